This design comes from an exercise in tuning for small area, a short achievable clock period and few clock cycles per item on the open sky130 flow, not from production work.
RTL that was checked went through simulation tests only; none was proved equivalent to the original.
Runs are listed by start time; runs that overlapped did not see each other's results, and the first one shown may already differ from the original design.
The series may have gaps, and a smaller design here may also do less where the tests do not look.
Function not checked in runs 2 to 4, 9, 10 and 20: the RTL went through the layout flow alone.
Power and IR drop assume default switching activity.

File: flow/run.sh
#!/bin/bash
# synth_recipe.tcl (not shown) runs the flow's synth.tcl, then flattens the netlist and writes it again
# the make line also repeats each setting of config.mk as NAME=value (left out here)
make -C /OpenROAD-flow-scripts/flow DESIGN_CONFIG=/design/flow/config.mk WORK_HOME=/design/flow/orfs CLKGATE_MAP_FILE= SYNTH_SCRIPT=/design/flow/synth_recipe.tcl finish
File: flow/config.mk
export PLATFORM = sky130hd
export DESIGN_NAME = top
export DESIGN_NICKNAME = top
export VERILOG_FILES = /design/flow/design.v
export SDC_FILE = /design/flow/constraint.sdc
export NUM_CORES = 4
export LEC_CHECK = 0
export CAP_MARGIN = 20
export CORE_MARGIN = 2
export CORE_UTILIZATION = 40
export SLEW_MARGIN = 20
File: flow/constraint.sdc
create_clock -name core_clock -period 8.0 [get_ports {clock}]
set_input_delay 1.6000 -clock core_clock [delete_from_list [all_inputs] [get_ports {clock}]]
set_output_delay 1.6000 -clock core_clock [all_outputs]
set_load 0.01 [all_outputs]
File: flow/design.v
module top(
    input start, op, reset, clock,
    input [31:0] data_a, data_b,
    output busy, ready,
    output [31:0] data_o
);
reg [1:0] EA;
reg [2:0] count;
reg [23:0] mantissa_a, mantissa_b;
reg [47:0] mantissa_soma;
reg [8:0] expoente_a, expoente_b;
reg sinal_o;
reg [8:0] expoente_o;
reg [22:0] mantissa_o;
wire [23:0] mantissa_b_inv;
wire[8:0] expoente_calculo;
wire complemento;
reg erro;
reg [6:0] virgula;
reg soma;
wire loop;
wire loop1;
wire loop2;
reg [4:0] loopcount;
reg A;
always @(posedge clock or posedge reset)
begin
    if(reset == 1'b1)
    begin
        EA <= 2'd0;
    end
    else
    begin
        case(EA)
            2'd0 : begin
                if(start == 1'b1)
                begin
                    EA <= 2'd1;
                end
            end
            2'd1 : begin
                if(count == 3'd7)
                begin
                    EA <= 2'd2;
                end
            end
            2'd2 : begin
                if(ready == 1'b1)
                begin
                    EA <= 2'd0;
                end
            end
        endcase   
    end
end
always @(posedge clock)
begin
    if((EA == 'd0 || EA == 2'd2 || start == 1'b1) && EA != 2'd1)
    begin
        count <= 3'd0;
    end
    else
    begin
        if(loop == 1'b1)
        begin
            count <= count;
        end
        else
        begin
        count <= count + 1'd1;
        end
    end
end
always @(posedge clock)
begin
    if(loop == 1'b0)
    begin
        if(EA == 2'd1)
        begin
            loopcount <= loopcount;
        end
        else
        begin
        loopcount <= 5'd0;
        end
    end
    else
    begin
        loopcount <= loopcount + 1'd1;
    end
end
always @(posedge clock or posedge reset)
begin
    if(reset == 1'b1)
    begin
        mantissa_a <= 23'd0;
        mantissa_b <= 23'd0;
        mantissa_o <= 23'd0;
        expoente_a <= 8'd0;
        expoente_b <= 8'd0;
        expoente_o <= 8'd0;
        A <= 1'b0;
        soma <= 1'b0;
    end
    else
    begin
        case(count)
        3'd0 : begin  
            expoente_a <= data_a[30:23];
            expoente_b <= data_b[30:23];
            virgula <= 7'd22;
            erro <= 1'b0;
            mantissa_soma <= 48'd0;
            mantissa_a <= {1'b1, data_a[22:0]};
            mantissa_b <= {1'b1, data_b[22:0]};
            soma <= 1'b0;
            erro <= 1'b0;
        end
        3'd1 : begin  
            if(expoente_calculo > 9'd23)
            begin
                if(expoente_a > expoente_b)
                begin
                    mantissa_soma <= {1'b0, mantissa_a, 23'd0};
                    expoente_o <= expoente_b;
                    A <= 1'b1;
                end
                else
                begin
                    mantissa_soma <= {1'b0, mantissa_b, 23'd0};
                    expoente_o <= expoente_a;
                end
            end
            else if(expoente_calculo <= 9'd23 && expoente_calculo != 9'd0)
            begin
                if(expoente_a > expoente_b)
                begin
                    mantissa_soma <= mantissa_a << expoente_calculo;
                    expoente_o <= expoente_b;
                    A <= 1'b1;
                end
                else
                begin
                    mantissa_soma <= mantissa_b << expoente_calculo;
                    expoente_o <= expoente_a;
                end
            end
            else
            begin
                expoente_o <= expoente_a;
                mantissa_soma <= mantissa_a;
                A <= 1'b1;
            end
        end
        3'd2 : begin  
            if(data_a[31] == 1'b1)
            begin
                if(A == 1'b1)
                begin
                    mantissa_soma <= ~mantissa_soma + 1'b1;
                end
                else
                begin
                    mantissa_a <= ~mantissa_a + 1'b1;
                end
            end
            if(data_b[31] == 1'b1)
            begin
                if(A == 1'b0)
                begin
                    mantissa_soma <= ~mantissa_soma + 1'b1;
                end
                else
                begin
                    mantissa_b <= ~mantissa_b + 1'b1;
                end
            end
        end
        3'd3 : begin  
        if(expoente_a > expoente_b && expoente_calculo < 8'd23)
        begin
            erro <= mantissa_b[expoente_calculo];
        end
        else if (expoente_calculo < 8'd23)
        begin
            erro <= mantissa_a[expoente_calculo];
        end
                if(op == 1'b0)
                begin
                    if(data_b == 1'b1)
                    begin
                        mantissa_soma[47:24] <= mantissa_soma[47:24] + 24'hFFFFFF;
                        mantissa_soma[23:0] <= mantissa_soma[23:0] + mantissa_b;
                    end
                    else
                    begin
                    mantissa_soma <= mantissa_soma + mantissa_b;
                    end
                end
                else
                begin
                if(data_b == 1'b1)
                    begin
                        mantissa_soma[47:24] <= mantissa_soma[47:24] - 24'hFFFFFF;
                        mantissa_soma[23:0] <= mantissa_soma[23:0] - mantissa_b;
                    end
                    else
                    begin
                    mantissa_soma <= mantissa_soma - mantissa_b;
                    end 
                end
        end
        3'd4 : begin  
        if(mantissa_soma[47] == 1'b1)
        begin
            sinal_o <= 1'b1;
            mantissa_soma <= ~mantissa_soma + 1'b1;
        end
        else
        begin
            sinal_o <= 1'b0;
        end
        end
        3'd5 : begin  
        if(|mantissa_soma[46:24] == 1'b1)
            begin
                soma <= 1'b1;
                mantissa_soma <= mantissa_soma >> 1'b1;
            end
        else
        begin
            if(|mantissa_soma[22:0] == 1'b1)
            begin
                mantissa_soma <= mantissa_soma << 1'b1;
            end
        end
        end
        3'd6 : begin  
        if(soma == 1'b1)
        begin
            expoente_o <= expoente_o + loopcount;
        end
        else
        begin
            expoente_o <= expoente_o - loopcount;
        end
        end
        3'd7 : begin  
        mantissa_o <= mantissa_soma[22:0];
        end
        endcase
    end
end
assign expoente_calculo = (expoente_a > expoente_b) ? expoente_a - expoente_b : (expoente_b > expoente_a) ? expoente_b - expoente_a : 8'd0;
assign data_o[31] = (EA == 2'd2) ? sinal_o : 1'b0;
assign data_o[30:23] = (EA == 2'd2) ? expoente_o[7:0] : 8'd0;
assign data_o[22:0] = (EA == 2'd2 && complemento == 1'b1) ? mantissa_o - erro : (EA == 2'd2 && complemento == 1'b0) ? mantissa_o + erro : 8'd0;
assign busy = (EA == 2'd1) ? 1'b1 : 1'b0;
assign ready = (EA == 2'd2) ? 1'b1 : 1'b0;
assign complemento = ((op == 1'b1 && data_a[31] == data_b[31]) || (op == 1'b0 && data_a[31] != data_b[31])) ? 1'b1 : 1'b0;
assign mantissa_b_inv = ~mantissa_b + 1'b1;
assign loop1 = (count == 3'd5 && (|mantissa_soma[46:24] == 1'b1)) ? 1'b1 : 1'b0;
assign loop2 = (count == 3'd5 && (|mantissa_soma[22:0] == 1'b1) && loop1 == 1'b0 && mantissa_soma[23] != 1'b1) ? 1'b1 : 1'b0;
assign loop = (loop1 || loop2 == 1'b1) ? 1'b1 : 1'b0;
endmodule
==> results of run 1 <==
## sequential cells by signal, summed over array words and instances, names as in the netlist, 2 cells and up
| register | count |
|---|---|
| mantissa_a | 24 |
| expoente_b | 8 |
| mantissa_b | 24 |
| mantissa_o | 23 |
| EA | 2 |
| loopcount | 5 |
| expoente_a | 8 |
| count | 3 |
| expoente_o | 8 |
| mantissa_soma | 48 |
## logic make-up (layout without fill, tap and decap cells)
logic type	count (synthesis)	after routing	share of synthesized area [%]
AO/OA/AOI/OAI	978	978	31.8
XOR/XNOR	80	80	3.45
adder cells (fa/ha/maj)	98	98	6.22
buffers and inverters	339	305	6.44
flip-flops	157	157	20.6
multiplexers	142	142	9.47
other	0	6	0
AND/OR/NAND/NOR	950	950	22.1
## final cells by class
cell class | instances | area share, %
Multi-Input combinational cell | 2248 | 66.4
Sequential cell | 157 | 18.7
Timing Repair Buffer | 168 | 6.78
Tap cell | 672 | 3.75
Clock buffer | 20 | 1.95
Inverter | 105 | 1.77
Clock inverter | 12 | 0.613
Antenna cell | 6 | 0.0669
## Yosys cell counts, types with 44 or more instances
| cell type | instances | area (µm²) |
|---|---|---|
| nand2_1 | 306 | 1150 |
| a21oi_1 | 227 | 1140 |
| o21ai_0 | 221 | 1110 |
| nor2_1 | 214 | 803 |
| clkbuf_1 | 204 | 766 |
| nor3_1 | 110 | 551 |
| inv_1 | 102 | 383 |
| dfrtp_1 | 99 | 2480 |
| ha_1 | 93 | 1160 |
| nand3_1 | 80 | 400 |
| mux2i_1 | 73 | 731 |
| a211oi_1 | 57 | 428 |
| edfxtp_1 | 55 | 1650 |
| a31oi_1 | 54 | 338 |
| xnor2_1 | 50 | 438 |
| a221oi_1 | 44 | 385 |
## worst max-delay path: stages, from the launching register on
cell	delay (ns)
dfrtp_1	0.48
or4_4	0.59
or3_4	0.35
or3_4	0.35
or3_4	0.35
or3_1	0.33
or3_4	0.36
nor4_2	0.26
nand2_1	0.13
or4_1	0.43
mux2_2	0.27
o21ai_1	0.11
and2_1	0.13
clkdlybuf4s50_1	0.53
## per-layer routing
metal / vias to the layer above / share of wire, %
li1: 10300 / -
met1: 11500 / 42
met2: 1479 / 44
met3: 245 / 10
met4: 2 / 4.1
met5: - / 0.018
## metrics by stage
step,hold slack (ns),util [%],setup WS (ns)
2_1_floorplan,0.481,-,2.44
3_3_place_gp,0.526,43.6,1.47
3_5_place_dp,0.520,43.6,1.48
4_1_cts,0.535,44.7,1.20
5_1_grt,0.583,44.7,1.01
6_report,0.529,44.7,1.23
## worst min path at each step
stage	from	endpoint	slack [ns]
6_report	expoente_o[0]$_DFFE_PP0P_	expoente_o[0]$_DFFE_PP0P_	0.53
5_1_grt	expoente_o[0]$_DFFE_PP0P_	expoente_o[0]$_DFFE_PP0P_	0.58
4_1_cts	expoente_o[0]$_DFFE_PP0P_	expoente_o[0]$_DFFE_PP0P_	0.54
3_5_place_dp	expoente_o[0]$_DFFE_PP0P_	expoente_o[0]$_DFFE_PP0P_	0.52
3_3_place_gp	expoente_o[0]$_DFFE_PP0P_	expoente_o[0]$_DFFE_PP0P_	0.53
2_1_floorplan	expoente_o[0]$_DFFE_PP0P_	expoente_o[0]$_DFFE_PP0P_	0.48
## cell usage in the layout (no fill, tap or decap), types with 42 or more instances in the layout
cell | netlist | routed
inv_1 | 102 | 101
a21oi_1 | 227 | 225
buf_4 | 1 | 66
dfrtp_1 | 99 | 99
nand3_1 | 80 | 80
and2_1 | 43 | 43
clkdlybuf4s50_1 | 0 | 100
a221oi_1 | 44 | 44
mux2i_1 | 73 | 73
nor2_1 | 214 | 210
a211oi_1 | 57 | 57
nor3_1 | 110 | 110
a31oi_1 | 54 | 54
edfxtp_1 | 55 | 55
xnor2_1 | 50 | 50
ha_1 | 93 | 92
nand2_1 | 306 | 305
o21ai_0 | 221 | 219
o211ai_1 | 42 | 42
==> results list, run 1 <==
- The flow ran to the end and the layout has no timing, DRC or antenna violations.
* Terminus of the critical flop-to-flop path: erro$_DFFE_PP_
- Maximum number of pins on one net before global-route repair: 78
- The number of placed instances, taps included, is between 3000 and 4000.
* TritonCTS Sinks: ~160
* Effective utilization at floorplan: 40.5%
- The number of global-route vias before repair came to roughly 22000.
* Busiest grt layer: met2
- Data on the critical path arrives at its endpoint at 5.17 ns.
- The worst register-to-register path begins at expoente_a[4]$_DFFE_PP0P_.
- Worst setup path endpoint: data_o[22]
- For this run the aggregate overflow at the end of global routing stands at 0.
* Combined area of all synthesized cells: slightly above 0.02 mm²
* H-tree levels: 4
- Area of the multi-input gates: ~0.015 mm²
* Area growth from synthesis to final layout: 10.4%
* Total via count in the routed design: 23500
- Clock-pin slew on the worst setup and hold paths: around 0.070 ns
* Critical Path Sink Type: primary output
- Count of cells along the worst register-to-register path: 16
- The worst register-to-register path has a setup slack of ~1.9 ns.
* Wire length of the first global-routing pass: between 100000 and 150000 µm
- Input/output buffers: 101
- Antenna-violating nets left: 0
- Clock latency on the worst-skew pair: roughly 0.5 ns
- On the final layout, the worst clock skew is between 0.02 and 0.025 ns.
- Final std cell area, no fill: 0.0225 mm²
- Width of the chip: around 230 µm
* M1 GR Usage: ~52%
* Launching element of the worst setup path: mantissa_o[2]$_DFFE_PP0P_
* Category of the critical setup timing path: reg -> out
* Number of flops mapped to enable cells by yosys: 55
* CTS Hold Bufs: 0
- Transition time at the pin with the least slew margin: between 1 and 1.5 ns
- In this run the count of I/O pins placed on the die edge is ~100.
- STA puts the critical path data required time at around 6.4 ns.
- Number of buffers inserted to repair setup after CTS: 0
* First-pass iteration count of the detailed router: 7
- Critical-path maximum fanout: 11
- Yosys reg bits: roughly 160
- Clock Tree Root: clkbuf_16
- TritonCTS clock tree: yes
* Post-layout minimum cycle time: 6.77 ns
- Resized cells post-CTS: 0
* Net count of the mapped netlist: around 2900
* Share of layout cells above drive strength 1: 7.71%
* DRC viols: 0
- Routing usage on met3: 8.19%
- Aggregate global-route resource usage: a little under two fifths
- Unrepaired setup endpoints after global routing: false
- Clock tree synthesis inserted a total of 17 buffers.
- Ys async rst share: a little over three fifths
* Worst hold path type: reg -> reg
* Slew HR: between 20 and 30%
* DRC marker count from the first detailed-route iteration: roughly 3600
- Number of failing hold endpoints at the final stage: 0
- After legalization and detailed placement, the total HPWL measured a little under 80000 µm.
- Yosys Warn Count: 1
- Number of fill cells in the layout: 5071
- Setup violations remaining at the end of the flow were counted as 0.
- The routed design has about 100000 µm of wire.
- Area of the die: 0.0526 mm²
* Detail-routed via count per cell: 6.95
* Per-instance average area after synthesis: 7.41 µm²
* Maximum buffer depth of the clock tree: 2
- After detailed routing, the average wire length per cell comes to 30.0 µm.
- In the synthesized netlist the dominant register cell turns out to be dfrtp_1.
- Final GP Congestion: ~1.1
* Cell depth of the worst hold path: 2
* Net count of the finished layout: roughly 2900
- In the global route stage, met2 resource usage came out at between 50% and 60%.
- Initial antenna violation count: 7
- Placement Rows: 82
- The netlist uses 86 different library cells.
* Setup TNS: 0 ns
- Sequential area share after synthesis: between 20% and 30%
* Number of max-slew violations in the final report: 0
* Fmax: about 150 MHz
- The die is about 230 µm tall.
- Across the run, the number of max-cap violations was 0.
- Core Region: 0.0502 mm²
* Final non-filler cell total: 3388
- Final Cycle Share: approximately 85%
- Counting every instance in the synthesized netlist gives around 2700.
- Placed cell areas: between 0.02 and 0.025 mm²
- Startpoint type of the worst setup path: flip-flop
- The sequential cells in the finished layout cover a total of 0.00419 mm².
Testbench counts, summed over its fixed seeds: cycles 56,687, items 3,200.
Power of run 1 is not shown: default switching activity piles up to over one toggle a cycle in this logic, so the estimate is an artifact.
==> run 2, diff against run 1 <==
==> flow/design.v (replaced) <==
module top(
    input start, op, reset, clock,
    input [31:0] data_a, data_b,
    output busy, ready,
    output [31:0] data_o
);
reg        act;    
reg        F;      
reg [29:0] X;      
reg        Un;     
reg [2:0]  cnt;    
wire        sa = data_a[31];
wire        sb = data_b[31];
wire [7:0]  ea = data_a[30:23];
wire [7:0]  eb = data_b[30:23];
wire [23:0] ma = {1'b1, data_a[22:0]};
wire [23:0] mb = {1'b1, data_b[22:0]};
wire [8:0] dab = {1'b0, ea} - {1'b0, eb};
wire [8:0] dba = {1'b0, eb} - {1'b0, ea};
wire       ge  = ~dab[8];
wire       gt  = ge & (dab[7:0] != 8'd0);
wire [7:0] d   = ge ? dab[7:0] : dba[7:0];
wire [4:0] k   = (d > 8'd23) ? 5'd23 : d[4:0];
wire Fn   = F | ge;
wire negS = (sa & Fn) | (sb & ~Fn);    
wire nega = sa & ~Fn;                  
wire negb = sb & Fn;                   
wire sgnZ = negS ^ op;                 
wire [23:0] nmb = -mb;
wire [23:0] M   = ge ? ma : mb;
wire        special = (data_b == 32'h00000001);
wire [4:0]  ks  = (ea > 8'd23) ? 5'd23 : ea[4:0];
wire [4:0]  is  = 5'd23 - ks;
wire        t23 = ma[is];                                    
wire        tnz = |(ma[22:0] & ((23'd1 << is) - 23'd1));     
wire        s23 = t23 ^ (sa & tnz);                          
wire        cy  = op ? (s23 & tnz)
                     : (s23 | (sa & (ea == 8'd0) & (data_a[22:0] == 23'h000001)));
wire [2:0]  Dsp = op ? (cy ? 3'd1 : 3'd2) : (cy ? 3'd6 : 3'd7);
wire [2:0]  Dz  = special ? (sa ? -Dsp : Dsp) : 3'd0;
wire [23:0] Zlo = (sgnZ ^ negb) ? nmb : mb;
wire [2:0]  Zhi = {3{sgnZ}} + Dz;
wire [29:0] Zsh = $signed({Zhi, Zlo, 3'b000}) >>> k;
wire [26:0] U = {3'b000, M} + Zsh[29:3];
wire done;
always @(posedge clock or posedge reset)
begin
    if (reset) begin
        act <= 1'b0;
        F   <= 1'b0;
    end else begin
        act <= start | (act & ~done);
        if (start)
            F <= Fn;
    end
end
wire [23:0] x    = gt ? mb : ma;
wire        negx = gt ? negb : nega;
wire        xd   = x[d[4:0]];
wire        xnz  = |(x & ((24'd1 << d[4:0]) - 24'd1));
wire        r    = (d < 8'd23) & (xd ^ (negx & xnz));
wire        c    = op ^ sa ^ sb;
wire [7:0]  emin = gt ? eb : ea;
wire        wrap = (k == 5'd23) & ~X[29] & X[27];
wire [2:0]  wj   = X[5:3] + {2'b00, data_b[22:0] != 23'd0};
wire [28:0] V    = X[29] ? -X[28:0] : X[28:0];
wire        Vnz  = |X;
wire [1:0]  lz   = V[28] ? 2'd0 : V[27] ? 2'd1 : V[26] ? 2'd2 : 2'd3;
assign      done = ~Vnz | (V[28:25] != 4'd0);
always @(posedge clock)
begin
    X   <= act ? {1'b0, V[24:0], 4'b0000} : {U, Zsh[2:0]};
    Un  <= act ? Un : U[26];
    cnt <= act ? cnt + 3'd1 : 3'd0;
end
wire [28:0] Vn   = V << lz;
wire [21:0] f22  = wrap ? -{19'd0, wj} : Vn[26:5];
wire [7:0]  eo   = wrap ? ((wj == 3'd0) ? emin : emin + 8'd23)
                 : Vnz  ? emin + {3'b000, k} + 8'd2 - {3'b000, cnt, lz}
                 : emin;
wire        sign = wrap ? (~negS | (wj == 3'd0))
                 : negS ? (~Un & Vnz) : Un;
wire [21:0] f22m = f22 - 22'd1;
wire [22:0] fo   = (c & r) ? {f22m, 1'b1} : {f22, r};
assign data_o = {sign, eo, fo};
assign ready  = act & done;
assign busy   = act & ~done;
endmodule
--- a/flow/config.mk
+++ b/flow/config.mk
@@ -9,3 +9,4 @@
 export CORE_MARGIN = 2
-export CORE_UTILIZATION = 40
+export CORE_UTILIZATION = 55
+export GPL_TIMING_DRIVEN = 0
 export SLEW_MARGIN = 20
==> run 2 against run 1 <==
The layout now fails its checks (setup timing). Cell count shrank 38%. Synthesized cell count is 41% lower. Count of clock-buffer cells in the layout down 14. Largest cell class unchanged.
==> results list, run 2 <==
* Wire length of the first global-routing pass: between 70000 and 80000 µm
- Of the synthesized area, sequential elements account for 6.95%.
- Placed Instances: 1975
- The number of antenna violations at the first check in global routing was 2.
* Number of fill cells in the layout: approximately 1400
* Post-layout minimum cycle time: 9.28 ns
* Library cell with the largest summed area after synthesis: ha_1
- In this run the core area contains 50 standard-cell rows.
- Num ports: ~100
- In this run, the number of DRC markers left after iteration 0 of detailed routing was between 2000 and 2500.
- Per-instance average area after synthesis: between 6 and 7 µm²
- The largest registers in the layout are X (30), cnt (3).
* Internal power of the cells: 1990 µW
- Setup TNS: -26.81 ns
- The design draws about 4600 µW.
- Top delay family on crit path: compound AO/OA/AOI/OAI gates
* Final non-filler cell total: 2100
- PD cells: between 300 and 400 mW/mm²
- Setup repair after global routing could not meet its margin everywhere.
* Effective utilization at floorplan: 56.4%
* Ys async rst share: 5.56%
- The critical path is of the in -> reg type.
* Area share of the largest cell type after synthesis: 7.98%
- Number of instances in the synthesized netlist: approximately 1600
* Width of the chip: 143 µm
- In this run, the clock network consumes ~4.7% of the power.
- Worst path max stage delay: about 0.44 ns
- Net count of the finished layout: 1984
- H-tree levels: 2
* Yosys reg bits: 36
- Clock skew on the completed layout was measured at between 0.005 and 0.006 ns.
- At the pin with the least slew margin, the transition time is 1.00 ns.
* Area of the multi-input gates: 0.0107 mm²
- Fmax: ~110 MHz
* Clock-pin slew on the worst setup and hold paths: around 0.06 ns
* Switching power share of the total: roughly 56%
* Wirelength, routed: approximately 51000 µm
* Number of failing hold endpoints at the final stage: 0
* Top_reg_cell synth: dfxtp_1
- Yosys Warn Count: 1
- Combined area of all synthesized cells: approximately 0.011 mm²
- Summed over all cells, the static leakage comes to 0.00586 µW.
- Critical path's slowest cell: or3_4
- Max-cap violations: 0
- Most numerous cell in the Yosys netlist: nand2_1
* HPWL Detailed: 34600 µm
- The number of slew-limit violations in the final report is 0.
- The final critical path takes up 116% of the cycle.
- After detailed routing, the average wire length per cell comes to between 20 and 25 µm.
- The layout checks failed on setup timing.
- Commonest non-fill, non-tap cell in the layout: nand2_1
- DRC viols: 0
- Final GP Congestion: between 1 and 1.5
- Critical-path maximum fanout: 4
- The worst hold path belongs to the class reg -> reg.
- The share of total power dissipated in combinational logic is ~90%.
- For this design, the CTS-stage hold fixing added 0 buffers.
* Setup WS post-layout: -1.28 ns
* Startpoint type of the worst setup path: input port
- In the synthesized netlist, the cells that appear most often are nand2_1, nor2_1, o21ai_0.
* Maximum buffer depth of the clock tree: 2
* Share of layout cells above drive strength 1: 25.3%
- Worst EP arrival: between 9 and 10 ns
- Antenna-violating nets left: 0
* Slew HR: 32.7%
- Data required time of the critical path: between 8 and 9 ns
- First-pass iteration count of the detailed router: 12
* Core Region: around 0.019 mm²
- Counting distinct cell types in the post-synthesis netlist gives 89.
- Top area cells in the synthesized netlist: ha_1, nand2_1, mux2i_1
- The worst-case IR drop observed on VDD is roughly 0.00016 V.
- Buf+Inv Stages, Crit Path: 9
- Sw Pwr: 2580 µW
- CTS saw 36 sinks.
- Global routing finished with a remaining overflow of 0.
- Input/output buffers: 92
* Net count of the mapped netlist: 1768
- In this run, CTS created clock tree buffers numbering 5.
- Relative to the synthesized area, the layout overhead comes to 37.9%.
* Final std cell area, no fill: about 0.015 mm²
- Counting flops with a built-in enable in the synthesized netlist gives 1.
* Register with the most flip-flops: X
- Final setup violation count: 50
- Maximum number of pins on one net before global-route repair: 13
- In the layout the commonest cells are nand2_1, nor2_1, o21ai_0.
- Area of the die: about 0.02 mm²
* Clock latency on the worst-skew pair: 0.30 ns
- ANT cells: 0
- Die Span Y: between 100 and 150 µm
- Detail-routed via count per cell: a little over 7
* Core Util, Final: 77.8%
- STA classifies the critical path endpoint as a flip-flop.
- TritonCTS built the clock tree.
- Storage cell area: between 700 and 800 µm²
* Total via count in the routed design: approximately 15000
* Largest register FFs: 30
* Clock Tree Root: clkbuf_16
- The number of global-route vias before repair came to ~14000.
- Aggregate global-route resource usage: roughly 47%
- Sequential share of power: under 10%
* Placed cell areas: 0.0123 mm²
- Status: complete, but fails checks
-- run 2: cell count changes after synthesis, moves of 33 or more --
| cell | previous run | this run |
|---|---|---|
| nor2_1 | 214 | 168 |
| nand3_1 | 80 | 27 |
| xor2_1 | 30 | 63 |
| clkbuf_1 | 204 | 83 |
| edfxtp_1 | 55 | 1 |
| mux4_2 | 37 | 3 |
| nor3_1 | 110 | 49 |
| nand2_1 | 306 | 206 |
| dfrtp_1 | 99 | 2 |
| and2_1 | 43 | 7 |
| a21oi_1 | 227 | 128 |
| o21ai_0 | 221 | 140 |
-- run 2: cells by family (layout without fill, tap and decap cells) --
| group | Yosys count | after routing | synth area share [%] |
|---|---|---|---|
| simple gates | 601 | 601 | 26.3 |
| compound gates | 509 | 509 | 30.5 |
| buf+inv | 181 | 398 | 6.69 |
| xor+xnor | 126 | 126 | 10.6 |
| mux | 92 | 92 | 9.20 |
| fa+ha+maj | 78 | 78 | 9.76 |
| flops | 36 | 36 | 6.95 |
-- run 2: path summary, 6_finish.rpt --
kind                                         from                 to  slack (ns)  depth (start not counted)
worst min register to register  cnt[0]$_SDFF_PN0_  cnt[0]$_SDFF_PN0_        0.47                          1
worst max-delay path                   data_a[28]      X[28]$_DFF_P_       -1.28                         47
worst max register to register      F$_DFFE_PP0P_      X[28]$_DFF_P_        1.23                         31
worst min-delay path            cnt[0]$_SDFF_PN0_  cnt[0]$_SDFF_PN0_        0.47                          1
min in group asynchronous                   reset      F$_DFFE_PP0P_        1.56                          2
max in group asynchronous                   reset      act$_DFF_PP0_        6.32                          2
-- run 2: per-stage QoR --
step / hold WS [ns] / setup WS [ns]
floorplan: 0.417 / -0.587
global placement: 0.430 / -2.62
detailed placement: 0.446 / -2.86
CTS: 0.455 / -0.961
global route: 0.500 / -1.42
finish: 0.475 / -1.28
-- run 2: repair_timing --
action	4_1_cts	5_1_grt
gates cloned	1	1
setup buffers	106	35
endpoints found under the setup margin	57	55
pin swaps	101	78
resized for setup	363	99
-- run 2: power by group through the flow --
stage	clock [µW]	sequential, µW	combinational (µW)
6_report	214	352	4000
3_5_place_dp	0	349	3150
4_1_cts	204	346	3560
3_3_place_gp	0	345	3110
5_1_grt	214	360	4170
2_1_floorplan	0	328	2130
-- run 2: final cells by class --
type / instances / area share, %
clock inverters: 2 / 0.0936
well taps: 260 / 2.21
plain buffers: 99 / 4.41
multi-input cells: 1406 / 72.4
inverters: 77 / 2.24
clock buffers: 6 / 0.944
repair buffers: 214 / 12.6
flip-flops and latches: 36 / 5.04
-- run 2: worst register-to-register path, delay by kind of cell, from the launching register on --
family          cells  cell delay [ns]
compound gates     12             3.02
xor+xnor            4             0.95
fa+ha+maj           3             0.80
buf+inv             6             0.65
simple gates        5             0.50
flops               1             0.43
mux                 1             0.29
-- run 2: layer usage --
metal	up-vias	global-route usage (%)	part of all wire (%)
li1	6353	-	-
met3	378	10.5	13
met2	1341	75.5	43
met4	4	22.1	7.6
met1	6755	59.3	36
met5	-	0	0.063
==> run 3, diff against run 2 <==
--- a/flow/config.mk
+++ b/flow/config.mk
@@ -9,4 +9,3 @@
 export CORE_MARGIN = 2
-export CORE_UTILIZATION = 55
-export GPL_TIMING_DRIVEN = 0
+export CORE_UTILIZATION = 40
 export SLEW_MARGIN = 20
==> run 3 against run 2 <==
Combinational power rose by 4%. Critical path depth fell by 4. Still fails the layout checks on setup timing. Die area rose by 36%. Critical path type unchanged. Largest cell class unchanged.
==> results list, run 3 <==
- The flow ran to the end, but the layout failed its checks.
* SO Viols: setup timing
- Counting distinct cell types in the post-synthesis netlist gives roughly 90.
- For this configuration, the core starts out at a cell density of 40.8%.
- Top_reg_cell synth: dfxtp_1
* Critical Path Sink Type: flip-flop
* Initial antenna violation count: 1
- The largest single stage delay on the critical path is between 0.3 and 0.4 ns.
- For this design the ratio of total power to cell area is between 200 and 300 mW/mm².
- The cell family contributing the most delay on the critical path is simple AND/OR/NAND/NOR gates.
- Critical-path maximum fanout: 6
- Dividing the detail-routed via count by the number of cells gives 5.90.
- Area share of the largest cell type after synthesis: roughly 8.0%
- After Yosys synthesis, full adders, half adders and majority gates account for approximately 10% of the synthesized area.
- Post-layout minimum cycle time: 8.60 ns
* Share of layout cells above drive strength 1: 36.0%
- Synth top cells by count: nand2_1, nor2_1, o21ai_0
* Register with the most flip-flops: X
* Number of max-slew violations in the final report: 0
* DRC marker count from the first detailed-route iteration: ~1400
* Number of failing hold endpoints at the final stage: 0
- H-tree levels: 2
- Global routing finished with a remaining overflow of 0.
- The largest registers in the layout are X (30), cnt (3).
- The die is approximately 170 µm tall.
- Data required time of the critical path: 8.18 ns
- Buf+Inv Stages, Crit Path: 5
- The floorplan step defined a die boundary enclosing ~0.028 mm².
* Dominant combinational cell family by area after synthesis: compound AO/OA/AOI/OAI gates
- Clock latency on the worst-skew pair: 0.29 ns
- Top area cells in the synthesized netlist: ha_1, nand2_1, mux2i_1
- First-pass iteration count of the detailed router: 27
* Final Cycle Share: 107%
* Yosys Warn Count: 1
* Number of instances in the synthesized netlist: ~1600
- Placement Rows: slightly below 60
* Clock Tree Root: clkbuf_16
- The number of global-route vias before repair was around 13000.
- Parity-gate share of the synthesized area counting xor and xnor cells: between 10% and 20%
- CTS Hold Bufs: 0
* Final setup violation count: 13
- Sequential elements use 6.95% of the synthesized area.
- Net count of the mapped netlist: approximately 1800
- Max-cap violations: 0
- The worst setup path is launched from an input port.
- Once placement finished, the instance area stood at roughly 0.015 mm².
- HPWL Detailed: between 30000 and 40000 µm
- Unrepaired setup endpoints after global routing: true
- Transition time at the pin with the least slew margin: roughly 1.1 ns
* Slew HR: roughly 25%
- Summing the areas of all and, or, nand and nor instances in the mapped netlist gives between 20% and 30% of the synthesized area.
- Library cell with the largest summed area after synthesis: ha_1
* Total via count in the routed design: ~14000
* Leakage: 0.00725 µW
- After detailed routing, the average wire length per cell comes to a little over 20 µm.
- Buffers inserted during clock tree synthesis total 5.
* Final std cell area, no fill: about 0.017 mm²
* Ys async rst share: about 5.6%
- The min-delay analysis places its worst path in the category reg -> reg.
- Worst EP arrival: just under 9 ns
- Static timing analysis puts the maximum clock frequency at ~120 MHz.
- Compound-cell area share of the yosys netlist: a little under a third
- IR analysis of the VDD net gives a maximum drop of between 0.00015 and 0.0002 V.
* Share of cell area taken by muxes after synthesis: under 10%
* Yosys reg bits: 36
- Clock-pin slew on the worst setup and hold paths: roughly 0.050 ns
- Maximum number of pins on one net before global-route repair: between 40 and 50
* Wirelength, routed: a little under 50000 µm
- From synthesis to final layout, the design area changed by 56.5%.
- The register with the most flip-flops in the layout has 30 of them.
- Leaving out filler cells and counting taps, the final layout contains ~2400.
- Combined area of all synthesized cells: between 0.01 and 0.015 mm²
- At the end of the flow, the number of nets in the layout was about 2200.
- The worst setup path is of the in -> reg kind.
- Critical path's slowest cell: a2111oi_4
- Dividing the synthesized area by the synthesized cell count gives 6.57 µm².
- TritonCTS Sinks: 36
* DRC viols: 0
- nand2_1 is the most common cell in the netlist.
- The first global-routing pass estimated 74100 µm of wire.
* Final GP Congestion: between 1 and 1.5
- Global routing used about 33% of the available tracks across all layers.
- Input/output buffers: 101
- Commonest cells after routing, fill and taps aside: buf_4, nand2_1, nor2_1
* Maximum buffer depth of the clock tree: 2
- The layout has approximately 2400 filler cells.
* Core Region: 0.0261 mm²
- TritonCTS built the clock tree.
- Counting flops with a built-in enable in the synthesized netlist gives 1.
* Setup WS post-layout: -0.600 ns
* Num ports: 102
- In this design, the critical path's most frequently occurring cell is o21ai_1.
- Worst clock skew on the final layout: a little over 0.006 ns
* Placed Instances: between 2000 and 2500
- Commonest non-fill, non-tap cell in the layout: buf_4
* Antenna-violating nets left: 0
* Width of the chip: around 170 µm
run 3: cell counts after synthesis:
No cell type changed its count.
run 3: power by group:
group / switching (µW) / internal (µW) / leakage [µW]
sequential: 124 / 262 / 0.000308
combinational: 2260 / 1910 / 0.00687
clock: 78.5 / 124 / 0.0000773
run 3: layer usage:
| metal | GRT usage [%] | part of all wire [%] | vias up |
|---|---|---|---|
| met4 | 8.02 | 2.7 | 0 |
| met5 | 0 | 0 | - |
| met2 | 55.5 | 46 | 600 |
| met1 | 45.4 | 44 | 6753 |
| li1 | - | - | 6837 |
| met3 | 2.86 | 6.5 | 98 |
run 3: final timing paths:
path                       slack [ns]                 to  cells after the start              start
setup reg to reg                 2.36   X[29]$_SDFF_PP0_                     26      F$_DFFE_PP0P_
setup / recovery                -0.60   X[29]$_SDFF_PP0_                     43         data_a[29]
hold reg to reg                  0.46  cnt[0]$_SDFF_PN0_                      1  cnt[0]$_SDFF_PN0_
max in group asynchronous        6.37      act$_DFF_PP0_                      2              reset
min in group asynchronous        1.52      F$_DFFE_PP0P_                      2              reset
hold / removal                   0.46  cnt[0]$_SDFF_PN0_                      1  cnt[0]$_SDFF_PN0_
run 3: logic make-up (layout without fill, tap and decap cells):
group                      after synthesis  in the layout
AOI/OAI and AO/OA                      509            509
xor gates and xnor gates               126            126
adders and majority gates               78             78
buffers and inverters                  181            645
DFF                                     36             36
muxes                                   92             92
other                                    0              1
and+or+nand+nor                        601            601
run 3: timing repair:
| item | CTS | global route |
|---|---|---|
| gates cloned | 0 | 1 |
| endpoints found under the setup margin | 54 | 51 |
| buffers inserted | 25 | 27 |
| pin swaps | 67 | 120 |
| gates resized for setup | 161 | 232 |
run 3: final cells by class:
class                   count  area (µm²)  area share [%]
inverters                  77         303            1.81
flip-flops and latches     36         741            4.44
diodes                      1        2.50          0.0150
multi-input cells        1406       10600            63.3
well taps                 335         419            2.51
clock buffers               6         139           0.832
repair buffers            560        4510            27.0
clock inverters             2        13.8          0.0825
run 3: stage by stage:
step / TNS, ns / hold WS (ns) / setup WS (ns) / total power [µW] / utilization, %
global placement: -48.28 / 0.433 / -1.35 / 4140 / 57.8
floorplan: -2.81 / 0.417 / -0.587 / 2460 / -
global route: -12.79 / 0.474 / -1.05 / 5100 / 63.9
detailed placement: -51.00 / 0.451 / -1.46 / 4180 / 57.8
CTS: -4.74 / 0.464 / -0.593 / 4430 / 60.4
finish: -3.88 / 0.463 / -0.600 / 4760 / 63.9
==> run 4, diff against run 3 <==
--- a/flow/design.v
+++ b/flow/design.v
@@ -10,3 +10,5 @@
 reg        Un;     
-reg [2:0]  cnt;    
+reg [7:0]  Eb;     
+reg        R;      
+reg        K23;    
 wire        sa = data_a[31];
@@ -22,3 +24,5 @@
 wire [7:0] d   = ge ? dab[7:0] : dba[7:0];
-wire [4:0] k   = (d > 8'd23) ? 5'd23 : d[4:0];
+wire [4:0] kab = (dab[7:0] > 8'd23) ? 5'd23 : dab[4:0];
+wire [4:0] kba = (dba[7:0] > 8'd23) ? 5'd23 : dba[4:0];
+wire [4:0] k   = ge ? kab : kba;
 wire Fn   = F | ge;
@@ -32,5 +36,9 @@
 wire [4:0]  ks  = (ea > 8'd23) ? 5'd23 : ea[4:0];
-wire [4:0]  is  = 5'd23 - ks;
-wire        t23 = ma[is];                                    
-wire        tnz = |(ma[22:0] & ((23'd1 << is) - 23'd1));     
+wire [23:0] mar;                                             
+genvar gi;
+generate for (gi = 0; gi < 24; gi = gi + 1) begin : rev
+    assign mar[gi] = ma[23 - gi];
+end endgenerate
+wire        t23 = mar[ks];                                   
+wire        tnz = |(mar[23:1] & ~((23'd1 << ks) - 23'd1));   
 wire        s23 = t23 ^ (sa & tnz);                          
@@ -38,8 +46,8 @@
                      : (s23 | (sa & (ea == 8'd0) & (data_a[22:0] == 23'h000001)));
-wire [2:0]  Dsp = op ? (cy ? 3'd1 : 3'd2) : (cy ? 3'd6 : 3'd7);
-wire [2:0]  Dz  = special ? (sa ? -Dsp : Dsp) : 3'd0;
 wire [23:0] Zlo = (sgnZ ^ negb) ? nmb : mb;
-wire [2:0]  Zhi = {3{sgnZ}} + Dz;
-wire [29:0] Zsh = $signed({Zhi, Zlo, 3'b000}) >>> k;
-wire [26:0] U = {3'b000, M} + Zsh[29:3];
+wire [2:0]  Zh0 = ~special ? {3{sgnZ}} : sa ? (op ? 3'd6 : 3'd0) : (op ? 3'd1 : 3'd7);
+wire [2:0]  Zh1 = ~special ? {3{sgnZ}} : sa ? (op ? 3'd7 : 3'd1) : (op ? 3'd0 : 3'd6);
+wire [2:0]  Zhi = cy ? Zh1 : Zh0;
+wire [29:0] Zx  = $signed({Zhi, Zlo, 3'b000}) >>> k;
+wire [26:0] U = {3'b000, M} + Zx[29:3];
 wire done;
@@ -63,3 +71,3 @@
 wire [7:0]  emin = gt ? eb : ea;
-wire        wrap = (k == 5'd23) & ~X[29] & X[27];
+wire        wrap = K23 & ~X[29] & X[27];
 wire [2:0]  wj   = X[5:3] + {2'b00, data_b[22:0] != 23'd0};
@@ -71,5 +79,7 @@
 begin
-    X   <= act ? {1'b0, V[24:0], 4'b0000} : {U, Zsh[2:0]};
+    X   <= act ? {1'b0, V[24:0], 4'b0000} : {U, Zx[2:0]};
     Un  <= act ? Un : U[26];
-    cnt <= act ? cnt + 3'd1 : 3'd0;
+    Eb  <= act ? Eb - 8'd4 : emin + {3'b000, k} + 8'd2;
+    R   <= act ? R : r;
+    K23 <= act ? K23 : (k == 5'd23);
 end
@@ -77,5 +87,4 @@
 wire [21:0] f22  = wrap ? -{19'd0, wj} : Vn[26:5];
-wire [7:0]  eo   = wrap ? ((wj == 3'd0) ? emin : emin + 8'd23)
-                 : Vnz  ? emin + {3'b000, k} + 8'd2 - {3'b000, cnt, lz}
-                 : emin;
+wire [1:0]  lze  = wrap ? 2'd2 : lz;                  
+wire [7:0]  eo   = (~Vnz | (wrap & (wj == 3'd0))) ? emin : Eb - {6'd0, lze};
 wire        sign = wrap ? (~negS | (wj == 3'd0))
@@ -83,3 +92,3 @@
 wire [21:0] f22m = f22 - 22'd1;
-wire [22:0] fo   = (c & r) ? {f22m, 1'b1} : {f22, r};
+wire [22:0] fo   = (c & R) ? {f22m, 1'b1} : {f22, R};
 assign data_o = {sign, eo, fo};
--- a/flow/config.mk
+++ b/flow/config.mk
@@ -10,2 +10,3 @@
 export CORE_UTILIZATION = 40
+export GPL_TIMING_DRIVEN = 0
 export SLEW_MARGIN = 20
==> run 4 against run 3 <==
Fmax grew 5.9%. Largest power group unchanged. Core utilization down 11 points. Area after synthesis is 10% higher. Sequential share of layout area is 1.6 points higher. Wire length grew 8.5%. The layout still fails its checks (setup timing).
==> results list, run 4 <==
- The flow ran to the end, but the layout failed its checks.
* SO Viols: setup timing
- The number of global-route vias before repair is 13400.
* Library cell with the largest summed area after synthesis: mux2i_1
* Total global routing overflow: 0
* Ys async rst share: between 4 and 5%
- For this run, the number of Yosys warnings is 1.
* Commonest cells after routing, fill and taps aside: nand2_1, nor2_1, a21oi_1
- Leaving out fill and tap cells, the most frequent cell in the layout is nand2_1.
* Wirelength, routed: ~53000 µm
- The number of slew-limit violations in the final report came to 0.
* Routed wire length per instance: 23.3 µm
- Entering global routing, the biggest net connects 20 pins.
* Internal power of the cells: between 1500 and 2000 µW
- The HPWL after detailed placement is 41000 µm.
- For this design the total switching power over the nets is 2100 µW.
- The worst hold path belongs to the class reg -> reg.
- Clock-pin slew on the worst setup and hold paths: around 0.06 ns
- Critical-path maximum fanout: 10
- Final setup violation count: 3
* Aggregate global-route resource usage: 32.4%
- Worst slack, placed: -2.58 ns
* Combined area of all synthesized cells: 0.0118 mm²
* Antenna-violating nets left: 0
- STA classifies the critical path endpoint as a flip-flop.
* Worst clock skew on the final layout: roughly 0.0095 ns
- Category of the critical setup timing path: in -> reg
- Yosys reg bits: between 40 and 50
- Fmax: 123 MHz
* Setup WS post-layout: -0.123 ns
- Summed over all cells, the static leakage comes to around 0.0059 µW.
- Share of layout cells above drive strength 1: about a fifth
- Top area cells in the synthesized netlist: mux2i_1, nand2_1, ha_1
- The first detailed-routing pass took 8 iterations.
- Net count of the finished layout: just over 2000
- X holds more flip-flops than any other register.
* Startpoint type of the worst setup path: input port
* Core Region: 0.0288 mm²
- Across the VDD grid, the largest voltage drop is between 0.0001 and 0.00015 V.
- After detailed placement, the design holds a cell count of between 2000 and 2500.
- The tree is rooted in a clkbuf_16.
- At the later pin of the worst-skew pair, clock insertion delay measures approximately 0.29 ns.
- In the routed layout, each cell is associated on average with a via count of 6.43.
- The clock network accounts for under 10% of the total power.
- Final GP Congestion: approximately 1
- Maximum buffer depth of the clock tree: 2
- Fraction of power consumed by combinational cells: between 80% and 90%
* Width of the chip: between 150 and 200 µm
* Transition time at the pin with the least slew margin: 1.11 ns
- During placement, the flow inserted port buffers numbering 90.
- On the critical path, the stage with the largest delay is an instance of clkbuf_1.
- For this block, the via count after detailed routing is roughly 15000.
* Worst EP arrival: 8.29 ns
- Among all cell types in the netlist, the one instantiated most often is nand2_1.
- H-tree levels: 2
- Synthesis produced a netlist with a net count of around 1800.
* DRC viols: 0
* Worst path max stage delay: 0.47 ns
* Number of instances in the synthesized netlist: approximately 1700
- Top_reg_cell synth: dfxtp_1
* Placement Rows: 62
- Sequential share of power: about a tenth
- Counting the fill cells in the layout gives 2868.
* Final non-filler cell total: around 2300
* Data required time of the critical path: 8.17 ns
- Per-instance average area after synthesis: approximately 6.9 µm²
- Number of failing hold endpoints at the final stage: 0
- Power comes to a little under 4000 µW.
- PD cells: 262 mW/mm²
- Number of flops mapped to enable cells by yosys: 5
- The first global-routing pass estimated just under 80000 µm of wire.
- DRC marker count from the first detailed-route iteration: about 1400
- The number of antenna violations at the first check in global routing is 1.
- The register with the most flip-flops in the layout has 30 of them.
- In this run, CTS created clock tree buffers numbering 5.
- TritonCTS built the clock tree.
- The routed design could run at a clock period as short as 8.12 ns.
- The die covers about 0.03 mm².
- Counting every sink on the clock net gives 43.
* Num ports: 102
* Unrepaired setup endpoints after global routing: true
- Slew HR: roughly a quarter
- Top flop regs: X (30), Eb (8)
- The commonest cells after synthesis are nand2_1, nor2_1, a21oi_1.
- Final Cycle Share: 102%
- Measured along the y axis, the die boundary spans between 150 and 200 µm.
- The initial utilization of the core area, before any placement, comes to 40.8%.
- Switching power share of the total: approximately 53%
* Sequential area share after synthesis: under 10%
* Area share of the largest cell type after synthesis: 8.01%
- Together, buffers and inverters on the worst path number 6.
- Top delay family on crit path: compound AO/OA/AOI/OAI gates
- From synthesis to final layout, the design area changed by 29.3%.
- The number of different library cells used by synthesis comes to 115.
- Max-cap violations: 0
==> run 4: changes by cell type after synthesis, moves of 11 or more <==
cell and change:
a21o_1 +11, nand3_1 +17, xor2_1 -13, nor2_1 -34, mux2i_1 +23, inv_1 -11, o21ai_0 -45, nor3_1 +11
a21oi_1 -11
==> run 4: logic make-up (layout without fill, tap and decap cells) <==
kind of cell               Yosys count  in the layout  share of synthesized area, %
DFF                                 43             43                          7.84
and+or+nand+nor                    661            661                          28.4
AOI/OAI and AO/OA                  499            499                          29.7
muxes                              126            126                          11.6
other                                0              1                             0
buffers and inverters              197            379                          6.78
adders and majority gates           66             66                          7.35
xor gates and xnor gates           109            109                          8.25
==> run 4: per-layer routing <==
layer  track usage, %  routed length [µm]  part of all wire (%)
met1             43.8               22100                    42
met2             53.5               24000                    45
met3             3.87                4790                   9.1
met4             10.7                2060                   3.9
met5                0                   0                     0
==> run 4: power by group through the flow <==
stage	clock [µW]	combinational, µW	sequential (µW)
floorplan	0	1990	392
global placement	0	2910	413
detailed placement	0	2930	416
CTS	218	3100	412
global route	228	3600	426
finish	218	3340	412
==> run 4: final cells by class <==
type	count	area, µm²	share of cell area, %
tap	384	480	3.16
inverter	67	270	1.78
antenna	1	2.50	0.0165
clock inverter	1	7.51	0.0494
clock buffer	7	153	1.00
timing repair buffer	179	1600	10.6
buffer	125	724	4.77
sequential	43	921	6.06
multi-input combinational	1461	11000	72.6
==> run 4: tightest hold or removal path: stages (launching register included) <==
cell and delay, ns:
dfxtp_1 0.32, nand2_1 0.05, o21ai_0 0.07
==> run 4: path summary, 6_finish.rpt <==
| kind | slack [ns] | end | cells after the start | start |
|---|---|---|---|---|
| min in group asynchronous | 1.49 | F$_DFFE_PP0P_ | 2 | reset |
| worst min register to register | 0.50 | X[4]$_DFF_P_ | 2 | X[0]$_SDFF_PP0_ |
| max in group asynchronous | 6.37 | act$_DFF_PP0_ | 2 | reset |
| worst min-delay path | 0.50 | X[4]$_DFF_P_ | 2 | X[0]$_SDFF_PP0_ |
| worst max register to register | 2.56 | X[27]$_DFF_P_ | 24 | F$_DFFE_PP0P_ |
| worst max-delay path | -0.12 | X[27]$_DFF_P_ | 31 | data_a[23] |
==> run 4: per-stage QoR <==
stage	cell area (µm²)	hold slack, ns	util (%)	setup TNS (ns)
floorplan	11800	0.439	-	0
global placement	13100	0.467	45.6	-96.29
detailed placement	13100	0.479	45.7	-81.93
CTS	14200	0.493	49.4	0
global route	15200	0.545	52.8	-1.38
finish	15200	0.500	52.8	-0.197
==> run 4: what timing repair did <==
| item | 4_1_cts | 5_1_grt |
|---|---|---|
| hold buffers | 0 | 0 |
| resized for setup | 176 | 176 |
| pin swaps | 25 | 57 |
| cloned | 0 | 1 |
| setup endpoints to repair | 63 | 33 |
| setup buffers | 44 | 44 |
==> run 5, diff against run 4 <==
--- a/flow/design.v
+++ b/flow/design.v
@@ -50,3 +50,4 @@
 wire [2:0]  Zhi = cy ? Zh1 : Zh0;
-wire [29:0] Zx  = $signed({Zhi, Zlo, 3'b000}) >>> k;
+wire [59:0] Zxw = {{30{Zhi[2]}}, Zhi, Zlo, 3'b000} >> k;
+wire [29:0] Zx  = Zxw[29:0];
 wire [26:0] U = {3'b000, M} + Zx[29:3];
==> flow/flow/run.sh (new file) <==
#!/bin/bash
# The standard layout (standard.sh, standard synthesis unchanged),
# with the port buffers made from sky130_fd_sc_hd__buf_2 instead of the
# default delay-cell buffer. Every port still gets its own buffer.
set -euo pipefail
export BUFFER_PORTS_ARGS="-buffer_cell sky130_fd_sc_hd__buf_2"
bash standard.sh > standard_make.log 2>&1
==> flow/standard.sh (new file) <==
#!/bin/bash
# synth_recipe.tcl (not shown) runs the flow's synth.tcl, then flattens the netlist and writes it again
# the make line also repeats each setting of config.mk as NAME=value (left out here)
make -C /OpenROAD-flow-scripts/flow DESIGN_CONFIG=/design/flow/config.mk WORK_HOME=/design/flow/orfs CLKGATE_MAP_FILE= SYNTH_SCRIPT=/design/flow/synth_recipe.tcl "${@:-finish}"
--- a/flow/config.mk
+++ b/flow/config.mk
@@ -9,4 +9,5 @@
 export CORE_MARGIN = 2
-export CORE_UTILIZATION = 40
+export CORE_UTILIZATION = 50
 export GPL_TIMING_DRIVEN = 0
+export SETUP_SLACK_MARGIN = 0.2
 export SLEW_MARGIN = 20
removed: flow/run.sh
==> run 5 against run 4 <==
The run now finishes clean. Largest power group unchanged. Clock power is 7% lower. Synthesized cell count shrank 4.8%. Clock skew fell by 0.0027 ns. Critical path type unchanged. Highest routed layer unchanged. Cell count decreased by 9.6%. Count of clock-buffer cells in the layout decreased by 1. Combinational power is 1% lower. Wire length shrank 8.3%.
==> results list, run 5 <==
* Combined area of all synthesized cells: roughly 0.011 mm²
* Basic-gate share of the synthesized area counting and, or, nand and nor cells: approximately 25%
* Worst clock skew on the final layout: 0.00682 ns
- Synth top cells by count: nand2_1, nor2_1, a21oi_1
- Number of instances in the synthesized netlist: between 1500 and 2000
* First-pass iteration count of the detailed router: 5
* Parity-gate share of the synthesized area counting xor and xnor cells: 9.53%
* Commonest non-fill, non-tap cell in the layout: nand2_1
- Area share of the largest cell type after synthesis: about 7.4%
- Clock latency on the worst-skew pair: between 0.2 and 0.3 ns
* Net count of the mapped netlist: ~1800
- Cells fill between 60% and 70% of the core in the end.
- The largest single stage delay on the critical path is around 0.53 ns.
- Unrepaired setup endpoints after global routing: true
- Routed wire length per instance: 23.7 µm
- The register with the most flip-flops in the layout has 30 of them.
- Aggregate global-route resource usage: between 30% and 40%
* Reg-to-reg critical path startpoint: F$_DFFE_PP0P_
- Area growth from synthesis to final layout: 19.9%
- Width of the chip: roughly 150 µm
- Area of the die: between 0.02 and 0.025 mm²
- Post-Synth Adder-Cell Area: around 7.6%
- Top area cells in the synthesized netlist: mux2i_1, ha_1, dfxtp_1
- Library cell with the largest summed area after synthesis: mux2i_1
* Critical Path Sink Type: flip-flop
- TritonCTS Sinks: 43
- Net count of the finished layout: about 1900
- Top_reg_cell synth: dfxtp_1
* Most numerous cell in the Yosys netlist: nand2_1
- Total global routing overflow: 0
- After synthesis, the share of flip-flops with an asynchronous set or reset is under 10%.
- In this run the most critical hold path is launched from X[0]$_SDFF_PP0_.
- The top cell types in the final layout, fill and taps aside, are nand2_1, nor2_1, a21oi_1.
- Sequential area share after synthesis: between 8 and 9%
* Slew HR: 24.4%
- The number of cells on the worst reg-to-reg path is 26.
- The first global-routing pass estimated 72900 µm of wire.
- TritonCTS clock tree: yes
* IR Drop Worst-Case VDD: roughly 0.00018 V
- Placed cell areas: 0.0122 mm²
* Cell variety after synth: 99
* Most used cell along the critical path: buf_6
- Of the post-synthesis cell area, the part taken by muxes is 12.4%.
- Detail-routed via count per cell: 6.74
- The die is 155 µm tall.
- In the finished design, the share of the clock period the worst path needs comes to between 90% and 100%.
- Category of the critical setup timing path: in -> reg
- The congestion estimate from routability-driven global placement came to 1.06.
- By area, the combinational part of the netlist is dominated by compound AO/OA/AOI/OAI gates.
- Startpoint type of the worst setup path: input port
- Initial antenna violation count: 0
- The region available for standard cell placement spans 0.0224 mm².
* H-tree levels: 2
* Final setup violation count: 0
- Clock-pin slew on the worst setup and hold paths: 0.06 ns
* Critical path's slowest cell: or4_4
- In this run the worst path has a maximum fanout of 5.
- Number of flops mapped to enable cells by yosys: 5
- Summed over all cells, the static leakage comes to between 0.005 and 0.006 µW.
- No sink is reached through more buffers than the 2 on the longest clock path.
- Worst Hold Slack: approximately 0.53 ns
- Timing would allow up to 130 MHz.
- For this design the top-level I/O count stands at about 100.
* Number of failing hold endpoints at the final stage: 0
- Compound-cell area share of the yosys netlist: 31.0%
- Maximum number of pins on one net before global-route repair: 15
- Post-layout minimum cycle time: a little under 8 ns
- After detailed routing, the total wire length is around 49000 µm.
- Cell depth of the worst hold path: 2
- Total power consumption of the routed design: between 3000 and 4000 µW
- Data required time of the critical path: 8.04 ns
* Placement Rows: between 50 and 60
- In the final layout, the share of cells above drive strength 1 is roughly 23%.
* Clock Tree Root: clkbuf_16
- Antenna-violating nets left: 0
* Yosys Warn Count: 1
- CTS Hold Bufs: 0
- Number of max-slew violations in the final report: 0
- Effective utilization at floorplan: between 50% and 60%
- The flow ran to the end and the layout has no timing, DRC or antenna violations.
- The number of global-route vias before repair was roughly 13000.
* Worst EP arrival: around 7.7 ns
* Endpoint with the worst hold slack: X[4]$_DFF_P_
- ANT cells: 0
- Inserted Clock Buffers: 5
- For flop-to-flop paths, the worst setup slack is between 2 and 2.5 ns.
- Final std cell area, no fill: 0.0136 mm²
* Yosys reg bits: 43
* Max-cap violations: 0
- Top flop regs: X (30), Eb (8)
- DRC viols: 0
- Transition time at the pin with the least slew margin: roughly 1.1 ns
- For this design the ratio of total power to cell area is slightly below 300 mW/mm².
* Per-instance average area after synthesis: ~7 µm²
- Register with the most flip-flops: X
* Terminus of the critical flop-to-flop path: Un$_DFFE_PN_
- HPWL Detailed: ~38000 µm
- For this block, the initial DRC count from the detailed router was 1349.
* Input/output buffers: just under 90
- Total via count in the routed design: between 10000 and 15000
* Worst hold path type: reg -> reg
-- run 5: power breakdown --
group / switching, µW / internal (µW) / total [µW]
Combinational: 1990 / 1310 / 3300
Clock: 88.0 / 115 / 203
Sequential: 113 / 320 / 433
-- run 5: stage by stage --
| stage | setup TNS (ns) | worst slack [ns] | instances |
|---|---|---|---|
| 6_report | 0 | 0.299 | 2050 |
| 5_1_grt | 0 | 0.114 | 2050 |
| 4_1_cts | 0 | 0.0529 | 2015 |
| 3_5_place_dp | -29.55 | -1.65 | 1993 |
| 3_3_place_gp | -28.20 | -1.68 | 1993 |
| 2_1_floorplan | 0 | 0.210 | 1620 |
-- run 5: kinds of logic (layout without fill, tap and decap cells) --
family                     count (synthesis)  in the layout
AOI/OAI and AO/OA                        511            511
xor gates and xnor gates                 121            121
adders and majority gates                 66             66
buffers and inverters                    189            334
DFF                                       43             43
muxes                                    129            129
and+or+nand+nor                          561            561
-- run 5: layout make-up --
| cell class | count | area (µm²) |
|---|---|---|
| Multi-Input combinational cell | 1388 | 10400 |
| Fill cell | 2178 | 8820 |
| Sequential cell | 43 | 921 |
| Timing Repair Buffer | 137 | 836 |
| Buffer | 116 | 616 |
| Tap cell | 285 | 357 |
| Inverter | 73 | 297 |
| Clock buffer | 6 | 129 |
| Clock inverter | 2 | 12.5 |
-- run 5: what timing repair did --
item / 4_1_cts / 5_1_grt
pin swaps: 20 / 64
cloned: 0 / 0
buffers inserted: 14 / 35
setup endpoints to repair: 52 / 31
resized for setup: 119 / 162
-- run 5: how the worst max path moves through the flow --
stage                     from  cells after the start             to
global route        data_a[27]                     28  X[27]$_DFF_P_
finish              data_a[27]                     27   Un$_DFFE_PN_
CTS                 data_a[29]                     28  X[28]$_DFF_P_
detailed placement  data_a[23]                     32  X[27]$_DFF_P_
floorplan           data_a[23]                     29  X[28]$_DFF_P_
global placement    data_a[23]                     32  X[27]$_DFF_P_
-- run 5: critical path: cells and delay by family --
| kind | cells | cell delay, ns |
|---|---|---|
| fa+ha+maj | 2 | 0.60 |
| buf+inv | 3 | 0.39 |
| mux | 2 | 0.82 |
| compound gates | 14 | 2.85 |
| simple gates | 6 | 1.48 |
-- run 5: per-layer routing --
layer / global-route usage [%] / routed length, µm / vias to the layer above / share of wire (%)
met4: 17.4 / 2670 / 0 / 5.5
met1: 49.6 / 18800 / 6383 / 39
met3: 4.93 / 4700 / 206 / 9.7
met2: 64.5 / 22300 / 884 / 46
li1: - / - / 6338 / -
met5: 0 / 0 / - / 0
Testbench counts for the RTL of run 5, summed over its fixed seeds: cycles 6,449, items 3,200.
==> run 6, diff against run 5 <==
--- a/flow/design.v
+++ b/flow/design.v
@@ -46,9 +46,11 @@
                      : (s23 | (sa & (ea == 8'd0) & (data_a[22:0] == 23'h000001)));
-wire [23:0] Zlo = (sgnZ ^ negb) ? nmb : mb;
+wire        nm  = act & X[29];
+wire [23:0] Zlo = (sgnZ ^ negb ^ nm) ? nmb : mb;
 wire [2:0]  Zh0 = ~special ? {3{sgnZ}} : sa ? (op ? 3'd6 : 3'd0) : (op ? 3'd1 : 3'd7);
 wire [2:0]  Zh1 = ~special ? {3{sgnZ}} : sa ? (op ? 3'd7 : 3'd1) : (op ? 3'd0 : 3'd6);
-wire [2:0]  Zhi = cy ? Zh1 : Zh0;
+wire [2:0]  Zhi = (cy ? Zh1 : Zh0) ^ {3{nm}};
 wire [59:0] Zxw = {{30{Zhi[2]}}, Zhi, Zlo, 3'b000} >> k;
 wire [29:0] Zx  = Zxw[29:0];
-wire [26:0] U = {3'b000, M} + Zx[29:3];
+wire [27:0] Uc = {{3{nm}}, M ^ {24{nm}}, nm} + {Zx[29:3], nm};    
+wire [26:0] U  = Uc[27:1];
 wire done;
@@ -74,11 +76,11 @@
 wire [2:0]  wj   = X[5:3] + {2'b00, data_b[22:0] != 23'd0};
-wire [28:0] V    = X[29] ? -X[28:0] : X[28:0];
+wire [28:0] V    = X[28:0];
 wire        Vnz  = |X;
 wire [1:0]  lz   = V[28] ? 2'd0 : V[27] ? 2'd1 : V[26] ? 2'd2 : 2'd3;
-assign      done = ~Vnz | (V[28:25] != 4'd0);
+assign      done = ~X[29] & (~Vnz | (V[28:25] != 4'd0));
 always @(posedge clock)
 begin
-    X   <= act ? {1'b0, V[24:0], 4'b0000} : {U, Zx[2:0]};
+    X   <= (act & ~X[29]) ? {1'b0, V[24:0], 4'b0000} : {U, Zx[2:0]};
     Un  <= act ? Un : U[26];
-    Eb  <= act ? Eb - 8'd4 : emin + {3'b000, k} + 8'd2;
+    Eb  <= act ? (X[29] ? Eb : Eb - 8'd4) : emin + {3'b000, k} + 8'd2;
     R   <= act ? R : r;
==> run 6 against run 5 <==
Still clean. Clock skew rose by 0.0027 ns. First-iteration DRC count fell by 1.9%. Critical path depth rose by 9. Design area fell by 9.2%. Via count fell by 11%. Power rose by 36%. Die area fell by 8.8%. Core utilization rose by 0.42 points. Area after synthesis fell by 9.0%. Critical path type unchanged. Highest routed layer is now met5.
==> results list, run 6 <==
- The library cell used most frequently in the layout, excluding fill and tap cells, is nor2_1.
- Per-instance average area after synthesis: between 6 and 7 µm²
- H-tree levels: 2
- For this run, the number of standard cells in the final layout without fillers is around 1900.
- Total via count in the routed design: approximately 12000
- Synthesis produced roughly 1500 cells.
* Area of the die: between 0.02 and 0.025 mm²
* TritonCTS clock tree: yes
- The tightest hold path in the finished design has a slack of 0.500 ns.
- The net count of the finished layout is roughly 1800.
- The number of slew-limit violations in the final report was 0.
- The number of antenna diodes in the final layout is 0.
- The first global-routing pass estimated around 64000 µm of wire.
- TritonCTS Sinks: 43
- Register with the most flip-flops: X
- Inserted Clock Buffers: 5
- Setup violations remaining at the end of the flow were counted as 0.
* Combined area of all synthesized cells: just over 0.01 mm²
- Transition time at the pin with the least slew margin: just under 1 ns
- The run finished with no timing, DRC or antenna violations.
- The clock arrives with 0.00947 ns of skew.
* Detail-routed via count per cell: approximately 6.5
- Number of fill cells in the layout: ~2000
- Largest register FFs: 30
* Final Cycle Share: a little over nine tenths
- Die Span Y: between 100 and 150 µm
- Clock latency on the worst-skew pair: between 0.2 and 0.3 ns
- After synthesis, the share of cell area in mux cells is between 10% and 20%.
- slightly above 100 I/O pins were placed.
- Count of cells along the worst register-to-register path: 28
- Net count of the mapped netlist: between 1500 and 2000
* Clock-pin slew on the worst setup and hold paths: about 0.070 ns
- Most numerous cell in the Yosys netlist: nor2_1
- The total count of hold-check failures in the final report is 0.
- Most used cell along the critical path: a21oi_2
- Of the post-synthesis cell area, the dominant cell type holds under 10%.
* Via count of the first global-routing pass: roughly 11000
- Maximum buffer depth of the clock tree: 2
- Sequential area share after synthesis: under 10%
- After floorplanning, the core was sized to cover ~0.02 mm².
- Timing would allow up to ~130 MHz.
* Wirelength, routed: 42000 µm
- Clock Tree Root: clkbuf_16
- Top flop regs: X (30), Eb (8)
- Of all flip-flops after synthesis, the portion carrying an async set or reset was roughly 4.7%.
- For this design the static power due to leakage is about 0.0051 µW.
* Final GP Congestion: approximately 1.0
- The initialized floorplan defines 52 standard-cell rows.
- Setup repair after global routing could not meet its margin everywhere.
- Final std cell area, no fill: 0.0124 mm²
- Share of layout cells above drive strength 1: 22.0%
* Initial antenna violation count: 1
* IR Drop Worst-Case VDD: 0.000178 V
- STA classifies the critical path startpoint as an input port.
* Post-Synth Adder-Cell Area: under 10%
* DRC viols: 0
- Measured against its own limit, the worst slew margin works out to about a third.
* Input/output buffers: 91
- Yosys mapped a number of flops with a built-in enable equal to 11.
* Dominant combinational cell family by area after synthesis: compound AO/OA/AOI/OAI gates
* Cell variety after synth: 99
* Cell depth of the worst hold path: 2
- Area growth from synthesis to final layout: 19.6%
- First-pass iteration count of the detailed router: 8
- Width of the chip: approximately 150 µm
* Category of the critical setup timing path: in -> reg
- Worst hold path type: reg -> reg
- Once the floorplan was initialized, standard cells occupied approximately half of the core.
- Subtracting the final worst setup slack from the clock period gives 7.71 ns.
- Summing the areas of all compound-gate instances in the mapped netlist gives about 28% of the synthesized area.
* Top_reg_cell synth: dfxtp_1
* Critical Path Sink Type: flip-flop
- STA puts the critical path data arrival time at 7.85 ns.
* PD cells: ~430 mW/mm²
* Critical-path maximum fanout: 5
* Placed cell areas: around 0.011 mm²
- Synth top cells by count: nor2_1, nand2_1, a21oi_1
- The wire-length estimate of the detail-placed layout is between 30000 and 40000 µm.
- Including well taps, the total number of placed cells is 1857.
- The detailed router finished its first iteration with 1323 violations.
- In the final timing run, aggregate negative setup slack is 0 ns.
- Critical path's slowest cell: or4_4
* Routed wire length per instance: 22.0 µm
* Yosys Warn Count: 1
- Parity-gate share of the synthesized area counting xor and xnor cells: 10.3%
* Antenna-violating nets left: 0
* Total global routing overflow: 0
- Basic-gate share of the synthesized area counting and, or, nand and nor cells: roughly a quarter
* Library cell with the largest summed area after synthesis: mux2i_1
* Worst path max stage delay: ~0.54 ns
* Top area cells in the synthesized netlist: mux2i_1, ha_1, a21oi_1
* Max-cap violations: 0
* Core Util, Final: about three fifths
- Maximum number of pins on one net before global-route repair: 16
* Commonest cells after routing, fill and taps aside: nor2_1, nand2_1, a21oi_1
- In this run, synthesis produced a sequential element count of 43.
* Aggregate global-route resource usage: about 37%
- Data required time of the critical path: about 8 ns
[run 6: changes by cell type in the layout (fill, tap and decap cells not counted), sizes merged, moves of 13 or more]
cell and delta:
nor2 +46, nand2 -23, mux2i +14, a211oi -13, o21ai -25, a21oi +22
mux2 -22, clkbuf -20
[run 6: path summary, 6_finish.rpt]
kind / startpoint / slack (ns) / end
worst min-delay path: X[0]$_SDFF_PP0_ / 0.50 / X[4]$_DFF_P_
worst max register to register: act$_DFF_PP0_ / 1.51 / Un$_DFFE_PN_
max in group asynchronous: reset / 6.75 / act$_DFF_PP0_
min in group asynchronous: reset / 1.15 / F$_DFFE_PP0P_
worst max-delay path: data_a[29] / 0.29 / Un$_DFFE_PN_
worst min register to register: X[0]$_SDFF_PP0_ / 0.50 / X[4]$_DFF_P_
[run 6: layout make-up]
class | count | area [µm²] | area share, %
multi-input cells | 1292 | 9320 | 75.4
flip-flops and latches | 43 | 981 | 7.94
repair buffers | 137 | 828 | 6.70
plain buffers | 94 | 479 | 3.88
well taps | 270 | 338 | 2.73
inverters | 67 | 263 | 2.13
clock buffers | 5 | 125 | 1.01
clock inverters | 3 | 25.0 | 0.202
[run 6: critical path: cells and delay by family]
kind | cells | cell delay, ns
xor+xnor | 1 | 0.27
fa+ha+maj | 2 | 0.59
compound gates | 17 | 2.85
mux | 2 | 0.35
simple gates | 10 | 1.63
buf+inv | 4 | 0.53
[run 6: kinds of logic (layout without fill, tap and decap cells)]
family,Yosys count,in the layout
AOI/OAI and AO/OA,441,441
xor gates and xnor gates,119,119
adders and majority gates,66,66
buffers and inverters,161,306
DFF,43,43
muxes,119,119
and+or+nand+nor,547,547
[run 6: through the flow]
stage	power, µW	setup WS, ns
detailed placement	4520	-1.85
floorplan	3420	0.232
global route	5740	-0.0187
CTS	5010	0.206
global placement	4500	-2.17
finish	5350	0.295
[run 6: power by group]
| group | switching, µW | total [µW] | internal [µW] |
|---|---|---|---|
| clock network | 93.7 | 211 | 117 |
| registers | 126 | 493 | 366 |
| logic | 2710 | 4640 | 1940 |
| total | 2930 | 5350 | 2420 |
[run 6: what timing repair did]
item	4_1_cts	5_1_grt
hold buffers	0	0
endpoints found under the setup margin	51	36
resized for setup	84	123
pin swaps	29	56
buffers inserted	22	24
[run 6: routing by layer]
metal / up-vias / global-route usage, % / wire (µm)
met5: - / 0 / 12
met4: 2 / 15.8 / 2100
met3: 134 / 4.44 / 3420
met2: 654 / 60.0 / 19200
met1: 5765 / 48.7 / 17300
li1: 5782 / - / -
Testbench counts for the RTL of run 6, summed over its fixed seeds: cycles 6,476, items 3,200.
==> run 7, diff against run 6 <==
==> flow/flow/run.sh (replaced) <==
#!/bin/bash
# Layout flow: the standard flow (standard.sh), with two changes.
# 1. Synthesis is ORFS's own synthesis script, run with a copy of the ORFS
#    scripts folder whose ABC mapping script (abc_speed.script, from this
#    folder) maps for a delay target, and without the full-adder cell
#    mapping (ADDER_MAP_FILE empty). Registers are mapped as before.
# 2. The port buffers are sky130_fd_sc_hd__buf_2 instead of the default
#    delay-cell buffer. Every port still gets its own buffer.
set -euo pipefail
here=$(pwd)
rm -rf "$here/scripts_abc"
cp -r "$FLOW_HOME/scripts" "$here/scripts_abc"
cp "$here/flow/abc_speed.script" "$here/scripts_abc/abc_speed.script"
export BUFFER_PORTS_ARGS="-buffer_cell sky130_fd_sc_hd__buf_2"
bash standard.sh SCRIPTS_DIR="$here/scripts_abc" ADDER_MAP_FILE= synth > synth_make.log 2>&1
bash standard.sh > standard_make.log 2>&1
==> flow/flow/abc_speed.script (new file) <==
strash
dch -f
map -D 4000
buffer -c
topo
upsize -c -D 4000
dnsize -c -D 4000
==> run 7 against run 6 <==
Fmax increased by 3.9%. Cell count increased by 10%. Die area decreased by 7.6%. Non-clock buffer count decreased by 75. Hold slack improved by 0.0052 ns. Power decreased by 22%. Sequential share of layout area increased by 1.4 points. Clock power about the same. Largest power group unchanged.
==> results list, run 7 <==
- Setup violations remaining at the end of the flow were counted as 0.
- Number of max-slew violations in the final report: 0
* Initial antenna violation count: 0
- Leakage: 0.00494 µW
- The floorplan has 50 rows.
- The congestion estimate from routability-driven global placement came to roughly 1.0.
- Subtracting the final worst setup slack from the clock period gives 7.42 ns.
- Once the floorplan was initialized, standard cells occupied 50.9% of the core.
- In this run the clock root is driven by a clkbuf_16.
* Category of the critical setup timing path: in -> out
- Ranked by flip-flop count, first place goes to X.
* Slew HR: 28.5%
* Width of the chip: around 140 µm
- Share of layout cells above drive strength 1: 11.7%
- Detail-routed via count per cell: 5.98
- On the final layout, the worst hold slack is 0.505 ns.
- In this design, the stage delay of the slowest critical-path cell is approximately 0.67 ns.
* Status: finished clean
* Fmax: 135 MHz
* Top area cells in the synthesized netlist: nand2_1, nor2_1, inv_1
- H-tree levels: 2
- Counting both buffers and inverters, the worst setup path holds a total of 5.
- Summed over all failing endpoints, the final setup total negative slack is 0 ns.
* HPWL Detailed: between 30000 and 40000 µm
* Aggregate global-route resource usage: between 30% and 40%
- First-pass iteration count of the detailed router: 8
* Area of the die: about 0.02 mm²
- Wire length of the first global-routing pass: slightly below 60000 µm
* Num ports: approximately 100
- In the final layout, the registers with the most flip-flops are X (30), Eb (8).
- In this run the post-CTS setup repair buffer count came out at 0.
- Worst hold path type: reg -> reg
* Startpoint type of the worst setup path: input port
- In this run, synthesis inferred 11 flip-flops with an integrated enable.
- nand2_1 takes more of the synthesized area than any other cell.
- Area of the multi-input gates: about 0.0074 mm²
- In the synthesized netlist the dominant register cell turns out to be dfxtp_1.
- Cell variety after synth: 78
- Transition time at the pin with the least slew margin: 1.07 ns
- For this design, the sink count on the clock tree is 43.
- Commonest non-fill, non-tap cell in the layout: nand2_1
- For this run the aggregate overflow at the end of global routing stands at 0.
* DRC marker count from the first detailed-route iteration: between 1000 and 1500
- Final Cycle Share: between 90% and 100%
- The total count of hold-check failures in the final report was 0.
- The worst setup path is captured at a primary output.
- Compared with the post-synthesis result, the final layout area differs by 10.4%.
- For this run, the register share of the synthesized area comes to around a tenth.
* Critical-path maximum fanout: 10
- After filler insertion, the fill cell instance count of the layout stands at 2056.
- Net count of the mapped netlist: 1828
* Core Region: about 0.019 mm²
- Top delay family on crit path: simple AND/OR/NAND/NOR gates
* CP Cell Sequence: buf_2, nor4_2, nand3_1, nor2_2, nand2_1, inv_1, a31oi_1, a21oi_1, nor2_1, clkbuf_1, a221oi_1, inv_1, nor2_1, nand2_1, nor2_1, nand4_1, nor3_2, nand3_1, xor2_1, buf_2
- Most numerous cell in the Yosys netlist: nand2_1
- Leaving out fill and tap cells, the most frequent cells in the layout are nand2_1, nor2_1, inv_1.
- Yosys Warn Count: 1
- Placed Instances: between 2000 and 2500
- TritonCTS built the clock tree.
- The detail route stage leaves a number of antenna-violating nets equal to 0.
- The synthesized design devotes to its leading area cell type about 15% of total area.
- Unrepaired setup endpoints after global routing: false
* Maximum number of pins on one net before global-route repair: 17
- The number of global-route vias before repair was about 12000.
* IR Drop Worst-Case VDD: approximately 0.00013 V
- Clock-pin slew was measured on the worst setup and hold paths at ~0.070 ns.
- Data on the critical path arrives at its endpoint at roughly 5.8 ns.
* Ys async rst share: under 10%
- In this run the cell area of the synthesized design comes to between 0.009 and 0.01 mm².
* Per-instance average area after synthesis: around 5.4 µm²
- Port buffering added a little over 100 buffers.
* PD cells: roughly 390 mW/mm²
* Number of instances in the synthesized netlist: about 1800
- The most numerous cell type found on the critical path is nor2_1.
- Wirelength, routed: about 38000 µm
- After detailed routing, the number of remaining DRC violations is 0.
- The commonest cells after synthesis are nand2_1, nor2_1, inv_1.
- Yosys reg bits: 43
- Summing all flip-flop and latch instances after layout gives 981 µm².
- The register with the most flip-flops in the layout has 30 of them.
- Across the run, the number of max-cap violations was 0.
- Worst clock skew on the final layout: 0.0117 ns
* Total via count in the routed design: around 13000
* ANT cells: 0
* Routed wire length per instance: 18.2 µm
* Clock latency on the worst-skew pair: about 0.30 ns
- Critical path's slowest cell: nor4_2
- For this run, the number of standard cells in the final layout without fillers is roughly 2100.
* CTS Hold Bufs: 0
* Inserted Clock Buffers: 5
* Data required time of the critical path: 6.40 ns
* Net count of the finished layout: roughly 1900
* Die Span Y: 142 µm
* Maximum buffer depth of the clock tree: 2
run 7: cell types whose count changed in the layout (fill, tap and decap cells not counted), sizes merged, moves of 18 or more:
cell	change
nand2	+231
inv	+174
o21ai	+126
nor2	+113
mux2i	-89
ha	-62
xnor2	-59
buf	-48
a21oi	-36
clkbuf	-27
xor2	+25
a31oi	+21
mux2	-18
run 7: timing repair:
action                                  CTS  global route
hold endpoints to repair                  0             0
endpoints found under the setup margin    4            10
resized for setup                         2            12
run 7: worst paths after layout:
check | startpoint | endpoint | slack (ns) | depth (start not counted)
min in group asynchronous | reset | act$_DFF_PP0_ | 1.13 | 2
setup / recovery | data_b[4] | data_o[22] | 0.58 | 20
hold / removal | X[1]$_SDFF_PP0_ | X[5]$_DFF_P_ | 0.51 | 2
hold reg to reg | X[1]$_SDFF_PP0_ | X[5]$_DFF_P_ | 0.51 | 2
max in group asynchronous | reset | F$_DFFE_PP0P_ | 6.76 | 2
setup reg to reg | act$_DFF_PP0_ | X[24]$_DFF_P_ | 2.49 | 27
run 7: logic make-up after synthesis:
group           count (synthesis)  share of synthesized area, %
flops                          43                          10.3
xor+xnor                       85                          7.89
compound gates                487                          31.1
buf+inv                       300                          12.0
mux                             9                         0.946
simple gates                  836                          37.8
run 7: where the power goes:
| part | switching [µW] | internal (µW) | total (µW) | leakage (µW) |
|---|---|---|---|---|
| combinational | 2370 | 1120 | 3490 | 0.00447 |
| sequential | 103 | 349 | 453 | 0.000386 |
| clock | 93.9 | 119 | 212 | 0.0000748 |
run 7: final cells by class:
type / instances / area share (%)
plain buffers: 55 / 2.18
clock buffers: 5 / 1.19
clock inverters: 3 / 0.250
inverters: 245 / 8.74
multi-input cells: 1417 / 70.7
flip-flops and latches: 43 / 9.33
well taps: 234 / 2.78
repair buffers: 101 / 4.81
run 7: worst min-delay path: stages (launching register included):
cell and delay, ns:
dfxtp_1 0.35, nand2_1 0.06, o21ai_0 0.07
run 7: routing by layer:
layer | wire [µm] | part of all wire (%) | GRT usage (%) | vias to the layer above
met3 | 2640 | 6.9 | 3.94 | 128
met1 | 16300 | 43 | 46.9 | 5690
met5 | 0 | 0 | 0 | -
li1 | - | - | - | 6161
met2 | 17400 | 46 | 63.1 | 595
met4 | 1870 | 4.9 | 17.0 | 0
run 7: through the flow:
step / total power [µW] / cell area, µm² / setup WS [ns] / utilization (%)
2_1_floorplan: 2870 / 9530 / 1.46 / -
3_3_place_gp: 3810 / 10300 / 0.148 / 55.2
3_5_place_dp: 3830 / 10300 / 0.102 / 55.2
4_1_cts: 4050 / 10500 / 0.291 / 56.0
5_1_grt: 4530 / 10500 / 0.228 / 56.2
6_report: 4150 / 10500 / 0.583 / 56.2
==> run 8, diff against run 7 <==
--- a/flow/config.mk
+++ b/flow/config.mk
@@ -11,3 +11,3 @@
 export GPL_TIMING_DRIVEN = 0
-export SETUP_SLACK_MARGIN = 0.2
+export SETUP_SLACK_MARGIN = 0.8
 export SLEW_MARGIN = 20
==> run 8 against run 7 <==
Cell count grew 0.62%. Worst setup slack improved by 0.49 ns. Wire length is 0.72% higher. Combinational power rose by 5%. Non-clock buffer count increased by 13. Fmax is 7.0% higher. Sequential power barely moved. Critical path depth unchanged. Global-route usage rose by 0.062 points. Critical path type unchanged. Largest cell class unchanged. Largest power group unchanged.
==> results list, run 8 <==
* Status: finished clean
* Input/output buffers: around 100
* Final non-filler cell total: between 2000 and 2500
- Yosys reg bits: 43
* Top delay family on crit path: simple AND/OR/NAND/NOR gates
- Worst clock skew on the final layout: between 0.01 and 0.015 ns
* Met3 routed WL: 2590 µm
- Clock-pin slew on the worst setup and hold paths: around 0.070 ns
- Yosys Warn Count: 1
* Aggregate global-route resource usage: between 30 and 40%
* Initial antenna violation count: 0
- Width of the chip: 142 µm
- In this run, synthesis inferred 11 flip-flops with an integrated enable.
* Synth top cells by count: nand2_1, nor2_1, inv_1
- Area share of the largest cell type after synthesis: 14.9%
- For this run, the detailed router's first-pass iteration total came to 6.
* Area growth from synthesis to final layout: 15.0%
* Unrepaired setup endpoints after global routing: false
- Once the floorplan was initialized, standard cells occupied 50.9% of the core.
* Placed Instances: between 2000 and 2500
- Dividing the synthesized area by the synthesized cell count gives 5.41 µm².
- VDD sags by at most around 0.00013 V.
- Antenna-violating nets left: 0
* Post-layout minimum cycle time: 6.93 ns
- Counting the fill cells in the layout gives ~2000.
- Detail-routed via count per cell: about 6
- The die covers approximately 0.020 mm².
- For this design the top-level I/O count stands at 102.
- Final GP Congestion: ~1.0
- Setup total negative slack on the finished layout was measured at 0 ns.
- Library cell with the largest summed area after synthesis: nand2_1
* Commonest non-fill, non-tap cell in the layout: nand2_1
- TritonCTS built the clock tree.
- Wire length of the first global-routing pass: roughly 60000 µm
- DRC marker count from the first detailed-route iteration: ~1100
- Wirelength, routed: approximately 38000 µm
- Maximum buffer depth of the clock tree: 2
* Top_reg_cell synth: dfxtp_1
* HPWL Detailed: about 32000 µm
- The number of slew-limit violations in the final report came to 0.
* Largest register FFs: 30
* Final Cycle Share: slightly below 90%
* Maximum number of pins on one net before global-route repair: 17
- After synthesis the cells add up to between 0.009 and 0.01 mm².
- Among all stages on the critical path, the largest delay is contributed by nor4_2.
* Critical-path maximum fanout: 10
- The initialized floorplan defines 50 standard-cell rows.
* Startpoint type of the worst setup path: input port
- Yosys mapped the design onto between 70 and 80 distinct sky130hd cell types.
* Reg-to-reg critical path startpoint: act$_DFF_PP0_
* Clock Tree Root: clkbuf_16
- H-tree levels: 2
- Worst EP arrival: roughly 5.3 ns
* Min-delay src: X[1]$_SDFF_PP0_
- With fillers left out, the area of the finished cells amounts to 0.0110 mm².
- Sequential area share after synthesis: 10.3%
- Number of failing hold endpoints at the final stage: 0
* Inserted Clock Buffers: 5
- Synthesis produced 1760 cells.
- The number of global-route vias before repair came to approximately 12000.
- Across all layers, the routed design uses 12700 vias.
- Top flop regs: X (30), Eb (8)
- Cells fill roughly 59% of the core in the end.
- The largest single stage delay on the critical path is 0.36 ns.
* Leakage: between 0.005 and 0.006 µW
- ANT cells: 0
- Net count of the finished layout: between 1500 and 2000
* Placed cell areas: roughly 0.010 mm²
* Most used cell along the critical path: nor2_1
- Total global routing overflow: 0
- Register with the most flip-flops: X
* Clock latency on the worst-skew pair: about 0.3 ns
- The tool flagged a number of max-cap violations equal to 0.
- CTS Hold Bufs: 0
- Final setup violation count: 0
- Share of layout cells above drive strength 1: about 15%
- After synthesis, the share of flip-flops with an asynchronous set or reset is under 10%.
- The core region is 0.0187 mm².
- DRC viols: 0
* PD cells: between 300 and 400 mW/mm²
* Fmax: between 100 and 150 MHz
* Transition time at the pin with the least slew margin: roughly 1.1 ns
- Category of the critical setup timing path: in -> out
- The worst setup path is captured at a primary output.
* Routed wire length per instance: roughly 18 µm
* Data required time of the critical path: 6.40 ns
- The detailed router put a total of around 16000 µm of wire on met1.
* CP Cell Sequence: buf_2, nor4_2, nand4_1, nor2_4, nand2_1, inv_1, a31oi_1, a21oi_1, nor2_1, clkbuf_1, a221oi_2, inv_1, nor2_1, nand2_1, nor2_1, nand4_1, nor3_4, nand3_1, xor2_1, buf_2
- Measured along the y axis, the die boundary spans 142 µm.
- Net count of the mapped netlist: 1828
- Buf+Inv Stages, Crit Path: 5
* Slew HR: 28.7%
- Launching element of the worst setup path: data_b[8]
* TritonCTS Sinks: 43
* Most numerous cell in the Yosys netlist: nand2_1
- Commonest cells after routing, fill and taps aside: nand2_1, nor2_1, inv_1
- The path class of the tightest hold or removal check is reg -> reg.
- Uppermost layer routed: met4
- Top area cells in the synthesized netlist: nand2_1, nor2_1, inv_1
- Met2 routed wirelength: about 18000 µm
## run 8: cell counts after synthesis
No cell type changed its count.
## run 8: path summary, 6_finish.rpt
path	end	slack, ns	depth (start not counted)
max reg2reg	X[26]$_DFF_P_	2.72	25
min in group asynchronous	act$_DFF_PP0_	1.13	2
min reg2reg	X[5]$_DFF_P_	0.50	2
max	data_o[22]	1.07	20
max in group asynchronous	F$_DFFE_PP0P_	6.76	2
min	X[5]$_DFF_P_	0.50	2
## run 8: layout make-up
class	count	area [µm²]	area share (%)
Multi-Input combinational cell	1417	7770	70.9
Sequential cell	43	981	8.95
Inverter	245	920	8.39
Timing Repair Buffer	114	603	5.50
Tap cell	234	293	2.67
Buffer	55	241	2.20
Clock buffer	5	125	1.14
Clock inverter	3	26.3	0.240
## run 8: layer usage
layer / up-vias / track usage (%)
met5: - / 0
met4: 0 / 16.6
met3: 105 / 3.94
met2: 621 / 63.3
met1: 5743 / 47.1
li1: 6189 / -
## run 8: per-stage QoR
stage | total power (µW) | hold slack, ns | setup slack, ns
after CTS | 4060 | 0.506 | 0.802
after global placement | 3810 | 0.474 | 0.148
after global routing | 4700 | 0.524 | 0.722
after detailed placement | 3830 | 0.484 | 0.102
final | 4310 | 0.497 | 1.07
after floorplan | 2870 | 0.430 | 1.46
## run 8: kinds of logic after synthesis
family          synth area share, %
compound gates                 31.1
buf+inv                        12.0
mux                           0.946
simple gates                   37.8
flops                          10.3
xor+xnor                       7.89
## run 8: worst register-to-register path: stages, from the launching register on
cell	delay [ns]
dfrtp_1	0.37
clkinv_1	0.29
nor2_1	0.73
inv_1	0.12
clkbuf_1	0.30
nand2_1	0.20
nand2_4	0.13
inv_2	0.16
nor2_1	0.07
xor2_1	0.15
nand2_1	0.06
o21ai_0	0.11
o21ai_0	0.27
nor2_1	0.07
a31oi_1	0.24
nand2_1	0.09
o211ai_1	0.15
nor2_1	0.08
a211o_1	0.39
nand2_2	0.19
o21ai_1	0.09
a21oi_1	0.19
nand2_1	0.16
nand3_1	0.14
nand4_1	0.13
a31oi_2	0.29
## run 8: timing repair
item,in CTS,in global routing
gates resized for setup,12,83
setup endpoints to repair,15,39
pin swaps,0,13
buffers inserted,0,13
cloned,0,0
## run 8: power breakdown
part | switching [µW] | internal, µW
Combinational | 2460 | 1190
Clock | 95.5 | 119
Sequential | 104 | 349
==> run 9, diff against run 8 <==
--- a/flow/design.v
+++ b/flow/design.v
@@ -13,2 +13,4 @@
 reg        K23;    
+reg        GT;     
+reg        BNZ;    
 wire        sa = data_a[31];
@@ -23,3 +25,2 @@
 wire       gt  = ge & (dab[7:0] != 8'd0);
-wire [7:0] d   = ge ? dab[7:0] : dba[7:0];
 wire [4:0] kab = (dab[7:0] > 8'd23) ? 5'd23 : dab[4:0];
@@ -69,9 +70,11 @@
 wire        negx = gt ? negb : nega;
-wire        xd   = x[d[4:0]];
-wire        xnz  = |(x & ((24'd1 << d[4:0]) - 24'd1));
-wire        r    = (d < 8'd23) & (xd ^ (negx & xnz));
+wire        xd   = x[k];                                   
+wire        xnz  = |(x & ((24'd1 << k) - 24'd1));
+wire        r    = (k != 5'd23) & (xd ^ (negx & xnz));
 wire        c    = op ^ sa ^ sb;
-wire [7:0]  emin = gt ? eb : ea;
+wire [7:0]  emin = GT ? eb : ea;
+wire        negR = F ? sa : sb;      
 wire        wrap = K23 & ~X[29] & X[27];
-wire [2:0]  wj   = X[5:3] + {2'b00, data_b[22:0] != 23'd0};
+wire [2:0]  wj   = X[5:3] + {2'b00, BNZ};
+wire        Uneg = Un | X[29];
 wire [28:0] V    = X[28:0];
@@ -83,6 +86,8 @@
     X   <= (act & ~X[29]) ? {1'b0, V[24:0], 4'b0000} : {U, Zx[2:0]};
-    Un  <= act ? Un : U[26];
-    Eb  <= act ? (X[29] ? Eb : Eb - 8'd4) : emin + {3'b000, k} + 8'd2;
-    R   <= act ? R : r;
-    K23 <= act ? K23 : (k == 5'd23);
+    Un  <= act & (Un | X[29]);
+    Eb  <= act ? (X[29] ? Eb : Eb - 8'd4) : (gt ? eb : ea) + {3'b000, k} + 8'd2;
+    R   <= r;
+    K23 <= (k == 5'd23);
+    GT  <= gt;
+    BNZ <= (data_b[22:0] != 23'd0);
 end
@@ -92,4 +97,4 @@
 wire [7:0]  eo   = (~Vnz | (wrap & (wj == 3'd0))) ? emin : Eb - {6'd0, lze};
-wire        sign = wrap ? (~negS | (wj == 3'd0))
-                 : negS ? (~Un & Vnz) : Un;
+wire        sign = wrap ? (~negR | (wj == 3'd0))
+                 : negR ? (~Uneg & Vnz) : Uneg;
 wire [21:0] f22m = f22 - 22'd1;
--- a/flow/config.mk
+++ b/flow/config.mk
@@ -11,3 +11,3 @@
 export GPL_TIMING_DRIVEN = 0
-export SETUP_SLACK_MARGIN = 0.8
+export SETUP_SLACK_MARGIN = 0.2
 export SLEW_MARGIN = 20
==> run 9 against run 8 <==
Still clean on timing, DRC and antenna. Synthesized cell count shrank 1.5%. Sequential power shrank 2%. Fmax decreased by 6.6%. First-iteration DRC count is 5.7% higher. Global-route usage is 0.85 points lower. Area after synthesis grew 1.3%. Worst setup slack got worse by 0.49 ns. Critical endpoint unchanged. Largest power group unchanged.
==> results list, run 9 <==
- Status: finished clean
- Summed over all cells, the static leakage comes to between 0.004 and 0.005 µW.
- The worst setup path is launched from an input port.
* Sequential area share after synthesis: about a tenth
* Largest register FFs: 30
* Top delay family on crit path: simple AND/OR/NAND/NOR gates
- H-tree levels: 2
- Final setup violation count: 0
- Fmax: ~130 MHz
- Synthesis produced a netlist whose cell count is around 1700.
* Synth top cells by count: nand2_1, nor2_1, inv_1
* Width of the chip: between 100 and 150 µm
* Aggregate global-route resource usage: between 30% and 40%
- The first global-routing pass estimated approximately 58000 µm of wire.
* Wirelength, routed: 37700 µm
* Clock Tree Root: clkbuf_16
- In the synthesized netlist the async set-or-reset flop fraction comes to around 4.4%.
* Register with the most flip-flops: X
* Yosys Warn Count: 1
- Critical path's slowest cell: or4_1
- Detail-routed via count per cell: between 5 and 6
- Yosys mapped a number of flops with a built-in enable equal to 8.
- The cell area that synthesis handed to floorplanning was around 0.0097 mm².
- Final Cycle Share: between 90% and 100%
- The clock net in this run drives a total of 45 sinks.
* Via count of the first global-routing pass: roughly 11000
- The worst-case IR drop observed on VDD is 0.000232 V.
- Core Region: about 0.019 mm²
- The worst setup path is captured at a primary output.
- Fill cells in the final layout number between 2000 and 2500.
- The sequential cells in the finished layout cover a total of 991 µm².
- Total global routing overflow: 0
* Maximum number of pins on one net before global-route repair: 16
* Area of the die: between 0.02 and 0.025 mm²
- For hold timing, the worst endpoint is X[4]$_DFF_P_.
- Number of max-slew violations in the final report: 0
- Worst hold path type: reg -> reg
- The first routing iteration left approximately 1200 violations.
- Core Util, Final: 56.7%
- In this run the critical register-to-register path is launched from act$_DFF_PP0_.
* Critical-path maximum fanout: 4
* Most numerous cell in the Yosys netlist: nand2_1
- Antenna-violating nets left: 0
- The first detailed-routing pass took 8 iterations.
- Yosys mapped the design onto 75 distinct sky130hd cell types.
- At the later pin of the worst-skew pair, clock insertion delay measures 0.29 ns.
- Top flop regs: X (30), Eb (8)
* Category of the critical setup timing path: in -> out
- CTS Hold Bufs: 0
- The die is between 100 and 150 µm tall.
- Num ports: between 100 and 150
- Clock tree synthesis inserted a total of 5 buffers.
- Row generation in the floorplan step produced 50 rows.
* Sum of routed wire segments on met1: about 17000 µm
- Clock-pin slew on the worst setup and hold paths: ~0.060 ns
* Reg-to-reg slack, setup: roughly 3.1 ns
- Net count of the finished layout: ~1900
- The number of gates resized after CTS was 0.
- Final GP Congestion: 1.01
* Terminus of the critical flop-to-flop path: X[26]$_DFF_P_
- STA puts the critical path data arrival time at 5.82 ns.
- Max-cap violations in this run came to 0.
* Uppermost layer routed: met4
- Setup repair after global routing left no endpoint under its margin.
- Cell depth of the worst hold path: 2
- At the pin with the least slew margin, the transition time is approximately 1.0 ns.
* Worst Hold Slack: between 0.4 and 0.5 ns
* Per-instance average area after synthesis: 5.57 µm²
* Initial antenna violation count: 0
- Slew HR: between 30 and 40%
- PD cells: between 400 and 500 mW/mm²
- Total via count in the routed design: approximately 12000
* Number of buffers inserted to repair setup after CTS: 0
- In the layout the commonest cells are nand2_1, nor2_1, inv_1.
- Wire segments on met2 add up to around 16000 µm in the final route.
- Top area cells in the synthesized netlist: nand2_1, nor2_1, inv_1
- TritonCTS clock tree: yes
* Worst clock skew on the final layout: ~0.0038 ns
- Data required time of the critical path: about 6.4 ns
* Count of cells along the worst register-to-register path: 26
- Post-layout minimum cycle time: approximately 7.4 ns
* Number of failing hold endpoints at the final stage: 0
- After detailed routing, the average wire length per cell comes to 18.0 µm.
- Met3 routed WL: around 3400 µm
- In this run the biggest area consumer among cell types represents between 10% and 20% of the synthesized area.
* Most used cell along the critical path: nand2_1
* Worst path max stage delay: between 0.4 and 0.5 ns
- Buf+Inv Stages, Crit Path: 5
- Setup TNS: 0 ns
- DRC viols: 0
* Library cell with the largest summed area after synthesis: nand2_1
* Top_reg_cell synth: dfxtp_1
- CP Cell Sequence: buf_2, inv_1, nand2_1, nand2_1, inv_1, nand2_1, nand3_1, or3_1, nor2_1, inv_1, nor4_2, nand2_1, or2_2, nor2_1, nand2_1, nor2_1, nand3_1, or2_2, or4_1, nor2_1, nand2_1, xor2_1, buf_2
* Commonest non-fill, non-tap cell in the layout: nand2_1
- Effective utilization at floorplan: 51.3%
- Maximum buffer depth of the clock tree: 2
* Share of layout cells above drive strength 1: 13.7%
* Input/output buffers: 100
* Area growth from synthesis to final layout: 10.5%
- After legalization and detailed placement, the total HPWL measured around 32000 µm.
* Yosys reg bits: 45
- ANT cells: 0
- Net count of the mapped netlist: around 1800
- In this run the most critical hold path is launched from X[0]$_SDFF_PP0_.
* Area of the multi-input gates: 0.00748 mm²
==> run 9: routing by layer <==
layer  vias up  GRT usage [%]
met5         -              0
met4         0           11.2
met3        69           4.09
met2       585           58.5
met1      5598           50.5
li1       6049              -
==> run 9: cell families after synthesis <==
kind of cell / after synthesis / share of synthesized area (%)
compound gates: 473 / 30.4
buf+inv: 302 / 12.3
simple gates: 818 / 38.2
flops: 45 / 10.3
mux: 11 / 1.14
xor+xnor: 84 / 7.70
==> run 9: worst max-delay path by stage <==
| stage | from | end | slack [ns] | cells after the start |
|---|---|---|---|---|
| after floorplan | op | data_o[22] | 1.21 | 21 |
| after global routing | op | data_o[22] | 0.21 | 23 |
| after detailed placement | op | data_o[22] | 0.49 | 23 |
| after CTS | op | data_o[22] | 0.48 | 23 |
| after global placement | op | data_o[22] | 0.58 | 23 |
| final | op | data_o[22] | 0.58 | 23 |
==> run 9: per-stage QoR <==
stage	cells	total power [µW]	instance area, µm²	setup WS [ns]
2_1_floorplan	1733	2960	9650	1.21
3_3_place_gp	2093	3890	10500	0.580
3_5_place_dp	2093	3920	10500	0.494
4_1_cts	2101	4190	10700	0.483
5_1_grt	2101	4660	10700	0.214
6_report	2101	4290	10700	0.576
==> run 9: cell type report <==
| class | count | area share, % |
|---|---|---|
| clock buffer | 6 | 1.41 |
| buffer | 66 | 2.79 |
| sequential | 45 | 9.29 |
| inverter | 236 | 8.30 |
| multi-input combinational | 1386 | 70.1 |
| timing repair buffer | 100 | 4.69 |
| tap | 260 | 3.05 |
| clock inverter | 2 | 0.328 |
==> run 9: where the power goes <==
group | internal (µW) | switching [µW] | total (µW)
clock | 166 | 88.3 | 254
sequential | 355 | 88.0 | 443
combinational | 1170 | 2430 | 3600
==> run 9: worst min-delay path, stage by stage, from the launching register on <==
cell and delay (ns):
dfxtp_1 0.33, nand2_1 0.05, o21ai_0 0.05
==> run 10, diff against run 9 <==
--- a/flow/design.v
+++ b/flow/design.v
@@ -8,3 +8,3 @@
 reg        F;      
-reg [29:0] X;      
+reg [28:0] X;      
 reg        Un;     
@@ -12,2 +12,3 @@
 reg        R;      
+reg        CR;     
 reg        K23;    
@@ -47,3 +48,3 @@
                      : (s23 | (sa & (ea == 8'd0) & (data_a[22:0] == 23'h000001)));
-wire        nm  = act & X[29];
+wire        nm  = act & X[28];
 wire [23:0] Zlo = (sgnZ ^ negb ^ nm) ? nmb : mb;
@@ -52,5 +53,5 @@
 wire [2:0]  Zhi = (cy ? Zh1 : Zh0) ^ {3{nm}};
-wire [59:0] Zxw = {{30{Zhi[2]}}, Zhi, Zlo, 3'b000} >> k;
-wire [29:0] Zx  = Zxw[29:0];
-wire [27:0] Uc = {{3{nm}}, M ^ {24{nm}}, nm} + {Zx[29:3], nm};    
+wire [57:0] Zxw = {{29{Zhi[2]}}, Zhi, Zlo, 2'b00} >> k;
+wire [28:0] Zx  = Zxw[28:0];
+wire [27:0] Uc = {{3{nm}}, M ^ {24{nm}}, nm} + {Zx[28:2], nm};    
 wire [26:0] U  = Uc[27:1];
@@ -73,18 +74,18 @@
 wire        r    = (k != 5'd23) & (xd ^ (negx & xnz));
-wire        c    = op ^ sa ^ sb;
 wire [7:0]  emin = GT ? eb : ea;
 wire        negR = F ? sa : sb;      
-wire        wrap = K23 & ~X[29] & X[27];
-wire [2:0]  wj   = X[5:3] + {2'b00, BNZ};
-wire        Uneg = Un | X[29];
-wire [28:0] V    = X[28:0];
+wire        wrap = K23 & ~X[28] & X[26];
+wire [2:0]  wj   = X[4:2] + {2'b00, BNZ};
+wire        Uneg = Un | X[28];
+wire [27:0] V    = X[27:0];
 wire        Vnz  = |X;
-wire [1:0]  lz   = V[28] ? 2'd0 : V[27] ? 2'd1 : V[26] ? 2'd2 : 2'd3;
-assign      done = ~X[29] & (~Vnz | (V[28:25] != 4'd0));
+wire [1:0]  lz   = V[27] ? 2'd0 : V[26] ? 2'd1 : V[25] ? 2'd2 : 2'd3;
+assign      done = ~X[28] & (~Vnz | (V[27:24] != 4'd0));
 always @(posedge clock)
 begin
-    X   <= (act & ~X[29]) ? {1'b0, V[24:0], 4'b0000} : {U, Zx[2:0]};
-    Un  <= act & (Un | X[29]);
-    Eb  <= act ? (X[29] ? Eb : Eb - 8'd4) : (gt ? eb : ea) + {3'b000, k} + 8'd2;
+    X   <= (act & ~X[28]) ? {1'b0, V[23:0], 4'b0000} : {U, Zx[1:0]};
+    Un  <= act & (Un | X[28]);
+    Eb  <= act ? (X[28] ? Eb : Eb - 8'd4) : (gt ? eb : ea) + {3'b000, k} + 8'd2;
     R   <= r;
+    CR  <= r & (op ^ sa ^ sb);
     K23 <= (k == 5'd23);
@@ -93,4 +94,4 @@
 end
-wire [28:0] Vn   = V << lz;
-wire [21:0] f22  = wrap ? -{19'd0, wj} : Vn[26:5];
+wire [27:0] Vn   = V << lz;
+wire [21:0] f22  = wrap ? -{19'd0, wj} : Vn[25:4];
 wire [1:0]  lze  = wrap ? 2'd2 : lz;                  
@@ -100,3 +101,3 @@
 wire [21:0] f22m = f22 - 22'd1;
-wire [22:0] fo   = (c & R) ? {f22m, 1'b1} : {f22, R};
+wire [22:0] fo   = {CR ? f22m : f22, R};
 assign data_o = {sign, eo, fo};
==> flow/flow/abc_speed.script (replaced) <==
strash
dch -f
map -D 4500
buffer -c
topo
upsize -c -D 4500
dnsize -c -D 4500
--- a/flow/config.mk
+++ b/flow/config.mk
@@ -11,3 +11,3 @@
 export GPL_TIMING_DRIVEN = 0
-export SETUP_SLACK_MARGIN = 0.2
+export SETUP_SLACK_MARGIN = 1.2
 export SLEW_MARGIN = 20
==> run 10 against run 9 <==
Still clean. Design area up 6.3%. Area after synthesis fell by 6.9%. Via count shrank 0.64%. Critical path type is now in -> reg.
==> results list, run 10 <==
- Status: finished clean
* DRC marker count from the first detailed-route iteration: ~1400
- Cell variety after synth: 75
- Per-instance average area after synthesis: 5.45 µm²
- Max-cap violations: 0
- Min-delay src: X[0]$_SDFF_PP0_
- The floorplan has between 40 and 50 rows.
- Number of instances in the synthesized netlist: approximately 1600
- In the layout the commonest cells are nand2_1, nor2_1, inv_1.
* Final setup violation count: 0
- Placed cell areas: between 0.009 and 0.01 mm²
- Yosys instantiated no cell more often than nand2_1.
* IR Drop Worst-Case VDD: ~0.0003 V
* Via count of the first global-routing pass: approximately 11000
* Clock latency on the worst-skew pair: between 0.2 and 0.3 ns
- The number of slew-limit violations in the final report is 0.
- The repair_antennas step left the layout with diodes totalling 0.
- Data on the critical path arrives at its endpoint at slightly above 7 ns.
- Buf+Inv Stages, Crit Path: 3
- The library cell used most frequently in the layout, excluding fill and tap cells, is nand2_1.
- Critical Path Sink Type: flip-flop
- Buffers placed on the I/O ports in this run total 100.
- Ranked by flip-flop count, first place goes to X.
* Number of failing hold endpoints at the final stage: 0
- Placed Instances: 1977
- Initial antenna violation count: 0
* Maximum buffer depth of the clock tree: 2
- Worst Hold Slack: approximately 0.48 ns
* Top_reg_cell synth: dfxtp_1
- After synthesis the netlist holds a flip-flop and latch count of between 40 and 50.
* Share of layout cells above drive strength 1: approximately 24%
- Core Util, Final: between 60 and 70%
- After synthesis, the cell types taking the most area are nand2_1, nor2_1, o21ai_0.
- Unrepaired setup endpoints after global routing: true
- Counting flops with an async set or reset pin after synthesis yields a share of 4.44%.
- Total global routing overflow: 0
- Once detailed placement completed, the half-perimeter wirelength came to ~30000 µm.
- Fill cells in the final layout number between 1500 and 2000.
- Power spread over the standard cell area amounts to 403 mW/mm².
- Clock-pin slew on the worst setup and hold paths: about 0.060 ns
- Critical-path maximum fanout: 5
- The worst register-to-register path begins at act$_DFF_PP0_.
- Startpoint type of the worst setup path: input port
- Width of the chip: 138 µm
- The tree built by TritonCTS fans out to 45 sinks.
* Setup WS post-layout: between 0.9 and 1 ns
- For this run, the number of standard cells in the final layout without fillers is 2043.
- Inserted Clock Buffers: 5
- Prior to clock tree synthesis, the placed netlist has a worst setup slack of -0.0581 ns.
- Largest register FFs: 29
- TritonCTS clock tree: yes
* Slew HR: 23.3%
- Wirelength, routed: about 38000 µm
- Static timing analysis puts the maximum clock frequency at approximately 140 MHz.
* Die Span Y: approximately 140 µm
- Using the TritonRoute via totals, the vias-per-cell ratio works out to around 6.
- After clock tree synthesis, the flow added hold-fix buffers numbering 0.
- Data required time of the critical path: between 8 and 9 ns
- Wire length of the first global-routing pass: roughly 57000 µm
- The net count of the finished layout is approximately 1900.
- Net count of the mapped netlist: between 1500 and 2000
* Launching element of the worst setup path: data_b[28]
* Area of the die: about 0.019 mm²
- Yosys Warn Count: 1
* DRC viols: 0
* Category of the critical setup timing path: in -> reg
- Maximum number of pins on one net before global-route repair: 16
* Effective utilization at floorplan: between 50% and 60%
* Worst path max stage delay: 0.98 ns
* Post-layout minimum cycle time: between 7 and 8 ns
- Combined area of all synthesized cells: 0.00898 mm²
- The tightest min-delay check is of the reg -> reg type.
- The count of nets left with antenna violations once routing finished came out at 0.
- Library cell with the largest summed area after synthesis: nand2_1
- The H-tree was split into 2 levels.
* Area share of the largest cell type after synthesis: 14.2%
- Among all stages on the critical path, the largest delay is contributed by nor4_1.
- The synthesized design contains 8 enable-type register cells.
* Num ports: around 100
- Once layout is done, the placed cells without fillers occupy around 0.011 mm².
- The area growth from synthesis to layout is 26.2%.
- Total via count in the routed design: 12200
* Transition time at the pin with the least slew margin: between 1 and 1.5 ns
- Final GP Congestion: approximately 1.1
* Sequential area share after synthesis: ~11%
- Top delay family on crit path: simple AND/OR/NAND/NOR gates
* Top flop regs: X (29), Eb (8)
- Aggregate global-route resource usage: a little over a third
- Core Region: 0.0178 mm²
- First-pass iteration count of the detailed router: 6
- Between clock sinks in the finished design, the worst skew comes to roughly 0.0057 ns.
- The commonest cells after synthesis are nand2_1, nor2_1, inv_1.
- The worst path uses just under 90% of the clock period.
* Leakage: ~0.005 µW
* Clock Tree Root: clkbuf_16
- In the final routed layout, each cell accounts on average for 18.4 µm.
## run 10: changes by cell type after synthesis, moves of 9 or more
| cell | change |
|---|---|
| o21ai_1 | -18 |
| nand3_1 | -17 |
| nand4_1 | -9 |
| nor2_1 | +37 |
| a21oi_1 | +11 |
| nor4_1 | +13 |
| inv_1 | -15 |
| nand2_1 | -47 |
| o21ai_0 | +31 |
## run 10: layer usage
| metal | up-vias | routed length [µm] | GRT usage [%] |
|---|---|---|---|
| li1 | 5851 | - | - |
| met1 | 5555 | 15500 | 49.5 |
| met2 | 699 | 16700 | 58.7 |
| met3 | 117 | 3660 | 5.02 |
| met4 | 0 | 1670 | 13.8 |
| met5 | - | 0 | 0 |
## run 10: final cells by class
cell class / instances / area (µm²) / share of cell area, %
clock buffer: 6 / 129 / 1.14
tap: 229 / 287 / 2.53
inverter: 219 / 833 / 7.35
buffer: 63 / 278 / 2.45
clock inverter: 2 / 10.0 / 0.0883
sequential: 45 / 991 / 8.74
multi-input combinational: 1322 / 7850 / 69.2
timing repair buffer: 157 / 962 / 8.49
## run 10: per-stage QoR
stage / TNS, ns / total power [µW]
after floorplan: 0 / 2640
after global placement: 0 / 3500
after detailed placement: -0.0841 / 3530
after CTS: 0 / 3930
after global routing: 0 / 4910
final: 0 / 4570
## run 10: where the power goes
part,switching [µW],internal [µW]
clock,80.3,115
sequential,102,355
combinational,2490,1430
## run 10: logic make-up (layout without fill, tap and decap cells)
logic type             count (synthesis)  count (layout)  synth area share, %
AO/OA/AOI/OAI                        454             454                 30.6
XOR/XNOR                              96              96                 9.44
buffers and inverters                282             447                 12.1
flip-flops                            45              45                 11.0
multiplexers                           7               7                0.780
AND/OR/NAND/NOR                      764             765                 36.0
## run 10: path summary, 6_finish.rpt
kind / endpoint / slack (ns) / depth (start not counted)
setup / recovery: X[24]$_DFF_P_ / 0.94 / 25
hold / removal: X[4]$_DFF_P_ / 0.48 / 2
setup reg to reg: X[24]$_DFF_P_ / 2.79 / 27
hold reg to reg: X[4]$_DFF_P_ / 0.48 / 2
max in group asynchronous: F$_DFFE_PP0P_ / 6.69 / 2
min in group asynchronous: act$_DFF_PP0_ / 1.17 / 2
## run 10: tightest hold or removal path: stages (launching register included)
cell and delay [ns]:
dfxtp_1 0.33, nand2_1 0.05, o21ai_0 0.06
## run 10: timing repair
action / CTS / global route
pin swaps: 28 / 83
gates resized for setup: 90 / 188
buffers inserted: 17 / 40
cloned: 1 / 0
endpoints found under the setup margin: 29 / 29
==> run 11, diff against run 10 <==
--- a/flow/design.v
+++ b/flow/design.v
@@ -12,3 +12,2 @@
 reg        R;      
-reg        CR;     
 reg        K23;    
@@ -74,2 +73,3 @@
 wire        r    = (k != 5'd23) & (xd ^ (negx & xnz));
+wire        c    = op ^ sa ^ sb;
 wire [7:0]  emin = GT ? eb : ea;
@@ -89,3 +89,2 @@
     R   <= r;
-    CR  <= r & (op ^ sa ^ sb);
     K23 <= (k == 5'd23);
@@ -101,3 +100,3 @@
 wire [21:0] f22m = f22 - 22'd1;
-wire [22:0] fo   = {CR ? f22m : f22, R};
+wire [22:0] fo   = (c & R) ? {f22m, 1'b1} : {f22, R};
 assign data_o = {sign, eo, fo};
==> flow/flow/abc_speed.script (replaced) <==
strash
dch -f
map -D 4000
buffer -c
topo
upsize -c -D 4000
dnsize -c -D 4000
--- a/flow/config.mk
+++ b/flow/config.mk
@@ -11,3 +11,3 @@
 export GPL_TIMING_DRIVEN = 0
-export SETUP_SLACK_MARGIN = 1.2
+export SETUP_SLACK_MARGIN = 0.8
 export SLEW_MARGIN = 20
==> run 11 against run 10 <==
Clock skew rose by 0.0021 ns. Still clean. Synthesized cell count rose by 3.5%. Worst setup slack improved by 0.26 ns. Core utilization fell by 6.9 points. Clock power rose by 6%. Register-to-register slack improved by 0.02 ns. Area after synthesis rose by 3.4%. Count of clock-buffer cells in the layout fell by 1. Combinational power fell by 18%. Via count fell by 1.6%. Sequential power fell by 3%.
==> results list, run 11 <==
- Core Region: between 0.015 and 0.02 mm²
- TritonCTS built the clock tree.
- The later pin in the worst-skew pair is clocked with a latency of approximately 0.29 ns.
- Clock-pin slew was measured on the worst setup and hold paths at 0.07 ns.
- PD cells: ~380 mW/mm²
* Synth top cells by count: nand2_1, nor2_1, inv_1
- Total via count in the routed design: about 12000
* Most used cell along the critical path: nand2_1
- Worst EP arrival: 6.95 ns
- Critical-path maximum fanout: 6
- Summed over its instances, the top area cell type makes up approximately 15% of the synthesized netlist area.
- Timing would allow up to roughly 150 MHz.
- The worst-case IR drop observed on VDD is 0.000225 V.
- In this run the worst setup path terminates at X[27]$_DFF_P_.
- Largest register FFs: 29
* Data required time of the critical path: 8.16 ns
* Busiest grt layer: met2
- M1 GR Usage: between 50 and 60%
* Count of cells along the worst register-to-register path: 27
* Cell variety after synth: 76
- Number of max-slew violations in the final report: 0
* Net count of the mapped netlist: approximately 1800
- Synthesis produced a netlist whose cell count is about 1700.
* Area growth from synthesis to final layout: 10.7%
- The first detailed-routing pass ran for 8 iterations.
- Area of the die: a little under 0.02 mm²
- TritonCTS Sinks: 44
- Effective utilization at floorplan: around half
- The number of antenna violations at the first check in global routing is 0.
- Stages on the worst setup path: 36
- For the pin with the worst max-slew slack, the measured transition is between 1 and 1.5 ns.
- The total count of hold-check failures in the final report came to 0.
- Aggregate global-route resource usage: a little over a third
- Total power for the finished layout comes to slightly below 4000 µW.
- Maximum number of pins on one net before global-route repair: 16
- Dividing the detail-routed via count by the number of cells gives roughly 6.
* Most numerous cell in the Yosys netlist: nand2_1
* Num ports: a little over 100
- Launching element of the worst setup path: data_a[29]
- Including well taps, the total number of placed cells is between 2000 and 2500.
- For this run, the register share of the synthesized area comes to 10.5%.
- Library cell with the largest summed area after synthesis: nand2_1
* Number of flops mapped to enable cells by yosys: 8
- DRC marker count from the first detailed-route iteration: between 1000 and 1500
- The first global-routing pass estimated 57400 µm of wire.
- Worst slack, placed: 0.867 ns
* Reg-to-reg critical path startpoint: act$_DFF_PP0_
* DRC viols: 0
- Ys async rst share: under 10%
- Counting flops per register, the top entry is X.
- At the end of routability-driven placement, the weighted congestion stood at approximately 1.0.
* Antenna-violating nets left: 0
* Critical path's slowest cell: o21ai_1
- Of the total power, the share spent switching nets is between 60% and 70%.
- Slew HR: between 30 and 40%
* Share of layout cells above drive strength 1: approximately 15%
- Category of the critical setup timing path: in -> reg
- Top area cells in the synthesized netlist: nand2_1, nor2_1, inv_1
- Via count of the first global-routing pass: 10900
- Final non-filler cell total: roughly 2000
* Yosys reg bits: 44
- Per report_power, the combinational group accounts for between 80% and 90% of the total.
- Combined area of all synthesized cells: 0.00929 mm²
- Total global routing overflow: 0
* Clock network fraction of design power: approximately 5.3%
- The worst hold path begins at X[9]$_DFF_P_.
- H-tree levels: 2
- Setup slack on the critical path of the routed design comes to roughly 1.2 ns.
- The worst setup path is launched from an input port.
- In this run the critical register-to-register path is captured at X[25]$_DFF_P_.
- Counting both buffers and inverters, the worst setup path holds a total of 2.
* Die Span Y: 140 µm
- Width of the chip: ~140 µm
* Setup TNS: 0 ns
- Max-cap violations: 0
- Inserted Clock Buffers: 5
- Wires add up to roughly 36000 µm.
- Counting along the longest clock path gives a buffer depth of 2.
* Status: finished clean
- For met2 alone, demand over resource in global routing was 56.6%.
- Yosys Warn Count: 1
* Commonest cells after routing, fill and taps aside: nand2_1, nor2_1, inv_1
- Commonest non-fill, non-tap cell in the layout: nand2_1
- Critical Path Sink Type: flip-flop
- For this run, the leading register cell type out of synthesis is dfxtp_1.
* Sw Pwr: between 2000 and 2500 µW
- Clock Tree Root: clkbuf_16
* Unrepaired setup endpoints after global routing: true
* Input/output buffers: 99
* Reg-to-reg slack, setup: between 2 and 3 ns
- Detailed placement finished with a half-perimeter wire length of approximately 31000 µm.
- Routing usage on met3: 3.11%
- The worst path in the final design needs a cycle of ~6.8 ns, including I/O delays and setup.
* Number of fill cells in the layout: between 2000 and 2500
- The largest single stage delay on the critical path is around 0.31 ns.
- The worst hold path belongs to the class reg -> reg.
- Across the routed clock network, the largest skew measured is ~0.0078 ns.
- Net count of the finished layout: ~1900
- The internal portion of the total power is roughly 1500 µW.
- Routed wire length per instance: about 18 µm
* Placement Rows: 49
* Top flop regs: X (29), Eb (8)
- Per report_power, the sequential group accounts for between 10 and 15% of the total.
- The cell family contributing the most delay on the critical path is simple AND/OR/NAND/NOR gates.
- At the end of the flow the core is filled with cells to ~57%.
- Per-instance average area after synthesis: 5.44 µm²
- After layout, the worst path uses between 80% and 90% of the clock period.
- In this run the static leakage power is 0.00483 µW.
- Buffers added to address setup during post-CTS repair amount to 0.
- Final setup violation count: 0
- The repair_antennas step left the layout with diodes totalling 0.
-- run 11: metrics by stage --
step / hold slack (ns) / area, µm²
final: 0.484 / 10300
after detailed placement: 0.482 / 10100
after floorplan: 0.430 / 9290
after global routing: 0.495 / 10300
after CTS: 0.486 / 10200
after global placement: 0.452 / 10100
-- run 11: area by class of cell --
cell class / count / area, µm² / area share [%]
plain buffers: 64 / 279 / 2.71
clock buffers: 5 / 125 / 1.22
clock inverters: 3 / 22.5 / 0.219
inverters: 238 / 898 / 8.74
multi-input cells: 1360 / 7200 / 70.1
flip-flops and latches: 44 / 971 / 9.44
well taps: 229 / 287 / 2.79
repair buffers: 99 / 495 / 4.82
-- run 11: cells by family after synthesis --
logic type | Yosys count | synth area share (%)
AOI/OAI and AO/OA | 446 | 29.5
xor gates and xnor gates | 89 | 8.47
buffers and inverters | 302 | 12.7
DFF | 44 | 10.5
muxes | 10 | 1.08
and+or+nand+nor | 815 | 37.8
-- run 11: power groups by stage --
stage	clock network (µW)	logic, µW	registers, µW
5_1_grt	214	3580	456
2_1_floorplan	0	2270	410
6_report	207	3220	443
3_5_place_dp	0	3130	446
4_1_cts	207	3140	441
3_3_place_gp	0	3110	443
-- run 11: tightest hold or removal path: cells and delay by family (launching register included) --
kind / cells / cell delay [ns]
simple gates: 1 / 0.07
flops: 1 / 0.33
compound gates: 1 / 0.05
-- run 11: how the worst min path moves through the flow --
stage                    end  slack [ns]  cells past startpoint
2_1_floorplan     Un$_DFF_P_        0.43                      2
3_3_place_gp      Un$_DFF_P_        0.45                      2
3_5_place_dp   X[13]$_DFF_P_        0.48                      2
4_1_cts        X[13]$_DFF_P_        0.49                      2
5_1_grt        X[13]$_DFF_P_        0.50                      2
6_report       X[13]$_DFF_P_        0.48                      2
-- run 11: per-layer routing --
| metal | part of all wire, % | routed length (µm) |
|---|---|---|
| met5 | 0 | 0 |
| met4 | 4.6 | 1670 |
| met3 | 9.5 | 3410 |
| met2 | 42 | 15100 |
| met1 | 44 | 15800 |
-- run 11: timing repair --
action / 4_1_cts / 5_1_grt
endpoints found under the setup margin: 0 / 19
hold buffers: 0 / 0
resized for setup: 0 / 20
Testbench counts for the RTL of run 11, summed over its fixed seeds: cycles 6,476, items 3,200.
==> run 12, diff against run 11 <==
--- a/flow/design.v
+++ b/flow/design.v
@@ -7,2 +7,4 @@
 reg        act;    
+reg        fst;    
+reg        CY;     
 reg        F;      
@@ -12,2 +14,3 @@
 reg        R;      
+reg        CR;     
 reg        K23;    
@@ -47,3 +50,4 @@
                      : (s23 | (sa & (ea == 8'd0) & (data_a[22:0] == 23'h000001)));
-wire        nm  = act & X[28];
+wire        sp1 = fst & special;
+wire        nm  = act & X[28] & ~sp1;
 wire [23:0] Zlo = (sgnZ ^ negb ^ nm) ? nmb : mb;
@@ -51,3 +55,3 @@
 wire [2:0]  Zh1 = ~special ? {3{sgnZ}} : sa ? (op ? 3'd7 : 3'd1) : (op ? 3'd0 : 3'd6);
-wire [2:0]  Zhi = (cy ? Zh1 : Zh0) ^ {3{nm}};
+wire [2:0]  Zhi = (CY ? Zh1 : Zh0) ^ {3{nm}};
 wire [57:0] Zxw = {{29{Zhi[2]}}, Zhi, Zlo, 2'b00} >> k;
@@ -61,2 +65,3 @@
         act <= 1'b0;
+        fst <= 1'b0;
         F   <= 1'b0;
@@ -64,2 +69,3 @@
         act <= start | (act & ~done);
+        fst <= start;
         if (start)
@@ -73,3 +79,2 @@
 wire        r    = (k != 5'd23) & (xd ^ (negx & xnz));
-wire        c    = op ^ sa ^ sb;
 wire [7:0]  emin = GT ? eb : ea;
@@ -82,9 +87,11 @@
 wire [1:0]  lz   = V[27] ? 2'd0 : V[26] ? 2'd1 : V[25] ? 2'd2 : 2'd3;
-assign      done = ~X[28] & (~Vnz | (V[27:24] != 4'd0));
+assign      done = ~sp1 & ~X[28] & (~Vnz | (V[27:24] != 4'd0));
 always @(posedge clock)
 begin
-    X   <= (act & ~X[28]) ? {1'b0, V[23:0], 4'b0000} : {U, Zx[1:0]};
-    Un  <= act & (Un | X[28]);
-    Eb  <= act ? (X[28] ? Eb : Eb - 8'd4) : (gt ? eb : ea) + {3'b000, k} + 8'd2;
+    X   <= (act & ~X[28] & ~sp1) ? {1'b0, V[23:0], 4'b0000} : {U, Zx[1:0]};
+    Un  <= act & (Un | nm);
+    Eb  <= act ? ((X[28] | sp1) ? Eb : Eb - 8'd4) : (gt ? eb : ea) + {3'b000, k} + 8'd2;
     R   <= r;
+    CY  <= cy;
+    CR  <= r & (op ^ sa ^ sb);
     K23 <= (k == 5'd23);
@@ -100,3 +107,3 @@
 wire [21:0] f22m = f22 - 22'd1;
-wire [22:0] fo   = (c & R) ? {f22m, 1'b1} : {f22, R};
+wire [22:0] fo   = {CR ? f22m : f22, R};
 assign data_o = {sign, eo, fo};
==> flow/flow/abc_speed.script (replaced) <==
strash
dch -f
map -D 4500
buffer -c
topo
upsize -c -D 4500
dnsize -c -D 4500
==> run 12 against run 11 <==
Core utilization rose by 1.5 points. Fmax decreased by 0.63%. Non-clock buffer count rose by 8. Highest routed layer is now met5. Sequential share of layout area up 0.82 points. Via count down 6.2%. Largest power group unchanged. Worst setup slack got worse by 0.043 ns. Area after synthesis decreased by 4.7%. Count of clock-buffer cells in the layout unchanged. Clock skew fell by 0.00081 ns. First-iteration DRC count down 32%.
==> results list, run 12 <==
* Worst EP arrival: 7.01 ns
- Sequential area share after synthesis: between 10% and 20%
- STA classifies the critical path startpoint as an input port.
* Wire length of the first global-routing pass: between 50000 and 60000 µm
* Yosys reg bits: 47
- After the last flow step, the layout net total stands at 1800.
- Max-cap violations: 0
* H-tree levels: 2
* Via count of the first global-routing pass: 10200
- Internal power of the cells: about 1700 µW
- Total power consumption of the routed design: slightly above 4000 µW
* IR Drop Worst-Case VDD: roughly 0.00031 V
- Final GP Congestion: 1.04
* Wirelength, routed: 33900 µm
- In the finished design, the share of the clock period the worst path needs comes to 85.5%.
- The pre-antenna-repair detailed-routing pass consisted of 5 iterations.
- In this run switching power makes up roughly 59% of total power.
* Maximum number of pins on one net before global-route repair: 17
- Synth top cells by count: nand2_1, nor2_1, inv_1
- Unrepaired setup endpoints after global routing: true
- 0 antenna diodes ended up in the layout.
- The count of nets left with antenna violations once routing finished came out at 0.
- Placement Rows: 48
- The area growth from synthesis to layout is 14.0%.
- The finished cells cover 0.0101 mm².
- In this run the standard cell core region covers roughly 0.017 mm².
* Net count of the mapped netlist: around 1700
* Effective utilization at floorplan: 51.2%
- Yosys mapped the design onto 65 distinct sky130hd cell types.
* Clock-pin slew on the worst setup and hold paths: approximately 0.070 ns
- In the layout the commonest cells are nand2_1, nor2_1, inv_1.
* Die Span Y: between 100 and 150 µm
* Inserted Clock Buffers: 5
* Width of the chip: 137 µm
* Sw Pwr: between 2000 and 2500 µW
- Detail-routed via count per cell: 5.76
- Before CTS, the worst setup slack after placement is between 0.6 and 0.7 ns.
- Summed over all nets, the half-perimeter wirelength after detailed placement is around 28000 µm.
- Critical Path Sink Type: flip-flop
* Clock Tree Root: clkbuf_16
- Subtracting the final worst setup slack from the clock period gives approximately 6.8 ns.
- Counting tap cells, the placed design contains a total of slightly below 2000 instances.
* Setup TNS: 0 ns
- Setup WS post-layout: between 1 and 1.5 ns
* Leakage: between 0.004 and 0.005 µW
* PD cells: ~400 mW/mm²
* Num ports: 102
* Per-instance average area after synthesis: 5.48 µm²
- Combined area of all synthesized cells: around 0.0089 mm²
* Aggregate global-route resource usage: about a third
- Most used cell along the critical path: inv_1
- The total count of hold-check failures in the final report came to 0.
- Status: finished clean
- Fraction of power consumed by combinational cells: just over 80%
* Data required time of the critical path: about 8.2 ns
* Yosys Warn Count: 1
* DRC viols: 0
- TritonCTS Sinks: 47
- Share of layout cells above drive strength 1: 13.2%
* Ys async rst share: 6.38%
- The final route contains ~11000 vias.
- The clock passes through at most 2 buffers.
- Of all nets on the critical path, the largest fanout is 10.
- Transition time at the pin with the least slew margin: 1.08 ns
- Worst path max stage delay: 0.81 ns
- DRC marker count from the first detailed-route iteration: 901
* Placed cell areas: 0.00964 mm²
- The die covers around 0.019 mm².
- Category of the critical setup timing path: in -> reg
- The min-delay analysis places its worst path in the category reg -> reg.
* Sequential share of power: 11.8%
* Top_reg_cell synth: dfxtp_1
- Number of instances in the synthesized netlist: 1615
* Register with the most flip-flops: X
* Final setup violation count: 0
- Commonest non-fill, non-tap cell in the layout: nand2_1
- Top flop regs: X (29), Eb (8)
* Critical path's slowest cell: nor2_1
* Top area cells in the synthesized netlist: nand2_1, nor2_1, o21ai_0
- Slew HR: 27.7%
- Library cell with the largest summed area after synthesis: nand2_1
* Reg-to-reg slack, setup: a little under 3 ns
* Clock network fraction of design power: under 10%
- TritonCTS clock tree: yes
- Most numerous cell in the Yosys netlist: nand2_1
- Summed over its instances, the top area cell type makes up around 16% of the synthesized netlist area.
- Number of flops mapped to enable cells by yosys: 8
- Total global routing overflow: 0
* Routed wire length per instance: 17.3 µm
- Excluding fillers, the count of instances in the completed layout stands at between 1500 and 2000.
* Clock latency on the worst-skew pair: between 0.2 and 0.3 ns
- The number of slew-limit violations in the final report is 0.
* Input/output buffers: 100
- For this run, the top clock speed supported by timing is between 100 and 150 MHz.
- The number of antenna violations at the first check in global routing came to 1.
* Worst clock skew on the final layout: ~0.0069 ns
* Largest register FFs: 29
## run 12: layer usage
| layer | wire [µm] | vias to the layer above | global-route usage, % |
|---|---|---|---|
| met5 | 13 | - | 0 |
| met4 | 1660 | 2 | 15.9 |
| met3 | 2840 | 95 | 7.15 |
| met2 | 14800 | 467 | 56.5 |
| met1 | 14600 | 5078 | 45.5 |
| li1 | - | 5639 | - |
## run 12: logic make-up after synthesis
kind of cell / synth area share, %
muxes: 1.70
AOI/OAI and AO/OA: 30.4
xor gates and xnor gates: 9.79
and+or+nand+nor: 34.5
DFF: 11.7
buffers and inverters: 11.9
## run 12: final timing paths
path | startpoint | end | depth (start not counted)
max | data_b[23] | X[22]$_DFF_P_ | 33
min | Un$_DFF_P_ | Un$_DFF_P_ | 2
max reg2reg | act$_DFF_PP0_ | X[24]$_DFF_P_ | 27
min reg2reg | Un$_DFF_P_ | Un$_DFF_P_ | 2
max in group asynchronous | reset | fst$_DFF_PP0_ | 2
min in group asynchronous | reset | act$_DFF_PP0_ | 2
## run 12: critical path, delay by kind of cell
kind / cells / cell delay, ns
compound gates: 10 / 2.08
buf+inv: 9 / 1.02
simple gates: 12 / 1.96
xor+xnor: 2 / 0.35
## run 12: repair_timing
action	in CTS	in global routing
setup endpoints to repair	0	21
hold buffers	0	0
buffers inserted	0	10
gates resized for setup	0	57
## run 12: power groups by stage
stage | clock network (µW) | logic (µW) | registers (µW)
3_3_place_gp | 0 | 3110 | 474
2_1_floorplan | 0 | 2280 | 438
4_1_cts | 244 | 3150 | 472
3_5_place_dp | 0 | 3130 | 476
5_1_grt | 253 | 3680 | 487
6_report | 242 | 3320 | 476
## run 12: layout make-up
cell class	instances	area, µm²
clock inverters	3	47.5
multi-input cells	1300	6970
plain buffers	61	280
well taps	225	282
inverters	207	779
fillers	1865	7200
clock buffers	5	125
repair buffers	110	576
flip-flops and latches	47	1040
## run 12: through the flow
stage / hold slack [ns] / utilization (%)
after floorplan: 0.430 / -
after global placement: 0.462 / 55.7
after detailed placement: 0.465 / 55.7
after CTS: 0.475 / 56.7
after global routing: 0.495 / 58.4
final: 0.477 / 58.4
Testbench counts for the RTL of run 12, summed over its fixed seeds: cycles 6,476, items 3,200.
==> run 13, diff against run 12 <==
--- a/flow/design.v
+++ b/flow/design.v
@@ -74,7 +74,8 @@
 end
-wire [23:0] x    = gt ? mb : ma;
-wire        negx = gt ? negb : nega;
-wire        xd   = x[k];                                   
-wire        xnz  = |(x & ((24'd1 << k) - 24'd1));
-wire        r    = (k != 5'd23) & (xd ^ (negx & xnz));
+wire [22:0] below = (23'd1 << k) - 23'd1;
+wire        nza  = |(data_a[22:0] & below);
+wire        nzb  = |(data_b[22:0] & below);
+wire        ra   = ma[k] ^ (nega & nza);
+wire        rb   = Zx[2] ^ ((sgnZ ^ nm) & nzb);
+wire        r    = (k != 5'd23) & (gt ? rb : ra);
 wire [7:0]  emin = GT ? eb : ea;
==> run 13 against run 12 <==
Sequential power is essentially flat. Fmax grew 1.1%. Power grew 1.5%. First-iteration DRC count grew 32%. Combinational power grew 2%. Cell count shrank 2.2%. Critical endpoint is now X[25]$_DFF_P_. Largest power group unchanged. Highest routed layer is now met4.
==> results list, run 13 <==
* Setup TNS: 0 ns
- Register with the most flip-flops: X
- HPWL Detailed: ~28000 µm
* Post-layout minimum cycle time: between 6 and 7 ns
- Via count of the first global-routing pass: about 9800
* Area of the multi-input gates: between 0.007 and 0.008 mm²
- For this block, the routed nets add up to between 30000 and 40000 µm of wire.
- Cell variety after synth: 76
* Net count of the mapped netlist: 1644
* Dominant combinational cell family by area after synthesis: simple AND/OR/NAND/NOR gates
* Final Cycle Share: between 80% and 90%
* Most numerous cell in the Yosys netlist: nand2_1
- Worst path max stage delay: about 0.37 ns
- TritonCTS built the clock tree.
- In this run the core area contains 48 standard-cell rows.
- In this run the horizontal extent of the chip is around 140 µm.
- Critical Path Sink Type: flip-flop
- Status: finished clean
- Counting flops with a built-in enable in the synthesized netlist gives 8.
- Of the total synthesized cell area, the portion taken by full adders, half adders and majority gates is 0%.
- Area of the die: approximately 0.019 mm²
- Clock latency on the worst-skew pair: a little under 0.3 ns
- In this run the worst path has a maximum fanout of 10.
- Die Span Y: between 100 and 150 µm
- Most used cell along the critical path: nand2_1
* Final setup violation count: 0
- Share of cell area taken by muxes after synthesis: 1.59%
- Summing every instance area after synthesis gives ~0.0088 mm².
- Inserted Clock Buffers: 5
- Summed over all cells, the static leakage comes to 0.00462 µW.
* Clock Tree Root: clkbuf_16
- In the synthesized netlist, the number of instances is between 1500 and 2000.
* Compound-cell area share of the yosys netlist: a little under a third
- The congestion estimate from routability-driven global placement came to just over 1.
- Top_reg_cell synth: dfxtp_1
- Unrepaired setup endpoints after global routing: true
- TritonCTS Sinks: 47
- The slowest stage of the critical path is the o31ai_4 cell.
- H-tree levels: 2
* Worst hold path type: reg -> reg
- Entering global routing, the biggest net connects 16 pins.
- For this run, the number of Yosys warnings is 1.
- Clock-pin slew on the worst setup and hold paths: roughly 0.07 ns
* Parity-gate share of the synthesized area counting xor and xnor cells: between 10% and 20%
- Leaving out fill and tap cells, the most frequent cell in the layout is nand2_1.
- DRC viols: 0
- Dividing the detail-routed wire length by the instance count gives about 17 µm.
* Storage cell area: a little over 0.001 mm²
* Detail-routed via count per cell: ~5.8
- The number of antenna violations at the first check in global routing came to 0.
- Port buffering added 100 buffers.
- Max-cap violations: 0
- PD cells: a little over 400 mW/mm²
- Number of max-slew violations in the final report: 0
* Fmax: 148 MHz
- The register with the most flip-flops in the layout has 29 of them.
- For the pin with the worst max-slew slack, the measured transition is 1.05 ns.
* Synth top cells by count: nand2_1, nor2_1, inv_1
- The repair_antennas step left the layout with diodes totalling 0.
- Commonest cells after routing, fill and taps aside: nand2_1, nor2_1, inv_1
* Ys async rst share: 6.38%
* Net count of the finished layout: roughly 1800
* Area growth from synthesis to final layout: 13.5%
- Total via count in the routed design: 11200
- Of the synthesized area, sequential elements account for 11.7%.
- Across the VDD grid, the largest voltage drop is around 0.00037 V.
- Category of the critical setup timing path: in -> reg
- Aggregate global-route resource usage: 34.9%
- For the worst setup path, the data arrival time is between 6 and 7 ns.
- STA puts the critical path data required time at 8.16 ns.
- After synthesis, the largest area contributor takes up 14.8% of total cell area.
- In the post-synthesis netlist, the biggest area contributors are nand2_1, nor2_1, dfxtp_1.
- DRC marker count from the first detailed-route iteration: approximately 1200
- Effective utilization at floorplan: 51.1%
- Num ports: a little over 100
* First-pass iteration count of the detailed router: 6
- Total global routing overflow: 0
- The layout has approximately 1900 filler cells.
- Library cell with the largest summed area after synthesis: nand2_1
* Wire length of the first global-routing pass: 51500 µm
- Worst clock skew on the final layout: between 0.007 and 0.008 ns
- After Yosys synthesis, and, or, nand and nor cells account for approximately a third of the synthesized area.
- Core Region: 0.0173 mm²
- Dividing the synthesized area by the synthesized cell count gives approximately 5.6 µm².
- The count of nets left with antenna violations once routing finished came out at 0.
- Top flop regs: X (29), Eb (8)
- Across all hold checks on the routed design, the worst slack comes to 0.468 ns.
- Headroom to the max-slew limit came out at about 30%.
- The worst setup path is launched from an input port.
* Yosys reg bits: 47
- The total count of hold-check failures in the final report was 0.
* Maximum buffer depth of the clock tree: 2
* Share of layout cells above drive strength 1: a little over an eighth
run 13: changes by cell type in the layout (fill, tap and decap cells not counted), moves of 5 or more:
cell / before / now
nor3_1: 20 / 25
buf_4: 17 / 7
xnor2_1: 42 / 24
a22oi_1: 9 / 16
inv_1: 194 / 171
nand2_1: 373 / 346
xor2_1: 51 / 68
o22ai_1: 23 / 32
o21ai_1: 49 / 60
a21oi_1: 106 / 97
o21ai_0: 143 / 124
inv_2: 10 / 21
run 13: repair_timing:
action                                  4_1_cts  5_1_grt
pin swaps                                     0        4
endpoints found under the setup margin        2       25
setup buffers                                 0        5
gates resized for setup                       1       55
hold buffers                                  0        0
run 13: cell families after synthesis:
group | count (synthesis)
flip-flops | 47
AND/OR/NAND/NOR | 720
multiplexers | 14
XOR/XNOR | 99
AO/OA/AOI/OAI | 444
buffers and inverters | 252
run 13: power by group:
part           internal (µW)  total [µW]  switching, µW
Clock                    147         237           89.8
Combinational           1200        3380           2190
Sequential               369         474            105
Total                   1710        4100           2380
run 13: worst max-delay path, delay by kind of cell:
kind | cells | cell delay (ns)
compound gates | 9 | 1.47
xor+xnor | 2 | 0.34
buf+inv | 7 | 0.58
simple gates | 25 | 2.90
run 13: layer usage:
layer	routed length (µm)	track usage, %	up-vias
li1	-	-	5533
met1	14600	47.3	5038
met2	14800	56.2	540
met3	2990	6.48	51
met4	1060	10.3	0
met5	0	0	-
run 13: layout make-up:
cell class / count / share of cell area, %
Buffer: 55 / 2.55
Clock buffer: 5 / 1.25
Clock inverter: 3 / 0.437
Inverter: 197 / 7.38
Multi-Input combinational cell: 1277 / 69.9
Sequential cell: 47 / 10.3
Tap cell: 225 / 2.81
Timing Repair Buffer: 105 / 5.37
run 13: final timing paths:
path	startpoint	end	slack, ns	cells past startpoint
worst min-delay path	Un$_DFF_P_	Un$_DFF_P_	0.47	2
worst max register to register	act$_DFF_PP0_	X[25]$_DFF_P_	2.60	30
min in group asynchronous	reset	act$_DFF_PP0_	1.19	2
worst max-delay path	data_a[24]	X[25]$_DFF_P_	1.24	43
max in group asynchronous	reset	F$_DFFE_PP0P_	6.66	2
worst min register to register	Un$_DFF_P_	Un$_DFF_P_	0.47	2
run 13: stage by stage:
step                      power, µW  setup WS (ns)  utilization [%]  cell area [µm²]  cells
after floorplan                2780           2.12                -             8830   1576
after global placement         3620          0.264             55.6             9620   1901
after detailed placement       3650          0.397             55.6             9620   1901
after CTS                      3890          0.803             56.6             9790   1909
after global routing           4480          0.753             57.9            10000   1914
final                          4100           1.24             57.9            10000   1914
Testbench counts for the RTL of run 13, summed over its fixed seeds: cycles 6,476, items 3,200.
==> run 14, diff against run 13 <==
--- a/flow/config.mk
+++ b/flow/config.mk
@@ -9,3 +9,4 @@
 export CORE_MARGIN = 2
-export CORE_UTILIZATION = 50
+export CORE_UTILIZATION = 60
+export CTS_BUF_LIST = sky130_fd_sc_hd__clkbuf_8
 export GPL_TIMING_DRIVEN = 0
==> run 14 against run 13 <==
Clock skew decreased by 0.0026 ns. Area after synthesis stayed put. Still clean on timing, DRC and antenna. First-iteration DRC count rose by 17%. Design area down 3.1%. Largest cell class unchanged. Combinational power fell by 4%. Count of clock-buffer cells in the layout unchanged. Worst setup slack got worse by 0.15 ns. Largest power group unchanged.
==> results list, run 14 <==
- Status: finished clean
- Commonest non-fill, non-tap cell in the layout: nand2_1
* Die Span Y: about 130 µm
* Input/output buffers: 100
- Fmax: between 100 and 150 MHz
- TritonCTS built the clock tree.
- Total power consumption of the routed design: roughly 3900 µW
- The worst setup path is launched from an input port.
- Final GP Congestion: approximately 1.1
- The total count of hold-check failures in the final report was 0.
* Number of instances in the synthesized netlist: ~1600
- Effective utilization at floorplan: a little over 60%
- The synthesized netlist contains 76 unique library cells.
- From synthesis to final layout, the design area changed by 9.98%.
- Area of the die: roughly 0.016 mm²
- Met3 routed WL: around 3300 µm
* Placed cell areas: about 0.0096 mm²
- Number of max-slew violations in the final report: 0
- Library cell with the largest summed area after synthesis: nand2_1
- Uppermost layer routed: met4
* TritonCTS Sinks: 47
* Yosys Warn Count: 1
* Data required time of the critical path: between 8 and 9 ns
* Net count of the mapped netlist: 1644
- The worst-case IR drop observed on VDD is 0.000265 V.
- For this block, the via count after detailed routing is roughly 11000.
* Setup TNS: 0 ns
- Sequential area share after synthesis: around an eighth
* Reg-to-reg slack, setup: around 2.6 ns
- Counting I/O delays and the setup requirement, the final critical path takes between 6 and 7 ns.
* Clock latency on the worst-skew pair: around 0.3 ns
* Top area cells in the synthesized netlist: nand2_1, nor2_1, dfxtp_1
- Num ports: approximately 100
- Share of layout cells above drive strength 1: 12.2%
* Top_reg_cell synth: dfxtp_1
* HPWL Detailed: between 20000 and 30000 µm
- Category of the critical setup timing path: in -> reg
* Count of cells along the worst register-to-register path: 24
- Width of the chip: 125 µm
* Maximum number of pins on one net before global-route repair: 16
- The kind of cell with the highest combined delay along the critical path is compound AO/OA/AOI/OAI gates.
* Stages on the worst setup path: 33
- The total overflow left after global routing is 0.
- After detailed routing, the total wire length is approximately 32000 µm.
- Sum of routed wire segments on met1: 13400 µm
* Worst path max stage delay: between 0.4 and 0.5 ns
* ANT cells: 0
- Critical Path Sink Type: flip-flop
- Aggregate global-route resource usage: about two fifths
- The critical path starts at data_a[24].
* Routed wire length per instance: between 15 and 20 µm
* Worst clock skew on the final layout: between 0.004 and 0.005 ns
* Inserted Clock Buffers: 5
- Before antenna repair, the detailed router went through 7 iterations.
- Top flop regs: X (29), Eb (8)
- Antenna-violating nets left: 0
- PD cells: approximately 400 mW/mm²
* Clock-pin slew on the worst setup and hold paths: roughly 0.09 ns
* Unrepaired setup endpoints after global routing: false
* Yosys reg bits: 47
* Reg-to-reg critical path startpoint: act$_DFF_PP0_
* DRC marker count from the first detailed-route iteration: 1385
* Core Region: about 0.014 mm²
* Transition time at the pin with the least slew margin: between 1 and 1.5 ns
- The number of antenna violations at the first check in global routing is 1.
* Slew HR: roughly 28%
* Max-cap violations: 0
- H-tree levels: 2
* Worst hold path type: reg -> reg
* Final setup violation count: 0
- The critical path ends at X[28]$_SDFF_PP0_.
- In this run, post-CTS repair resized a total of 0 instances.
- In the routed layout, each cell is associated on average with a via count of approximately 6.1.
- Of the post-synthesis cell area, the dominant cell type holds roughly 15%.
- Critical path's slowest cell: nor2_1
- The routed design uses 13500 µm of met2 wire.
* Final std cell area, no fill: slightly below 0.01 mm²
* Placement Rows: 44
* Core Util, Final: roughly two thirds
- Per-instance average area after synthesis: 5.61 µm²
* Wire length of the first global-routing pass: ~50000 µm
* CTS Hold Bufs: 0
- Commonest cells after routing, fill and taps aside: nand2_1, nor2_1, inv_1
- Synth top cells by count: nand2_1, nor2_1, inv_1
- The register with the most flip-flops in the layout has 29 of them.
- The final layout contains roughly 1800 nets.
- The endpoint identified for the worst register-to-register timing path is X[28]$_SDFF_PP0_.
- Maximum buffer depth of the clock tree: 2
- Of all nets on the critical path, the largest fanout is 10.
- Number of buffers inserted to repair setup after CTS: 0
- For this design the static power due to leakage is ~0.0045 µW.
- Register with the most flip-flops: X
* Combined area of all synthesized cells: ~0.0088 mm²
* Worst EP arrival: around 7.1 ns
- The cell sitting at the root of the clock tree is a clkbuf_8.
- Counting both buffers and inverters, the worst setup path holds a total of 9.
* Ys async rst share: about 6.4%
- Final Cycle Share: between 80 and 90%
- Yosys mapped a number of flops with a built-in enable equal to 8.
* Most numerous cell in the Yosys netlist: nand2_1
* DRC viols: 0
- Via count of the first global-routing pass: 10300
-- run 14: cell counts after synthesis --
No cell type changed its count.
-- run 14: per-stage QoR --
stage / instances / hold slack, ns / setup slack [ns]
after global routing: 1868 / 0.515 / 0.774
after detailed placement: 1860 / 0.473 / 0.647
after global placement: 1860 / 0.456 / 0.515
after floorplan: 1576 / 0.430 / 2.12
after CTS: 1868 / 0.487 / 0.924
final: 1868 / 0.486 / 1.08
-- run 14: cells by family (layout without fill, tap and decap cells) --
logic type | count (synthesis) | after routing | synth area share, %
simple gates | 720 | 720 | 34.0
compound gates | 444 | 444 | 31.5
xor+xnor | 99 | 99 | 10.1
mux | 14 | 14 | 1.59
flops | 47 | 47 | 11.7
buf+inv | 252 | 360 | 11.2
-- run 14: how the worst min path moves through the flow --
stage / startpoint / end / cells past startpoint
floorplan: X[0]$_SDFF_PP0_ / X[4]$_DFF_P_ / 2
global placement: X[0]$_SDFF_PP0_ / X[4]$_DFF_P_ / 2
detailed placement: X[19]$_DFF_P_ / X[23]$_DFF_P_ / 2
CTS: X[19]$_DFF_P_ / X[23]$_DFF_P_ / 2
global route: X[19]$_DFF_P_ / X[23]$_DFF_P_ / 2
finish: X[19]$_DFF_P_ / X[23]$_DFF_P_ / 2
-- run 14: layout make-up --
cell class	instances	area, µm²
fillers	1449	4760
flip-flops and latches	47	1040
well taps	184	230
clock inverters	3	20.0
repair buffers	100	500
inverters	197	739
multi-input cells	1277	6870
clock buffers	5	68.8
plain buffers	55	251
-- run 14: per-layer routing --
| metal | GRT usage, % | vias to the layer above |
|---|---|---|
| met3 | 5.31 | 118 |
| met2 | 62.8 | 688 |
| li1 | - | 5530 |
| met4 | 19.3 | 0 |
| met1 | 52.3 | 5076 |
| met5 | 0 | - |
-- run 14: tightest hold or removal path, delay by kind of cell (launching register included) --
kind            cells  cell delay, ns
flops               1            0.33
simple gates        1            0.06
compound gates      1            0.05
-- run 14: power breakdown --
part / leakage (µW) / switching [µW] / internal (µW) / total [µW]
Sequential: 0.000418 / 106 / 368 / 475
Combinational: 0.00404 / 2100 / 1130 / 3230
Clock: 0.0000402 / 82.5 / 60.9 / 143
==> run 15, diff against run 14 <==
==> flow/flow/abc_speed.script (replaced) <==
strash
dch -f
map -D 4000
buffer -c
topo
upsize -c -D 4000
dnsize -c -D 4000
--- a/flow/config.mk
+++ b/flow/config.mk
@@ -9,4 +9,3 @@
 export CORE_MARGIN = 2
-export CORE_UTILIZATION = 60
-export CTS_BUF_LIST = sky130_fd_sc_hd__clkbuf_8
+export CORE_UTILIZATION = 50
 export GPL_TIMING_DRIVEN = 0
==> run 15 against run 14 <==
Flip-flop and latch count did not move. Critical endpoint is now X[25]$_DFF_P_. Cell count up 4.4%. Critical path type unchanged. Largest cell class unchanged. Still clean on timing, DRC and antenna. Sequential share of layout area shrank 0.51 points. Synthesized cell count grew 1.8%.
==> results list, run 15 <==
- Number of max-slew violations in the final report: 0
- For this run, asynchronously set or reset flops after synthesis account for 6.38%.
- Setup repair after global routing could not meet its margin everywhere.
- Entering global routing, the biggest net connects 16 pins.
- Top delay family on crit path: compound AO/OA/AOI/OAI gates
- The library cell used most frequently in the layout, excluding fill and tap cells, is nand2_1.
* Critical-path maximum fanout: 10
* Yosys reg bits: 47
- The worst setup path is captured at a flip-flop.
- Adding up every negative setup slack in the final design gives 0 ns.
- In this run the tightest slew margin relative to its limit is roughly 49%.
* Net count of the mapped netlist: about 1700
- Sequential cells were found to cover 11.5% of the synthesized design area.
- Summing every instance area after synthesis gives between 0.008 and 0.009 mm².
- The cell that appears most often on the critical path is nand2_1.
- The routed design uses ~15000 µm of met2 wire.
- In the layout the commonest cells are nand2_1, nor2_1, inv_1.
- Leakage: between 0.004 and 0.005 µW
- Input/output buffers: 100
- In the final layout, the registers with the most flip-flops are X (29), Eb (8).
* Total power consumption of the routed design: approximately 3500 µW
- After the last flow step, the layout net total stands at ~1800.
- For this block, wires on met1 add up to between 15000 and 20000 µm.
- Final setup violation count: 0
- The number of clock buffers added by TritonCTS is 5.
* Most numerous cell in the Yosys netlist: nand2_1
- The die covers 0.0191 mm².
- Number of instances in the synthesized netlist: ~1600
* Final non-filler cell total: between 1500 and 2000
- Uppermost layer routed: met4
- The worst-case IR drop observed on VDD is 0.000285 V.
- The commonest cells after synthesis are nand2_1, nor2_1, inv_1.
- CTS placed an instance of clkbuf_16 at the clock tree root.
- Fmax: around 140 MHz
- Worst EP arrival: about 7.1 ns
* Clock latency on the worst-skew pair: 0.29 ns
- DRC viols: 0
* Maximum buffer depth of the clock tree: 2
- Startpoint type of the worst setup path: input port
* Effective utilization at floorplan: approximately 51%
- Area share of the largest cell type after synthesis: between 10% and 20%
- Via count of the first global-routing pass: 10600
- Antenna-violating nets left: 0
- Placement Rows: between 40 and 50
- The number of cells on the worst reg-to-reg path is 24.
* ANT cells: 0
* Worst path max stage delay: 0.34 ns
- Routed wire length per instance: 18.0 µm
- Counting instances, the worst hold path has a depth of 2.
- Data required time of the critical path: approximately 8.2 ns
- First-pass iteration count of the detailed router: 6
- TritonCTS clock tree: yes
- Relative to the synthesized area, the layout overhead comes to 13.4%.
- During I/O placement, the number of pins put on the boundary was slightly above 100.
* DRC marker count from the first detailed-route iteration: approximately 1100
- Core Region: ~0.018 mm²
- Largest register FFs: 29
- Yosys Warn Count: 1
- In this run the worst hold path is classified as reg -> reg.
* Register with the most flip-flops: X
* Number of flops mapped to enable cells by yosys: 8
* Transition time at the pin with the least slew margin: approximately 0.74 ns
* Share of layout cells above drive strength 1: about 14%
- Top_reg_cell synth: dfxtp_1
- Clock tree synthesis found a total of 47 sinks.
- Routability-driven placement finished with a final weighted congestion of between 1 and 1.5.
- The wire-length estimate of the detail-placed layout is slightly below 30000 µm.
- Cell variety after synth: between 70 and 80
- The number of antenna violations at the first check in global routing was 0.
- Detail-routed via count per cell: 5.97
- The die is around 140 µm tall.
* Stages on the worst setup path: 33
* Wirelength, routed: approximately 35000 µm
- Yosys attributes the largest share of cell area to nand2_1, nor2_1, dfxtp_1.
* Total via count in the routed design: ~12000
- Each instance of the synthesized netlist takes up on average ~5.6 µm².
* Category of the critical setup timing path: in -> reg
* Total global routing overflow: 0
- The number of buffers and inverters on the critical path is 6.
- CTS built an H-tree with a depth of 2.
- Post-layout minimum cycle time: 6.94 ns
- In this run the power density over the cells is between 300 and 400 mW/mm².
- The first global-routing pass estimated roughly 55000 µm of wire.
- Width of the chip: 138 µm
* Critical path's slowest cell: xor2_2
- Max-cap violations in this run came to 0.
* Status: finished clean
- The total count of hold-check failures in the final report came to 0.
* Library cell with the largest summed area after synthesis: nand2_1
- Clock-pin slew on the worst setup and hold paths: about 0.07 ns
- Met3 routed WL: about 3500 µm
- For the final database, setup skew stands at a little over 0.005 ns.
* Placed Instances: 1933
* Final Cycle Share: between 80% and 90%
- Global routing used a little over a third of the available tracks across all layers.
## run 15: changes by cell type after synthesis, sizes merged, moves of 5 or more
cell | before | now
xor2 | 70 | 53
nand4 | 11 | 23
a31oi | 11 | 22
o21ai | 192 | 200
xnor2 | 29 | 36
nor2 | 254 | 260
nor3 | 27 | 21
a21oi | 102 | 97
nand2 | 353 | 348
nand3 | 35 | 30
o211ai | 7 | 12
## run 15: layout make-up
class | count | area, µm²
fill | 1951 | 7580
inverter | 199 | 749
clock inverter | 2 | 37.5
multi-input combinational | 1301 | 7100
clock buffer | 6 | 150
buffer | 57 | 273
tap | 229 | 287
sequential | 47 | 1040
timing repair buffer | 109 | 568
## run 15: worst paths after layout
kind	startpoint	endpoint	slack, ns
worst min register to register	Un$_DFF_P_	Un$_DFF_P_	0.47
worst max-delay path	data_b[30]	X[25]$_DFF_P_	1.06
worst max register to register	act$_DFF_PP0_	X[25]$_DFF_P_	2.85
worst min-delay path	Un$_DFF_P_	Un$_DFF_P_	0.47
min in group asynchronous	reset	act$_DFF_PP0_	1.18
max in group asynchronous	reset	F$_DFFE_PP0P_	6.69
## run 15: report_power, final
group	internal (µW)	switching [µW]	leakage, µW	total (µW)
combinational	966	1820	0.00410	2780
clock	166	94.1	0.0000882	261
sequential	359	97.4	0.000417	456
## run 15: stage by stage
| step | worst slack, ns | util (%) | area (µm²) | hold slack [ns] |
|---|---|---|---|---|
| 2_1_floorplan | 2.19 | - | 8990 | 0.430 |
| 3_3_place_gp | 0.731 | 55.0 | 9780 | 0.444 |
| 3_5_place_dp | 0.768 | 55.0 | 9780 | 0.454 |
| 4_1_cts | 1.04 | 56.1 | 9970 | 0.472 |
| 5_1_grt | 0.732 | 57.4 | 10200 | 0.492 |
| 6_report | 1.06 | 57.4 | 10200 | 0.472 |
## run 15: timing repair
item,4_1_cts,5_1_grt
hold buffers,0,0
setup buffers,0,9
endpoints found under the setup margin,0,21
hold endpoints to repair,0,0
gates resized for setup,0,50
## run 15: per-layer routing
layer | vias to the layer above | GRT usage (%)
met3 | 85 | 7.14
met1 | 5280 | 48.3
met2 | 576 | 55.1
li1 | 5696 | -
met5 | - | 0
met4 | 0 | 12.5
## run 15: cells by family (layout without fill, tap and decap cells)
kind of cell    count (synthesis)  after routing  share of synthesized area, %
compound gates                468            468                          32.7
xor+xnor                       89             89                          8.83
buf+inv                       256            373                          11.3
flops                          47             47                          11.5
mux                            11             11                          1.22
simple gates                  733            733                          34.5
## run 15: worst reg2reg max path, cell delays in order, from the launching register on
cell and delay [ns]:
dfrtp_1 0.45, inv_1 0.16, nor3_1 0.18, buf_2 0.27
inv_2 0.18, xor2_2 0.37, nand2_1 0.17, and2_4 0.19
buf_6 0.14, buf_8 0.15, o21ai_2 0.18, mux2i_1 0.13
o21ai_1 0.21, mux2i_1 0.13, o21ai_1 0.27, a21oi_1 0.13
and2_2 0.24, nor2_2 0.22, nand2_1 0.18, o21ai_1 0.31
a21oi_1 0.12, o21ai_0 0.29, nor2_1 0.09, nand2_1 0.15
a31oi_1 0.10
==> run 16, diff against run 15 <==
==> flow/flow/abc_speed.script (replaced) <==
strash
dch -f
map -D 4500
buffer -c
topo
upsize -c -D 4500
dnsize -c -D 4500
--- a/flow/config.mk
+++ b/flow/config.mk
@@ -11,3 +11,3 @@
 export GPL_TIMING_DRIVEN = 0
-export SETUP_SLACK_MARGIN = 0.8
+export SETUP_SLACK_MARGIN = 1.0
 export SLEW_MARGIN = 20
==> run 16 against run 15 <==
Still clean. Core utilization increased by 1.8 points. Fmax increased by 3.3%. Design area increased by 0.33%. Synthesized cell count decreased by 1.7%. Worst setup slack improved by 0.22 ns. Global-route usage decreased by 0.27 points. Combinational power increased by 26%. Critical path depth decreased by 6. Count of clock-buffer cells in the layout decreased by 1. Critical endpoint is now CR$_DFF_P_.
==> results list, run 16 <==
* Setup WS post-layout: 1.28 ns
* ANT cells: 0
* Input/output buffers: 100
* Transition time at the pin with the least slew margin: about 1.1 ns
* Yosys Warn Count: 1
* Number of instances in the synthesized netlist: 1576
- Terminus of the critical flop-to-flop path: X[24]$_DFF_P_
* Via count of the first global-routing pass: slightly below 10000
- For this block, the routed nets add up to between 30000 and 40000 µm of wire.
- Aggregate global-route resource usage: 35.0%
- The worst setup path is of the in -> reg kind.
* HPWL Detailed: between 20000 and 30000 µm
- The most critical setup path has its endpoint at CR$_DFF_P_.
- The synthesized design devotes to its leading area cell type 14.8% of total area.
* Worst slack, placed: 0.397 ns
- H-tree levels: 2
- Timing would allow up to about 150 MHz.
- Across the run, the number of max-cap violations was 0.
- The net count of the finished layout is 1761.
- After synthesis, the most frequently instantiated cells are nand2_1, nor2_1, inv_1.
- Leakage: approximately 0.0047 µW
- Largest register FFs: 29
* Storage cell area: 0.00104 mm²
* TritonCTS clock tree: yes
- The detailed router finished its first iteration with ~1100 violations.
- The worst path needs ~6.7 ns of the cycle, external delays included.
- Yosys reg bits: 47
- Setup slack on the worst reg-to-reg path comes out at around 2.7 ns.
- Placement Rows: 48
- Once detail routing completed, the nets flagged for antenna violations numbered 0.
- TritonCTS Sinks: 47
- Die Span Y: 137 µm
- Launching element of the worst setup path: data_a[24]
- The floorplan step set the die width to 137 µm.
- Net count of the mapped netlist: around 1600
* Most numerous cell in the Yosys netlist: nand2_1
- Per-instance average area after synthesis: between 5 and 6 µm²
- DRC viols: 0
- After clock tree synthesis, the flow added hold-fix buffers numbering 0.
* Final GP Congestion: 1.03
* Final setup violation count: 0
* Number of failing hold endpoints at the final stage: 0
* Commonest cells after routing, fill and taps aside: nand2_1, nor2_1, inv_1
- Initial antenna violation count: 1
- Entering global routing, the biggest net connects 16 pins.
- In this run the count of I/O pins placed on the die edge is 102.
* PD cells: between 400 and 500 mW/mm²
* Effective utilization at floorplan: 51.1%
- Share of layout cells above drive strength 1: 16.2%
- Yosys attributes the largest share of cell area to nand2_1, nor2_1, dfxtp_1.
- Of all nets on the critical path, the largest fanout is 10.
- Detail-routed via count per cell: about 5.9
- IR Drop Worst-Case VDD: 0.000329 V
- Top_reg_cell synth: dfxtp_1
- Clock Tree Root: clkbuf_16
- For the worst setup path, the data required time is between 8 and 9 ns.
* Maximum buffer depth of the clock tree: 2
- Clock-pin slew was measured on the worst setup and hold paths at approximately 0.060 ns.
- In this run, synthesis inferred 8 flip-flops with an integrated enable.
- Across the routed clock network, the largest skew measured is roughly 0.0082 ns.
* Core Region: ~0.017 mm²
* Top flop regs: X (29), Eb (8)
- Counting cells, the worst reg-to-reg path comes to 30.
- Clock latency on the worst-skew pair, taken at its later pin, is 0.29 ns.
- Library cell with the largest summed area after synthesis: nand2_1
* Area of the die: between 0.015 and 0.02 mm²
* Status: finished clean
* Register with the most flip-flops: X
- The slowest stage of the critical path is the o21ai_0 cell.
* Commonest non-fill, non-tap cell in the layout: nand2_1
* Area growth from synthesis to final layout: 15.9%
* Combined area of all synthesized cells: ~0.0088 mm²
* Worst EP arrival: roughly 6.9 ns
* Ys async rst share: under 10%
- Slew HR: between 20% and 30%
- Dividing the detail-routed wire length by the instance count gives 17.6 µm.
* Number of max-slew violations in the final report: 0
- The tightest min-delay check is of the reg -> reg type.
* Wire length of the first global-routing pass: 51600 µm
* Total via count in the routed design: 11300
- Sequential area share after synthesis: 11.7%
- The multi-input combinational cells in the finished layout cover a total of slightly above 0.007 mm².
* Startpoint type of the worst setup path: input port
* Worst path max stage delay: just under 0.6 ns
- Setup TNS: 0 ns
* Unrepaired setup endpoints after global routing: false
* Reg-to-reg critical path startpoint: act$_DFF_PP0_
* Number of fill cells in the layout: approximately 1800
- Dividing the final minimum period by the clock period gives approximately 84%.
* Worst Hold Slack: 0.468 ns
- First-pass iteration count of the detailed router: 6
* Cell variety after synth: 76
- Total global routing overflow: 0
* Inserted Clock Buffers: 5
- Critical Path Sink Type: flip-flop
[run 16: logic make-up after synthesis]
group	synth area share, %
flops	11.7
buf+inv	11.2
mux	1.59
compound gates	31.5
simple gates	34.0
xor+xnor	10.1
[run 16: stage by stage]
| step | area [µm²] | total power (µW) | util, % | cells |
|---|---|---|---|---|
| 2_1_floorplan | 8830 | 2780 | - | 1576 |
| 3_3_place_gp | 9620 | 3620 | 55.6 | 1901 |
| 3_5_place_dp | 9620 | 3650 | 55.6 | 1901 |
| 4_1_cts | 9800 | 3900 | 56.7 | 1909 |
| 5_1_grt | 10200 | 4580 | 59.2 | 1919 |
| 6_report | 10200 | 4200 | 59.2 | 1919 |
[run 16: layout make-up]
cell class              instances  area share [%]
plain buffers                  55            2.59
multi-input cells            1277            70.0
repair buffers                110            5.62
well taps                     225            2.75
clock inverters                 3           0.428
inverters                     197            7.25
flip-flops and latches         47            10.1
clock buffers                   5            1.22
[run 16: routing by layer]
layer,track usage (%),vias up,wire length [µm]
met5,0,-,10
met4,9.97,2,1030
met3,7.19,65,3130
met2,56.6,536,15000
met1,46.8,5119,14600
li1,-,5548,-
[run 16: worst min-delay path by stage]
stage / startpoint / end / slack, ns / cells past startpoint
after CTS: Un$_DFF_P_ / Un$_DFF_P_ / 0.47 / 2
after detailed placement: Un$_DFF_P_ / Un$_DFF_P_ / 0.46 / 2
final: Un$_DFF_P_ / Un$_DFF_P_ / 0.47 / 2
after global placement: Un$_DFF_P_ / Un$_DFF_P_ / 0.46 / 2
after global routing: Un$_DFF_P_ / Un$_DFF_P_ / 0.49 / 2
after floorplan: X[0]$_SDFF_PP0_ / X[4]$_DFF_P_ / 0.43 / 2
[run 16: what timing repair did]
item / in CTS / in global routing
buffers inserted: 0 / 10
pin swaps: 0 / 11
resized for setup: 4 / 105
gates cloned: 0 / 0
endpoints found under the setup margin: 7 / 30
[run 16: critical path: cells and delay by family]
kind | cells | cell delay [ns]
XOR/XNOR | 2 | 0.37
buffers and inverters | 6 | 0.98
AO/OA/AOI/OAI | 12 | 2.99
AND/OR/NAND/NOR | 7 | 0.94
[run 16: power by group]
part	switching [µW]	internal, µW
logic	2240	1250
clock network	88.6	147
registers	106	369
total	2440	1760
==> run 17, diff against run 16 <==
==> flow/flow/abc_speed.script (replaced) <==
strash
dch -f
map -D 5000
buffer -c
topo
upsize -c -D 5000
dnsize -c -D 5000
--- a/flow/config.mk
+++ b/flow/config.mk
@@ -11,3 +11,3 @@
 export GPL_TIMING_DRIVEN = 0
-export SETUP_SLACK_MARGIN = 1.0
+export SETUP_SLACK_MARGIN = 0.8
 export SLEW_MARGIN = 20
==> run 17 against run 16 <==
Cell count rose by 1.6%. Flip-flop and latch count stayed put. Area after synthesis fell by 2.5%. Synthesized cell count rose by 1.5%. Global-route usage rose by 0.73 points. Critical path type unchanged. Critical endpoint is now X[26]$_DFF_P_.
==> results list, run 17 <==
- Status: finished clean
- Input/output buffers: 100
- STA classifies the critical path endpoint as a flip-flop.
- Routed wire length per instance: between 15 and 20 µm
* Internal power of the cells: roughly 1700 µW
- Of the post-synthesis cell area, the dominant cell type holds 14.9%.
- Clock network fraction of design power: around 5.3%
- The floorplan has 47 rows.
- Number of flops mapped to enable cells by yosys: 8
* DRC viols: 0
- Core Region: 0.0167 mm²
- Detailed placement ended at an HPWL of around 27000 µm.
- Initial antenna violation count: 0
- TritonCTS clock tree: yes
- Between clock sinks in the finished design, the worst skew comes to between 0.006 and 0.007 ns.
- Fraction of power consumed by combinational cells: 83.1%
* Maximum number of pins on one net before global-route repair: 18
- Maximum buffer depth of the clock tree: 2
- The register with the most flip-flops in the final layout is X.
* Worst path max stage delay: between 0.3 and 0.4 ns
* Cell variety after synth: 55
- On the final layout, the worst hold slack is between 0.4 and 0.5 ns.
* Ys async rst share: under 10%
- The die is ~140 µm tall.
- Total power consumption of the routed design: just over 4000 µW
- The most used flip-flop cell after synthesis is dfxtp_1.
- Effective utilization at floorplan: about half
* Total via count in the routed design: 11500
- The detail route stage leaves a number of antenna-violating nets equal to 0.
- CTS placed an instance of clkbuf_16 at the clock tree root.
- Library cell with the largest summed area after synthesis: nand2_1
- Counting I/O delays and the setup requirement, the final critical path takes 6.98 ns.
- Area growth from synthesis to final layout: 18.0%
* Setup TNS: 0 ns
- CTS saw 47 sinks.
- For the worst setup path, the data required time is ~8.2 ns.
* Max-cap violations: 0
- Critical-path maximum fanout: 10
- VDD sags by at most approximately 0.00032 V.
* Inserted Clock Buffers: 5
- The number of slew-limit violations in the final report came to 0.
- The register with the most flip-flops in the layout has 29 of them.
* Wirelength, routed: around 34000 µm
- The congestion estimate from routability-driven global placement came to between 1 and 1.5.
- Yosys Warn Count: 1
- Setup repair after global routing could not meet its margin everywhere.
* Wire length of the first global-routing pass: ~52000 µm
* Yosys reg bits: 47
- PD cells: between 300 and 400 mW/mm²
- Before CTS, the worst setup slack after placement is -0.195 ns.
- Clock-pin slew on the worst setup and hold paths: about 0.07 ns
- The most common cell in the synthesized netlist is nand2_1.
* Final setup violation count: 0
- First-pass iteration count of the detailed router: 6
- Sequential area share after synthesis: 12.0%
* Transition time at the pin with the least slew margin: around 0.9 ns
* Worst EP arrival: 7.14 ns
- Setup WS post-layout: ~1.0 ns
- The worst setup path is launched from an input port.
- The H-tree was split into 2 levels.
- Per-instance average area after synthesis: 5.38 µm²
- Timing would allow up to roughly 140 MHz.
* Top flop regs: X (29), Eb (8)
- Across every metal layer, demand over resource in global routing totals between 30% and 40%.
* Core Util, Final: about three fifths
- The later pin in the worst-skew pair is clocked with a latency of just under 0.3 ns.
- DRC marker count from the first detailed-route iteration: between 1000 and 1500
- The worst pin sits at a relative slew slack of 38.5%.
- The analysis attributes to cell leakage a power of about 0.0047 µW.
* Detail-routed via count per cell: 5.89
- The worst path uses around 87% of the clock period.
- Number of instances in the synthesized netlist: between 1500 and 2000
- Num ports: 102
- Combined area of all synthesized cells: about 0.0086 mm²
- After synthesis, the most frequently instantiated cells are nand2_1, nor2_1, inv_1.
- Sequential share of power: 11.5%
* Via count of the first global-routing pass: a little under 10000
- Area of the die: 0.0183 mm²
- The post-route netlist has about 15% of its cells at a drive strength greater than 1.
* Switching power share of the total: about three fifths
- The tightest min-delay check is of the reg -> reg type.
- Sw Pwr: 2390 µW
* Commonest cells after routing, fill and taps aside: nand2_1, nor2_1, inv_1
* Total global routing overflow: 0
- Width of the chip: 135 µm
* Commonest non-fill, non-tap cell in the layout: nand2_1
* Category of the critical setup timing path: in -> reg
- The slowest stage of the critical path belongs to the cell a221oi_2.
- At the end of the flow, the number of nets in the layout was 1796.
- Net count of the mapped netlist: about 1700
- By area the synthesized netlist is led by nand2_1, nor2_1, o21ai_0.
* Number of failing hold endpoints at the final stage: 0
## run 17: worst max-delay path, delay by kind of cell
family	cells	cell delay (ns)
simple gates	16	1.67
xor+xnor	3	0.73
buf+inv	13	1.31
compound gates	11	1.81
## run 17: cell type report
cell class / instances / area (µm²)
multi-input cells: 1273 / 6910
clock inverters: 3 / 26.3
fillers: 1769 / 6540
inverters: 226 / 868
plain buffers: 54 / 251
diodes: 1 / 2.50
clock buffers: 5 / 125
repair buffers: 121 / 667
flip-flops and latches: 47 / 1040
well taps: 220 / 275
## run 17: path summary, 6_finish.rpt
check	to	start	slack [ns]	depth (start not counted)
worst max-delay path	X[26]$_DFF_P_	data_a[24]	1.02	43
worst min-delay path	X[4]$_DFF_P_	X[0]$_SDFF_PP0_	0.48	2
worst max register to register	X[26]$_DFF_P_	act$_DFF_PP0_	2.97	29
worst min register to register	X[4]$_DFF_P_	X[0]$_SDFF_PP0_	0.48	2
max in group asynchronous	F$_DFFE_PP0P_	reset	6.67	2
min in group asynchronous	fst$_DFF_PP0_	reset	1.18	2
## run 17: metrics by stage
step	area (µm²)	std cells
final	10200	1950
after global routing	10200	1949
after CTS	9670	1929
after detailed placement	9390	1920
after global placement	9390	1920
after floorplan	8610	1600
## run 17: repair_timing
item | 4_1_cts | 5_1_grt
setup endpoints to repair | 29 | 30
buffers inserted | 1 | 19
hold endpoints to repair | 0 | 0
pin swaps | 4 | 23
hold buffers | 0 | 0
cloned | 0 | 1
gates resized for setup | 37 | 141
## run 17: kinds of logic after synthesis
family	after synthesis	share of synthesized area, %
buf+inv	280	12.3
xor+xnor	98	9.97
mux	9	1.05
compound gates	449	31.0
simple gates	717	33.6
flops	47	12.0
## run 17: power groups by stage
stage / clock (µW) / combinational (µW) / sequential, µW
global placement: 0 / 3000 / 468
finish: 215 / 3380 / 469
CTS: 215 / 3090 / 467
global route: 224 / 3710 / 484
floorplan: 0 / 2180 / 437
detailed placement: 0 / 3010 / 471
## run 17: per-layer routing
metal	up-vias	share of wire (%)	track usage, %
li1	5617	-	-
met1	5153	43	49.6
met4	0	4.0	12.3
met2	633	43	57.2
met3	86	9.9	4.30
met5	-	0	0
==> run 18, diff against run 17 <==
==> flow/flow/abc_speed.script (replaced) <==
strash
dch -f
map -D 4500
buffer -c
topo
upsize -c -D 4500
dnsize -c -D 4500
--- a/flow/config.mk
+++ b/flow/config.mk
@@ -11,3 +11,3 @@
 export GPL_TIMING_DRIVEN = 0
-export SETUP_SLACK_MARGIN = 0.8
+export SETUP_SLACK_MARGIN = 0.6
 export SLEW_MARGIN = 20
==> run 18 against run 17 <==
Still clean. Die area rose by 2.5%. Register-to-register slack lost 0.46 ns. Critical path depth is 15 lower. Clock power up about 10%. Area after synthesis up 2.6%. Count of clock-buffer cells in the layout unchanged. Global-route usage decreased by 0.79 points. Non-clock buffer count down 20. Core utilization fell by 4.0 points. Synthesized cell count down 1.5%. Critical endpoint is now CR$_DFF_P_. Largest power group unchanged. Highest routed layer unchanged.
==> results list, run 18 <==
- Measured along the y axis, the die boundary spans approximately 140 µm.
- Wirelength, routed: around 33000 µm
- Of the synthesized area, sequential elements account for a little under an eighth.
* Core Region: 0.0173 mm²
- Core Util, Final: around 57%
- Library cell with the largest summed area after synthesis: nand2_1
* Clock-pin slew on the worst setup and hold paths: about 0.06 ns
* Placed Instances: around 1900
- The synthesized netlist contains 76 unique library cells.
- Worst hold path type: reg -> reg
- The number of slew-limit violations in the final report came to 0.
- Yosys reg bits: 47
- The worst register-to-register path begins at act$_DFF_PP0_.
- Commonest cells after routing, fill and taps aside: nand2_1, nor2_1, inv_1
- Total via count in the routed design: approximately 11000
* Area share of the largest cell type after synthesis: 14.8%
- For this run, the number of standard cells in the final layout without fillers is between 1500 and 2000.
* Share of layout cells above drive strength 1: between 10% and 20%
- TritonCTS Sinks: 47
* Ys async rst share: between 6 and 7%
* Launching element of the worst setup path: data_a[24]
* Per-instance average area after synthesis: 5.61 µm²
* ANT cells: 0
- The first TritonRoute pass finished after 6 iterations.
- DRC viols: 0
- After clock tree synthesis, the setup repair step added 0 buffers.
- Maximum number of pins on one net before global-route repair: 16
- The detailed router finished its first iteration with around 1100 violations.
- Clock latency on the worst-skew pair: approximately 0.29 ns
- Max-cap violations: 0
- Worst slack, placed: approximately 0.40 ns
- For this run, the number of Yosys warnings is 1.
* Commonest non-fill, non-tap cell in the layout: nand2_1
* Maximum buffer depth of the clock tree: 2
* Worst EP arrival: 7.07 ns
- At the worst endpoint, the required time is a little over 8 ns.
- Effective utilization at floorplan: about 50%
- Number of failing hold endpoints at the final stage: 0
* Inserted Clock Buffers: 5
- Category of the critical setup timing path: in -> reg
* Unrepaired setup endpoints after global routing: true
* Count of cells along the worst register-to-register path: 30
- The most common cell in the synthesized netlist is nand2_1.
- Setup TNS: 0 ns
- TritonCTS clock tree: yes
- Setup WS post-layout: around 1.1 ns
* Transition time at the pin with the least slew margin: 1.03 ns
- Register with the most flip-flops: X
- In this run the tightest slew margin relative to its limit is 30.6%.
- Net count of the finished layout: 1751
* Status: finished clean
- Num ports: approximately 100
- Once detail routing completed, the nets flagged for antenna violations numbered 0.
* Final setup violation count: 0
- The largest registers in the layout are X (29), Eb (8).
- The first global-routing pass estimated a little over 50000 µm of wire.
- Fmax: between 100 and 150 MHz
- The register with the most flip-flops in the layout has 29 of them.
* Clock Tree Root: clkbuf_16
- PD cells: slightly above 400 mW/mm²
- Width of the chip: ~140 µm
- Final Cycle Share: a little under nine tenths
- Detail-routed via count per cell: 5.83
- Setup slack on the worst reg-to-reg path comes out at 2.51 ns.
- At the end of routability-driven placement, the weighted congestion stood at approximately 1.0.
- The number of antenna violations at the first check in global routing came to 0.
- Once detailed placement completed, the half-perimeter wirelength came to 27900 µm.
* Number of flops mapped to enable cells by yosys: 8
* Synth top cells by count: nand2_1, nor2_1, inv_1
- Summing all placed instances gives a cell area of a little under 0.01 mm².
- Net count of the mapped netlist: about 1600
- In this run the critical register-to-register path is captured at X[24]$_DFF_P_.
- Startpoint type of the worst setup path: input port
- The worst setup path is captured at a flip-flop.
* Combined area of all synthesized cells: 0.00883 mm²
- In this run the tool buffered the top-level ports with 100 buffer cells.
- In this run the number of H-tree levels came out at 2.
- Area of the die: roughly 0.019 mm²
- Leakage: 0.00454 µW
- Summed over all layers, the global routing overflow is 0.
- After routing the design area is between 0.009 and 0.01 mm².
* Routed wire length per instance: about 17 µm
- Placement Rows: 48
* Worst clock skew on the final layout: slightly below 0.007 ns
- In this run the worst path has a maximum fanout of 10.
* Post-layout minimum cycle time: roughly 6.9 ns
- Number of instances in the synthesized netlist: 1576
- The worst-case IR drop observed on VDD is 0.000416 V.
- Yosys attributes the largest share of cell area to nand2_1, nor2_1, dfxtp_1.
* Top_reg_cell synth: dfxtp_1
- The number of global-route vias before repair was 9808.
- Following the worst setup path forward leads to its endpoint at CR$_DFF_P_.
- Area growth from synthesis to final layout: 11.3%
- CTS Hold Bufs: 0
- Global routing consumed, over all layers together, about a third of the routing resources.
-- run 18: cell types whose count changed in the layout (fill, tap and decap cells not counted), sizes merged, moves of 8 or more --
cell,change
nand2,+9
inv,-33
nor2,-13
clkbuf,-8
buf,-12
-- run 18: through the flow --
stage	power (µW)	hold WS (ns)
floorplan	2780	0.430
global placement	3620	0.457
detailed placement	3650	0.458
CTS	3890	0.469
global route	4350	0.490
finish	3970	0.469
-- run 18: worst min path at each step --
stage                     slack, ns  cells after the start      endpoint       startpoint
after global placement         0.46                      2    Un$_DFF_P_       Un$_DFF_P_
after global routing           0.49                      2    Un$_DFF_P_       Un$_DFF_P_
after detailed placement       0.46                      2    Un$_DFF_P_       Un$_DFF_P_
final                          0.47                      2    Un$_DFF_P_       Un$_DFF_P_
after CTS                      0.47                      2    Un$_DFF_P_       Un$_DFF_P_
after floorplan                0.43                      2  X[4]$_DFF_P_  X[0]$_SDFF_PP0_
-- run 18: final cells by class --
type	instances	area (µm²)
plain buffers	55	251
flip-flops and latches	47	1040
clock buffers	5	125
well taps	225	282
fillers	1874	7470
inverters	197	739
multi-input cells	1277	6850
repair buffers	100	500
clock inverters	3	43.8
-- run 18: critical path, stage by stage --
cell       delay [ns]
buf_2            0.14
inv_2            0.08
nor2_2           0.04
nor2_1           0.21
inv_2            0.05
nor2_1           0.14
nor2_2           0.07
inv_2            0.07
a21oi_1          0.09
o31ai_2          0.27
nand3_1          0.12
nand2_1          0.09
xor2_1           0.19
o2111a_1         0.19
nand2_1          0.12
o22ai_2          0.52
inv_1            0.24
clkbuf_1         0.37
o21ai_0          0.52
o31ai_1          0.21
a31oi_1          0.32
o31ai_1          0.18
o2111ai_1        0.23
a2111oi_0        0.08
a31oi_1          0.23
xnor2_1          0.20
o21ai_0          0.15
nor3_1           0.31
-- run 18: logic make-up (layout without fill, tap and decap cells) --
kind of cell,Yosys count,after routing,synth area share [%]
simple gates,720,720,34.0
compound gates,444,444,31.5
buf+inv,252,360,11.2
xor+xnor,99,99,10.1
flops,47,47,11.7
mux,14,14,1.59
-- run 18: layer usage --
metal | wire (µm) | GRT usage (%)
met1 | 14600 | 47.3
met4 | 1150 | 10.3
met5 | 0 | 0
met3 | 3020 | 6.48
met2 | 14500 | 56.2
-- run 18: repair_timing --
item                                   in CTS  in global routing
endpoints found under the hold margin       0                  0
setup endpoints to repair                   0                 22
resized for setup                           0                 19
-- run 18: report_power, final --
group | internal (µW) | switching (µW) | leakage (µW)
Combinational | 1130 | 2120 | 0.00404
Clock | 147 | 89.5 | 0.0000838
Sequential | 369 | 105 | 0.000418
==> run 19, diff against run 18 <==
--- a/flow/flow/run.sh
+++ b/flow/flow/run.sh
@@ -6,3 +6,3 @@
 #    mapping (ADDER_MAP_FILE empty). Registers are mapped as before.
-# 2. The port buffers are sky130_fd_sc_hd__buf_2 instead of the default
+# 2. The port buffers are sky130_fd_sc_hd__buf_1 instead of the default
 #    delay-cell buffer. Every port still gets its own buffer.
@@ -13,3 +13,3 @@
 cp "$here/flow/abc_speed.script" "$here/scripts_abc/abc_speed.script"
-export BUFFER_PORTS_ARGS="-buffer_cell sky130_fd_sc_hd__buf_2"
+export BUFFER_PORTS_ARGS="-buffer_cell sky130_fd_sc_hd__buf_1"
 bash standard.sh SCRIPTS_DIR="$here/scripts_abc" ADDER_MAP_FILE= synth > synth_make.log 2>&1
--- a/flow/config.mk
+++ b/flow/config.mk
@@ -11,3 +11,3 @@
 export GPL_TIMING_DRIVEN = 0
-export SETUP_SLACK_MARGIN = 0.6
+export SETUP_SLACK_MARGIN = 0.8
 export SLEW_MARGIN = 20
==> run 19 against run 18 <==
Cell count is the same. Non-clock buffer count is the same. First-iteration DRC count shrank 17%. Synthesized cell count is the same.
==> results list, run 19 <==
- Status: finished clean
- Internal power of the cells: approximately 1600 µW
* GR met2 Demand/Resource: 54.7%
* Most numerous cell in the Yosys netlist: nand2_1
- Top delay family on crit path: compound AO/OA/AOI/OAI gates
* Clock network fraction of design power: 5.4%
* Sequential area share after synthesis: roughly an eighth
* Detail-routed via count per cell: 5.83
- The biggest area contributor in the post-synthesis netlist is nand2_1.
- The clock reaches the later pin of the worst-skew pair after 0.29 ns.
* Number of failing hold endpoints at the final stage: 0
* Fraction of power consumed by combinational cells: 82.8%
- about 100 I/O pins were placed.
- Entering global routing, the biggest net connects 17 pins.
- Worst Hold Slack: 0.479 ns
- The worst pin sits at a relative slew slack of around a third.
- Reg-to-reg critical path startpoint: act$_DFF_PP0_
- H-tree levels: 2
- In the finished design, the share of the clock period the worst path needs comes to ~85%.
- Terminus of the critical flop-to-flop path: X[27]$_DFF_P_
- Cells with a size suffix above 1 make up 7.66% of the layout.
- Ranked by instance count, the synthesized netlist is headed by nand2_1, nor2_1, inv_1.
* TritonCTS clock tree: yes
* Unrepaired setup endpoints after global routing: true
- Worst clock skew on the final layout: roughly 0.008 ns
- Number of max-slew violations in the final report: 0
- For this configuration, the core starts out at a cell density of between 50% and 60%.
* Clock Tree Root: clkbuf_16
- For this run, design rule violations remaining after detail routing come to 0.
* Inserted Clock Buffers: 5
- Area share of the largest cell type after synthesis: around 15%
- Worst hold path type: reg -> reg
- In this run the worst path has a maximum fanout of 10.
* Wirelength, routed: between 30000 and 40000 µm
- The congestion estimate from routability-driven global placement came to ~1.1.
- In this run the worst setup path terminates at X[27]$_DFF_P_.
- First-pass iteration count of the detailed router: 6
- IR analysis of the VDD net gives a maximum drop of 0.000360 V.
- Summed over all failing endpoints, the final setup total negative slack is 0 ns.
- Area growth from synthesis to final layout: 11.5%
- The number of global-route vias before repair was 9788.
- The analysis attributes to net switching a power of approximately 2400 µW.
- On the critical path, the stage with the largest delay is an instance of a221o_1.
- The number of antenna violations at the first check in global routing came to 0.
- The worst register-to-register path has a depth of 28.
* Startpoint type of the worst setup path: input port
- The largest registers in the layout are X (29), Eb (8).
- Net count of the mapped netlist: approximately 1600
- The floorplan has 48 rows.
- Commonest non-fill, non-tap cell in the layout: nand2_1
* Width of the chip: 137 µm
- Switching power share of the total: about three fifths
- In this run the most used layer during global routing was met2.
- Ranked by flip-flop count, first place goes to X.
- Total via count in the routed design: between 10000 and 15000
- Input/output buffers: 100
- Number of instances in the synthesized netlist: approximately 1600
* Core Util, Final: between 50% and 60%
- Reg-to-reg slack, setup: roughly 2.7 ns
* Top area cells in the synthesized netlist: nand2_1, nor2_1, dfxtp_1
- Summed over all layers, the global routing overflow is 0.
- Max-cap violations in this run came to 0.
- Routed wire length per instance: roughly 18 µm
- The number of setup buffers added after CTS is 0.
- On the worst path, the slowest cell contributes a delay of roughly 0.36 ns.
- Global routing used about a third of the available tracks across all layers.
- Launching element of the worst setup path: data_a[23]
- After the last flow step, the layout net total stands at roughly 1800.
- The critical path crosses 31 cells after its start point.
* Cell variety after synth: between 70 and 80
- Fill cells in the final layout number a little under 2000.
- Derived from the worst setup path, the maximum achievable clock frequency is 147 MHz.
* Number of flops mapped to enable cells by yosys: 8
- The register with the most flip-flops in the layout has 29 of them.
- Once detail routing completed, the nets flagged for antenna violations numbered 0.
- Per report_power, the sequential group accounts for a little under an eighth of the total.
- For the pin with the worst max-slew slack, the measured transition is between 0.9 and 1 ns.
* CTS Hold Bufs: 0
- Top_reg_cell synth: dfxtp_1
* Final std cell area, no fill: approximately 0.0099 mm²
- Wire length of the first global-routing pass: ~50000 µm
- The repair_antennas step left the layout with diodes totalling 0.
- Category of the critical setup timing path: in -> reg
- From bottom edge to top edge, the die measures roughly 140 µm.
- For this run, the number of Yosys warnings is 1.
- The longest clock path from root to sink contains 2 buffers.
* Leakage: 0.00431 µW
- Critical Path Sink Type: flip-flop
- Counting stages on the worst path, the most repeated cell is nor2_1.
- TritonCTS Sinks: 47
- Combined area of all synthesized cells: about 0.0088 mm²
- The synthesized design contains 47 register bits.
- The routed design could run at a clock period as short as 6.80 ns.
* HPWL Detailed: roughly 28000 µm
- Ys async rst share: under 10%
* Clock-pin slew on the worst setup and hold paths: about 0.07 ns
* Final setup violation count: 0
- Area of the die: 0.0187 mm²
* Per-instance average area after synthesis: 5.61 µm²
- Counting both buffers and inverters, the worst setup path holds a total of 7.
- Global routing consumed, on the met3 layer, between 5 and 6% of the routing resources.
- In the layout the commonest cells are nand2_1, nor2_1, inv_1.
- In this run the power density over the cells is 405 mW/mm².
* DRC marker count from the first detailed-route iteration: approximately 900
- STA puts the critical path data required time at roughly 8.2 ns.
- Worst EP arrival: about 7 ns
* Core Region: 0.0173 mm²
- The placed instances occupy a cell area of 0.00949 mm².
- For met1 alone, demand over resource in global routing was between 40% and 50%.
==> run 19: cell counts after synthesis <==
No cell type changed its count.
==> run 19: logic make-up after synthesis <==
family / Yosys count / share of synthesized area [%]
DFF: 47 / 11.7
AOI/OAI and AO/OA: 444 / 31.5
muxes: 14 / 1.59
xor gates and xnor gates: 99 / 10.1
buffers and inverters: 252 / 11.2
and+or+nand+nor: 720 / 34.0
==> run 19: stage by stage <==
stage | setup WS [ns] | total power, µW | std cells
2_1_floorplan | 2.12 | 2780 | 1576
3_3_place_gp | 0.270 | 3580 | 1901
3_5_place_dp | 0.297 | 3600 | 1901
4_1_cts | 0.854 | 3830 | 1909
5_1_grt | 0.769 | 4380 | 1909
6_report | 1.20 | 3990 | 1909
==> run 19: area by class of cell <==
| cell class | instances | area, µm² | share of cell area, % |
|---|---|---|---|
| sequential | 47 | 1040 | 10.5 |
| inverter | 197 | 742 | 7.53 |
| timing repair buffer | 100 | 382 | 3.87 |
| buffer | 55 | 265 | 2.69 |
| tap | 225 | 282 | 2.86 |
| clock buffer | 5 | 125 | 1.27 |
| multi-input combinational | 1277 | 7000 | 71.0 |
| clock inverter | 3 | 22.5 | 0.229 |
==> run 19: worst min-delay path by stage <==
stage                    start            end  slack (ns)  cells past startpoint
3_3_place_gp        Un$_DFF_P_     Un$_DFF_P_        0.46                      2
5_1_grt          X[21]$_DFF_P_  X[25]$_DFF_P_        0.51                      2
3_5_place_dp        Un$_DFF_P_     Un$_DFF_P_        0.47                      2
6_report            Un$_DFF_P_     Un$_DFF_P_        0.48                      2
4_1_cts             Un$_DFF_P_     Un$_DFF_P_        0.48                      2
2_1_floorplan  X[0]$_SDFF_PP0_   X[4]$_DFF_P_        0.43                      2
==> run 19: power by group through the flow <==
| stage | clock network, µW | registers, µW | logic, µW |
|---|---|---|---|
| global placement | 0 | 474 | 3100 |
| detailed placement | 0 | 475 | 3130 |
| floorplan | 0 | 440 | 2340 |
| finish | 214 | 475 | 3310 |
| CTS | 213 | 471 | 3140 |
| global route | 223 | 488 | 3670 |
==> run 19: tightest hold or removal path, delay by kind of cell (launching register included) <==
kind / cells / cell delay (ns)
DFF: 1 / 0.32
and+or+nand+nor: 2 / 0.12
==> run 19: repair_timing <==
action                                  4_1_cts  5_1_grt
endpoints found under the setup margin        4       25
gates resized for setup                       2       63
pin swaps                                     0        0
==> run 19: layer usage <==
| layer | wire [µm] | part of all wire (%) |
|---|---|---|
| met1 | 15000 | 45 |
| met4 | 1440 | 4.3 |
| met2 | 14500 | 43 |
| met3 | 2640 | 7.9 |
| met5 | 0 | 0 |
==> run 20, diff against run 19 <==
--- a/flow/design.v
+++ b/flow/design.v
@@ -36,3 +36,9 @@
 wire sgnZ = negS ^ op;                 
-wire [23:0] nmb = -mb;
+reg  [23:0] mlo;
+integer b;
+always @* begin
+    mlo[0] = 1'b0;
+    for (b = 1; b < 24; b = b + 1)
+        mlo[b] = mlo[b-1] | mb[b-1];
+end
 wire [23:0] M   = ge ? ma : mb;
@@ -52,3 +58,3 @@
 wire        nm  = act & X[28] & ~sp1;
-wire [23:0] Zlo = (sgnZ ^ negb ^ nm) ? nmb : mb;
+wire [23:0] Zlo = mb ^ ({24{sgnZ ^ negb ^ nm}} & mlo);
 wire [2:0]  Zh0 = ~special ? {3{sgnZ}} : sa ? (op ? 3'd6 : 3'd0) : (op ? 3'd1 : 3'd7);
==> flow/flow/abc_speed.script (replaced) <==
strash
dch
map -D 4500
buffer -c
topo
upsize -c -D 4500
dnsize -c -D 4500
==> run 20 against run 19 <==
The flow now stops in synthesis (1_2_yosys).
==> results list, run 20 <==
* Status: did not finish
- The stage where the run came to a stop is synthesis (1_2_yosys).
- The first error in the log reads "ERROR: ABC script did not complete successfully".
* Yosys Warn Count: 1
==> run 21, diff against run 20 <==
--- a/flow/design.v
+++ b/flow/design.v
@@ -36,9 +36,3 @@
 wire sgnZ = negS ^ op;                 
-reg  [23:0] mlo;
-integer b;
-always @* begin
-    mlo[0] = 1'b0;
-    for (b = 1; b < 24; b = b + 1)
-        mlo[b] = mlo[b-1] | mb[b-1];
-end
+wire [23:0] nmb = -mb;
 wire [23:0] M   = ge ? ma : mb;
@@ -58,3 +52,3 @@
 wire        nm  = act & X[28] & ~sp1;
-wire [23:0] Zlo = mb ^ ({24{sgnZ ^ negb ^ nm}} & mlo);
+wire [23:0] Zlo = (sgnZ ^ negb ^ nm) ? nmb : mb;
 wire [2:0]  Zh0 = ~special ? {3{sgnZ}} : sa ? (op ? 3'd6 : 3'd0) : (op ? 3'd1 : 3'd7);
==> flow/flow/abc_speed.script (replaced) <==
strash
dch -f
map -D 4500
buffer -c
topo
upsize -c -D 4500
dnsize -c -D 4500
--- a/flow/config.mk
+++ b/flow/config.mk
@@ -10,2 +10,4 @@
 export CORE_UTILIZATION = 50
+export CTS_CLUSTER_DIAMETER = 150
+export CTS_CLUSTER_SIZE = 50
 export GPL_TIMING_DRIVEN = 0
==> run 21 against run 20 <==
The run now finishes clean.
==> results list, run 21 <==
* Worst hold path type: reg -> reg
- Cell variety after synth: 76
- Clock latency on the worst-skew pair: roughly 0.29 ns
- Commonest non-fill, non-tap cell in the layout: nand2_1
- Critical-path maximum fanout: 10
* Combined area of all synthesized cells: between 0.008 and 0.009 mm²
- Width of the chip: 137 µm
* Net count of the mapped netlist: between 1500 and 2000
- The finished cells cover 0.00985 mm².
- The highest layer touched by signal routing is met4.
* Total global routing overflow: 0
- Clock-pin slew on the worst setup and hold paths: roughly 0.07 ns
- Yosys Warn Count: 1
- For the final database, setup skew stands at between 0.007 and 0.008 ns.
* TritonCTS Sinks: 47
- Wirelength, routed: 33500 µm
* Total via count in the routed design: about 11000
- Status: finished clean
- Final setup violation count: 0
* Unrepaired setup endpoints after global routing: true
* Effective utilization at floorplan: 51.1%
- ANT cells: 0
- In this run the tightest slew margin relative to its limit is roughly a third.
* Fmax: between 100 and 150 MHz
- STA classifies the critical path endpoint as a flip-flop.
* Net count of the finished layout: around 1800
* Initial antenna violation count: 0
- In the routed layout, each cell is associated on average with a via count of a little under 6.
* Most numerous cell in the Yosys netlist: nand2_1
- The worst register-to-register path begins at act$_DFF_PP0_.
- Category of the critical setup timing path: in -> reg
- Routed wire length per instance: around 18 µm
- The final critical path takes up 85.0% of the cycle.
- In this run, synthesis produced a sequential element count of 47.
- Register with the most flip-flops: X
- In the global route stage, overall resource usage came out at a little over a third.
* Resized cells post-CTS: 2
* Clock Tree Root: clkbuf_16
- Across the VDD grid, the largest voltage drop is between 0.0003 and 0.0004 V.
* Number of buffers inserted to repair setup after CTS: 0
- Counting stages on the worst path, the most repeated cell is nor2_1.
* Endpoint with the worst hold slack: Un$_DFF_P_
- Area of the die: around 0.019 mm²
- H-tree levels: 2
* Maximum buffer depth of the clock tree: 2
- Commonest cells after routing, fill and taps aside: nand2_1, nor2_1, inv_1
- For the pin with the worst max-slew slack, the measured transition is 0.983 ns.
- Number of flops mapped to enable cells by yosys: 8
- Critical path's slowest cell: a221o_1
* Met3 routed WL: between 2000 and 3000 µm
- Wire length of the first global-routing pass: about 52000 µm
* Die Span Y: ~140 µm
- Worst path max stage delay: between 0.3 and 0.4 ns
- The floorplan has between 40 and 50 rows.
- Post-layout minimum cycle time: approximately 7 ns
* Area growth from synthesis to final layout: 11.5%
- In this run the critical register-to-register path is captured at X[27]$_DFF_P_.
- Number of instances in the synthesized netlist: roughly 1600
* Reg-to-reg slack, setup: around 2.7 ns
* Max-cap violations: 0
* Num ports: between 100 and 150
- The worst setup path is launched from an input port.
- Input/output buffers: 100
- Largest register FFs: 29
- The most used flip-flop cell after synthesis is dfxtp_1.
- The number of global-route vias before repair was 9788.
- In the synthesized netlist, the cells that appear most often are nand2_1, nor2_1, inv_1.
- Data arrives at the worst endpoint at 7.01 ns.
- A synthesized cell averages approximately 5.6 µm².
- In this run the cell area measured after placement is approximately 0.0095 mm².
* Ys async rst share: roughly 6.4%
- The post-route netlist has under 10% of its cells at a drive strength greater than 1.
* First-pass iteration count of the detailed router: 6
- Sequential elements use a little under an eighth of the synthesized area.
* Sum of routed wire segments on met1: around 15000 µm
- TritonCTS built the clock tree.
* CTS Hold Bufs: 0
* Library cell with the largest summed area after synthesis: nand2_1
- After floorplanning, the core was sized to cover ~0.017 mm².
* Min-delay src: Un$_DFF_P_
- Data required time of the critical path: a little over 8 ns
- The number of buffers and inverters on the critical path is 7.
* Setup TNS: 0 ns
- Maximum number of pins on one net before global-route repair: 17
- DRC marker count from the first detailed-route iteration: 903
* Top area cells in the synthesized netlist: nand2_1, nor2_1, dfxtp_1
* Top delay family on crit path: compound AO/OA/AOI/OAI gates
- After legalization and detailed placement, the total HPWL measured roughly 28000 µm.
* Area share of the largest cell type after synthesis: 14.8%
- The congestion estimate from routability-driven global placement came to roughly 1.1.
- Counting cells, the worst reg-to-reg path comes to 28.
- Inserted Clock Buffers: 5
- After detailed routing, the number of remaining DRC violations is 0.
- For this design the static power due to leakage is roughly 0.0043 µW.
* Number of failing hold endpoints at the final stage: 0
- Antenna-violating nets left: 0
* PD cells: ~410 mW/mm²
- Number of max-slew violations in the final report: 0
- Top flop regs: X (29), Eb (8)
* Met2 routed wirelength: 14500 µm
* Cell depth of the worst hold path: 2
## run 21: worst max-delay path by stage
| stage | from | to | slack [ns] | cells past startpoint |
|---|---|---|---|---|
| after floorplan | data_a[29] | X[27]$_DFF_P_ | 2.12 | 31 |
| after global placement | data_a[24] | CR$_DFF_P_ | 0.27 | 30 |
| after detailed placement | data_a[24] | CR$_DFF_P_ | 0.30 | 30 |
| after CTS | data_a[24] | CR$_DFF_P_ | 0.85 | 26 |
| after global routing | data_a[24] | X[28]$_SDFF_PP0_ | 0.77 | 37 |
| final | data_a[23] | X[27]$_DFF_P_ | 1.20 | 31 |
## run 21: routing by layer
metal  track usage [%]  vias up
met5                 0        -
met4              14.5        0
met3              5.70       73
met2              54.7      494
met1              47.9     5032
li1                  -     5538
## run 21: tightest hold or removal path: stages (launching register included)
cell,delay [ns]
dfxtp_1,0.32
nand2_1,0.07
nand2_1,0.05
## run 21: final cells by class
type	count	area [µm²]
multi-input combinational	1277	7000
inverter	197	742
sequential	47	1040
clock inverter	3	22.5
timing repair buffer	100	382
tap	225	282
fill	1926	7440
clock buffer	5	125
buffer	55	265
## run 21: report_power, final
part	leakage (µW)	internal, µW	switching, µW	total [µW]
Clock	0.0000708	117	96.8	214
Combinational	0.00382	1120	2190	3310
Sequential	0.000418	369	106	475
## run 21: logic make-up (layout without fill, tap and decap cells)
group	after synthesis	count (layout)	share of synthesized area, %
mux	14	14	1.59
compound gates	444	444	31.5
xor+xnor	99	99	10.1
simple gates	720	720	34.0
buf+inv	252	360	11.2
flops	47	47	11.7
## run 21: through the flow
step	hold WS (ns)	power (µW)	utilization (%)	cells	worst slack [ns]
final	0.479	3990	57.0	1909	1.20
after global routing	0.514	4380	57.0	1909	0.769
after CTS	0.479	3830	55.7	1909	0.854
after detailed placement	0.468	3600	54.9	1901	0.297
after global placement	0.459	3580	54.9	1901	0.270
after floorplan	0.430	2780	-	1576	2.12
Testbench counts for the RTL of run 21, summed over its fixed seeds: cycles 6,476, items 3,200.
==> run 22, diff against run 21 <==
--- a/flow/config.mk
+++ b/flow/config.mk
@@ -9,5 +9,3 @@
 export CORE_MARGIN = 2
-export CORE_UTILIZATION = 50
-export CTS_CLUSTER_DIAMETER = 150
-export CTS_CLUSTER_SIZE = 50
+export CORE_UTILIZATION = 55
 export GPL_TIMING_DRIVEN = 0
==> run 22 against run 21 <==
Sequential power about the same. Critical path type unchanged. Clock skew decreased by 0.0025 ns. Core utilization increased by 5.3 points. Power decreased by 0.43%. Cell count decreased by 0.42%. Register-to-register slack got worse by 0.07 ns. Die area decreased by 8.8%. Wire length decreased by 5.0%. Largest cell class unchanged.
==> results list, run 22 <==
- The synthesized netlist devotes 0% of its cell area to adder and majority cells.
- Along the worst path, the maximum fanout reaches 10.
- Reg-to-reg slack, setup: 2.65 ns
* Net count of the finished layout: about 1800
- Num ports: 102
* Transition time at the pin with the least slew margin: between 1 and 1.5 ns
- Worst hold path type: reg -> reg
- Wire length of the first global-routing pass: slightly below 50000 µm
* Initial antenna violation count: 0
- In this design, the stage delay of the slowest critical-path cell is between 0.6 and 0.7 ns.
* Unrepaired setup endpoints after global routing: true
* Inserted Clock Buffers: 5
- Setup violations remaining at the end of the flow were counted as 0.
- The register with the most flip-flops in the layout has 29 of them.
* Worst Hold Slack: just under 0.5 ns
- Final Cycle Share: around nine tenths
* Width of the chip: ~130 µm
* Total via count in the routed design: 11200
- Summing the areas of all compound-gate instances in the mapped netlist gives between 30% and 40% of the synthesized area.
* Synth top cells by count: nand2_1, nor2_1, inv_1
- The finished layout holds between 1500 and 2000 standard cells, fillers aside.
* Leakage: about 0.0043 µW
* Clock Tree Root: clkbuf_16
- Via count of the first global-routing pass: between 9000 and 10000
- In this run the critical register-to-register path is captured at X[24]$_DFF_P_.
* Count of cells along the worst register-to-register path: 30
- IR Drop Worst-Case VDD: 0.000303 V
- Worst slack, placed: roughly 0.45 ns
* Commonest non-fill, non-tap cell in the layout: nand2_1
- Aggregate global-route resource usage: roughly 37%
- Setup WS post-layout: between 0.9 and 1 ns
- TritonCTS built the clock tree.
- Ranked by flip-flop count, first place goes to X.
* Basic-gate share of the synthesized area counting and, or, nand and nor cells: 34.0%
- DRC marker count from the first detailed-route iteration: between 1000 and 1500
- Share of cell area taken by muxes after synthesis: approximately 1.6%
- Summing all multi-input logic gate instances after layout gives approximately 0.0070 mm².
- Net count of the mapped netlist: between 1500 and 2000
* Critical Path Sink Type: flip-flop
- The internal portion of the total power is around 1600 µW.
* Placed cell areas: ~0.0095 mm²
- Library cell with the largest summed area after synthesis: nand2_1
- Cell depth of the worst hold path: 2
* Cell variety after synth: between 70 and 80
- Area share of the largest cell type after synthesis: around 15%
* Number of flops mapped to enable cells by yosys: 8
- Reg-to-reg critical path startpoint: act$_DFF_PP0_
* ANT cells: 0
* Top_reg_cell synth: dfxtp_1
* Clock network fraction of design power: around 6.1%
* Input/output buffers: 100
- The HPWL after detailed placement is between 20000 and 30000 µm.
- After synthesis the netlist holds a flip-flop and latch count of 47.
- Yosys instantiated no cell more often than nand2_1.
* Post-layout minimum cycle time: between 7 and 8 ns
- Summed over all layers, the routed wires come to between 30000 and 40000 µm.
- Across the whole layout, storage elements account for between 0.001 and 0.0015 mm².
* Dominant combinational cell family by area after synthesis: simple AND/OR/NAND/NOR gates
- Worst EP arrival: just over 7 ns
* Core Region: between 0.015 and 0.02 mm²
- After detailed routing, the number of remaining DRC violations is 0.
* Parity-gate share of the synthesized area counting xor and xnor cells: 10.1%
- For this design, the sink count on the clock tree is 47.
- After detailed routing, the number of vias per cell comes to 5.91.
- Clock-pin slew was measured on the worst setup and hold paths at about 0.07 ns.
- Routed wire length per instance: 16.7 µm
- The number of slew-limit violations in the final report was 0.
- Combined area of all synthesized cells: ~0.0088 mm²
- Placement Rows: 46
* Final std cell area, no fill: 0.00983 mm²
- Switching power share of the total: 59.0%
* Slew HR: around a third
- Share of layout cells above drive strength 1: about 7.5%
- The floorplan step set the die height to roughly 130 µm.
* Critical path's slowest cell: o21ai_0
* Status: finished clean
* Number of failing hold endpoints at the final stage: 0
- Entering global routing, the biggest net connects 17 pins.
* Total global routing overflow: 0
- Setup total negative slack on the finished layout was measured at 0 ns.
- CTS built an H-tree with a depth of 2.
- For this run, the number of Yosys warnings is 1.
- Area growth from synthesis to final layout: 11.2%
- For this run, the top clock speed supported by timing is between 100 and 150 MHz.
- Clock latency on the worst-skew pair: 0.29 ns
* First-pass iteration count of the detailed router: 6
- Once detail routing completed, the nets flagged for antenna violations numbered 0.
- Combinational logic is responsible for a little over 80% of the overall power.
* Maximum buffer depth of the clock tree: 2
* Top area cells in the synthesized netlist: nand2_1, nor2_1, dfxtp_1
- The initial utilization of the core area, before any placement, comes to a little under three fifths.
* Data required time of the critical path: 8.16 ns
- Per-instance average area after synthesis: between 5 and 6 µm²
- Sequential area share after synthesis: between 10% and 20%
- For this run, asynchronously set or reset flops after synthesis account for 6.38%.
- Worst clock skew on the final layout: 0.00540 ns
- Sw Pwr: about 2300 µW
- In the layout the commonest cells are nand2_1, nor2_1, inv_1.
* Startpoint type of the worst setup path: input port
* Endpoint with the worst hold slack: X[23]$_DFF_P_
* Area of the die: between 0.015 and 0.02 mm²
- Category of the critical setup timing path: in -> reg
* Number of instances in the synthesized netlist: roughly 1600
* Final GP Congestion: around 1.2
* Max-cap violations: 0
* Number of fill cells in the layout: between 1500 and 2000
* Min-delay src: X[19]$_DFF_P_
- In the final layout, the registers with the most flip-flops are X (29), Eb (8).
- Once placement completed, the tool counted placed cells totaling 1892.
* PD cells: a little over 400 mW/mm²
- Sequential share of power: about an eighth
-- run 22: cell count changes in the layout (fill, tap and decap cells not counted), sizes merged --
cell / delta
buf: +4
bufinv: +1
clkinvlp: -1
clkbuf: -3
-- run 22: cells by family (layout without fill, tap and decap cells) --
family                 count (synthesis)  count (layout)
flip-flops                            47              47
XOR/XNOR                              99              99
buffers and inverters                252             361
AND/OR/NAND/NOR                      720             720
AO/OA/AOI/OAI                        444             444
multiplexers                          14              14
-- run 22: critical path: cells and delay by family --
family	cells	cell delay, ns
AO/OA/AOI/OAI	12	3.14
XOR/XNOR	2	0.36
buffers and inverters	5	1.01
AND/OR/NAND/NOR	6	1.06
-- run 22: final cells by class --
class                      instances  share of cell area (%)
buffer                            55                    2.59
clock buffer                       5                    1.27
clock inverter                     3                   0.458
inverter                         197                    7.53
multi-input combinational       1277                    70.9
sequential                        47                    10.5
tap                              216                    2.75
timing repair buffer             101                    3.96
-- run 22: repair_timing --
action,4_1_cts,5_1_grt
pin swaps,0,2
hold buffers,0,0
setup endpoints to repair,1,22
setup buffers,0,1
gates resized for setup,1,49
-- run 22: worst max-delay path by stage --
stage / slack, ns / cells after the start / endpoint / start
3_3_place_gp: 0.34 / 31 / CR$_DFF_P_ / data_a[24]
3_5_place_dp: 0.45 / 31 / CR$_DFF_P_ / data_a[24]
2_1_floorplan: 2.12 / 31 / X[27]$_DFF_P_ / data_a[29]
6_report: 0.96 / 25 / CR$_DFF_P_ / data_a[23]
5_1_grt: 0.68 / 32 / CR$_DFF_P_ / data_a[24]
4_1_cts: 0.86 / 31 / CR$_DFF_P_ / data_a[24]
-- run 22: power by group through the flow --
| stage | Clock [µW] | Sequential, µW | Combinational [µW] |
|---|---|---|---|
| global route | 255 | 488 | 3630 |
| global placement | 0 | 472 | 3070 |
| floorplan | 0 | 440 | 2340 |
| CTS | 243 | 470 | 3110 |
| finish | 244 | 472 | 3260 |
| detailed placement | 0 | 474 | 3100 |
-- run 22: metal layers --
metal  GRT usage [%]  part of all wire, %
met4            15.3                  4.6
met3            5.29                  9.6
met2            57.2                   43
met5               0                    0
met1            50.3                   43
-- run 22: stage by stage --
stage | utilization, % | total power (µW)
2_1_floorplan | - | 2780
3_3_place_gp | 60.1 | 3540
3_5_place_dp | 60.1 | 3570
4_1_cts | 61.2 | 3820
5_1_grt | 62.3 | 4370
6_report | 62.3 | 3980
==> run 23, diff against run 22 <==
--- a/flow/config.mk
+++ b/flow/config.mk
@@ -9,4 +9,5 @@
 export CORE_MARGIN = 2
-export CORE_UTILIZATION = 55
+export CORE_UTILIZATION = 50
 export GPL_TIMING_DRIVEN = 0
+export PLACE_DENSITY = 0.75
 export SETUP_SLACK_MARGIN = 0.8
==> run 23 against run 22 <==
Still clean. Non-clock buffer count is 2 higher. Wire length is 4.6% higher. Fmax is 2.0% higher. Sequential share of layout area is 0.089 points lower. Register-to-register slack better by 0.02 ns. Hold slack worse by 0.023 ns. Core utilization is 5.0 points lower. Clock power hardly changed. Synthesized cell count stayed put. Critical endpoint unchanged.
==> results list, run 23 <==
* Status: finished clean
- The largest single stage delay on the critical path is approximately 0.6 ns.
* Via count of the first global-routing pass: approximately 10000
- Fraction of power consumed by combinational cells: between 80% and 90%
- Sequential area share after synthesis: roughly an eighth
- For this run, the number of Yosys warnings is 1.
- The worst setup path is of the in -> reg kind.
- In this run the worst hold path is classified as reg -> reg.
- The first TritonRoute pass finished after 6 iterations.
- The repair_antennas step left the layout with diodes totalling 0.
- The initial utilization of the core area, before any placement, comes to roughly 50%.
* Share of layout cells above drive strength 1: roughly 7.6%
- Clock skew on the completed layout was measured at around 0.0046 ns.
- Commonest non-fill, non-tap cell in the layout: nand2_1
- Most used cell along the critical path: nand2_1
- In the routed design, unresolved DRC markers number 0.
- Worst EP arrival: about 7 ns
- Dividing the detail-routed via count by the number of cells gives 5.86.
- Cell internal power was estimated by the tool at roughly 1700 µW.
- By instance count, the leading cell after synthesis is nand2_1.
* Number of instances in the synthesized netlist: between 1500 and 2000
- Final setup violation count: 0
* TritonCTS Sinks: 47
* Sequential share of power: 11.7%
- Total power consumption of the routed design: around 4000 µW
- In this run the worst path has a maximum fanout of 10.
* Critical path's slowest cell: a2111oi_1
* Switching power share of the total: roughly three fifths
* Top_reg_cell synth: dfxtp_1
- Worst Hold Slack: 0.463 ns
- The total count of hold-check failures in the final report was 0.
* Area share of the largest cell type after synthesis: roughly 15%
* Synth top cells by count: nand2_1, nor2_1, inv_1
- Total via count in the routed design: 11200
- Routed wire length per instance: approximately 17 µm
- TritonCTS built the clock tree.
- HPWL Detailed: between 20000 and 30000 µm
- The worst path meets setup with about 1.1 ns of slack.
* Unrepaired setup endpoints after global routing: true
* Clock latency on the worst-skew pair: roughly 0.28 ns
- Final GP Congestion: ~1.1
- The initialized floorplan defines 48 standard-cell rows.
- During placement, the flow inserted port buffers numbering 100.
- Synthesis produced a netlist with a net count of 1644.
- Total global routing overflow: 0
* Number of max-slew violations in the final report: 0
- After synthesis, the mean cell area works out to between 5 and 6 µm².
* Wire length of the first global-routing pass: ~51000 µm
- Compared with the post-synthesis result, the final layout area differs by 12.2%.
* Top area cells in the synthesized netlist: nand2_1, nor2_1, dfxtp_1
- IR Drop Worst-Case VDD: about 0.0003 V
* Critical Path Sink Type: flip-flop
* Combined area of all synthesized cells: approximately 0.0088 mm²
- H-tree levels: 2
* Slew HR: between 20% and 30%
- Data required time of the critical path: around 8.2 ns
- Fill cells in the final layout number ~1800.
- Counting along the longest clock path gives a buffer depth of 2.
* Final Cycle Share: between 80 and 90%
- Die Span Y: around 140 µm
- Sw Pwr: about 2300 µW
- The die is ~140 µm wide.
- TritonCTS created 5 clock buffers.
* Setup TNS: 0 ns
* Startpoint type of the worst setup path: input port
- Ys async rst share: ~6.4%
- Cell variety after synth: 76
- In this run, synthesis produced a sequential element count of 47.
- Clock-pin slew on the worst setup and hold paths: 0.06 ns
- The region available for standard cell placement spans approximately 0.017 mm².
- The synthesized design contains 8 enable-type register cells.
- CTS Hold Bufs: 0
* Top flop regs: X (29), Eb (8)
* Area of the die: about 0.019 mm²
* Clock network fraction of design power: roughly 6.0%
- Post-layout minimum cycle time: around 6.9 ns
* Fmax: around 140 MHz
- Max-cap violations: 0
* Register with the most flip-flops: X
- Clock Tree Root: clkbuf_16
* DRC marker count from the first detailed-route iteration: between 1000 and 1500
* Leakage: about 0.0043 µW
* Worst slack, placed: 0.222 ns
* Core Util, Final: 57.3%
- PD cells: just over 400 mW/mm²
- Global routing consumed, over all layers together, roughly a third of the routing resources.
* Commonest cells after routing, fill and taps aside: nand2_1, nor2_1, inv_1
- The detail route stage leaves a number of antenna-violating nets equal to 0.
* Num ports: roughly 100
- Maximum number of pins on one net before global-route repair: 15
- For the pin with the worst max-slew slack, the measured transition is roughly 1.1 ns.
* Initial antenna violation count: 0
* Wirelength, routed: ~33000 µm
- Library cell with the largest summed area after synthesis: nand2_1
- At the end of the flow, the number of nets in the layout was about 1800.
* Largest register FFs: 29
## run 23: cell types whose count changed in the layout (fill, tap and decap cells not counted), moves of 2 or more
| cell | previous run | this run |
|---|---|---|
| buf_4 | 3 | 5 |
| clkbuf_1 | 35 | 33 |
| nor2_2 | 21 | 17 |
| nor2_4 | 1 | 4 |
| o31ai_2 | 5 | 3 |
| o31ai_4 | 2 | 4 |
## run 23: area by class of cell
cell class / instances / area, µm² / share of cell area, %
Inverter: 197 / 739 / 7.46
Multi-Input combinational cell: 1277 / 7020 / 70.8
Tap cell: 225 / 282 / 2.84
Buffer: 55 / 260 / 2.63
Clock buffer: 6 / 139 / 1.40
Sequential cell: 47 / 1040 / 10.5
Timing Repair Buffer: 103 / 402 / 4.05
Clock inverter: 2 / 35.0 / 0.354
## run 23: cells by family after synthesis
logic type      count (synthesis)  synth area share (%)
mux                            14                  1.59
xor+xnor                       99                  10.1
flops                          47                  11.7
buf+inv                       252                  11.2
simple gates                  720                  34.0
compound gates                444                  31.5
## run 23: worst max-delay path: cells and delay by family
kind	cells	cell delay (ns)
xor+xnor	2	0.33
compound gates	10	2.13
buf+inv	8	1.48
simple gates	11	1.50
## run 23: power by group through the flow
stage	Clock, µW	Combinational (µW)	Sequential (µW)
after global placement	0	3060	469
after CTS	240	3110	468
after detailed placement	0	3100	472
after floorplan	0	2340	440
after global routing	253	3630	486
final	241	3280	468
## run 23: final timing paths
check,from,to,slack [ns],cells after the start
setup / recovery,data_a[24],CR$_DFF_P_,1.10,31
hold / removal,X[0]$_SDFF_PP0_,X[4]$_DFF_P_,0.46,2
hold reg to reg,X[0]$_SDFF_PP0_,X[4]$_DFF_P_,0.46,2
min in group asynchronous,reset,fst$_DFF_PP0_,1.14,2
max in group asynchronous,reset,act$_DFF_PP0_,6.72,2
setup reg to reg,act$_DFF_PP0_,X[28]$_SDFF_PP0_,2.67,24
## run 23: stage by stage
step           cell area (µm²)  cells
2_1_floorplan             8830   1576
3_3_place_gp              9490   1901
3_5_place_dp              9490   1901
4_1_cts                   9670   1909
5_1_grt                   9910   1912
6_report                  9910   1912
## run 23: metal layers
| layer | vias to the layer above | global-route usage (%) | share of wire, % |
|---|---|---|---|
| met4 | 0 | 10.1 | 3.6 |
| met1 | 5015 | 47.2 | 44 |
| met2 | 564 | 56.3 | 44 |
| li1 | 5544 | - | - |
| met5 | - | 0 | 0 |
| met3 | 83 | 5.85 | 8.9 |
## run 23: what timing repair did
| item | CTS | global route |
|---|---|---|
| endpoints found under the hold margin | 0 | 0 |
| setup endpoints to repair | 2 | 25 |
| gates resized for setup | 2 | 58 |
| pin swaps | 0 | 3 |
| setup buffers | 0 | 3 |
==> run 24, diff against run 23 <==
--- a/flow/config.mk
+++ b/flow/config.mk
@@ -11,4 +11,3 @@
 export GPL_TIMING_DRIVEN = 0
-export PLACE_DENSITY = 0.75
-export SETUP_SLACK_MARGIN = 0.8
+export SETUP_SLACK_MARGIN = 0.9
 export SLEW_MARGIN = 20
==> run 24 against run 23 <==
Largest cell class unchanged. Area after synthesis unchanged. Flip-flop and latch count unchanged. Synthesized cell count unchanged. Clock power down 12%. Largest power group unchanged. Global-route usage up 0.38 points. Core utilization up 0.25 points. Die area unchanged. Clock skew up 0.0034 ns. Power up 1.9%. Critical path depth up 1.
==> results list, run 24 <==
* Worst clock skew on the final layout: between 0.007 and 0.008 ns
- Aggregate global-route resource usage: a little over a third
- The final critical path takes up a little over four fifths of the cycle.
* Most used cell along the critical path: nand2_1
- Yosys reg bits: 47
- GR met2 Demand/Resource: between 50% and 60%
* Initial antenna violation count: 0
* Area share of the largest cell type after synthesis: 14.8%
- Wire length of the first global-routing pass: between 50000 and 60000 µm
- Most numerous cell in the Yosys netlist: nand2_1
* Fraction of power consumed by combinational cells: roughly 83%
- After routing, the total negative slack on setup checks comes to 0 ns.
- Wirelength, routed: 33600 µm
* Number of fill cells in the layout: ~1900
- Detailed placement ended at an HPWL of between 20000 and 30000 µm.
- TritonCTS built the clock tree.
- Area of the die: approximately 0.019 mm²
- Maximum number of pins on one net before global-route repair: 17
* Top area cells in the synthesized netlist: nand2_1, nor2_1, dfxtp_1
* Worst EP arrival: approximately 7.0 ns
- The internal power of the cells totals between 1500 and 2000 µW.
- Along the worst path, the maximum fanout reaches 10.
* Clock network fraction of design power: 5.2%
* Largest register FFs: 29
* Synth top cells by count: nand2_1, nor2_1, inv_1
* Transition time at the pin with the least slew margin: about 0.99 ns
* Clock Tree Root: clkbuf_16
- Fmax: between 100 and 150 MHz
- Number of failing hold endpoints at the final stage: 0
- In this run, post-CTS hold repair placed 0 buffers.
- Leakage: around 0.0044 µW
- The analysis attributes to net switching a power of roughly 2400 µW.
- Global routing consumed, on the met1 layer, 47.8% of the routing resources.
* Max-cap violations: 0
- From left edge to right edge, the die measures ~140 µm.
* Num ports: slightly above 100
* Commonest cells after routing, fill and taps aside: nand2_1, nor2_1, inv_1
* Net count of the mapped netlist: 1644
- For this run, the leading register cell type out of synthesis is dfxtp_1.
* Ys async rst share: 6.38%
- Yosys Warn Count: 1
* Total power consumption of the routed design: roughly 4000 µW
* Setup WS post-layout: between 1 and 1.5 ns
- Maximum buffer depth of the clock tree: 2
- Worst slack, placed: roughly 0.30 ns
* Switching power share of the total: approximately 60%
- Clock-pin slew on the worst setup and hold paths: 0.07 ns
* Via count of the first global-routing pass: around 10000
* Number of instances in the synthesized netlist: about 1600
- Share of layout cells above drive strength 1: under 10%
* Final GP Congestion: about 1.1
- Post-layout minimum cycle time: 6.80 ns
- The die is 137 µm tall.
- Unrepaired setup endpoints after global routing: true
* Critical Path Sink Type: flip-flop
- Data required time of the critical path: approximately 8.2 ns
- Compared with the post-synthesis result, the final layout area differs by 12.7%.
- The largest registers in the layout are X (29), Eb (8).
* Register with the most flip-flops: X
- Final setup violation count: 0
- The tree built by TritonCTS fans out to 47 sinks.
* PD cells: 409 mW/mm²
- Effective utilization at floorplan: roughly half
- Commonest non-fill, non-tap cell in the layout: nand2_1
- Detail-routed via count per cell: between 5 and 6
- After detailed routing, the number of remaining DRC violations is 0.
- In this run the worst hold path is classified as reg -> reg.
- Routing usage on met3: ~5.7%
* Number of max-slew violations in the final report: 0
- The critical path is of the in -> reg type.
- Total via count in the routed design: 11300
* Worst Hold Slack: 0.479 ns
- The first detailed-routing pass took 7 iterations.
- Cell variety after synth: 76
- met2 is the most crowded layer.
* DRC marker count from the first detailed-route iteration: between 900 and 1000
* Worst path max stage delay: 0.74 ns
- Sequential elements use between 10% and 20% of the synthesized area.
* H-tree levels: 2
- The later pin in the worst-skew pair is clocked with a latency of 0.29 ns.
* Placement Rows: 48
* IR Drop Worst-Case VDD: ~0.00037 V
- Clock tree synthesis inserted a total of 5 buffers.
- Combined area of all synthesized cells: approximately 0.0088 mm²
* Sequential share of power: between 10% and 20%
- Input/output buffers: 100
- Core Region: around 0.017 mm²
* Final non-filler cell total: between 1500 and 2000
- Counting tap cells, the placed design contains a total of ~1900 instances.
- Critical path's slowest cell: nor3_2
- Net count of the finished layout: between 1500 and 2000
- The total overflow left after global routing is 0.
- Slew HR: ~34%
* Antenna-violating nets left: 0
- Routed wire length per instance: approximately 18 µm
- Per-instance average area after synthesis: ~5.6 µm²
- Of all cell types, the one taking the most synthesized area is nand2_1.
- Number of flops mapped to enable cells by yosys: 8
- Startpoint type of the worst setup path: input port
* ANT cells: 0
* Status: finished clean
## run 24: final cells by class
cell class                 count  area [µm²]  share of cell area, %
clock buffer                   5         125                   1.26
timing repair buffer         104         413                   4.15
multi-input combinational   1277        7070                   71.0
buffer                        55         268                   2.69
sequential                    47        1040                   10.4
clock inverter                 3        22.5                  0.226
inverter                     197         742                   7.45
tap                          225         282                   2.83
## run 24: worst max-delay path, delay by kind of cell
family          cells  cell delay (ns)
compound gates     10             1.78
xor+xnor            2             0.51
buf+inv             5             0.64
simple gates       15             2.45
## run 24: through the flow
step	util, %	instance area [µm²]
after global placement	54.9	9490
after CTS	55.8	9650
final	57.5	9950
after global routing	57.5	9950
after floorplan	-	8830
after detailed placement	54.9	9490
## run 24: layer usage
layer,vias up,routed length (µm)
met2,531,14500
met3,80,2640
li1,5545,-
met4,0,1540
met1,5110,15000
met5,-,0
## run 24: repair_timing
item	in CTS	in global routing
pin swaps	0	6
endpoints found under the setup margin	4	30
gates resized for setup	4	80
buffers inserted	0	4
## run 24: final timing paths
path / startpoint / to / slack (ns) / depth (start not counted)
worst max-delay path: data_b[3] / X[27]$_DFF_P_ / 1.20 / 32
worst min-delay path: Un$_DFF_P_ / Un$_DFF_P_ / 0.48 / 2
worst max register to register: act$_DFF_PP0_ / X[27]$_DFF_P_ / 2.72 / 25
worst min register to register: Un$_DFF_P_ / Un$_DFF_P_ / 0.48 / 2
max in group asynchronous: reset / F$_DFFE_PP0P_ / 6.71 / 2
min in group asynchronous: reset / act$_DFF_PP0_ / 1.15 / 2
## run 24: cell families after synthesis
logic type / synth area share (%)
compound gates: 31.5
xor+xnor: 10.1
buf+inv: 11.2
simple gates: 34.0
mux: 1.59
flops: 11.7
## run 24: power groups by stage
| stage | combinational [µW] | clock, µW | sequential (µW) |
|---|---|---|---|
| global placement | 3100 | 0 | 474 |
| global route | 3730 | 223 | 488 |
| CTS | 3140 | 213 | 471 |
| detailed placement | 3130 | 0 | 475 |
| finish | 3380 | 211 | 475 |
| floorplan | 2340 | 0 | 440 |
==> run 25, diff against run 24 <==
--- a/flow/config.mk
+++ b/flow/config.mk
@@ -10,4 +10,4 @@
 export CORE_UTILIZATION = 50
-export GPL_TIMING_DRIVEN = 0
-export SETUP_SLACK_MARGIN = 0.9
+export GPL_TIMING_DRIVEN = 1
+export SETUP_SLACK_MARGIN = 0.8
 export SLEW_MARGIN = 20
==> run 25 against run 24 <==
Cell count down 1.6%. Power decreased by 3.6%. Hold slack got worse by 0.0040 ns. Global-route usage is 1.0 points lower. Worst setup slack got worse by 0.021 ns. Die area did not move. Register-to-register slack gained 0.16 ns. Fmax fell by 0.31%. Largest cell class unchanged. Largest power group unchanged. Highest routed layer unchanged.
==> results list, run 25 <==
- The highest layer touched by signal routing is met4.
- The total overflow left after global routing is 0.
* TritonCTS Sinks: 47
* Number of instances in the synthesized netlist: approximately 1600
- Core Region: around 0.017 mm²
- STA classifies the critical path endpoint as a flip-flop.
- TritonCTS built the clock tree.
- The die covers 0.0187 mm².
- The placed instances occupy a cell area of approximately 0.0095 mm².
- Critical path's slowest cell: a31oi_2
* Final std cell area, no fill: approximately 0.0098 mm²
- Parity-gate share of the synthesized area counting xor and xnor cells: about a tenth
- In the finished design, the share of the clock period the worst path needs comes to between 80% and 90%.
- The congestion estimate from routability-driven global placement came to approximately 1.
- Measured against the total synthesized area, the mux share comes to about 1.6%.
- In this run the tightest slew margin relative to its limit is 32.0%.
- The clock passes through at most 2 buffers.
- Basic-gate share of the synthesized area counting and, or, nand and nor cells: about a third
- Number of max-slew violations in the final report: 0
- In this run the clock root is driven by a clkbuf_16.
- In this design, the stage delay of the slowest critical-path cell is between 0.2 and 0.3 ns.
- Worst clock skew on the final layout: 0.00718 ns
- Wirelength, routed: roughly 33000 µm
- Relative to the synthesized area, the layout overhead comes to 10.5%.
- Input/output buffers: just over 100
* Met2 routed wirelength: approximately 14000 µm
- Number of failing hold endpoints at the final stage: 0
* Width of the chip: about 140 µm
- Along the worst hold path, the cell count comes to 2.
- Setup violations remaining at the end of the flow were counted as 0.
* Fmax: ~150 MHz
- Commonest non-fill, non-tap cell in the layout: nand2_1
- Dividing the detail-routed via count by the number of cells gives around 5.9.
- Yosys instantiated no cell more often than nand2_1.
- ANT cells: 0
* Clock latency on the worst-skew pair: between 0.2 and 0.3 ns
- Sequential area share after synthesis: 11.7%
- At the end of the flow, the number of nets in the layout was about 1700.
- STA puts the critical path data required time at a little over 8 ns.
- The number of global-route vias before repair is about 10000.
* PD cells: 402 mW/mm²
- Per-instance average area after synthesis: 5.61 µm²
- In the routed design, unresolved DRC markers number 0.
- Across all setup checks in the final design, the least slack found is approximately 1.2 ns.
- The worst register-to-register path ends at X[19]$_DFF_P_.
- OpenSTA, run right after detailed placement, puts the worst setup slack at around 0.56 ns.
- The sequential cells in the finished layout cover a total of ~0.0010 mm².
- Dominant combinational cell family by area after synthesis: simple AND/OR/NAND/NOR gates
- Initial antenna violation count: 1
- After synthesis, the cell types taking the most area are nand2_1, nor2_1, dfxtp_1.
- Wire length of the first global-routing pass: roughly 51000 µm
* HPWL Detailed: about 27000 µm
- Reg-to-reg slack, setup: about 2.9 ns
- Of all cell types, the one taking the most synthesized area is nand2_1.
- In this run the static leakage power is between 0.004 and 0.005 µW.
* Area of the multi-input gates: 0.00693 mm²
- The worst hold path begins at Un$_DFF_P_.
- Row generation in the floorplan step produced 48 rows.
* Largest register FFs: 29
- The die is 137 µm tall.
- Setup TNS: 0 ns
- Area share of the largest cell type after synthesis: between 10 and 15%
- Startpoint type of the worst setup path: input port
- Reg-to-reg critical path startpoint: act$_DFF_PP0_
* Yosys Warn Count: 1
* Num ports: approximately 100
* Register with the most flip-flops: X
- Aggregate global-route resource usage: between 30% and 40%
* Transition time at the pin with the least slew margin: 1.02 ns
- Unrepaired setup endpoints after global routing: false
- Routed wire length per instance: 17.5 µm
- Worst Hold Slack: between 0.4 and 0.5 ns
- Of all flip-flops after synthesis, the portion carrying an async set or reset was under 10%.
* Category of the critical setup timing path: in -> reg
- Number of fill cells in the layout: 1890
* Total via count in the routed design: ~11000
- Clock-pin slew on the worst setup and hold paths: approximately 0.07 ns
* Maximum number of pins on one net before global-route repair: 54
* Met3 routed WL: approximately 2700 µm
- Counting flops with a built-in enable in the synthesized netlist gives 8.
* Antenna-violating nets left: 0
* Top_reg_cell synth: dfxtp_1
* Yosys reg bits: 47
- Net count of the mapped netlist: roughly 1600
- Critical-path maximum fanout: 12
* Inserted Clock Buffers: 5
- Max-cap violations in this run came to 0.
- Status: finished clean
- Effective utilization at floorplan: about half
- H-tree levels: 2
- Synthesis instantiated between 70 and 80 different standard cells from the library.
* First-pass iteration count of the detailed router: 6
* CTS Hold Bufs: 0
- IR analysis of the VDD net gives a maximum drop of 0.000269 V.
* Post-Synth Adder-Cell Area: 0%
* Share of layout cells above drive strength 1: 7.84%
- Worst EP arrival: about 7 ns
* Top flop regs: X (29), Eb (8)
* Worst hold path type: reg -> reg
- Count of cells along the worst register-to-register path: 26
* Sum of routed wire segments on met1: about 14000 µm
- Leaving out fill and tap cells, the most frequent cells in the layout are nand2_1, nor2_1, inv_1.
- Synth top cells by count: nand2_1, nor2_1, inv_1
- After layout, the minimum clock period comes to a little under 7 ns.
- Summing every instance area after synthesis gives a little under 0.009 mm².
- The worst hold path terminates at Un$_DFF_P_.
- Compound-cell area share of the yosys netlist: between 30% and 40%
- DRC marker count from the first detailed-route iteration: between 900 and 1000
## run 25: routing by layer
layer | track usage, % | up-vias
met2 | 55.0 | 520
met5 | 0 | -
li1 | - | 5485
met3 | 3.81 | 86
met1 | 46.2 | 4961
met4 | 13.8 | 0
## run 25: cells by family (layout without fill, tap and decap cells)
family,after synthesis,count (layout)
AOI/OAI and AO/OA,444,444
xor gates and xnor gates,99,99
buffers and inverters,252,333
DFF,47,47
muxes,14,14
and+or+nand+nor,720,721
## run 25: what timing repair did
action | CTS | global route
setup buffers | 0 | 1
gates resized for setup | 0 | 32
setup endpoints to repair | 0 | 22
## run 25: how the worst max path moves through the flow
stage / depth (start not counted) / startpoint / end
finish: 36 / data_b[29] / X[19]$_DFF_P_
global route: 41 / data_a[29] / X[24]$_DFF_P_
detailed placement: 41 / data_a[26] / X[23]$_DFF_P_
floorplan: 31 / data_a[29] / X[27]$_DFF_P_
global placement: 41 / data_a[26] / X[23]$_DFF_P_
CTS: 41 / data_a[26] / X[23]$_DFF_P_
## run 25: where the power goes
part           switching [µW]  internal, µW  leakage [µW]  total (µW)
clock network            89.6           147     0.0000838         237
logic                    2110          1100       0.00382        3200
registers                 111           369      0.000418         480
## run 25: area by class of cell
class	count	area share [%]
Multi-Input combinational cell	1278	71.0
Sequential cell	47	10.6
Inverter	197	7.60
Timing Repair Buffer	128	6.18
Tap cell	225	2.88
Clock buffer	5	1.28
Clock inverter	3	0.449
## run 25: through the flow
| stage | std cells | utilization (%) | total power [µW] |
|---|---|---|---|
| 6_report | 1883 | 56.4 | 3920 |
| 2_1_floorplan | 1576 | - | 2780 |
| 5_1_grt | 1883 | 56.4 | 4310 |
| 4_1_cts | 1881 | 55.7 | 3820 |
| 3_3_place_gp | 1873 | 54.7 | 3560 |
| 3_5_place_dp | 1873 | 54.7 | 3570 |
## run 25: critical path: cells and delay by family
kind / cells / cell delay (ns)
compound gates: 13 / 1.99
simple gates: 15 / 2.03
mux: 1 / 0.13
buf+inv: 5 / 0.71
xor+xnor: 2 / 0.48
==> run 26, diff against run 25 <==
--- a/flow/config.mk
+++ b/flow/config.mk
@@ -11,3 +11,3 @@
 export GPL_TIMING_DRIVEN = 1
-export SETUP_SLACK_MARGIN = 0.8
+export SETUP_SLACK_MARGIN = 0.6
 export SLEW_MARGIN = 20
==> run 26 against run 25 <==
Still clean. Synthesized cell count unchanged. Clock skew is 0.00072 ns lower. Die area is the same. Count of clock-buffer cells in the layout unchanged. Non-clock buffer count decreased by 1. Worst setup slack got worse by 0.10 ns. Area after synthesis is the same. Global-route usage stayed put. Critical path depth increased by 2. Sequential share of layout area rose by 0.092 points. Critical path type unchanged. Largest cell class unchanged.
==> results list, run 26 <==
- At the worst endpoint, the required time is approximately 8 ns.
- Cells fill 56.0% of the core in the end.
- GR met2 Demand/Resource: 55.0%
* Maximum number of pins on one net before global-route repair: between 50 and 60
- Core Region: 0.0173 mm²
- The number of global-route vias before repair came to a little under 10000.
- Summing the areas of all compound-gate instances in the mapped netlist gives between 30% and 40% of the synthesized area.
- Clock Tree Root: clkbuf_16
* Detail-routed via count per cell: between 5 and 6
- For this run, design rule violations remaining after detail routing come to 0.
- Slew HR: 32.8%
* Yosys reg bits: between 40 and 50
- Routing usage on met3: under 10%
- Of the available clock period, the critical path in the final layout requires slightly below 90%.
* Wire length of the first global-routing pass: between 50000 and 60000 µm
* Width of the chip: 137 µm
- In this run the register-to-register setup slack is 2.87 ns.
- Status: finished clean
- Largest register FFs: 29
- After Yosys synthesis, XOR and XNOR cells account for between 10% and 20% of the synthesized area.
- The number of antenna diodes in the final layout is 0.
- TritonCTS clock tree: yes
- For the worst setup path, the data arrival time is 7.06 ns.
- Share of layout cells above drive strength 1: under 10%
- Yosys Warn Count: 1
- Counting stages on the worst path, the most repeated cell is inv_2.
- At the later pin of the worst-skew pair, clock insertion delay measures 0.29 ns.
- Startpoint type of the worst setup path: input port
- By area the synthesized netlist is led by nand2_1, nor2_1, dfxtp_1.
- Counting instances, the worst hold path has a depth of 2.
- In the final design database the tool counted about 1700 nets.
- Compared with the post-synthesis result, the final layout area differs by 9.56%.
- Share of cell area taken by muxes after synthesis: under 10%
- The final layout contains routed wiring with a total length of between 30000 and 40000 µm.
- For this run, the total global-route usage over all layers was measured as approximately a third.
* TritonCTS Sinks: 47
- When the netlist entered floorplanning its net count stood at around 1600.
* Commonest non-fill, non-tap cell in the layout: nand2_1
- Once the floorplan was initialized, standard cells occupied between 50% and 60% of the core.
- Die Span Y: approximately 140 µm
- HPWL Detailed: between 20000 and 30000 µm
- Count of cells along the worst register-to-register path: 26
* Number of instances in the synthesized netlist: roughly 1600
- Worst path max stage delay: 0.35 ns
* Total via count in the routed design: ~11000
- In the layout the commonest cells are nand2_1, nor2_1, inv_1.
- The die covers between 0.015 and 0.02 mm².
- Number of max-slew violations in the final report: 0
- Row generation in the floorplan step produced between 40 and 50 rows.
- In this run the worst path has a maximum fanout of 6.
- For the pin with the worst max-slew slack, the measured transition is 1.01 ns.
- The longest clock path from root to sink contains 2 buffers.
- Leakage: 0.00429 µW
* DRC marker count from the first detailed-route iteration: approximately 1100
- Post-layout minimum cycle time: around 7 ns
- The worst setup path is captured at a flip-flop.
- Per-instance average area after synthesis: 5.61 µm²
- Final std cell area, no fill: between 0.009 and 0.01 mm²
- Worst clock skew on the final layout: 0.00646 ns
* Register with the most flip-flops: X
- Summing every instance area after synthesis gives around 0.0088 mm².
- Most numerous cell in the Yosys netlist: nand2_1
- Final setup violation count: 0
- The total count of hold-check failures in the final report came to 0.
* Terminus of the critical flop-to-flop path: X[19]$_DFF_P_
- Post-Synth Adder-Cell Area: 0%
- Max-cap violations: 0
- Dominant combinational cell family by area after synthesis: simple AND/OR/NAND/NOR gates
- In the final routed layout, each cell accounts on average for approximately 17 µm.
- Num ports: slightly above 100
- Counting flops with an async set or reset pin after synthesis yields a share of 6.38%.
- Setup TNS: 0 ns
* Basic-gate share of the synthesized area counting and, or, nand and nor cells: approximately a third
- Critical path's slowest cell: a21oi_1
* Endpoint with the worst hold slack: X[4]$_DFF_P_
- TritonCTS created 5 clock buffers.
- Category of the critical setup timing path: in -> reg
- Synth top cells by count: nand2_1, nor2_1, inv_1
* Library cell with the largest summed area after synthesis: nand2_1
- Derived from the worst setup path, the maximum achievable clock frequency is about 140 MHz.
- Input/output buffers: ~100
* Worst hold path type: reg -> reg
* Reg-to-reg critical path startpoint: act$_DFF_PP0_
- Antenna-violating nets left: 0
- The clock tree synthesis step divided the H-tree into 2 levels.
- Total global routing overflow: 0
- Area share of the largest cell type after synthesis: between 10% and 20%
* Busiest grt layer: met2
* Clock-pin slew on the worst setup and hold paths: around 0.07 ns
- Min-delay src: X[0]$_SDFF_PP0_
- The number of antenna violations at the first check in global routing is 1.
* Unrepaired setup endpoints after global routing: false
- Placed cell areas: 0.00947 mm²
- In the final layout, the registers with the most flip-flops are X (29), Eb (8).
- In this run, synthesis inferred 8 flip-flops with an integrated enable.
* Final GP Congestion: 1.00
* M1 GR Usage: 46.2%
- Power spread over the standard cell area amounts to 402 mW/mm².
- First-pass iteration count of the detailed router: 6
- Across the VDD grid, the largest voltage drop is approximately 0.00027 V.
- Top_reg_cell synth: dfxtp_1
* Cell variety after synth: 76
- Sequential area share after synthesis: 11.7%
-- run 26: cell count changes in the layout (fill, tap and decap cells not counted), moves of 2 or more --
| cell | change |
|---|---|
| nor2_1 | +7 |
| nor2_2 | -7 |
| buf_1 | +4 |
| clkbuf_2 | -4 |
| o21ai_0 | +2 |
| o21ai_1 | -2 |
-- run 26: logic make-up after synthesis --
kind of cell | after synthesis
AO/OA/AOI/OAI | 444
XOR/XNOR | 99
buffers and inverters | 252
flip-flops | 47
multiplexers | 14
AND/OR/NAND/NOR | 720
-- run 26: worst max-delay path by stage --
stage | from | endpoint | slack (ns) | cells past startpoint
after global placement | data_a[26] | X[23]$_DFF_P_ | 0.56 | 41
after CTS | data_a[26] | X[23]$_DFF_P_ | 0.85 | 41
after floorplan | data_a[29] | X[27]$_DFF_P_ | 2.12 | 31
after detailed placement | data_a[26] | X[23]$_DFF_P_ | 0.56 | 41
after global routing | data_b[24] | Eb[7]$_DFFE_PN_ | 0.59 | 40
final | data_b[24] | X[19]$_DFF_P_ | 1.08 | 38
-- run 26: cell type report --
| type | count | area (µm²) |
|---|---|---|
| fillers | 1902 | 7620 |
| well taps | 225 | 282 |
| clock buffers | 5 | 125 |
| inverters | 197 | 742 |
| multi-input cells | 1277 | 6860 |
| flip-flops and latches | 47 | 1040 |
| repair buffers | 127 | 591 |
| clock inverters | 3 | 43.8 |
-- run 26: critical path: cells and delay by family --
kind | cells | cell delay, ns
simple gates | 15 | 1.89
buf+inv | 8 | 0.76
compound gates | 13 | 2.29
xor+xnor | 2 | 0.51
-- run 26: per-layer routing --
layer  up-vias  wire, µm
li1       5469         -
met1      4991     14300
met2       520     14300
met3        87      2590
met4         0      1500
met5         -         0
-- run 26: per-stage QoR --
| step | power, µW | cells | setup WS (ns) | hold WS (ns) |
|---|---|---|---|---|
| floorplan | 2780 | 1576 | 2.12 | 0.430 |
| global route | 4270 | 1881 | 0.587 | 0.509 |
| CTS | 3820 | 1881 | 0.853 | 0.482 |
| global placement | 3560 | 1873 | 0.560 | 0.455 |
| detailed placement | 3570 | 1873 | 0.562 | 0.457 |
| finish | 3890 | 1881 | 1.08 | 0.475 |
-- run 26: report_power, final --
group | switching [µW] | leakage, µW | internal (µW)
Clock | 88.2 | 0.0000838 | 147
Combinational | 2090 | 0.00379 | 1080
Sequential | 111 | 0.000418 | 369
-- run 26: what timing repair did --
item	CTS	global route
endpoints found under the setup margin	0	16
resized for setup	0	12
hold buffers	0	0
buffers inserted	0	0
==> run 27, diff against run 26 <==
--- a/flow/config.mk
+++ b/flow/config.mk
@@ -11,3 +11,3 @@
 export GPL_TIMING_DRIVEN = 1
-export SETUP_SLACK_MARGIN = 0.6
+export SETUP_SLACK_MARGIN = 0.7
 export SLEW_MARGIN = 20
==> run 27 against run 26 <==
Sequential power barely moved. Flip-flop and latch count unchanged. Combinational power about the same. Via count about the same. Worst setup slack improved by 0.029 ns. Clock power is essentially flat. First-iteration DRC count grew 1.1%. Synthesized cell count unchanged. Design area rose by 0.31%. Die area unchanged. Clock skew about the same. Critical path type unchanged.
==> results list, run 27 <==
* TritonCTS clock tree: yes
* H-tree levels: 2
* Core Region: between 0.015 and 0.02 mm²
- For the pin with the worst max-slew slack, the measured transition is approximately 1.0 ns.
* Most used cell along the critical path: nor2_1
- The detailed router placed between 10000 and 15000 vias in this run.
- Initial antenna violation count: 1
- Once detailed placement completed, the half-perimeter wirelength came to ~27000 µm.
- The synthesized design contains 8 enable-type register cells.
- Cells with a size suffix above 1 make up between 7 and 8% of the layout.
* Area growth from synthesis to final layout: 9.90%
- Cell depth of the worst hold path: 2
- Width of the chip: 137 µm
- Total global routing overflow: 0
* Core Util, Final: between 50 and 60%
- VDD sags by at most between 0.0002 and 0.0003 V.
- The repair_antennas step left the layout with diodes totalling 0.
* Final GP Congestion: about 1.0
* Sequential area share after synthesis: 11.7%
- After clock tree synthesis, the clock-pin slew on the worst setup and hold paths is ~0.070 ns.
- The number of slew-limit violations in the final report was 0.
- The worst setup path is captured at a flip-flop.
- Net count of the mapped netlist: 1644
* Ys async rst share: under 10%
* Final Cycle Share: 86.1%
* Routed wire length per instance: around 17 µm
* Per-instance average area after synthesis: between 5 and 6 µm²
- Input/output buffers: between 100 and 150
- Setup repair after global routing left no endpoint under its margin.
* Aggregate global-route resource usage: between 30% and 40%
- Clock latency on the worst-skew pair: 0.29 ns
- The run finished with no timing, DRC or antenna violations.
- Combined area of all synthesized cells: 0.00883 mm²
- From bottom edge to top edge, the die measures ~140 µm.
* Detail-routed via count per cell: slightly below 6
- The register with the most flip-flops in the layout has 29 of them.
- The path class of the tightest hold or removal check is reg -> reg.
- For the worst flop-to-flop path, the logic depth is 26.
- The first detailed-routing pass ran for 5 iterations.
- Yosys reg bits: 47
* Final std cell area, no fill: just under 0.01 mm²
- Cell variety after synth: 76
* Top_reg_cell synth: dfxtp_1
- For this run, the number of Yosys warnings is 1.
- Across the run, the number of max-cap violations was 0.
* Inserted Clock Buffers: 5
- PD cells: 402 mW/mm²
- Counting every instance in the synthesized netlist gives 1576.
* Wire length of the first global-routing pass: roughly 51000 µm
- For this design, the CTS-stage hold fixing added 0 buffers.
* Commonest cells after routing, fill and taps aside: nand2_1, nor2_1, inv_1
* Post-layout minimum cycle time: just under 7 ns
* Register with the most flip-flops: X
- Maximum number of pins on one net before global-route repair: between 50 and 60
* Wirelength, routed: about 33000 µm
- Worst path max stage delay: approximately 0.44 ns
- No sink is reached through more buffers than the 2 on the longest clock path.
* Num ports: ~100
* Worst EP arrival: 7.03 ns
- The commonest cells after synthesis are nand2_1, nor2_1, inv_1.
- Area of the die: between 0.015 and 0.02 mm²
* Data required time of the critical path: 8.14 ns
* Net count of the finished layout: around 1700
- Timing would allow up to between 100 and 150 MHz.
- The critical path is of the in -> reg type.
- Via count of the first global-routing pass: roughly 10000
- On the final layout, the worst clock skew is between 0.006 and 0.007 ns.
- Startpoint type of the worst setup path: input port
- Library cell with the largest summed area after synthesis: nand2_1
* Top flop regs: X (29), Eb (8)
- Adding up every negative setup slack in the final design gives 0 ns.
- For this design, the slowest cell found on the critical path is o21ai_4.
- Measured against its own limit, the worst slew margin works out to between 30% and 40%.
* Number of fill cells in the layout: 1899
* Placed cell areas: 0.00947 mm²
* Area share of the largest cell type after synthesis: 14.8%
- The total count of hold-check failures in the final report came to 0.
- In the post-synthesis netlist, the biggest area contributors are nand2_1, nor2_1, dfxtp_1.
* Antenna-violating nets left: 0
- Final setup violation count: 0
* Leakage: 0.00430 µW
- TritonCTS Sinks: 47
- Clock Tree Root: clkbuf_16
* Placement Rows: 48
- For this block, the initial DRC count from the detailed router was around 1100.
- Among all cell types in the netlist, the one instantiated most often is nand2_1.
- Resized cells post-CTS: 0
- Commonest non-fill, non-tap cell in the layout: nand2_1
* Critical-path maximum fanout: 27
- DRC viols: 0
- Effective utilization at floorplan: 51.1%
- Number of buffers inserted to repair setup after CTS: 0
-- run 27: cell counts after synthesis --
No cell type changed its count.
-- run 27: critical path, delay by kind of cell --
family	cells	cell delay, ns
compound gates	13	2.37
simple gates	10	1.06
buf+inv	8	1.00
xor+xnor	3	0.75
mux	1	0.22
-- run 27: cells by family after synthesis --
family | share of synthesized area, %
compound gates | 31.5
xor+xnor | 10.1
mux | 1.59
flops | 11.7
buf+inv | 11.2
simple gates | 34.0
-- run 27: final timing paths --
path                                 end           from  slack, ns
min reg2reg                   Un$_DFF_P_     Un$_DFF_P_       0.48
min                           Un$_DFF_P_     Un$_DFF_P_       0.48
max in group asynchronous  F$_DFFE_PP0P_          reset       6.69
min in group asynchronous  fst$_DFF_PP0_          reset       1.17
max reg2reg                X[19]$_DFF_P_  act$_DFF_PP0_       2.91
max                        X[19]$_DFF_P_     data_b[24]       1.11
-- run 27: layout make-up --
cell class	instances	area, µm²	share of cell area (%)
tap	225	282	2.90
timing repair buffer	127	591	6.08
multi-input combinational	1277	6890	71.0
clock inverter	3	43.8	0.451
clock buffer	5	125	1.29
sequential	47	1040	10.7
inverter	197	742	7.64
-- run 27: power breakdown --
part | switching [µW] | total [µW] | internal, µW
registers | 111 | 480 | 369
logic | 2100 | 3190 | 1090
clock network | 89.1 | 236 | 147
-- run 27: stage by stage --
step                hold slack, ns  total power, µW  setup WS (ns)  instances
finish                       0.475             3910           1.11       1881
global route                 0.509             4290          0.662       1881
CTS                          0.482             3820          0.853       1881
detailed placement           0.457             3570          0.562       1873
global placement             0.455             3560          0.560       1873
floorplan                    0.430             2780           2.12       1576
-- run 27: routing by layer --
layer	GRT usage (%)	share of wire, %
met5	0	0
met1	46.2	43
met2	55.0	44
met4	13.8	4.8
met3	3.81	8.0
==> run 28, diff against run 27 <==
--- a/flow/config.mk
+++ b/flow/config.mk
@@ -9,5 +9,5 @@
 export CORE_MARGIN = 2
-export CORE_UTILIZATION = 50
+export CORE_UTILIZATION = 55
 export GPL_TIMING_DRIVEN = 1
-export SETUP_SLACK_MARGIN = 0.7
+export SETUP_SLACK_MARGIN = 0.8
 export SLEW_MARGIN = 20
==> run 28 against run 27 <==
Sequential power about the same. Power rose by 0.12%. Global-route usage up 1.9 points. Cell count is 0.64% lower. Flip-flop and latch count unchanged. Via count up 0.21%. Synthesized cell count did not move. Clock skew about the same. Still clean. Die area down 8.8%. Count of clock-buffer cells in the layout stayed put. Critical path depth grew 8. Critical path type unchanged. Highest routed layer unchanged. Non-clock buffer count shrank 3.
==> results list, run 28 <==
* Status: finished clean
- Setup TNS: 0 ns
- Max-cap violations: 0
- Core Region: approximately 0.016 mm²
- The floorplan step defined a die boundary enclosing around 0.017 mm².
- The initial utilization of the core area, before any placement, comes to around 56%.
* Resized cells post-CTS: 0
* Wire length of the first global-routing pass: a little under 50000 µm
- Post-layout minimum cycle time: between 6 and 7 ns
* Final GP Congestion: 1.02
- Number of buffers inserted to repair setup after CTS: 0
- The wire-length estimate of the detail-placed layout is between 20000 and 30000 µm.
- Wirelength, routed: 31400 µm
* Via count of the first global-routing pass: 9747
- Number of fill cells in the layout: approximately 1700
- Clock tree synthesis found a total of between 40 and 50 sinks.
* Maximum number of pins on one net before global-route repair: between 50 and 60
- For the worst-skew pair, the clock arrives at the later sink with an insertion delay of 0.29 ns.
- Sequential share of power: 12.2%
- Most numerous cell in the Yosys netlist: nand2_1
- DRC viols: 0
- The number of different library cells used by synthesis comes to between 70 and 80.
* Input/output buffers: roughly 100
- The count of nets left with antenna violations once routing finished came out at 0.
- Setup violations remaining at the end of the flow were counted as 0.
- Clock Tree Root: clkbuf_16
- Maximum buffer depth of the clock tree: 2
- The number of nets handed over by synthesis was approximately 1600.
* Aggregate global-route resource usage: between 30% and 40%
* Critical-path maximum fanout: 24
* Area of the multi-input gates: between 0.006 and 0.007 mm²
* Worst path max stage delay: roughly 0.29 ns
- In the synthesized netlist the async set-or-reset flop fraction comes to ~6.4%.
- Measured against its own limit, the worst slew margin works out to a little over a third.
- The tightest min-delay check is of the reg -> reg type.
* Routed wire length per instance: 16.8 µm
* Fmax: approximately 150 MHz
* Num ports: ~100
- Net count of the finished layout: approximately 1700
- Commonest cells after routing, fill and taps aside: nand2_1, nor2_1, inv_1
- Counting every instance in the synthesized netlist gives around 1600.
* Critical path's slowest cell: o31ai_4
- For this block, the initial DRC count from the detailed router was approximately 1300.
- Placed Instances: between 1500 and 2000
- Initial antenna violation count: 1
- Summed over its instances, the top area cell type makes up about 15% of the synthesized netlist area.
* Inserted Clock Buffers: 5
- Data on the critical path is required at its endpoint by about 8.1 ns.
- Commonest non-fill, non-tap cell in the layout: nand2_1
- Most used cell along the critical path: nand2_1
* Total global routing overflow: 0
- X holds more flip-flops than any other register.
- Combinational logic is responsible for between 80 and 90% of the overall power.
* First-pass iteration count of the detailed router: 6
* Number of flops mapped to enable cells by yosys: 8
- Synth top cells by count: nand2_1, nor2_1, inv_1
- The internal portion of the total power is 1610 µW.
- Across the VDD grid, the largest voltage drop is ~0.00025 V.
* Placement Rows: 46
- Unrepaired setup endpoints after global routing: false
* Largest register FFs: 29
- H-tree levels: 2
* Detail-routed via count per cell: between 5 and 6
* TritonCTS clock tree: yes
* Number of max-slew violations in the final report: 0
- Averaged over all synthesized cells, the footprint is about 5.6 µm².
- Yosys reg bits: between 40 and 50
* Final non-filler cell total: 1869
- For the final database, setup skew stands at 0.00644 ns.
- In the finished design, the share of the clock period the worst path needs comes to 83.8%.
* Share of layout cells above drive strength 1: 7.80%
* Worst EP arrival: ~6.9 ns
- Dividing total power by cell area gives a power density of between 400 and 500 mW/mm².
- Number of failing hold endpoints at the final stage: 0
- Top_reg_cell synth: dfxtp_1
* Total power consumption of the routed design: between 3000 and 4000 µW
- Width of the chip: roughly 130 µm
- ANT cells: 0
- The worst setup path is of the in -> reg kind.
- Die Span Y: about 130 µm
* Clock network fraction of design power: approximately 6%
* Storage cell area: ~0.0010 mm²
* Area growth from synthesis to final layout: 10.2%
- After synthesis, flip-flops and latches occupy approximately an eighth of the total area.
- Clock-pin slew on the worst setup and hold paths: about 0.070 ns
- Library cell with the largest summed area after synthesis: nand2_1
- Top flop regs: X (29), Eb (8)
- Sorting the synthesized cells by area gives the leading types as nand2_1, nor2_1, dfxtp_1.
- For this design the static power due to leakage is between 0.004 and 0.005 µW.
* Switching power share of the total: 58.8%
- After clock tree synthesis, the flow added hold-fix buffers numbering 0.
* Yosys Warn Count: 1
- The final route contains about 11000 vias.
* Sw Pwr: about 2300 µW
- STA classifies the critical path startpoint as an input port.
* Transition time at the pin with the least slew margin: 0.976 ns
- The mapped netlist covers 0.00883 mm².
* Critical Path Sink Type: flip-flop
## run 28: changes by cell type in the layout (fill, tap and decap cells not counted), sizes merged
| cell | before | now |
|---|---|---|
| clkbuf | 8 | 11 |
| buf | 124 | 118 |
## run 28: worst paths after layout
| kind | from | to | slack [ns] | cells past startpoint |
|---|---|---|---|---|
| setup / recovery | data_b[24] | X[25]$_DFF_P_ | 1.30 | 43 |
| hold / removal | Un$_DFF_P_ | Un$_DFF_P_ | 0.47 | 2 |
| setup reg to reg | act$_DFF_PP0_ | X[25]$_DFF_P_ | 2.95 | 29 |
| hold reg to reg | Un$_DFF_P_ | Un$_DFF_P_ | 0.47 | 2 |
| max in group asynchronous | reset | F$_DFFE_PP0P_ | 6.71 | 2 |
| min in group asynchronous | reset | fst$_DFF_PP0_ | 1.16 | 2 |
## run 28: through the flow
step	instance area (µm²)	utilization (%)	setup slack (ns)	hold slack [ns]
after global placement	9430	59.8	0.737	0.456
after global routing	9740	61.7	0.788	0.518
after detailed placement	9430	59.8	0.711	0.451
after CTS	9600	60.9	0.986	0.475
after floorplan	8830	-	2.12	0.430
final	9740	61.7	1.30	0.474
## run 28: cell type report
type | instances | share of cell area, %
repair buffers | 124 | 5.87
well taps | 216 | 2.78
clock buffers | 5 | 1.29
multi-input cells | 1277 | 71.4
inverters | 197 | 7.62
clock inverters | 3 | 0.450
flip-flops and latches | 47 | 10.6
## run 28: per-layer routing
metal | share of wire (%) | track usage [%] | up-vias
li1 | - | - | 5464
met1 | 42 | 47.9 | 4962
met2 | 43 | 57.9 | 562
met3 | 9.0 | 5.01 | 110
met4 | 5.4 | 17.0 | 0
met5 | 0 | 0 | -
## run 28: cell families after synthesis
| group | count (synthesis) | synth area share (%) |
|---|---|---|
| AOI/OAI and AO/OA | 444 | 31.5 |
| xor gates and xnor gates | 99 | 10.1 |
| buffers and inverters | 252 | 11.2 |
| DFF | 47 | 11.7 |
| muxes | 14 | 1.59 |
| and+or+nand+nor | 720 | 34.0 |
## run 28: critical path: cells and delay by family
| kind | cells | cell delay [ns] |
|---|---|---|
| AO/OA/AOI/OAI | 10 | 1.36 |
| XOR/XNOR | 2 | 0.40 |
| buffers and inverters | 6 | 0.47 |
| AND/OR/NAND/NOR | 25 | 2.98 |
## run 28: power groups by stage
stage | registers, µW | logic [µW] | clock network [µW]
after floorplan | 440 | 2340 | 0
after global placement | 476 | 3030 | 0
after detailed placement | 478 | 3050 | 0
after CTS | 474 | 3070 | 237
after global routing | 493 | 3550 | 247
final | 479 | 3200 | 235

## port drivers added, routing unchanged
How much do the figures lean on ideal ports? The routed layouts below were timed once more, with nothing changed but the port constraints. Step 1 (the two cells are an assumption about what drives the block):
set clk [get_ports {clock}]
set_driving_cell -lib_cell sky130_fd_sc_hd__clkbuf_16 $clk
set_driving_cell -lib_cell sky130_fd_sc_hd__buf_2 [delete_from_list [all_inputs] $clk]
Step 2 times the ports against the registers' clock, not the clock port: input delays grow and output delays shrink by t, the midpoint of the rising clock arrivals with the driver on. Slacks: ideal ports / drivers / drivers and shift; pairs: ideal ports / drivers.
| run | t, ns | setup slack, ns | clock arrival spread, ns |
|---|---|---|---|
| run 1 | 0.553 | 1.228 / 1.169 / 1.344 | 0.020 / 0.020 |
| run 2 | 0.324 | -1.285 / -1.297 / -1.621 | 0.005 / 0.006 |
| run 3 | 0.319 | -0.600 / -0.604 / -0.923 | 0.007 / 0.006 |
| run 4 | 0.319 | -0.123 / -0.119 / -0.438 | 0.010 / 0.010 |
| run 5 | 0.336 | 0.299 / 0.306 / -0.029 | 0.006 / 0.007 |
| run 6 | 0.324 | 0.295 / 0.284 / -0.040 | 0.011 / 0.011 |
| run 7 | 0.331 | 0.583 / 0.554 / 0.388 | 0.012 / 0.012 |
| run 8 | 0.333 | 1.068 / 1.047 / 0.857 | 0.011 / 0.012 |
| run 9 | 0.322 | 0.576 / 0.555 / 0.493 | 0.004 / 0.004 |
| run 10 | 0.312 | 0.944 / 0.950 / 0.638 | 0.005 / 0.006 |
| run 11 | 0.321 | 1.203 / 1.215 / 0.895 | 0.009 / 0.009 |
| run 12 | 0.322 | 1.159 / 1.174 / 0.852 | 0.008 / 0.007 |
| run 13 | 0.321 | 1.236 / 1.254 / 0.934 | 0.007 / 0.007 |
| run 14 | 0.332 | 1.084 / 1.090 / 0.759 | 0.005 / 0.005 |
| run 15 | 0.327 | 1.056 / 1.072 / 0.745 | 0.006 / 0.006 |
| run 16 | 0.320 | 1.281 / 1.299 / 0.979 | 0.008 / 0.008 |
| run 17 | 0.323 | 1.018 / 1.032 / 0.709 | 0.008 / 0.008 |
| run 18 | 0.321 | 1.107 / 1.127 / 0.807 | 0.007 / 0.007 |
| run 19 | 0.327 | 1.200 / 1.211 / 0.884 | 0.008 / 0.008 |
| run 21 | 0.327 | 1.200 / 1.211 / 0.884 | 0.008 / 0.008 |
| run 22 | 0.327 | 0.958 / 0.970 / 0.643 | 0.006 / 0.006 |
| run 23 | 0.318 | 1.098 / 1.112 / 0.794 | 0.005 / 0.005 |
| run 24 | 0.324 | 1.201 / 1.216 / 0.892 | 0.008 / 0.008 |
| run 25 | 0.321 | 1.180 / 1.183 / 0.863 | 0.007 / 0.007 |
| run 26 | 0.319 | 1.080 / 1.092 / 0.774 | 0.007 / 0.007 |
| run 27 | 0.321 | 1.109 / 1.122 / 0.801 | 0.008 / 0.007 |
| run 28 | 0.321 | 1.299 / 1.310 / 0.989 | 0.007 / 0.007 |
Met with ideal ports but missed after step 2: setup timing in run 5 and run 6. The setup slack of run 2, which loses most, moves by -0.012 ns with the drivers and by -0.336 ns with both steps.
